This design comes from an exercise in tuning for small area on the open sky130 flow, not from production work. RTL that was checked went through simulation tests only; none was proved equivalent to the original. The runs stand in the order in which they began. Some may have run side by side, so a run need not build on the results above it, and the first need not be the original design. Some runs may be left out. An edit can pass the tests and still lose a function that they never use. Only the layout flow was run in runs 1, 3 to 5, 8 and 9; the RTL was not checked for function there. Power figures rest on the tool's default switching activity, not on a simulated workload. No driver is modelled on the clock port, so clocking that relies on it looks cheaper here than on a real chip.

**design.v**
```verilog
module ate(clk,reset,pix_data,bin,threshold);
input clk;
input reset;
input [7:0] pix_data;
output reg bin;
output reg [7:0] threshold;
reg [7:0] buffer [64:0]; 
reg [6:0] count;  
reg [7:0] min;
reg [7:0] max;
reg [4:0] block_count;
reg [8:0] tmp;
integer i;
always @(*) begin    
bin= ~|block_count[2:1] ? 1'b0: (buffer[64]>= threshold);
end
always @(posedge reset or posedge clk) begin
if (reset) begin
    max<= 'b0;
	min<= 'hff;
	for(i=0; i<=64; i= i+1)
		buffer[i]<= 'b0;
	count<= 'b0; 
	block_count<= 'b0;
	tmp<= 'b0;
	threshold<= 'b0;
end
else begin
	buffer[0]<= pix_data;
	for(i=1; i<=64; i= i+1)
		buffer[i]<= buffer[i-1];
	if(count[6]) begin
		count<= 1;
		max<= pix_data;
		min<= pix_data;
	end
	else begin
		count<= count+ 1;
		if(pix_data> max)
			max<= pix_data;
		if(pix_data< min)
			min<= pix_data;
	end
	tmp= {1'b0, max}+ {1'b0, min};
	if(count[6]) begin
		if (block_count[2] & block_count[0])  
			block_count <= 5'b0;
		else 
			block_count<= block_count+ 1;
		if ((block_count[1]==0) & ~(block_count[0] ^ block_count[2]))  
			threshold<= 5'b0;
		else
			threshold= tmp[8:1]+ {7'b0, tmp[0]};
	end
end
end
endmodule
```
**run.sh**
```bash
#!/bin/bash
# synth_recipe.tcl (not shown) runs the flow's synth.tcl, then flattens the netlist and writes it again
# the make line also repeats each setting of config.mk as NAME=value (left out here)
make -C /OpenROAD-flow-scripts/flow DESIGN_CONFIG=/design/flow/config.mk WORK_HOME=/design/flow/orfs CLKGATE_MAP_FILE= SYNTH_SCRIPT=/design/flow/synth_recipe.tcl finish
```
**config.mk**
```make
export PLATFORM = sky130hd
export DESIGN_NAME = ate
export DESIGN_NICKNAME = ate
export VERILOG_FILES = /design/flow/design.v
export SDC_FILE = /design/flow/constraint.sdc
export NUM_CORES = 4
export LEC_CHECK = 0
export CAP_MARGIN = 20
export CORE_MARGIN = 2
export CORE_UTILIZATION = 45
export SLEW_MARGIN = 20
```
**constraint.sdc**
```tcl
create_clock -name core_clock -period 4.0 [get_ports {clk}]
set_input_delay 0.8000 -clock core_clock [delete_from_list [all_inputs] [get_ports {clk}]]
set_output_delay 0.8000 -clock core_clock [all_outputs]
set_load 0.01 [all_outputs]
```
==> results of run 1 <==
[critical path, cell delays in order, from the launching register on]
cell and delay, ns:
dfrtp_1 0.42, ha_1 0.30, nand2b_1 0.14, a21o_1 0.18, a21oi_1 0.15, nor2b_1 0.07, o2111ai_1 0.17, a21oi_1 0.10
clkdlybuf4s50_1 0.48
[power by group through the flow]
stage	Clock, mW	Combinational (mW)	Sequential, mW
finish	4.86	1.55	6.09
global route	5.25	1.76	6.12
CTS	5.03	1.56	6.09
detailed placement	0	1.55	6.19
global placement	0	1.52	6.18
floorplan	0	1.24	6.13
[state kept, by name, indices dropped and copies added, names as in the netlist]
register     flops
count            7
min              8
buffer         520
threshold        8
max              8
block_count      3
[per-stage QoR]
stage	util	TNS, ns
6_report	0.530	0
5_1_grt	0.530	0
4_1_cts	0.530	0
3_5_place_dp	0.479	0
3_3_place_gp	0.479	0
2_1_floorplan	-	-2383.72
[cell type report]
class,count,share of cell area
clock buffer,78,0.0868
clock inverter,15,0.00944
inverter,29,0.00620
multi-input combinational,194,0.0862
sequential,554,0.764
tap,455,0.0313
timing repair buffer,27,0.0164
[placed cells by master, fill, tap and decap left out, drive strengths merged, types with 2 or more instances in the layout]
cell type        n
buf              9
nor3            14
clkinvlp         2
nand2           13
o32ai            8
a211oi           6
o21ai            7
clkdlybuf4s50   18
a21oi            7
a211o            8
xor2             7
o22ai            5
clkbuf          78
nand3            3
nand2b           9
and3             2
and2             2
clkinv           9
a21o            10
o21a             4
ha              36
nor2            11
inv             30
a22o            11
nor2b            3
nand4            5
o21bai           2
dfrtp          546
a221oi           2
xnor2            5
dfstp            8
bufinv           3
[cell families (layout without fill, tap and decap cells)]
family,after synthesis,in the layout,share of synthesized area
compound gates,76,76,0.0394
xor+xnor,12,12,0.00675
simple gates,67,67,0.0228
buf+inv,33,149,0.00796
flops,554,554,0.891
mux,2,2,0.00137
fa+ha+maj,37,37,0.0302
[layer usage]
metal  up-vias  part of all wire  track usage
met5         -                 0            0
met4         0             0.024       0.0453
met3        44             0.042       0.0275
met2        93              0.41        0.163
met1      3239              0.52        0.199
li1       2748                 -            -
[final timing paths]
path | from | endpoint | slack [ns] | depth (start not counted)
setup reg to reg | max[0] | threshold[6] | 1.46 | 8
setup / recovery | threshold[0] | bin | 0.62 | 8
hold / removal | buffer[20][1] | buffer[21][1] | 0.34 | 0
hold reg to reg | buffer[20][1] | buffer[21][1] | 0.34 | 0
max in group asynchronous | reset | buffer[19][5] | 2.25 | 3
min in group asynchronous | reset | buffer[30][0] | 0.59 | 2
==> impl_metrics.csv, run 1 <==
group,metric,value,unit
run_status,status,"finished clean",
placement,place_inst,1259,
flow_run,max_cap_viol_count,0,
synthesis,ys_seq_elements,554,
cts,post_cts_resize_count,0,
timing,period_minus_slack,3.38,ns
cts,cts_root_buffer,"clkbuf_16",
timing,finalSetupViolCount,0,
synthesis,synth_edf_count,0,
timing,timing.final.hold_violations,0,
synthesis,synthTopCellsByArea,"dfrtp_1 (88%), ha_1 (2.9%), dfstp_2 (1.4%)",
finish,drive_above_1_share,0.128,
pwr,p_seq_frac,0.487,
finish,num-nets-final,903,
cts,cts_hold_buf,0,
finish,multiInputGateArea,1570,sq um
worst_setup_path,start_kind,"flop",
cts,path_clk_slew,0.06,ns
worst_setup_path,arrival,2.58,ns
detailed_routing,final_antenna_net_count,0,
placement,portBuffers,18,
die,core,34300,sq um
detailed_routing,avgRoutedWirePerCell,15.0,um
finish,fin_area,18200,sq um
finish,stdcell_count,1352,
timing,clock-skew-final,0.0110,ns
detailed_routing,num_vias,6124,
cts,cts_tree,"yes",
timing,fmax,0.296,GHz
synthesis,yosys.cell_count.top_type,"dfrtp_1",
timing,slew_headroom,0.333,
grt,overflow,0,
detailed_routing,first_pass_iters,4,
pwr,power,12.5,mW
finish,n_fill_cell,2668,
detailed_routing,viasPerCell,4.53,
die,die_x,190,um
cts,cts_buffer_depth,3,
grt,grt_pass1_vias,6516,
die,num_rows,68,
placement,gp_congestion,0.713,
pwr,intPower,9.48,mW
die,dieHeight,190,um
worst_setup_path,worstPathMaxFanout,3,
cts,cts.sinks,554,
grt,grt_use_total,0.123,
synthesis,yosysTopAreaCellShare,0.878,
timing,maxSlewViolCount,0,
placement,place_area,16400,sq um
die,io_pins,19,
worst_setup_path,worst_ep_required_time,3.20,ns
synthesis,syn_inst,781,
placement,dp_slack,0.951,ns
pwr,power_frac_clock,0.389,
synthesis,synthArstFlopShare,1.00,
grt,grt_max_degree,167,
pwr,max-vdd-ir-drop,0.388,mV
synthesis,seq_area_frac_synth,0.891,
synthesis,yosys_most_used_dff,"dfrtp_1",
cts,h-tree-depth,2,
finish,antenna_cells,0,
pwr,p_leak,8.56,nW
finish,area_growth,16.7,%
synthesis,yosysUniqueCellTypes,49,
grt,antenna_found_initial,0,
pwr,power.switching,3.02,mW
placement,dp_hpwl,10800,um
finish,regArea,13900,sq um
pwr,cellPowerDensity,688,nW/um^2
synthesis,avgSynthCellArea,19.9,sq um
synthesis,syn-cell-area,15600,sq um
worst_setup_path,critPathCaptureType,"output port",
synthesis,syn-num-nets,828,
detailed_routing,drcViolationCount,0,
synthesis,yosys.area.top_type,"dfrtp_1",
detailed_routing,drt_iter0_markers,435,
timing,rsz0062_at_grt,"no",
synthesis,synthTopCellsByCount,"dfrtp_1 (546), ha_1 (36), inv_1 (29)",
pwr,power_frac_comb,0.124,
worst_setup_path,path_class,"flop to output port",
grt,grt_pass1_wl,35200,um
cts,post-cts-setup-buffer-count,0,
timing,fin_crit_sh,0.844,
timing,tightest_slew,0.992,ns
pwr,swShare,0.242,
cts,cts_made_buffers,50,
detailed_routing,finalWirelength,20300,um
die,initial_utilization,0.454,
cts,worstSkewPairLatency,0.56,ns
synthesis,yosysWarnings,2,
die,die-area,36100,sq um
hold_path,hp-class,"flop to flop",
timing,setup_slack,0.622,ns
timing,hold_ws,0.336,ns
==> run 2: changes to the inputs <==
==> design.v (replaced) <==
module ate(clk,reset,pix_data,bin,threshold);
input clk;
input reset;
input [7:0] pix_data;
output reg bin;
output reg [7:0] threshold;
reg [7:0] buffer [63:0];
reg [5:0] count;         
reg [2:0] block_count;   
reg [7:0] max;
reg [7:0] min;
integer i;
wire       last = &count;
wire [8:0] sum  = {1'b0, max} + {1'b0, min} + 9'd1;
wire       skip = (block_count == 3'd0) | (block_count[2] & (block_count[0] | block_count[1]));
wire [2:0] bc_next = (block_count[2] & ~block_count[1] & block_count[0]) ? 3'd0 : block_count + 3'd1;
wire [7:0] thr_next = last ? (skip ? 8'd0 : sum[8:1]) : threshold;
wire       valid_next = bc_next[1] ^ bc_next[2];
always @(posedge clk) begin
	buffer[0] <= pix_data;
	for (i = 1; i < 64; i = i + 1)
		buffer[i] <= buffer[i-1];
	if (last) begin
		max <= pix_data;
		min <= pix_data;
	end
	else begin
		if (pix_data > max)
			max <= pix_data;
		if (pix_data < min)
			min <= pix_data;
	end
end
always @(posedge reset or posedge clk) begin
	if (reset) begin
		count <= 6'd63;
		block_count <= 3'd7;
		threshold <= 8'd0;
		bin <= 1'b0;
	end
	else begin
		count <= count + 6'd1;
		if (last)
			block_count <= bc_next;
		threshold <= thr_next;
		bin <= (last ? valid_next : (block_count[1] ^ block_count[2])) & (buffer[63] >= thr_next);
	end
end
endmodule
==> run 2 against run 1 <==
  * Still clean
  * Clock power down 11%
  * Combinational power decreased by about 80%
  * Sequential power is 4.9% lower
  * Routed wire length decreased by 28%
  * Synthesized area down 20%
  * Register-to-register slack got worse by 0.32 ns
  * Sequential share of layout area grew 0.50 points
  * Power fell by 17%
  * Count of clock-buffer cells in the layout shrank 7
  * Critical path depth up 3
  * Global-route usage decreased by 1.6 points
  * Critical endpoint is now bin
  * Largest cell class unchanged
  * Highest routed layer unchanged
==> impl_metrics.csv, run 2 <==
group,metric,value,unit
finish,area_growth,17.2,%
synthesis,synthTopCellsByArea,"dfxtp_1 (82%), edfxtp_1 (3.9%), ha_1 (3.4%)",
synthesis,syn_inst,702,
timing,timing.final.hold_violations,0,
synthesis,synthArstFlopShare,0.0330,
timing,slew_headroom,0.408,
synthesis,syn-num-nets,747,
finish,n_fill_cell,2136,
flow_run,max_cap_viol_count,0,
finish,antenna_cells,0,
finish,multiInputGateArea,1140,sq um
grt,overflow,0,
detailed_routing,num_vias,4871,
timing,finalSetupViolCount,0,
synthesis,synth_edf_count,16,
pwr,cellPowerDensity,716,nW/um^2
detailed_routing,drt_iter0_markers,195,
timing,rsz0062_at_grt,"no",
cts,cts.sinks,546,
synthesis,yosys_most_used_dff,"dfxtp_1",
cts,h-tree-depth,2,
die,dieHeight,170,um
grt,grt_pass1_wl,24600,um
cts,post-cts-setup-buffer-count,0,
synthesis,yosys.area.top_type,"dfxtp_1",
detailed_routing,final_antenna_net_count,0,
timing,fmax,0.349,GHz
placement,place_area,13000,sq um
cts,cts_root_buffer,"clkbuf_16",
hold_path,hp-class,"flop to flop",
cts,post_cts_resize_count,0,
synthesis,avgSynthCellArea,17.7,sq um
finish,drive_above_1_share,0.122,
grt,grt_max_degree,20,
worst_setup_path,path_class,"flop to flop",
finish,stdcell_count,1145,
pwr,max-vdd-ir-drop,0.428,mV
timing,period_minus_slack,2.86,ns
placement,dp_hpwl,8500,um
detailed_routing,first_pass_iters,4,
cts,worstSkewPairLatency,0.54,ns
placement,place_inst,1059,
die,initial_utilization,0.460,
finish,num-nets-final,813,
detailed_routing,finalWirelength,14500,um
detailed_routing,drcViolationCount,0,
finish,regArea,11200,sq um
placement,gp_congestion,0.811,
worst_setup_path,worstPathMaxFanout,3,
die,core,27000,sq um
grt,antenna_found_initial,0,
die,die_x,170,um
cts,cts_made_buffers,48,
timing,maxSlewViolCount,0,
finish,layout_commonest_cell,"dfxtp_1",
timing,hold_ws,0.321,ns
worst_setup_path,arrival,3.27,ns
grt,grt_use_total,0.107,
cts,cts_buffer_depth,3,
pwr,intPower,8.37,mW
detailed_routing,viasPerCell,4.25,
run_status,status,"finished clean",
placement,portBuffers,18,
pwr,swShare,0.198,
timing,fin_crit_sh,0.715,
finish,regMostFlops,"buffer",
synthesis,yosysWarnings,2,
synthesis,seq_area_frac_synth,0.900,
timing,setup_slack,1.14,ns
die,io_pins,19,
pwr,power.switching,2.06,mW
synthesis,yosysUniqueCellTypes,51,
worst_setup_path,worst_ep_required_time,4.41,ns
cts,cts_hold_buf,0,
finish,fin_util,0.539,
synthesis,syn-cell-area,12400,sq um
synthesis,yosys.cell_count.top_type,"dfxtp_1",
finish,mostFrequentLayoutCells,"dfxtp_1 (512), clkbuf_16 (48), ha_1 (34)",
die,num_rows,60,
timing,tns,0,ns
pwr,p_leak,6.13,nW
pwr,power_frac_comb,0.030,
finish,largest_reg_flops,512,
pwr,power,10.4,mW
worst_setup_path,critPathCaptureType,"flop",
finish,fin_area,14600,sq um
synthesis,synthTopCellsByCount,"dfxtp_1 (512), ha_1 (34), inv_1 (23)",
timing,clock-skew-final,0.0125,ns
worst_setup_path,start_kind,"flop",
die,die-area,29000,sq um
pwr,p_seq_frac,0.555,
pwr,power_frac_clock,0.415,
grt,grt_pass1_vias,5023,
cts,path_clk_slew,0.06,ns
timing,tightest_slew,0.888,ns
placement,dp_slack,0.802,ns
synthesis,yosysTopAreaCellShare,0.825,
synthesis,ys_seq_elements,546,
cts,cts_tree,"yes",
detailed_routing,avgRoutedWirePerCell,12.7,um
run 2: cell types whose count changed after synthesis, sizes merged, moves of 6 or more:
cell	previous run	this run
dfrtp	546	9
nor3	14	2
inv	29	23
a211o	8	1
a22o	11	2
dfxtp	0	512
nand2b	9	1
edfxtp	0	16
o32ai	8	0
a21o	10	4
run 2: routing by layer:
metal	part of all wire	wire, um	GRT usage	vias up
met5	0	0	0	-
met4	0.028	401	0.0509	0
met3	0.061	890	0.0330	37
met2	0.41	5930	0.148	106
met1	0.50	7320	0.153	2311
li1	-	-	-	2417
run 2: path summary, 6_finish.rpt:
| path | from | endpoint | slack [ns] | cells after the start |
|---|---|---|---|---|
| min reg2reg | buffer[60][2] | buffer[61][2] | 0.32 | 0 |
| min | buffer[60][2] | buffer[61][2] | 0.32 | 0 |
| max reg2reg | min[0] | bin | 1.14 | 11 |
| max | min[0] | bin | 1.14 | 11 |
| min in group asynchronous | reset | threshold[4] | 0.72 | 2 |
| max in group asynchronous | reset | threshold[7] | 2.83 | 2 |
run 2: critical path, stage by stage (launching register included):
cell and delay [ns]:
edfxtp_1 0.39, nor2_1 0.24, fa_1 0.29, nor2b_4 0.06
o31a_1 0.27, o22a_2 0.24, xnor2_2 0.16, o31a_1 0.26
ha_1 0.30, a21o_1 0.18, a211oi_1 0.21, a211oi_1 0.11
run 2: cell families after synthesis:
kind of cell	share of synthesized area
xor gates and xnor gates	0.0106
DFF	0.900
and+or+nand+nor	0.0159
buffers and inverters	0.00795
adders and majority gates	0.0358
muxes	0.00161
AOI/OAI and AO/OA	0.0277
run 2: area by class of cell:
| type | instances | share of cell area |
|---|---|---|
| clock buffers | 71 | 0.0974 |
| clock inverters | 15 | 0.00825 |
| inverters | 23 | 0.00593 |
| multi-input cells | 131 | 0.0782 |
| flip-flops and latches | 546 | 0.769 |
| well taps | 341 | 0.0293 |
| repair buffers | 18 | 0.0124 |
run 2: power by group through the flow:
stage | logic, mW | registers [mW] | clock network, mW
global placement | 0.285 | 5.90 | 0
floorplan | 0.212 | 5.88 | 0
finish | 0.310 | 5.79 | 4.33
global route | 0.340 | 5.81 | 4.72
CTS | 0.310 | 5.80 | 4.47
detailed placement | 0.306 | 5.91 | 0
==> run 3: changes to the inputs <==
==> design.v (replaced) <==
module ate(clk,reset,pix_data,bin,threshold);
input clk;
input reset;
input [7:0] pix_data;
output reg bin;
output reg [7:0] threshold;
reg [7:0] buffer [63:0];
reg [5:0] count;    
reg [2:0] col;      
reg [7:0] max;
reg [7:0] min;
integer i;
function ge8;
	input [7:0] a;
	input [7:0] b;
	integer k;
	reg r;
	begin
		r = 1'b1;
		for (k = 0; k < 8; k = k + 1)
			r = (a[k] & ~b[k]) | ((a[k] | ~b[k]) & r);
		ge8 = r;
	end
endfunction
wire       low0     = ~|count[4:0];
wire       last     = low0 & ~count[5];
wire [2:0] col_next = last ? {col[1:0], ~col[2]} : col;
wire       act_next = ~col_next[0] | col_next[2];    
wire [8:0] sum      = {1'b0, max} + {1'b0, min} + 9'd1;
wire [7:0] thr_next = last ? (act_next ? sum[8:1] : 8'd0) : threshold;
always @(posedge clk) begin
	buffer[0] <= pix_data;
	for (i = 1; i < 64; i = i + 1)
		buffer[i] <= buffer[i-1];
	if (last | ~ge8(max, pix_data))
		max <= pix_data;
	if (last | ~ge8(pix_data, min))
		min <= pix_data;
end
always @(posedge reset or posedge clk) begin
	if (reset) begin
		count <= 6'd0;
		col <= 3'd0;
		threshold <= 8'd0;
		bin <= 1'b0;
	end
	else begin
		count <= {count[4:0], count[5] ^ count[4] ^ low0};
		col <= col_next;
		threshold <= thr_next;
		bin <= act_next & ge8(buffer[63], thr_next);
	end
end
endmodule
==> flow/run.sh (new file) <==
#!/bin/bash
export CTS_ARGS="-sink_clustering_enable -repair_clock_nets -dont_use_dummy_load -buf_list sky130_fd_sc_hd__clkbuf_16 -sink_clustering_size 32 -sink_clustering_max_diameter 80"
export BUFFER_PORTS_ARGS="-buffer_cell sky130_fd_sc_hd__buf_1"
bash standard.sh > standard.log 2>&1
==> standard.sh (new file) <==
#!/bin/bash
# synth_recipe.tcl (not shown) runs the flow's synth.tcl, then flattens the netlist and writes it again
# the make line also repeats each setting of config.mk as NAME=value (left out here)
make -C /OpenROAD-flow-scripts/flow DESIGN_CONFIG=/design/flow/config.mk WORK_HOME=/design/flow/orfs CLKGATE_MAP_FILE= SYNTH_SCRIPT=/design/flow/synth_recipe.tcl "${@:-finish}"
--- a/config.mk
+++ b/config.mk
@@ -8,4 +8,4 @@
 export CAP_MARGIN = 20
 export CORE_MARGIN = 2
-export CORE_UTILIZATION = 45
+export CORE_UTILIZATION = 65
 export SLEW_MARGIN = 20
removed: run.sh
==> run 3 against run 2 <==
  * Sequential share of layout area increased by 10 points
  * Still clean
  * First-iteration DRC count decreased by 30%
  * Combinational power decreased by 55%
  * Synthesized area shrank 3.5%
  * Highest routed layer unchanged
==> impl_metrics.csv, run 3 <==
group,metric,value,unit
worst_setup_path,path_class,"flop to flop",
timing,period_minus_slack,3.41,ns
timing,fmax,0.293,GHz
die,io_pins,19,
timing,clock-skew-final,0.0616,ns
worst_setup_path,worstPathMaxFanout,8,
timing,maxSlewViolCount,0,
worst_setup_path,crit_chain,"nand2b_1, maj3_2, maj3_2, maj3_2, maj3_2, maj3_2, maj3_2, maj3_2, nand2_1",
worst_setup_path,cpPeakStageDelay,0.43,ns
die,num_rows,49,
synthesis,syn_inst,668,
pwr,p_leak,5.35,nW
cts,path_clk_slew,0.11,ns
cts,worstSkewPairLatency,0.52,ns
grt,grt_use_total,0.131,
cts,cts_buffer_depth,3,
detailed_routing,finalWirelength,12400,um
detailed_routing,first_pass_iters,4,
cts,h-tree-depth,1,
finish,largest_reg_flops,512,
die,dieHeight,140,um
worst_setup_path,crit_buf_inv,0,
finish,area_growth,7.27,%
die,core,18000,sq um
synthesis,seq_area_frac_synth,0.932,
worst_setup_path,cp_common_cell,"maj3_2",
synthesis,yosysUniqueCellTypes,41,
timing,setup_slack,0.592,ns
pwr,max-vdd-ir-drop,0.532,mV
worst_setup_path,worst_ep_required_time,4.19,ns
synthesis,yosysWarnings,2,
finish,drive_above_1_share,0.0454,
timing,rsz0062_at_grt,"no",
run_status,status,"finished clean",
detailed_routing,avgRoutedWirePerCell,13.3,um
timing,slew_headroom,0.516,
hold_path,hp-class,"flop to flop",
detailed_routing,num_vias,4305,
timing,finalSetupViolCount,0,
timing,timing.final.hold_violations,0,
placement,dp_slack,0.0734,ns
placement,portBuffers,18,
grt,grt_max_degree,33,
timing,tightest_slew,0.721,ns
die,initial_utilization,0.665,
finish,regMostFlops,"buffer",
grt,antenna_found_initial,0,
cts,post-cts-setup-buffer-count,0,
worst_setup_path,cp_slowest_cell,"edfxtp_1",
finish,antenna_cells,0,
timing,tns,0,ns
finish,stdcell_count,934,
grt,overflow,0,
timing,fin_crit_sh,0.852,
detailed_routing,drcViolationCount,0,
synthesis,ys_seq_elements,546,
synthesis,synth_edf_count,16,
synthesis,yosys.area.top_type,"dfxtp_1",
cts,cts_tree,"yes",
placement,place_inst,913,
worst_setup_path,arrival,3.60,ns
timing,hold_ws,0.259,ns
synthesis,yosysTopAreaCellShare,0.855,
cts,cts_root_buffer,"clkbuf_16",
grt,grt_pass1_wl,21000,um
die,die-area,19500,sq um
synthesis,avgSynthCellArea,17.9,sq um
cts,post_cts_resize_count,0,
placement,dp_hpwl,7150,um
detailed_routing,final_antenna_net_count,0,
die,die_x,140,um
cts,cts.sinks,546,
pwr,cellPowerDensity,641,nW/um^2
worst_setup_path,path_delay_family,"adder cells",
synthesis,yosys.cell_count.top_type,"dfxtp_1",
placement,gp_congestion,0.808,
detailed_routing,drt_iter0_markers,136,
worst_setup_path,start_kind,"flop",
synthesis,yosys_most_used_dff,"dfxtp_1",
synthesis,synthArstFlopShare,0.0330,
synthesis,synthTopCellsByArea,"dfxtp_1 (85%), edfxtp_1 (4.0%), dfrtp_1 (3.8%)",
detailed_routing,viasPerCell,4.61,
flow_run,max_cap_viol_count,0,
grt,grt_pass1_vias,4272,
worst_setup_path,ff2ff_setup_slack,0.59,ns
finish,mostFrequentLayoutCells,"dfxtp_1 (512), clkbuf_16 (21), inv_1 (19)",
synthesis,syn-cell-area,12000,sq um
finish,num-nets-final,725,
cts,cts_hold_buf,0,
cts,cts_made_buffers,21,
synthesis,synthTopCellsByCount,"dfxtp_1 (512), inv_1 (19), dfrtp_1 (18)",
worst_setup_path,critPathCaptureType,"flop",
finish,layout_commonest_cell,"dfxtp_1",
pwr,power,8.25,mW
synthesis,syn-num-nets,686,
==> run 3: changes by cell type in the layout (fill, tap and decap cells not counted), moves of 10 or more <==
| cell | change |
|---|---|
| clkinv_2 | -10 |
| buf_1 | +18 |
| clkbuf_16 | -27 |
| clkdlybuf4s50_1 | -18 |
| clkbuf_8 | -13 |
| clkbuf_1 | -10 |
| maj3_2 | +10 |
| ha_1 | -27 |
==> run 3: cell families (layout without fill, tap and decap cells) <==
logic type,after synthesis,in the layout,synth area share
flip-flops,546,546,0.932
AND/OR/NAND/NOR,39,39,0.0154
AO/OA/AOI/OAI,35,35,0.0199
adder cells (fa/ha/maj),21,21,0.0209
buffers and inverters,21,58,0.00657
XOR/XNOR,4,4,0.00292
multiplexers,2,2,0.00177
==> run 3: path summary, 6_finish.rpt <==
kind / from / endpoint / cells past startpoint
max: max[0] / max[7] / 9
min: buffer[2][3] / buffer[3][3] / 0
max reg2reg: max[0] / max[7] / 9
min reg2reg: buffer[2][3] / buffer[3][3] / 0
max in group asynchronous: reset / threshold[4] / 2
min in group asynchronous: reset / count[1] / 2
==> run 3: layer usage <==
metal | share of wire | track usage
met2 | 0.40 | 0.188
met4 | 0.028 | 0.0437
met5 | 0 | 0
met3 | 0.030 | 0.0265
met1 | 0.54 | 0.202
==> run 3: cell type report <==
| class | count | area [sq um] |
|---|---|---|
| Tap cell | 229 | 287 |
| Fill cell | 1169 | 5160 |
| Sequential cell | 546 | 11200 |
| Multi-Input combinational cell | 101 | 731 |
| Timing Repair Buffer | 18 | 67.6 |
| Inverter | 19 | 71.3 |
| Clock buffer | 21 | 526 |
==> run 3: per-stage QoR <==
stage	util	instance area (sq um)
floorplan	-	12000
global placement	0.684	12300
detailed placement	0.684	12300
CTS	0.714	12900
global route	0.714	12900
finish	0.714	12900
==> run 3: power by group <==
| group | total (mW) | leakage, nW | switching [mW] | internal [mW] |
|---|---|---|---|---|
| combinational | 0.141 | 0.416 | 0.0818 | 0.0592 |
| sequential | 5.76 | 4.67 | 0.0598 | 5.70 |
| clock | 2.35 | 0.259 | 1.40 | 0.950 |
==> run 4: changes to the inputs <==
==> flow/run.sh (replaced) <==
#!/bin/bash
export CTS_ARGS="-sink_clustering_enable -repair_clock_nets -dont_use_dummy_load -buf_list sky130_fd_sc_hd__clkbuf_8 -sink_clustering_size 20 -sink_clustering_max_diameter 60"
export BUFFER_PORTS_ARGS="-buffer_cell sky130_fd_sc_hd__buf_1"
bash standard.sh > standard.log 2>&1
--- a/config.mk
+++ b/config.mk
@@ -8,4 +8,4 @@
 export CAP_MARGIN = 20
 export CORE_MARGIN = 2
-export CORE_UTILIZATION = 65
+export CORE_UTILIZATION = 45
 export SLEW_MARGIN = 20
==> run 4 against run 3 <==
  * Worst hold slack improved by 0.013 ns
  * Synthesized area did not move
  * Clock skew rose by 0.00060 ns
  * Global-route usage fell by 3.5 points
  * Critical path type unchanged
  * Critical endpoint is now max[2]
  * Largest cell class unchanged
  * Largest power group unchanged
==> impl_metrics.csv, run 4 <==
group,metric,value,unit
run_status,status,"finished clean",
placement,dp_hpwl,7250,um
grt,grt_use_total,0.0964,
worst_setup_path,start_kind,"flop",
cts,cts.sinks,546,
synthesis,yosys_most_used_dff,"dfxtp_1",
finish,area_growth,8.01,%
cts,cts_hold_buf,0,
cts,cts_made_buffers,35,
die,initial_utilization,0.459,
timing,fmax,0.294,GHz
cts,path_clk_slew,0.10,ns
placement,portBuffers,18,
finish,fin_util,0.496,
detailed_routing,finalWirelength,12700,um
pwr,cellPowerDensity,627,nW/um^2
worst_setup_path,rr_endpoint,"max[2]",
synthesis,synthTopCellsByCount,"dfxtp_1 (512), inv_1 (19), dfrtp_1 (18)",
timing,setup_slack,0.601,ns
timing,clock-skew-final,0.0622,ns
cts,cts_buffer_depth,3,
hold_path,hold_start,"buffer[55][2]",
detailed_routing,drcViolationCount,0,
worst_setup_path,worstPathMaxFanout,8,
grt,antenna_found_initial,0,
detailed_routing,num_vias,4417,
hold_path,hp-class,"flop to flop",
synthesis,synth_edf_count,16,
cts,worstSkewPairLatency,0.54,ns
cts,cts_root_buffer,"clkbuf_8",
timing,tightest_slew,0.746,ns
worst_setup_path,cpPeakStageDelay,0.42,ns
placement,gp_congestion,0.762,
finish,num-nets-final,739,
cts,post-cts-setup-buffer-count,0,
synthesis,yosysWarnings,2,
placement,dp_slack,0.0573,ns
cts,h-tree-depth,2,
synthesis,syn-num-nets,686,
detailed_routing,final_antenna_net_count,0,
detailed_routing,first_pass_iters,17,
timing,maxSlewViolCount,0,
grt,grt_pass1_wl,22200,um
worst_setup_path,path_class,"flop to flop",
detailed_routing,met2_length,4800,um
synthesis,syn_inst,668,
cts,cts_tree,"yes",
worst_setup_path,path_delay_family,"adder cells",
finish,regMostFlops,"buffer",
worst_setup_path,crit_buf_inv,0,
die,io_pins,19,
timing,hold_ws,0.272,ns
worst_setup_path,worst_ep_required_time,4.16,ns
synthesis,yosys.area.top_type,"dfxtp_1",
worst_setup_path,r2r-start,"max[0]",
finish,mostFrequentLayoutCells,"dfxtp_1 (512), clkbuf_8 (35), inv_1 (19)",
synthesis,syn-cell-area,12000,sq um
worst_setup_path,cp_slowest_cell,"edfxtp_1",
worst_setup_path,r2r_cells,9,
worst_setup_path,critPathLaunch,"max[0]",
synthesis,synthTopCellsByArea,"dfxtp_1 (85%), edfxtp_1 (4.0%), dfrtp_1 (3.8%)",
detailed_routing,highest_layer,"met4",
detailed_routing,drt_iter0_markers,177,
finish,layout_commonest_cell,"dfxtp_1",
worst_setup_path,crit_chain,"nand2b_1, maj3_2, maj3_2, maj3_2, maj3_2, maj3_2, maj3_2, maj3_2, nand2_1",
die,die_x,167,um
worst_setup_path,ff2ff_setup_slack,0.60,ns
worst_setup_path,arrival,3.56,ns
pwr,p_leak,5.34,nW
grt,overflow,0,
cts,post_cts_resize_count,0,
finish,antenna_cells,0,
timing,timing.final.hold_violations,0,
timing,fin_crit_sh,0.850,
timing,rsz0062_at_grt,"no",
synthesis,yosys.cell_count.top_type,"dfxtp_1",
die,core,26100,sq um
synthesis,synthArstFlopShare,0.0330,
hold_path,hold_path_end,"buffer[56][2]",
synthesis,yosysTopAreaCellShare,0.855,
grt,grt_pass1_vias,4619,
timing,finalSetupViolCount,0,
detailed_routing,drt-met1-wl,6730,um
synthesis,ys_seq_elements,546,
timing,period_minus_slack,3.40,ns
finish,drive_above_1_share,0.0640,
synthesis,seq_area_frac_synth,0.932,
hold_path,min_path_cells,0,
worst_setup_path,critPathCaptureType,"flop",
timing,slew_headroom,0.499,
worst_setup_path,cp_common_cell,"maj3_2",
synthesis,avgSynthCellArea,17.9,sq um
detailed_routing,wl_met3,756,um
timing,tns,0,ns
synthesis,yosysUniqueCellTypes,41,
grt,grt_max_degree,21,
die,dieHeight,167,um
detailed_routing,viasPerCell,4.19,
die,num_rows,59,
detailed_routing,avgRoutedWirePerCell,12.0,um
flow_run,max_cap_viol_count,0,
die,die-area,28000,sq um
pwr,max-vdd-ir-drop,0.353,mV
finish,largest_reg_flops,512,
==> run 4: cells by family after synthesis <==
group | count (synthesis) | synth area share
and+or+nand+nor | 39 | 0.0154
AOI/OAI and AO/OA | 35 | 0.0199
adders and majority gates | 21 | 0.0209
muxes | 2 | 0.00177
xor gates and xnor gates | 4 | 0.00292
DFF | 546 | 0.932
buffers and inverters | 21 | 0.00657
==> run 4: final cells by class <==
type	count	area, sq um
multi-input combinational	101	731
fill	2211	13200
timing repair buffer	18	67.6
clock buffer	35	482
inverter	19	71.3
sequential	546	11200
tap	335	419
==> run 4: worst max-delay path by stage <==
stage          endpoint  slack [ns]  cells after the start
4_1_cts          max[2]        0.57                      9
3_5_place_dp     max[4]        0.06                     10
3_3_place_gp     max[0]        0.17                     10
6_report         max[2]        0.60                      9
2_1_floorplan    max[0]        0.50                      9
5_1_grt          min[2]        0.47                      9
==> run 4: routing by layer <==
metal / GRT usage / vias to the layer above
met5: 0 / -
met4: 0.0412 / 0
met3: 0.0272 / 31
met2: 0.130 / 76
met1: 0.145 / 2104
li1: - / 2206
==> run 4: through the flow <==
stage	power [mW]	instance area, sq um	cells
final	8.12	13000	1054
after global placement	6.01	12500	1019
after global routing	8.49	13000	1054
after CTS	8.25	13000	1054
after floorplan	5.96	12000	668
after detailed placement	6.03	12500	1019
==> run 4: power by group <==
part / internal [mW] / switching (mW) / leakage (nW) / total (mW)
logic: 0.0590 / 0.0820 / 0.416 / 0.141
registers: 5.70 / 0.0587 / 4.67 / 5.76
clock network: 0.794 / 1.42 / 0.252 / 2.22
total: 6.55 / 1.56 / 5.34 / 8.12
==> run 4: worst reg2reg max path: stages, from the launching register on <==
cell and delay [ns]:
edfxtp_1 0.42, nand2b_1 0.18, maj3_2 0.31, maj3_2 0.32, maj3_2 0.31, maj3_2 0.31, maj3_2 0.31, maj3_2 0.32
maj3_2 0.31, nand2_1 0.27
==> run 5: changes to the inputs <==
==> flow/run.sh (replaced) <==
#!/bin/bash
export CTS_ARGS="-sink_clustering_enable -repair_clock_nets -dont_use_dummy_load -buf_list sky130_fd_sc_hd__clkbuf_4 -sink_clustering_size 12 -sink_clustering_max_diameter 50"
export BUFFER_PORTS_ARGS="-buffer_cell sky130_fd_sc_hd__buf_1"
bash standard.sh > standard.log 2>&1
==> run 5 against run 4 <==
  * Synthesized area is the same
  * Critical path type unchanged
  * Still clean
  * Highest routed layer unchanged
  * Register-to-register slack barely moved
  * First-iteration DRC count up 17%
==> impl_metrics.csv, run 5 <==
group,metric,value,unit
worst_setup_path,path_class,"flop to flop",
cts,cts_made_buffers,52,
die,io_pins,19,
detailed_routing,avgRoutedWirePerCell,12.0,um
synthesis,syn-num-nets,686,
synthesis,synth_simple_gate_area_share,0.0154,
worst_setup_path,cp_common_cell,"maj3_2",
worst_setup_path,crit_chain,"nand2b_1, maj3_2, maj3_2, maj3_2, maj3_2, maj3_2, maj3_2, maj3_2, nand2_1",
synthesis,yosysTopAreaCellShare,0.855,
grt,overflow,0,
die,core,26100,sq um
synthesis,yosys-mux-area-fraction,0.00177,
detailed_routing,drt_iter0_markers,207,
synthesis,synth_top_family_by_area,"adder cells",
detailed_routing,finalWirelength,12900,um
grt,grt_max_degree,19,
cts,cts_hold_buf,0,
synthesis,yosysUniqueCellTypes,41,
synthesis,synth_adder_area_share,0.0209,
finish,regMostFlops,"buffer",
timing,maxSlewViolCount,0,
synthesis,synthArstFlopShare,0.0330,
pwr,p_leak,5.33,nW
finish,drive_above_1_share,0.0856,
detailed_routing,first_pass_iters,18,
cts,cts.sinks,546,
timing,fmax,0.294,GHz
flow_run,max_cap_viol_count,0,
synthesis,yosysWarnings,2,
run_status,status,"finished clean",
placement,gp_congestion,0.762,
finish,area_growth,7.27,%
placement,dp_slack,0.0573,ns
synthesis,avgSynthCellArea,17.9,sq um
cts,path_clk_slew,0.12,ns
synthesis,seq_area_frac_synth,0.932,
grt,grt_use_total,0.0992,
cts,post_cts_resize_count,0,
finish,layout_commonest_cell,"dfxtp_1",
finish,fin_util,0.492,
cts,cts_buffer_depth,3,
timing,clock-skew-final,0.0678,ns
synthesis,synth_xor_area_frac,0.00292,
worst_setup_path,start_kind,"flop",
die,num_rows,59,
timing,rsz0062_at_grt,"no",
detailed_routing,drcViolationCount,0,
grt,grt_pass1_wl,22800,um
die,initial_utilization,0.459,
timing,tns,0,ns
worst_setup_path,arrival,3.71,ns
detailed_routing,viasPerCell,4.23,
cts,worstSkewPairLatency,0.63,ns
synthesis,synth_edf_count,16,
cts,cts_root_buffer,"clkbuf_4",
synthesis,yosys.cell_count.top_type,"dfxtp_1",
timing,fin_crit_sh,0.850,
pwr,cellPowerDensity,617,nW/um^2
die,dieHeight,167,um
synthesis,yosys_most_used_dff,"dfxtp_1",
cts,h-tree-depth,2,
cts,cts_tree,"yes",
timing,finalSetupViolCount,0,
placement,portBuffers,18,
synthesis,ys_seq_elements,546,
timing,tightest_slew,0.761,ns
synthesis,synth-compound-area-share,0.0199,
synthesis,syn-cell-area,12000,sq um
timing,slew_headroom,0.490,
synthesis,synthTopCellsByCount,"dfxtp_1 (512), inv_1 (19), dfrtp_1 (18)",
grt,grt_pass1_vias,4740,
synthesis,syn_inst,668,
hold_path,hp-class,"primary input to asynchronous set/reset pin",
detailed_routing,final_antenna_net_count,0,
worst_setup_path,cpPeakStageDelay,0.43,ns
synthesis,synthTopCellsByArea,"dfxtp_1 (85%), edfxtp_1 (4.0%), dfrtp_1 (3.8%)",
worst_setup_path,critPathCaptureType,"flop",
timing,period_minus_slack,3.40,ns
detailed_routing,num_vias,4536,
pwr,max-vdd-ir-drop,0.380,mV
finish,largest_reg_flops,512,
finish,num-nets-final,756,
synthesis,yosys.area.top_type,"dfxtp_1",
worst_setup_path,worst_ep_required_time,4.31,ns
placement,dp_hpwl,7250,um
grt,antenna_found_initial,1,
die,die-area,28000,sq um
die,die_x,167,um
finish,mostFrequentLayoutCells,"dfxtp_1 (512), clkbuf_4 (52), inv_1 (19)",
timing,setup_slack,0.601,ns
worst_setup_path,worstPathMaxFanout,8,
timing,timing.final.hold_violations,0,
cts,post-cts-setup-buffer-count,0,
timing,hold_ws,0.187,ns
worst_setup_path,cp_slowest_cell,"edfxtp_1",
## run 5: changes by cell type in the layout (fill, tap and decap cells not counted)
cell,delta
diode_2,+1
clkbuf_8,-35
clkbuf_4,+52
## run 5: metrics by stage
stage | area (sq um) | power, mW | std cells
after CTS | 12900 | 8.06 | 1071
after global routing | 12900 | 8.33 | 1072
after floorplan | 12000 | 5.96 | 668
final | 12900 | 7.94 | 1072
after detailed placement | 12500 | 6.03 | 1019
after global placement | 12500 | 6.01 | 1019
## run 5: worst max-delay path: cells and delay by family (launching register included)
| family | cells | cell delay (ns) |
|---|---|---|
| adder cells (fa/ha/maj) | 7 | 2.20 |
| flip-flops | 1 | 0.43 |
| AND/OR/NAND/NOR | 2 | 0.45 |
## run 5: cell type report
type | instances | area (sq um)
well taps | 335 | 419
fillers | 2222 | 13300
repair buffers | 18 | 67.6
diodes | 1 | 2.50
flip-flops and latches | 546 | 11200
inverters | 19 | 71.3
clock buffers | 52 | 390
multi-input cells | 101 | 731
## run 5: metal layers
layer  track usage  part of all wire  up-vias
met3        0.0310             0.061       35
li1              -                 -     2265
met4        0.0510             0.030        0
met2         0.131              0.38       90
met1         0.145              0.53     2146
met5             0                 0        -
## run 5: power by group
group	switching [mW]	leakage, nW	internal [mW]
Clock	1.44	0.239	0.601
Combinational	0.0826	0.416	0.0590
Sequential	0.0585	4.67	5.70
Total	1.58	5.33	6.36
## run 5: cells by family after synthesis
logic type | Yosys count
flip-flops | 546
AND/OR/NAND/NOR | 39
AO/OA/AOI/OAI | 35
buffers and inverters | 21
adder cells (fa/ha/maj) | 21
XOR/XNOR | 4
multiplexers | 2
## run 5: worst paths after layout
| kind | start | endpoint | slack [ns] | depth (start not counted) |
|---|---|---|---|---|
| worst min-delay path | reset | count[4] | 0.19 | 2 |
| max in group asynchronous | reset | threshold[3] | 3.36 | 2 |
| worst max-delay path | max[0] | max[3] | 0.60 | 9 |
| worst min register to register | buffer[10][2] | buffer[11][2] | 0.25 | 0 |
| min in group core_clock | buffer[10][2] | buffer[11][2] | 0.25 | 0 |
| worst max register to register | max[0] | max[3] | 0.60 | 9 |
==> run 6: changes to the inputs <==
--- a/design.v
+++ b/design.v
@@ -27,5 +27,16 @@
 wire [2:0] col_next = last ? {col[1:0], ~col[2]} : col;
 wire       act_next = ~col_next[0] | col_next[2];    
-wire [8:0] sum      = {1'b0, max} + {1'b0, min} + 9'd1;
+reg  [8:0] sum;      
+reg        cy;
+integer j;
+always @(*) begin
+	cy = max[0] | min[0];
+	sum[0] = 1'b0;
+	for (j = 1; j < 8; j = j + 1) begin
+		sum[j] = max[j] ^ min[j] ^ cy;
+		cy = (max[j] & min[j]) | (max[j] & cy) | (min[j] & cy);
+	end
+	sum[8] = cy;
+end
 wire [7:0] thr_next = last ? (act_next ? sum[8:1] : 8'd0) : threshold;
 always @(posedge clk) begin
--- a/config.mk
+++ b/config.mk
@@ -9,3 +9,4 @@
 export CORE_MARGIN = 2
 export CORE_UTILIZATION = 45
+export SETUP_SLACK_MARGIN = 0.15
 export SLEW_MARGIN = 20
==> run 6 against run 5 <==
  * Still clean on timing, DRC and antenna
  * Synthesized cell count is 1.9% lower
  * First-iteration DRC count is 14% higher
  * Worst hold slack hardly changed
  * Power is 0.37% lower
  * Sequential share of layout area is 0.44 points higher
  * Critical path depth is 5 higher
  * Non-clock buffer count is 1 higher
  * Clock power hardly changed
  * Via count is 3.4% lower
  * Setup slack worse by 0.46 ns
  * Maximum frequency is 12% lower
  * Largest cell class unchanged
  * Largest power group unchanged
==> impl_metrics.csv, run 6 <==
group,metric,value,unit
synthesis,yosys.cell_count.top_type,"dfxtp_1",
placement,dp_hpwl,7240,um
worst_setup_path,critPathCaptureType,"flop",
die,die_x,167,um
cts,cts.sinks,546,
placement,gp_congestion,0.726,
finish,area_growth,7.57,%
worst_setup_path,worstPathMaxFanout,3,
timing,setup_slack,0.136,ns
timing,maxSlewViolCount,0,
die,num_rows,59,
finish,n_fill_cell,2149,
worst_setup_path,path_class,"flop to flop",
grt,antenna_found_initial,1,
worst_setup_path,r2r-start,"max[1]",
cts,cts_tree,"yes",
pwr,max-vdd-ir-drop,0.286,mV
synthesis,yosysUniqueCellTypes,30,
synthesis,yosys_most_used_dff,"dfxtp_1",
synthesis,yosys.area.top_type,"dfxtp_1",
timing,tightest_slew,0.663,ns
die,core,26000,sq um
cts,cts_made_buffers,51,
finish,fin_util,0.492,
detailed_routing,num_vias,4380,
synthesis,syn-cell-area,11900,sq um
die,die-area,27800,sq um
worst_setup_path,cpPeakStageDelay,0.40,ns
worst_setup_path,arrival,4.45,ns
pwr,swShare,0.197,
detailed_routing,viasPerCell,4.13,
cts,post-cts-setup-buffer-count,0,
synthesis,syn_inst,655,
cts,worstSkewPairLatency,0.68,ns
cts,cts_buffer_depth,3,
synthesis,synthTopCellsByCount,"dfxtp_1 (512), inv_1 (26), dfrtp_1 (18)",
grt,grt_use_total,0.0958,
timing,fin_crit_sh,0.966,
hold_path,hp-class,"primary input to asynchronous set/reset pin",
cts,path_clk_slew,0.11,ns
worst_setup_path,r2r_cells,14,
flow_run,max_cap_viol_count,0,
timing,rsz0062_at_grt,"yes",
synthesis,avgSynthCellArea,18.2,sq um
timing,fmax,0.259,GHz
worst_setup_path,worst_ep_required_time,4.59,ns
worst_setup_path,critPathLaunch,"max[1]",
die,initial_utilization,0.458,
grt,overflow,0,
detailed_routing,first_pass_iters,4,
synthesis,yosysWarnings,2,
worst_setup_path,start_kind,"flop",
synthesis,synthTopCellsByArea,"dfxtp_1 (86%), edfxtp_1 (4.0%), dfrtp_1 (3.8%)",
worst_setup_path,path_delay_family,"adder cells",
worst_setup_path,crit_path_end,"bin",
pwr,power_frac_clock,0.254,
worst_setup_path,crit_buf_inv,2,
finish,largest_reg_flops,512,
cts,h-tree-depth,2,
worst_setup_path,ff2ff_setup_slack,0.14,ns
die,io_pins,19,
worst_setup_path,crit_chain,"inv_2, fa_2, fa_2, fa_2, fa_2, fa_2, fa_2, inv_1, fa_1, nor3b_1, a21oi_2, o21ai_1, a31o_2, a21oi_2",
pwr,p_leak,5.29,nW
synthesis,syn-num-nets,672,
worst_setup_path,rr_endpoint,"bin",
finish,drive_above_1_share,0.0953,
worst_setup_path,cp_common_cell,"fa_2",
detailed_routing,drcViolationCount,0,
worst_setup_path,cp.depth,14,
detailed_routing,final_antenna_net_count,0,
detailed_routing,avgRoutedWirePerCell,11.8,um
synthesis,ys_seq_elements,546,
pwr,p_seq_frac,0.729,
placement,dp_slack,-0.0360,ns
cts,cts_hold_buf,0,
synthesis,seq_area_frac_synth,0.940,
detailed_routing,finalWirelength,12600,um
grt,grt_pass1_wl,21800,um
pwr,power_frac_comb,0.017,
worst_setup_path,cp_slowest_cell,"fa_1",
die,dieHeight,167,um
synthesis,yosysTopAreaCellShare,0.862,
timing,timing.final.hold_violations,0,
timing,slew_headroom,0.555,
grt,grt_pass1_vias,4600,
placement,portBuffers,18,
finish,mostFrequentLayoutCells,"dfxtp_1 (512), clkbuf_4 (51), inv_1 (24)",
timing,finalSetupViolCount,0,
pwr,power.switching,1.56,mW
synthesis,synth_edf_count,16,
finish,regMostFlops,"buffer",
timing,tns,0,ns
run_status,status,"finished clean",
synthesis,synthArstFlopShare,0.0330,
timing,period_minus_slack,3.86,ns
grt,grt_max_degree,19,
pwr,intPower,6.35,mW
pwr,cellPowerDensity,618,nW/um^2
finish,num-nets-final,743,
pwr,power,7.91,mW
finish,layout_commonest_cell,"dfxtp_1",
detailed_routing,drt_iter0_markers,237,
timing,clock-skew-final,0.0403,ns
cts,cts_root_buffer,"clkbuf_4",
==> run 6: final cells by class <==
cell class,instances,area [sq um],share of cell area
repair buffers,19,75.1,0.00587
clock buffers,51,383,0.0299
flip-flops and latches,546,11200,0.874
inverters,26,97.6,0.00763
multi-input cells,82,637,0.0498
well taps,335,419,0.0328
diodes,2,5.00,0.000391
==> run 6: power groups by stage <==
| stage | clock [mW] | sequential, mW | combinational, mW |
|---|---|---|---|
| after floorplan | 0 | 5.87 | 0.0885 |
| after global placement | 0 | 5.88 | 0.124 |
| after detailed placement | 0 | 5.89 | 0.132 |
| after CTS | 2.13 | 5.77 | 0.136 |
| after global routing | 2.35 | 5.80 | 0.154 |
| final | 2.01 | 5.77 | 0.133 |
==> run 6: per-stage QoR <==
stage / area (sq um) / hold WS [ns] / instances
5_1_grt: 12800 / 0.186 / 1060
3_5_place_dp: 12400 / 0.312 / 1008
2_1_floorplan: 11900 / 0.310 / 655
6_report: 12800 / 0.187 / 1061
3_3_place_gp: 12400 / 0.311 / 1008
4_1_cts: 12800 / 0.123 / 1059
==> run 6: how the worst min path moves through the flow <==
stage,start,endpoint,depth (start not counted)
finish,reset,count[0],2
global route,reset,count[3],2
CTS,reset,count[2],2
detailed placement,buffer[22][3],buffer[23][3],0
global placement,buffer[2][4],buffer[3][4],0
floorplan,buffer[9][0],buffer[10][0],0
==> run 6: timing repair <==
action,in CTS,in global routing
setup endpoints to repair,1,2
cloned,0,0
resized for setup,5,1
==> run 6: kinds of logic (layout without fill, tap and decap cells) <==
kind of cell,Yosys count,count (layout),share of synthesized area
flops,546,546,0.940
compound gates,32,32,0.0175
buf+inv,27,96,0.00852
other cells,0,2,0
fa+ha+maj,16,16,0.0199
simple gates,33,33,0.0136
xor+xnor,1,1,0.000736
==> run 6: per-layer routing <==
layer | global-route usage | routed length (um) | vias to the layer above
li1 | - | - | 2207
met1 | 0.134 | 6520 | 2058
met2 | 0.134 | 5020 | 83
met3 | 0.0288 | 654 | 32
met4 | 0.0528 | 363 | 0
met5 | 0 | 0 | -
==> run 7: changes to the inputs <==
==> flow/run.sh (replaced) <==
#!/bin/bash
export CTS_ARGS="-sink_clustering_enable -repair_clock_nets -dont_use_dummy_load -buf_list sky130_fd_sc_hd__clkbuf_16 -sink_clustering_size 40 -sink_clustering_max_diameter 40"
export BUFFER_PORTS_ARGS="-buffer_cell sky130_fd_sc_hd__buf_1"
bash standard.sh > standard.log 2>&1
--- a/config.mk
+++ b/config.mk
@@ -8,5 +8,5 @@
 export CAP_MARGIN = 20
 export CORE_MARGIN = 2
-export CORE_UTILIZATION = 45
+export CORE_UTILIZATION = 65
 export SETUP_SLACK_MARGIN = 0.15
 export SLEW_MARGIN = 20
==> run 7 against run 6 <==
  * Still clean on timing, DRC and antenna
  * Via count fell by 1.1%
  * Worst hold slack improved by 0.10 ns
  * Die area fell by 30%
  * Clock power rose by 61%
  * Synthesized area did not move
  * Synthesized cell count did not move
==> impl_metrics.csv, run 7 <==
group,metric,value,unit
worst_setup_path,start_kind,"flop",
finish,layout_commonest_cell,"dfxtp_1",
synthesis,yosysUniqueCellTypes,30,
timing,rsz0062_at_grt,"yes",
worst_setup_path,r2r_cells,14,
finish,fin_util,0.737,
synthesis,ys_seq_elements,546,
finish,regArea,11200,sq um
timing,tightest_slew,1.00,ns
finish,mostFrequentLayoutCells,"dfxtp_1 (512), clkbuf_16 (38), inv_1 (25)",
timing,maxSlewViolCount,0,
grt,grt_use_total,0.139,
cts,worstSkewPairLatency,0.52,ns
timing,setup_slack,0.112,ns
placement,place_area,12300,sq um
grt,antenna_found_initial,0,
cts,cts.sinks,546,
hold_path,hold_start,"buffer[57][6]",
synthesis,seq_area_frac_synth,0.940,
grt,overflow,0,
flow_run,max_cap_viol_count,0,
timing,fin_crit_sh,0.972,
pwr,cellPowerDensity,690,nW/um^2
detailed_routing,drcViolationCount,0,
finish,area_growth,11.3,%
cts,cts_root_buffer,"clkbuf_16",
detailed_routing,first_pass_iters,4,
timing,fmax,0.257,GHz
detailed_routing,num_vias,4330,
detailed_routing,drt_iter0_markers,165,
finish,n_fill_cell,1110,
placement,portBuffers,18,
finish,num-nets-final,731,
synthesis,synthTopCellsByArea,"dfxtp_1 (86%), edfxtp_1 (4.0%), dfrtp_1 (3.8%)",
timing,timing.final.hold_violations,0,
synthesis,yosys_most_used_dff,"dfxtp_1",
detailed_routing,viasPerCell,4.60,
synthesis,syn-cell-area,11900,sq um
synthesis,synthTopCellsByCount,"dfxtp_1 (512), inv_1 (26), dfrtp_1 (18)",
pwr,power,9.13,mW
finish,multiInputGateArea,642,sq um
worst_setup_path,critPathLaunch,"min[1]",
hold_path,hp-class,"flop to flop",
placement,gp_congestion,0.738,
finish,regMostFlops,"buffer",
pwr,p_leak,5.53,nW
detailed_routing,finalWirelength,12800,um
synthesis,yosysTopAreaCellShare,0.862,
grt,grt_max_degree,29,
cts,cts_tree,"yes",
die,num_rows,49,
placement,dp_hpwl,7110,um
grt,grt_pass1_vias,4430,
die,initial_utilization,0.662,
worst_setup_path,worst_ep_required_time,4.42,ns
die,dieHeight,139,um
detailed_routing,avgRoutedWirePerCell,13.6,um
hold_path,min_path_cells,0,
synthesis,yosysWarnings,2,
worst_setup_path,r2r-start,"min[1]",
pwr,max-vdd-ir-drop,0.512,mV
detailed_routing,final_antenna_net_count,0,
cts,h-tree-depth,2,
synthesis,synthArstFlopShare,0.0330,
worst_setup_path,path_class,"flop to flop",
worst_setup_path,arrival,4.30,ns
worst_setup_path,worstPathMaxFanout,3,
cts,path_clk_slew,0.07,ns
die,io_pins,19,
timing,period_minus_slack,3.89,ns
synthesis,yosys.area.top_type,"dfxtp_1",
timing,tns,0,ns
die,die-area,19400,sq um
synthesis,avgSynthCellArea,18.2,sq um
die,die_x,139,um
finish,largest_reg_flops,512,
finish,drive_above_1_share,0.0801,
worst_setup_path,critPathCaptureType,"flop",
grt,grt_pass1_wl,21600,um
timing,clock-skew-final,0.0491,ns
synthesis,syn_inst,655,
cts,cts_buffer_depth,3,
synthesis,syn-num-nets,672,
cts,cts_made_buffers,38,
synthesis,yosys.cell_count.top_type,"dfxtp_1",
timing,slew_headroom,0.323,
placement,dp_slack,-0.0849,ns
die,core,18000,sq um
run_status,status,"finished clean",
finish,fin_area,13200,sq um
synthesis,synth_edf_count,16,
finish,antenna_cells,0,
timing,finalSetupViolCount,0,
[run 7: cell counts after synthesis]
Identical to the previous run, type by type.
[run 7: kinds of logic after synthesis]
group                      synth area share
DFF                                   0.940
adders and majority gates            0.0199
xor gates and xnor gates           0.000736
buffers and inverters               0.00852
and+or+nand+nor                      0.0136
AOI/OAI and AO/OA                    0.0175
[run 7: timing repair]
item / 4_1_cts / 5_1_grt
setup buffers: 1 / 0
pin swaps: 0 / 0
setup endpoints to repair: 1 / 1
resized for setup: 3 / 3
hold buffers: 0 / 0
[run 7: through the flow]
step	std cells	hold WS (ns)
2_1_floorplan	655	0.310
3_3_place_gp	902	0.311
3_5_place_dp	902	0.312
4_1_cts	941	0.293
5_1_grt	941	0.292
6_report	941	0.289
[run 7: final timing paths]
check	endpoint	slack (ns)
max	bin	0.11
min	buffer[58][6]	0.29
max reg2reg	bin	0.11
min reg2reg	buffer[58][6]	0.29
max in group asynchronous	threshold[3]	3.20
min in group asynchronous	count[0]	0.35
[run 7: power breakdown]
group | total [mW] | switching (mW) | internal (mW)
registers | 5.77 | 0.0623 | 5.71
logic | 0.131 | 0.0755 | 0.0552
clock network | 3.23 | 1.55 | 1.68
[run 7: final cells by class]
| class | count | area share |
|---|---|---|
| Inverter | 26 | 0.00737 |
| Clock buffer | 38 | 0.0718 |
| Timing Repair Buffer | 20 | 0.00624 |
| Tap cell | 229 | 0.0216 |
| Sequential cell | 546 | 0.844 |
| Multi-Input combinational cell | 82 | 0.0485 |
[run 7: layer usage]
metal | track usage | part of all wire | up-vias
li1 | - | - | 2163
met1 | 0.202 | 0.51 | 2071
met2 | 0.200 | 0.42 | 66
met3 | 0.0382 | 0.040 | 30
met4 | 0.0558 | 0.027 | 0
met5 | 0 | 0 | -
[run 7: critical path, cell delays in order (launching register included)]
cell and delay, ns:
edfxtp_1 0.35, inv_1 0.06, fa_2 0.36, fa_2 0.35
fa_2 0.35, fa_2 0.35, fa_2 0.35, fa_2 0.34
inv_1 0.07, fa_1 0.41, nor3b_2 0.18, a21oi_2 0.19
o21ai_1 0.10, a31o_2 0.26, a21oi_2 0.09
==> run 8: changes to the inputs <==
--- a/design.v
+++ b/design.v
@@ -8,6 +8,8 @@
 reg [5:0] count;    
 reg [2:0] col;      
-reg [7:0] max;
-reg [7:0] min;
+reg [7:0] nmax;        
+reg [7:0] nmin;        
+wire [7:0] max = ~nmax;
+wire [7:0] min = ~nmin;
 integer i;
 function ge8;
@@ -28,14 +30,17 @@
 wire       act_next = ~col_next[0] | col_next[2];    
 reg  [8:0] sum;      
-reg        cy;
+reg        ncy;
+reg  [7:0] nmx, nmn;
 integer j;
 always @(*) begin
-	cy = max[0] | min[0];
+	nmx = nmax;
+	nmn = nmin;
+	ncy = nmx[0] & nmn[0];
 	sum[0] = 1'b0;
 	for (j = 1; j < 8; j = j + 1) begin
-		sum[j] = max[j] ^ min[j] ^ cy;
-		cy = (max[j] & min[j]) | (max[j] & cy) | (min[j] & cy);
+		sum[j] = ~(nmx[j] ^ nmn[j] ^ ncy);
+		ncy = (nmx[j] & nmn[j]) | (nmx[j] & ncy) | (nmn[j] & ncy);
 	end
-	sum[8] = cy;
+	sum[8] = ~ncy;
 end
 wire [7:0] thr_next = last ? (act_next ? sum[8:1] : 8'd0) : threshold;
@@ -45,7 +50,7 @@
 		buffer[i] <= buffer[i-1];
 	if (last | ~ge8(max, pix_data))
-		max <= pix_data;
+		nmax <= ~pix_data;
 	if (last | ~ge8(pix_data, min))
-		min <= pix_data;
+		nmin <= ~pix_data;
 end
 always @(posedge reset or posedge clk) begin
==> flow/run.sh (replaced) <==
#!/bin/bash
export CTS_ARGS="-sink_clustering_enable -repair_clock_nets -dont_use_dummy_load -buf_list sky130_fd_sc_hd__clkbuf_4 -sink_clustering_size 12 -sink_clustering_max_diameter 50"
export BUFFER_PORTS_ARGS="-buffer_cell sky130_fd_sc_hd__buf_1"
bash standard.sh > standard.log 2>&1
--- a/config.mk
+++ b/config.mk
@@ -8,5 +8,5 @@
 export CAP_MARGIN = 20
 export CORE_MARGIN = 2
-export CORE_UTILIZATION = 65
+export CORE_UTILIZATION = 45
 export SETUP_SLACK_MARGIN = 0.15
 export SLEW_MARGIN = 20
==> run 8 against run 7 <==
  * Now fails the layout checks on negative setup slack
  * First-iteration DRC count decreased by 7.3%
  * Via count rose by 4.5%
  * Cell area down 2.5%
  * Critical endpoint unchanged
  * Largest cell class unchanged
  * Clock power decreased by 37%
  * Setup slack got worse by 0.30 ns
  * Routed wire length rose by 1.3%
==> impl_metrics.csv, run 8 <==
group,metric,value,unit
synthesis,synth_xor_area_frac,0.000731,
timing,slew_headroom,0.571,
pwr,p_leak,5.31,nW
worst_setup_path,worstPathMaxFanout,4,
synthesis,synth-compound-area-share,0.0285,
hold_path,hp-class,"primary input to asynchronous set/reset pin",
die,dieHeight,167,um
synthesis,synthArstFlopShare,0.0330,
timing,tightest_slew,0.643,ns
die,io_pins,19,
timing,fmax,0.239,GHz
cts,cts_hold_buf,0,
placement,place_inst,1014,
die,core,26100,sq um
timing,maxSlewViolCount,0,
finish,num-nets-final,751,
timing,fin_crit_sh,1.05,
timing,rsz0062_at_grt,"yes",
synthesis,synth_simple_gate_area_share,0.0166,
finish,layout_commonest_cell,"dfxtp_1",
cts,path_clk_slew,0.11,ns
die,die-area,27900,sq um
cts,worstSkewPairLatency,0.67,ns
grt,grt_max_degree,19,
grt,antenna_found_initial,3,
synthesis,yosys_most_used_dff,"dfxtp_1",
synthesis,synthTopCellsByCount,"dfxtp_1 (512), dfrtp_1 (18), edfxtp_1 (16)",
synthesis,yosys.cell_count.top_type,"dfxtp_1",
cts,cts.sinks,546,
worst_setup_path,cp_common_cell,"fa_2",
worst_setup_path,cp.depth,13,
worst_setup_path,path_class,"flop to flop",
grt,grt_pass1_wl,22400,um
cts,h-tree-depth,2,
synthesis,synth_edf_count,16,
timing,finalSetupViolCount,1,
worst_setup_path,path_delay_family,"adder cells",
worst_setup_path,cp_slowest_cell,"fa_1",
finish,n_fill_cell,2201,
synthesis,yosysUniqueCellTypes,46,
pwr,cellPowerDensity,618,nW/um^2
timing,setup_slack,-0.189,ns
run_status,so.violations,"negative setup slack",
finish,mostFrequentLayoutCells,"dfxtp_1 (512), clkbuf_4 (52), dfrtp_1 (18), buf_1 (18), edfxtp_1 (16)",
synthesis,yosysWarnings,2,
grt,grt_pass1_vias,4684,
detailed_routing,num_vias,4527,
finish,stdcell_count,1068,
worst_setup_path,rr_endpoint,"bin",
cts,cts_made_buffers,52,
worst_setup_path,arrival,4.70,ns
worst_setup_path,r2r_cells,13,
detailed_routing,avgRoutedWirePerCell,12.1,um
detailed_routing,finalWirelength,13000,um
detailed_routing,final_antenna_net_count,0,
placement,gp_congestion,0.765,
worst_setup_path,crit_chain,"and2_4, fa_2, fa_2, fa_2, fa_2, fa_2, fa_2, fa_1, nor4_2, a21oi_2, a221o_1, a211oi_2, a211oi_1",
synthesis,yosys-mux-area-fraction,0.000835,
synthesis,syn-cell-area,12000,sq um
worst_setup_path,r2r-start,"nmin[0]",
detailed_routing,drt_iter0_markers,153,
detailed_routing,drcViolationCount,0,
worst_setup_path,cpPeakStageDelay,0.45,ns
placement,dp_slack,-0.173,ns
synthesis,syn_inst,660,
synthesis,seq_area_frac_synth,0.933,
die,die_x,167,um
worst_setup_path,ff2ff_setup_slack,-0.19,ns
die,num_rows,59,
cts,cts_tree,"yes",
die,initial_utilization,0.458,
detailed_routing,viasPerCell,4.24,
cts,cts_root_buffer,"clkbuf_4",
worst_setup_path,start_kind,"flop",
worst_setup_path,critPathCaptureType,"flop",
finish,area_growth,7.72,%
synthesis,synth_top_family_by_area,"compound AO/OA/AOI/OAI gates",
synthesis,avgSynthCellArea,18.2,sq um
synthesis,yosys.area.top_type,"dfxtp_1",
cts,cts_buffer_depth,3,
grt,overflow,0,
timing,period_minus_slack,4.19,ns
finish,regMostFlops,"buffer",
worst_setup_path,crit_buf_inv,0,
flow_run,max_cap_viol_count,0,
synthesis,ys_seq_elements,546,
grt,grt_use_total,0.0993,
finish,largest_reg_flops,512,
synthesis,yosysTopAreaCellShare,0.855,
run_status,status,"complete, but fails checks",
synthesis,syn-num-nets,677,
synthesis,synth_adder_area_share,0.0135,
placement,dp_hpwl,7430,um
synthesis,synthTopCellsByArea,"dfxtp_1 (86%), edfxtp_1 (4.0%), dfrtp_1 (3.8%)",
timing,timing.final.hold_violations,0,
finish,drive_above_1_share,0.104,
pwr,max-vdd-ir-drop,0.331,mV
timing,clock-skew-final,0.0489,ns
detailed_routing,first_pass_iters,15,
placement,portBuffers,18,
worst_setup_path,worst_ep_required_time,4.51,ns
-- run 8: cell types whose count changed after synthesis, sizes merged, moves of 3 or more --
cell / change
nor3: -3
a21oi: -6
o211ai: +3
nand3: +3
a211oi: +7
inv: -11
and3: +3
maj3: -7
-- run 8: cell families (layout without fill, tap and decap cells) --
group,count (synthesis),after routing
compound gates,45,45
buf+inv,19,91
xor+xnor,1,1
fa+ha+maj,9,9
mux,1,1
simple gates,39,39
other cells,0,1
flops,546,546
-- run 8: layer usage --
metal / vias up / global-route usage / wire [um]
li1: 2254 / - / -
met3: 37 / 0.0364 / 764
met4: 0 / 0.0454 / 386
met5: - / 0 / 0
met2: 91 / 0.138 / 5090
met1: 2145 / 0.139 / 6730
-- run 8: worst max-delay path by stage --
stage / endpoint / startpoint
2_1_floorplan: bin / nmin[0]
3_3_place_gp: bin / nmin[0]
3_5_place_dp: bin / nmax[0]
4_1_cts: bin / nmin[0]
5_1_grt: bin / nmin[0]
6_report: bin / nmin[0]
-- run 8: worst register-to-register path, cell delays in order, from the launching register on --
cell	delay, ns
edfxtp_1	0.40
and2_4	0.17
fa_2	0.34
fa_2	0.35
fa_2	0.35
fa_2	0.35
fa_2	0.35
fa_2	0.34
fa_1	0.45
nor4_2	0.30
a21oi_2	0.09
a221o_1	0.35
a211oi_2	0.14
a211oi_1	0.06
-- run 8: final cells by class --
| cell class | count | area, sq um | area share |
|---|---|---|---|
| Antenna cell | 1 | 2.50 | 0.000194 |
| Clock buffer | 52 | 390 | 0.0302 |
| Inverter | 15 | 56.3 | 0.00436 |
| Multi-Input combinational cell | 95 | 744 | 0.0577 |
| Sequential cell | 546 | 11200 | 0.866 |
| Tap cell | 335 | 419 | 0.0325 |
| Timing Repair Buffer | 24 | 113 | 0.00873 |
-- run 8: power by group --
| part | switching [mW] | leakage, nW | internal [mW] |
|---|---|---|---|
| clock | 1.44 | 0.239 | 0.601 |
| combinational | 0.0809 | 0.400 | 0.0690 |
| sequential | 0.0751 | 4.67 | 5.71 |
| total | 1.60 | 5.31 | 6.38 |
-- run 8: through the flow --
stage	utilization	hold slack (ns)	instance area [sq um]	setup TNS (ns)	total power, mW
after global routing	0.494	0.176	12900	-0.323	8.39
after detailed placement	0.478	0.312	12500	-0.173	6.06
after CTS	0.493	0.133	12900	-0.207	8.11
final	0.494	0.186	12900	-0.189	7.98
after global placement	0.478	0.311	12500	-0.103	6.05
after floorplan	-	0.310	12000	0	5.98
-- run 8: timing repair --
action | in CTS | in global routing
gates resized for setup | 1 | 1
cloned | 0 | 0
setup buffers | 0 | 1
endpoints found under the setup margin | 1 | 1
pin swaps | 0 | 0
==> run 9: changes to the inputs <==
--- a/design.v
+++ b/design.v
@@ -13,4 +13,17 @@
 wire [7:0] min = ~nmin;
 integer i;
+function cy8;
+	input [7:0] x;
+	input [7:0] y;
+	input       cin;
+	integer k;
+	reg c;
+	begin
+		c = cin;
+		for (k = 0; k < 8; k = k + 1)
+			c = (x[k] & y[k]) | (x[k] & c) | (y[k] & c);
+		cy8 = c;
+	end
+endfunction
 function ge8;
 	input [7:0] a;
@@ -49,7 +62,7 @@
 	for (i = 1; i < 64; i = i + 1)
 		buffer[i] <= buffer[i-1];
-	if (last | ~ge8(max, pix_data))
+	if (last | cy8(pix_data, nmax, 1'b0))      
 		nmax <= ~pix_data;
-	if (last | ~ge8(pix_data, min))
+	if (last | ~cy8(pix_data, nmin, 1'b1))     
 		nmin <= ~pix_data;
 end
==> run 9 against run 8 <==
  * The layout still fails its checks (negative setup slack)
  * Flip-flop and latch count unchanged
  * Final cell count unchanged
  * Sequential power about the same
  * Clock skew is essentially flat
  * Utilization about the same
  * Setup slack improved by 0.13 ns
  * Largest cell class unchanged
==> impl_metrics.csv, run 9 <==
group,metric,value,unit
worst_setup_path,rr_endpoint,"bin",
timing,clock-skew-final,0.0488,ns
finish,mostFrequentLayoutCells,"dfxtp_1 (512), clkbuf_4 (51), dfrtp_1 (18), buf_1 (18), inv_1 (17)",
die,num_rows,59,
grt,grt_use_total,0.0945,
synthesis,synthTopCellsByArea,"dfxtp_1 (86%), edfxtp_1 (4.0%), dfrtp_1 (3.8%)",
die,initial_utilization,0.458,
timing,period_minus_slack,4.06,ns
worst_setup_path,crit_path_end,"bin",
detailed_routing,avgRoutedWirePerCell,12.0,um
synthesis,yosys.area.top_type,"dfxtp_1",
synthesis,avgSynthCellArea,18.2,sq um
detailed_routing,viasPerCell,4.17,
placement,dp_hpwl,7350,um
synthesis,yosys_most_used_dff,"dfxtp_1",
worst_setup_path,critPathCaptureType,"flop",
timing,timing.final.hold_violations,0,
finish,regMostFlops,"buffer",
grt,antenna_found_initial,1,
synthesis,syn-num-nets,674,
die,core,26100,sq um
placement,dp_slack,-0.134,ns
synthesis,yosysTopAreaCellShare,0.859,
worst_setup_path,arrival,4.61,ns
finish,fin_area,12900,sq um
finish,largest_reg_flops,512,
timing,tightest_slew,0.671,ns
finish,num-nets-final,750,
timing,finalSetupViolCount,1,
pwr,power,7.96,mW
cts,cts_made_buffers,51,
synthesis,syn-cell-area,11900,sq um
cts,cts_tree,"yes",
cts,h-tree-depth,2,
worst_setup_path,ff2ff_setup_slack,-0.06,ns
hold_path,hp-class,"primary input to asynchronous set/reset pin",
synthesis,yosysWarnings,2,
worst_setup_path,r2r_cells,13,
synthesis,yosysUniqueCellTypes,36,
synthesis,yosys.cell_count.top_type,"dfxtp_1",
synthesis,ys_seq_elements,546,
finish,fin_util,0.494,
grt,overflow,0,
cts,worstSkewPairLatency,0.67,ns
timing,fmax,0.246,GHz
placement,gp_congestion,0.714,
synthesis,seq_area_frac_synth,0.937,
finish,area_growth,7.87,%
timing,hold_ws,0.198,ns
finish,stdcell_count,1068,
placement,place_area,12500,sq um
finish,layout_commonest_cell,"dfxtp_1",
detailed_routing,drcViolationCount,0,
cts,cts.sinks,546,
detailed_routing,first_pass_iters,4,
worst_setup_path,worstPathMaxFanout,4,
grt,grt_max_degree,20,
timing,slew_headroom,0.551,
pwr,cellPowerDensity,619,nW/um^2
die,dieHeight,167,um
worst_setup_path,path_class,"flop to flop",
synthesis,synthTopCellsByCount,"dfxtp_1 (512), dfrtp_1 (18), inv_1 (17)",
detailed_routing,finalWirelength,12800,um
cts,cts_buffer_depth,3,
placement,place_inst,1012,
die,io_pins,19,
worst_setup_path,r2r-start,"nmax[0]",
timing,tns,-0.0576,ns
synthesis,syn_inst,657,
finish,drive_above_1_share,0.0999,
placement,portBuffers,18,
pwr,max-vdd-ir-drop,0.379,mV
timing,setup_slack,-0.0576,ns
flow_run,max_cap_viol_count,0,
grt,grt_pass1_wl,21500,um
cts,cts_root_buffer,"clkbuf_4",
worst_setup_path,start_kind,"flop",
die,die-area,27800,sq um
cts,path_clk_slew,0.12,ns
grt,grt_pass1_vias,4583,
pwr,p_leak,5.32,nW
timing,maxSlewViolCount,0,
run_status,status,"complete, but fails checks",
worst_setup_path,worst_ep_required_time,4.55,ns
timing,rsz0062_at_grt,"yes",
detailed_routing,drt_iter0_markers,208,
detailed_routing,final_antenna_net_count,0,
synthesis,synth_edf_count,16,
detailed_routing,num_vias,4455,
worst_setup_path,critPathLaunch,"nmax[0]",
synthesis,synthArstFlopShare,0.0330,
finish,n_fill_cell,2177,
die,die_x,167,um
timing,fin_crit_sh,1.01,
run_status,so.violations,"negative setup slack",
## run 9: worst min-delay path by stage
stage,start,end,cells past startpoint
2_1_floorplan,buffer[9][0],buffer[10][0],0
3_3_place_gp,buffer[9][3],buffer[10][3],0
3_5_place_dp,buffer[20][1],buffer[21][1],0
4_1_cts,reset,threshold[0],2
5_1_grt,reset,threshold[1],2
6_report,reset,threshold[4],2
## run 9: layout make-up
cell class / instances / area [sq um] / area share
flip-flops and latches: 546 / 11200 / 0.868
multi-input cells: 93 / 709 / 0.0551
well taps: 335 / 419 / 0.0326
clock buffers: 51 / 383 / 0.0297
repair buffers: 24 / 113 / 0.00875
inverters: 17 / 63.8 / 0.00496
diodes: 2 / 5.00 / 0.000389
## run 9: cell families after synthesis
family,share of synthesized area
AO/OA/AOI/OAI,0.0221
buffers and inverters,0.00566
adder cells (fa/ha/maj),0.0134
multiplexers,0.00723
flip-flops,0.937
XOR/XNOR,0.000734
AND/OR/NAND/NOR,0.0139
## run 9: routing by layer
layer  up-vias  track usage  routed length (um)
met5         -            0                   0
met4         0       0.0487                 361
met3        35       0.0304                 710
met2       105        0.128                5060
met1      2084        0.135                6660
li1       2231            -                   -
## run 9: power breakdown
part	total (mW)	internal, mW	switching [mW]
Clock	2.01	0.591	1.42
Sequential	5.79	5.72	0.0785
Combinational	0.154	0.0672	0.0869
## run 9: what timing repair did
action / in CTS / in global routing
resized for setup: 1 / 2
pin swaps: 1 / 3
buffers inserted: 1 / 2
endpoints found under the setup margin: 1 / 1
hold buffers: 0 / 0
## run 9: worst max-delay path, cell delays in order (launching register included)
cell	delay, ns
edfxtp_1	0.42
and2_4	0.16
fa_2	0.33
fa_2	0.35
fa_2	0.36
fa_2	0.35
fa_2	0.35
fa_2	0.34
fa_1	0.44
nor2_2	0.10
mux2i_2	0.10
a222oi_1	0.40
o31a_1	0.22
a21oi_2	0.05
==> run 10: changes to the inputs <==
==> design.v (replaced) <==
module ate(clk,reset,pix_data,bin,threshold);
input clk;
input reset;
input [7:0] pix_data;
output reg bin;
output reg [7:0] threshold;
reg [7:0] buffer [63:0];
reg [5:0] count;    
reg [2:0] col;      
reg [7:0] max;
reg [7:0] min;
integer i;
function ge8;
	input [7:0] a;
	input [7:0] b;
	integer k;
	reg r;
	begin
		r = 1'b1;
		for (k = 0; k < 8; k = k + 1)
			r = (a[k] & ~b[k]) | ((a[k] | ~b[k]) & r);
		ge8 = r;
	end
endfunction
wire       low0     = ~|count[4:0];
wire       last     = low0 & ~count[5];
wire [2:0] col_next = last ? {col[1:0], ~col[2]} : col;
wire       act_next = ~col_next[0] | col_next[2];    
reg  [8:0] sum;      
reg        cy;
integer j;
always @(*) begin
	cy = max[0] | min[0];
	sum[0] = 1'b0;
	for (j = 1; j < 8; j = j + 1) begin
		sum[j] = max[j] ^ min[j] ^ cy;
		cy = (max[j] & min[j]) | (max[j] & cy) | (min[j] & cy);
	end
	sum[8] = cy;
end
wire [7:0] thr_next = last ? (act_next ? sum[8:1] : 8'd0) : threshold;
always @(posedge clk) begin
	buffer[0] <= pix_data;
	for (i = 1; i < 64; i = i + 1)
		buffer[i] <= buffer[i-1];
	if (last | ~ge8(max, pix_data))
		max <= pix_data;
	if (last | ~ge8(pix_data, min))
		min <= pix_data;
end
always @(posedge reset or posedge clk) begin
	if (reset) begin
		count <= 6'd0;
		col <= 3'd0;
		threshold <= 8'd0;
		bin <= 1'b0;
	end
	else begin
		count <= {count[4:0], count[5] ^ count[4] ^ low0};
		col <= col_next;
		threshold <= thr_next;
		bin <= act_next & ge8(buffer[63], thr_next);
	end
end
endmodule
--- a/config.mk
+++ b/config.mk
@@ -9,4 +9,5 @@
 export CORE_MARGIN = 2
 export CORE_UTILIZATION = 45
+export PLACE_DENSITY = 0.85
 export SETUP_SLACK_MARGIN = 0.15
 export SLEW_MARGIN = 20
==> run 10 against run 9 <==
  * Now clean on timing, DRC and antenna
  * Routed wire length decreased by 0.13%
  * Synthesized cell count decreased by 0.30%
  * Critical path depth rose by 1
  * Combinational power shrank 12%
  * Power is 0.86% lower
  * Worst hold slack better by 0.027 ns
  * Via count shrank 1.9%
  * Maximum frequency grew 5.0%
  * Critical endpoint unchanged
  * Largest cell class unchanged
  * Largest power group unchanged
  * Highest routed layer unchanged
==> impl_metrics.csv, run 10 <==
group,metric,value,unit
die,die-area,27800,sq um
pwr,max-vdd-ir-drop,0.370,mV
finish,num-nets-final,745,
die,io_pins,19,
cts,cts_hold_buf,0,
synthesis,syn-cell-area,11900,sq um
worst_setup_path,ff2ff_setup_slack,0.13,ns
timing,maxSlewViolCount,0,
synthesis,yosys.cell_count.top_type,"dfxtp_1",
cts,cts_made_buffers,51,
cts,cts.sinks,546,
cts,cts_root_buffer,"clkbuf_4",
finish,layout_commonest_cell,"dfxtp_1",
pwr,p_leak,5.30,nW
finish,multiInputGateArea,642,sq um
finish,drive_above_1_share,0.101,
worst_setup_path,worstPathMaxFanout,3,
detailed_routing,drt_iter0_markers,277,
timing,rsz0062_at_grt,"yes",
worst_setup_path,r2r_cells,14,
grt,grt_use_total,0.0965,
synthesis,avgSynthCellArea,18.2,sq um
flow_run,max_cap_viol_count,0,
pwr,power,7.89,mW
finish,area_growth,7.76,%
detailed_routing,avgRoutedWirePerCell,12.0,um
synthesis,synth_edf_count,16,
finish,n_fill_cell,2125,
timing,fin_crit_sh,0.966,
synthesis,yosys.area.top_type,"dfxtp_1",
synthesis,syn-num-nets,672,
detailed_routing,viasPerCell,4.11,
finish,fin_area,12800,sq um
synthesis,yosysWarnings,2,
die,die_x,167,um
synthesis,synthTopCellsByCount,"dfxtp_1 (512), inv_1 (26), dfrtp_1 (18)",
die,dieHeight,167,um
grt,antenna_found_initial,0,
die,num_rows,59,
die,initial_utilization,0.458,
synthesis,yosysUniqueCellTypes,30,
cts,cts_tree,"yes",
finish,regArea,11200,sq um
cts,cts_buffer_depth,3,
detailed_routing,first_pass_iters,4,
run_status,status,"finished clean",
pwr,cellPowerDensity,616,nW/um^2
synthesis,yosysTopAreaCellShare,0.862,
grt,overflow,0,
detailed_routing,finalWirelength,12800,um
cts,worstSkewPairLatency,0.65,ns
finish,fin_util,0.493,
timing,fmax,0.259,GHz
timing,slew_headroom,0.501,
grt,grt_pass1_vias,4556,
cts,h-tree-depth,2,
worst_setup_path,arrival,4.40,ns
synthesis,yosys_most_used_dff,"dfxtp_1",
timing,clock-skew-final,0.0594,ns
timing,period_minus_slack,3.87,ns
synthesis,ys_seq_elements,546,
hold_path,hp-class,"primary input to asynchronous set/reset pin",
detailed_routing,num_vias,4372,
cts,path_clk_slew,0.12,ns
timing,finalSetupViolCount,0,
worst_setup_path,worst_ep_required_time,4.54,ns
synthesis,syn_inst,655,
worst_setup_path,r2r-start,"min[1]",
finish,mostFrequentLayoutCells,"dfxtp_1 (512), clkbuf_4 (51), inv_1 (23)",
detailed_routing,drcViolationCount,0,
finish,regMostFlops,"buffer",
worst_setup_path,critPathCaptureType,"flop",
placement,place_area,12400,sq um
finish,largest_reg_flops,512,
detailed_routing,final_antenna_net_count,0,
synthesis,seq_area_frac_synth,0.940,
worst_setup_path,path_class,"flop to flop",
worst_setup_path,rr_endpoint,"bin",
die,core,26000,sq um
synthesis,synthTopCellsByArea,"dfxtp_1 (86%), edfxtp_1 (4.0%), dfrtp_1 (3.8%)",
placement,portBuffers,18,
synthesis,synthArstFlopShare,0.0330,
worst_setup_path,start_kind,"flop",
timing,timing.final.hold_violations,0,
placement,dp_hpwl,7660,um
timing,tightest_slew,0.743,ns
grt,grt_pass1_wl,21700,um
placement,gp_congestion,0.749,
timing,tns,0,ns
timing,hold_ws,0.225,ns
grt,grt_max_degree,19,
[run 10: changes by cell type in the layout (fill, tap and decap cells not counted), moves of 4 or more]
cell,delta
nor2_1,-8
o21ai_0,-7
inv_1,+6
maj3_2,+5
mux2i_1,-5
nor3_1,+4
[run 10: cell type report]
type,instances,share of cell area
Sequential cell,546,0.872
Multi-Input combinational cell,82,0.0501
Tap cell,335,0.0327
Clock buffer,51,0.0299
Inverter,26,0.00761
Timing Repair Buffer,21,0.00703
Antenna cell,3,0.000586
[run 10: cell families (layout without fill, tap and decap cells)]
group / count (synthesis) / after routing / share of synthesized area
other: 0 / 3 / 0
adders and majority gates: 16 / 16 / 0.0199
and+or+nand+nor: 33 / 33 / 0.0136
buffers and inverters: 27 / 98 / 0.00852
DFF: 546 / 546 / 0.940
AOI/OAI and AO/OA: 32 / 32 / 0.0175
xor gates and xnor gates: 1 / 1 / 0.000736
[run 10: power by group]
group          leakage, nW  switching (mW)  internal, mW  total (mW)
sequential            4.67          0.0623          5.71        5.77
combinational        0.390          0.0796        0.0566       0.136
clock                0.235            1.40         0.591        1.99
[run 10: how the worst max path moves through the flow]
| stage | to | from | slack (ns) | depth (start not counted) |
|---|---|---|---|---|
| finish | bin | min[1] | 0.13 | 14 |
| global placement | bin | max[1] | 0.07 | 14 |
| global route | bin | max[1] | 0.005 | 14 |
| CTS | bin | max[1] | 0.05 | 14 |
| floorplan | bin | max[1] | 0.18 | 14 |
| detailed placement | bin | min[1] | 0.01 | 14 |
[run 10: metrics by stage]
step | std cells | setup WS (ns)
after floorplan | 655 | 0.181
after global placement | 1009 | 0.0735
after detailed placement | 1009 | 0.0101
after CTS | 1061 | 0.0516
after global routing | 1061 | 0.00466
final | 1064 | 0.134
[run 10: worst max-delay path, stage by stage (launching register included)]
cell	delay [ns]
edfxtp_1	0.38
inv_2	0.05
fa_2	0.36
fa_2	0.36
fa_2	0.35
fa_2	0.35
fa_2	0.35
fa_2	0.34
inv_2	0.06
fa_1	0.40
nor3b_2	0.18
a21oi_2	0.18
o31ai_1	0.10
a31o_2	0.25
a21oi_2	0.10
[run 10: routing by layer]
metal	vias to the layer above	share of wire	GRT usage
li1	2208	-	-
met1	2052	0.52	0.138
met2	88	0.41	0.138
met3	24	0.049	0.0299
met4	0	0.017	0.0356
met5	-	0	0
[run 10: timing repair]
action	in CTS	in global routing
gates cloned	0	0
resized for setup	4	4
endpoints found under the setup margin	1	1
pin swaps	1	1
setup buffers	1	0
==> run 11: changes to the inputs <==
==> flow/run.sh (replaced) <==
#!/bin/bash
export CTS_ARGS="-sink_clustering_enable -repair_clock_nets -dont_use_dummy_load -buf_list sky130_fd_sc_hd__clkbuf_4 -sink_clustering_size 13 -sink_clustering_max_diameter 40"
export BUFFER_PORTS_ARGS="-buffer_cell sky130_fd_sc_hd__buf_1"
bash standard.sh > standard.log 2>&1
--- a/config.mk
+++ b/config.mk
@@ -9,5 +9,4 @@
 export CORE_MARGIN = 2
 export CORE_UTILIZATION = 45
-export PLACE_DENSITY = 0.85
 export SETUP_SLACK_MARGIN = 0.15
 export SLEW_MARGIN = 20
==> run 11 against run 10 <==
  * Flip-flop and latch count did not move
  * Largest cell class unchanged
  * Power grew 0.49%
  * Sequential share of layout area barely moved
==> impl_metrics.csv, run 11 <==
group,metric,value,unit
synthesis,syn_inst,655,
pwr,p_leak,5.30,nW
cts,worstSkewPairLatency,0.67,ns
finish,largest_reg_flops,512,
cts,cts_made_buffers,53,
pwr,max-vdd-ir-drop,0.296,mV
finish,drive_above_1_share,0.0963,
placement,dp_slack,-0.0360,ns
detailed_routing,viasPerCell,4.15,
timing,timing.final.hold_violations,0,
finish,mostFrequentLayoutCells,"dfxtp_1 (512), clkbuf_4 (53), inv_1 (26)",
die,num_rows,59,
synthesis,yosys.area.top_type,"dfxtp_1",
worst_setup_path,start_kind,"flop",
grt,overflow,0,
detailed_routing,avgRoutedWirePerCell,11.8,um
timing,tns,0,ns
timing,rsz0062_at_grt,"yes",
die,core,26000,sq um
grt,grt_pass1_vias,4591,
cts,cts.sinks,546,
worst_setup_path,arrival,4.40,ns
placement,dp_hpwl,7240,um
die,initial_utilization,0.458,
detailed_routing,finalWirelength,12600,um
grt,antenna_found_initial,1,
hold_path,hp-class,"primary input to asynchronous set/reset pin",
synthesis,avgSynthCellArea,18.2,sq um
synthesis,synthArstFlopShare,0.0330,
grt,grt_use_total,0.0962,
synthesis,yosysWarnings,2,
run_status,status,"finished clean",
cts,cts_tree,"yes",
synthesis,yosysTopAreaCellShare,0.862,
die,io_pins,19,
synthesis,yosys_most_used_dff,"dfxtp_1",
finish,layout_commonest_cell,"dfxtp_1",
timing,period_minus_slack,3.90,ns
detailed_routing,drt_iter0_markers,254,
synthesis,synthTopCellsByCount,"dfxtp_1 (512), inv_1 (26), dfrtp_1 (18)",
synthesis,syn-num-nets,672,
cts,path_clk_slew,0.12,ns
grt,grt_pass1_wl,21900,um
detailed_routing,first_pass_iters,4,
synthesis,yosys.cell_count.top_type,"dfxtp_1",
finish,stdcell_count,1065,
synthesis,syn-cell-area,11900,sq um
pwr,cellPowerDensity,619,nW/um^2
worst_setup_path,cp_common_cell,"fa_2",
worst_setup_path,path_class,"flop to flop",
detailed_routing,num_vias,4418,
synthesis,synth_edf_count,16,
worst_setup_path,cpPeakStageDelay,0.37,ns
cts,cts_hold_buf,0,
timing,finalSetupViolCount,0,
grt,grt_max_degree,19,
timing,fmax,0.256,GHz
cts,cts_buffer_depth,3,
finish,regMostFlops,"buffer",
timing,maxSlewViolCount,0,
die,dieHeight,167,um
detailed_routing,drcViolationCount,0,
cts,h-tree-depth,2,
die,die_x,167,um
synthesis,ys_seq_elements,546,
finish,area_growth,7.78,%
detailed_routing,final_antenna_net_count,0,
placement,gp_congestion,0.726,
finish,n_fill_cell,2159,
synthesis,yosysUniqueCellTypes,30,
timing,tightest_slew,0.663,ns
worst_setup_path,worst_ep_required_time,4.50,ns
placement,portBuffers,18,
timing,fin_crit_sh,0.975,
worst_setup_path,crit_chain,"nor2_1, fa_2, fa_2, fa_2, fa_2, fa_2, fa_2, inv_1, fa_1, nor3b_1, a21oi_2, buf_4, a222oi_1, a21oi_2",
timing,slew_headroom,0.555,
cts,cts_root_buffer,"clkbuf_4",
finish,num-nets-final,746,
placement,place_inst,1008,
synthesis,synthTopCellsByArea,"dfxtp_1 (86%), edfxtp_1 (4.0%), dfrtp_1 (3.8%)",
worst_setup_path,worstPathMaxFanout,3,
worst_setup_path,critPathCaptureType,"flop",
synthesis,seq_area_frac_synth,0.940,
flow_run,max_cap_viol_count,0,
worst_setup_path,cp_slowest_cell,"edfxtp_1",
die,die-area,27800,sq um
timing,clock-skew-final,0.0659,ns
timing,setup_slack,0.0984,ns
-- run 11: final cells by class --
| cell class | count | area (sq um) | share of cell area |
|---|---|---|---|
| inverter | 26 | 97.6 | 0.00761 |
| timing repair buffer | 20 | 82.6 | 0.00644 |
| tap | 335 | 419 | 0.0327 |
| sequential | 546 | 11200 | 0.872 |
| multi-input combinational | 82 | 637 | 0.0497 |
| antenna | 3 | 7.51 | 0.000585 |
| clock buffer | 53 | 398 | 0.0310 |
-- run 11: power by group --
| group | internal [mW] | switching (mW) |
|---|---|---|
| combinational | 0.0561 | 0.0782 |
| clock | 0.611 | 1.42 |
| sequential | 5.71 | 0.0586 |
-- run 11: worst max-delay path: cells and delay by family (launching register included) --
kind	cells	cell delay, ns
fa+ha+maj	7	2.23
compound gates	3	0.54
flops	1	0.37
simple gates	2	0.35
buf+inv	2	0.23
-- run 11: stage by stage --
step           area [sq um]  power (mW)  utilization  hold WS [ns]
2_1_floorplan         11900        5.95            -         0.310
3_3_place_gp          12400        6.01        0.477         0.311
3_5_place_dp          12400        6.03        0.477         0.312
4_1_cts               12800        8.05        0.493         0.138
5_1_grt               12800        8.33        0.493         0.191
6_report              12800        7.93        0.493         0.180
-- run 11: worst paths after layout --
check / start / end / slack (ns) / depth (start not counted)
max: max[0] / bin / 0.1 / 14
min: reset / count[0] / 0.18 / 2
max reg2reg: max[0] / bin / 0.1 / 14
min reg2reg: buffer[42][7] / buffer[43][7] / 0.25 / 0
max in group asynchronous: reset / bin / 3.36 / 2
min in group core_clock: buffer[42][7] / buffer[43][7] / 0.25 / 0
-- run 11: cells by family (layout without fill, tap and decap cells) --
family / count (synthesis) / count (layout) / synth area share
buffers and inverters: 27 / 99 / 0.00852
adders and majority gates: 16 / 16 / 0.0199
DFF: 546 / 546 / 0.940
xor gates and xnor gates: 1 / 1 / 0.000736
and+or+nand+nor: 33 / 33 / 0.0136
other: 0 / 3 / 0
AOI/OAI and AO/OA: 32 / 32 / 0.0175
-- run 11: layer usage --
metal  vias to the layer above  global-route usage  share of wire
li1                       2208                   -              -
met1                      2067               0.135           0.51
met2                        97               0.133           0.40
met3                        46              0.0280          0.058
met4                         0              0.0536          0.037
met5                         -                   0              0
-- run 11: repair_timing --
action                                  in CTS  in global routing
endpoints found under the setup margin       1                  2
setup buffers                                1                  0
resized for setup                            3                  1
pin swaps                                    0                  0
==> run 12: changes to the inputs <==
--- a/design.v
+++ b/design.v
@@ -8,7 +8,22 @@
 reg [5:0] count;    
 reg [2:0] col;      
-reg [7:0] max;
-reg [7:0] min;
+reg [7:0] nmax;        
+reg [7:0] nmin;        
+wire [7:0] max = ~nmax;
+wire [7:0] min = ~nmin;
 integer i;
+function cy8;
+	input [7:0] x;
+	input [7:0] y;
+	input       cin;
+	integer k;
+	reg c;
+	begin
+		c = cin;
+		for (k = 0; k < 8; k = k + 1)
+			c = (x[k] & y[k]) | (x[k] & c) | (y[k] & c);
+		cy8 = c;
+	end
+endfunction
 function ge8;
 	input [7:0] a;
@@ -28,24 +43,27 @@
 wire       act_next = ~col_next[0] | col_next[2];    
 reg  [8:0] sum;      
-reg        cy;
+reg        ncy;
+reg  [7:0] nmx, nmn;
 integer j;
 always @(*) begin
-	cy = max[0] | min[0];
+	nmx = nmax;
+	nmn = nmin;
+	ncy = nmx[0] & nmn[0];
 	sum[0] = 1'b0;
 	for (j = 1; j < 8; j = j + 1) begin
-		sum[j] = max[j] ^ min[j] ^ cy;
-		cy = (max[j] & min[j]) | (max[j] & cy) | (min[j] & cy);
+		sum[j] = ~(nmx[j] ^ nmn[j] ^ ncy);
+		ncy = (nmx[j] & nmn[j]) | (nmx[j] & ncy) | (nmn[j] & ncy);
 	end
-	sum[8] = cy;
+	sum[8] = ~ncy;
 end
 wire [7:0] thr_next = last ? (act_next ? sum[8:1] : 8'd0) : threshold;
 always @(posedge clk) begin
-	buffer[0] <= pix_data;
+	buffer[0] <= ~pix_data;
 	for (i = 1; i < 64; i = i + 1)
 		buffer[i] <= buffer[i-1];
-	if (last | ~ge8(max, pix_data))
-		max <= pix_data;
-	if (last | ~ge8(pix_data, min))
-		min <= pix_data;
+	if (last | cy8(pix_data, nmax, 1'b0))      
+		nmax <= ~pix_data;
+	if (last | ~cy8(pix_data, nmin, 1'b1))     
+		nmin <= ~pix_data;
 end
 always @(posedge reset or posedge clk) begin
@@ -60,5 +78,5 @@
 		col <= col_next;
 		threshold <= thr_next;
-		bin <= act_next & ge8(buffer[63], thr_next);
+		bin <= act_next & ~cy8(buffer[63], thr_next, 1'b0);    
 	end
 end
==> flow/run.sh (replaced) <==
#!/bin/bash
# The standard layout with three changes:
#  - synthesis is the standard flow's own (same passes, flatten and rename) except that abc
#    maps the logic with flow/area.script; registers are untouched;
#  - CTS builds the clock tree from clkbuf_4 in clusters of at most 12 sinks
#    and inserts no dummy loads;
#  - the port buffers are buf_1.
# Tool logs stay under orfs/logs; make's output goes to synth.log and standard.log.
set -e
here=$PWD
export MY_ABC_SCRIPT=$here/flow/area.script
export CTS_ARGS="-sink_clustering_enable -repair_clock_nets -dont_use_dummy_load -buf_list sky130_fd_sc_hd__clkbuf_4 -sink_clustering_size 12 -sink_clustering_max_diameter 50"
export BUFFER_PORTS_ARGS="-buffer_cell sky130_fd_sc_hd__buf_1"
sed "s#SYNTH_SCRIPT=[^ ]*#SYNTH_SCRIPT=$here/flow/my_synth.tcl#" standard.sh > my_standard.sh
bash my_standard.sh synth > synth.log 2>&1
bash standard.sh > standard.log 2>&1
==> flow/area.script (new file) <==
strash
dch
amap
topo
==> flow/my_synth.tcl (new file) <==
# synth_recipe.tcl with one change: abc maps the logic with flow/area.script
# (an area-oriented script) in place of ORFS's delay-oriented one.
proc synth {args} { yosys synth -nofsm -noshare {*}$args }
proc abc {args} {
  set i [lsearch $args -script]
  if {$i >= 0} { lset args [expr {$i+1}] $::env(MY_ABC_SCRIPT) }
  yosys abc {*}$args
}
source $::env(SCRIPTS_DIR)/synth.tcl
# left out here: clear keep_hierarchy, flatten, clean up, hide names made inside functions, write 1_2_yosys.v
==> run 12 against run 11 <==
  * The layout now fails its checks (negative setup slack)
  * Via count shrank 2.0%
  * Count of clock-buffer cells in the layout shrank 1
  * Maximum frequency shrank 5.5%
  * Critical path depth is the same
  * Global-route usage grew 0.13 points
  * Synthesized cell count shrank 3.4%
  * Sequential power is essentially flat
  * Cell area shrank 0.86%
==> impl_metrics.csv, run 12 <==
group,metric,value,unit
finish,regArea,11200,sq um
cts,cts_tree,"yes",
synthesis,syn-cell-area,11800,sq um
worst_setup_path,crit_chain,"and2_4, fa_2, fa_2, fa_2, fa_2, fa_2, fa_2, fa_1, o31ai_2, o22ai_1, a31oi_1, a21o_1, a222oi_1, nor2b_1",
detailed_routing,num_vias,4331,
grt,grt_pass1_wl,21900,um
grt,overflow,0,
synthesis,synthTopCellsByCount,"dfxtp_1 (512), nand2_1 (24), dfrtp_1 (18)",
synthesis,yosys_most_used_dff,"dfxtp_1",
synthesis,synth_edf_count,16,
finish,layout_commonest_cell,"dfxtp_1",
cts,path_clk_slew,0.12,ns
worst_setup_path,cp_slowest_cell,"fa_1",
timing,rsz0062_at_grt,"yes",
detailed_routing,viasPerCell,4.14,
pwr,cellPowerDensity,623,nW/um^2
cts,h-tree-depth,2,
hold_path,hp-class,"primary input to asynchronous set/reset pin",
detailed_routing,final_antenna_net_count,0,
synthesis,yosysTopAreaCellShare,0.872,
grt,grt_max_degree,19,
detailed_routing,drt-met1-wl,6620,um
timing,tightest_slew,0.590,ns
worst_setup_path,critPathCaptureType,"flop",
placement,dp_hpwl,7010,um
run_status,so.violations,"negative setup slack",
cts,cts_buffer_depth,3,
finish,area_growth,8.14,%
cts,cts_root_buffer,"clkbuf_4",
finish,regMostFlops,"buffer",
timing,period_minus_slack,4.13,ns
detailed_routing,drt_iter0_markers,217,
die,die_x,166,um
placement,gp_congestion,0.728,
die,die-area,27400,sq um
detailed_routing,first_pass_iters,4,
timing,timing.final.hold_violations,0,
cts,cts_hold_buf,0,
synthesis,synthTopCellsByArea,"dfxtp_1 (87%), edfxtp_1 (4.1%), dfrtp_1 (3.8%)",
timing,finalSetupViolCount,1,
finish,num-nets-final,729,
grt,antenna_found_initial,3,
cts,cts_made_buffers,52,
die,dieHeight,166,um
timing,maxSlewViolCount,0,
detailed_routing,met2_length,4880,um
synthesis,yosys.cell_count.top_type,"dfxtp_1",
detailed_routing,finalWirelength,12800,um
finish,mostFrequentLayoutCells,"dfxtp_1 (512), clkbuf_4 (52), nand2_1 (24)",
synthesis,avgSynthCellArea,18.6,sq um
worst_setup_path,path_delay_family,"adder cells",
finish,fin_util,0.492,
pwr,max-vdd-ir-drop,0.244,mV
timing,fin_crit_sh,1.03,
worst_setup_path,worstPathMaxFanout,2,
flow_run,max_cap_viol_count,0,
synthesis,yosysUniqueCellTypes,21,
worst_setup_path,worst_ep_required_time,4.58,ns
synthesis,seq_area_frac_synth,0.951,
timing,slew_headroom,0.604,
detailed_routing,drcViolationCount,0,
die,io_pins,19,
grt,grt_pass1_vias,4489,
detailed_routing,avgRoutedWirePerCell,12.2,um
cts,worstSkewPairLatency,0.70,ns
worst_setup_path,path_class,"flop to flop",
worst_setup_path,cp_common_cell,"fa_2",
worst_setup_path,start_kind,"flop",
worst_setup_path,crit_buf_inv,0,
synthesis,yosys.area.top_type,"dfxtp_1",
placement,portBuffers,18,
die,core,25800,sq um
synthesis,yosysWarnings,2,
timing,fmax,0.242,GHz
finish,n_fill_cell,2141,
timing,setup_slack,-0.129,ns
finish,drive_above_1_share,0.0944,
finish,largest_reg_flops,512,
placement,dp_slack,-0.0735,ns
finish,multiInputGateArea,552,sq um
die,initial_utilization,0.455,
cts,cts.sinks,546,
worst_setup_path,arrival,4.71,ns
detailed_routing,highest_layer,"met5",
detailed_routing,wl_met3,824,um
synthesis,synthArstFlopShare,0.0330,
run_status,status,"complete, but fails checks",
pwr,p_leak,5.14,nW
timing,clock-skew-final,0.0761,ns
die,num_rows,59,
timing,tns,-0.129,ns
synthesis,syn_inst,633,
worst_setup_path,cpPeakStageDelay,0.50,ns
grt,grt_use_total,0.0975,
synthesis,syn-num-nets,650,
synthesis,ys_seq_elements,546,
-- run 12: worst register-to-register path, cell delays in order (launching register included) --
cell and delay [ns]:
edfxtp_1 0.40, and2_4 0.17, fa_2 0.34, fa_2 0.35, fa_2 0.35, fa_2 0.35
fa_2 0.35, fa_2 0.34, fa_1 0.50, o31ai_2 0.07, o22ai_1 0.12, a31oi_1 0.06
a21o_1 0.18, a222oi_1 0.28, nor2b_1 0.16
-- run 12: metrics by stage --
step	power, mW	instances	hold slack (ns)	instance area, sq um
6_report	7.92	1047	0.104	12700
3_3_place_gp	5.99	992	0.310	12300
3_5_place_dp	6.00	992	0.312	12300
5_1_grt	8.28	1046	0.0929	12700
4_1_cts	8.04	1045	0.0508	12700
2_1_floorplan	5.94	633	0.310	11800
-- run 12: worst paths after layout --
kind	start	to	slack (ns)	cells past startpoint
min in group core_clock	buffer[39][0]	buffer[40][0]	0.28	0
min	reset	count[0]	0.10	2
max reg2reg	nmin[0]	bin	-0.13	14
max in group asynchronous	reset	col[1]	3.57	2
max	nmin[0]	bin	-0.13	14
min reg2reg	buffer[39][0]	buffer[40][0]	0.28	0
-- run 12: area by class of cell --
| class | count | area share |
|---|---|---|
| Inverter | 12 | 0.00354 |
| Multi-Input combinational cell | 75 | 0.0434 |
| Antenna cell | 2 | 0.000394 |
| Clock buffer | 52 | 0.0307 |
| Timing Repair Buffer | 25 | 0.00945 |
| Sequential cell | 546 | 0.880 |
| Tap cell | 335 | 0.0330 |
-- run 12: repair_timing --
action | in CTS | in global routing
resized for setup | 1 | 0
pin swaps | 1 | 0
setup buffers | 1 | 0
endpoints found under the setup margin | 1 | 1
-- run 12: report_power, final --
part	internal (mW)	total (mW)	switching [mW]	leakage, nW
sequential	5.71	5.77	0.0687	4.67
combinational	0.0451	0.0997	0.0546	0.235
clock	0.601	2.04	1.44	0.239
-- run 12: cell families (layout without fill, tap and decap cells) --
logic type / count (synthesis) / count (layout) / synth area share
XOR/XNOR: 1 / 1 / 0.000745
flip-flops: 546 / 546 / 0.951
AO/OA/AOI/OAI: 31 / 31 / 0.0194
buffers and inverters: 12 / 89 / 0.00383
AND/OR/NAND/NOR: 36 / 36 / 0.0130
adder cells (fa/ha/maj): 7 / 7 / 0.0119
other: 0 / 2 / 0
-- run 12: routing by layer --
layer  GRT usage  up-vias
met2       0.130       83
met1       0.138     2032
li1            -     2168
met3      0.0363       46
met5           0        -
met4      0.0510        2
==> run 13: changes to the inputs <==
==> flow/area.script (replaced) <==
strash
&get -n
&st
&dch
&nf -a
&put
topo
==> run 13 against run 12 <==
  * The run now finishes clean
  * Clock skew fell by 0.014 ns
  * Routed wire length rose by 0.41%
  * Register-to-register slack improved by 0.18 ns
  * Count of clock-buffer cells in the layout fell by 1
  * Worst hold slack improved by 0.0017 ns
  * Cell area fell by 0.21%
  * Maximum frequency rose by 4.6%
  * Largest power group unchanged
  * Sequential share of layout area rose by 0.18 points
==> impl_metrics.csv, run 13 <==
group,metric,value,unit
synthesis,synthTopCellsByCount,"dfxtp_1 (512), dfrtp_1 (18), edfxtp_1 (16)",
cts,post-cts-setup-buffer-count,0,
die,dieHeight,166,um
run_status,status,"finished clean",
worst_setup_path,cp_slowest_cell,"fa_1",
grt,grt_pass1_wl,22300,um
cts,cts_tree,"yes",
synthesis,avgSynthCellArea,18.7,sq um
die,num_rows,59,
timing,finalSetupViolCount,0,
synthesis,yosysUniqueCellTypes,31,
timing,maxSlewViolCount,0,
timing,clock-skew-final,0.0618,ns
detailed_routing,final_antenna_net_count,0,
synthesis,syn-num-nets,647,
placement,place_area,12300,sq um
die,die-area,27500,sq um
finish,largest_reg_flops,512,
cts,cts_made_buffers,51,
cts,cts_root_buffer,"clkbuf_4",
detailed_routing,num_vias,4353,
detailed_routing,first_pass_iters,4,
detailed_routing,finalWirelength,12800,um
synthesis,synth_adder_area_share,0.0119,
worst_setup_path,arrival,4.54,ns
finish,fin_util,0.490,
worst_setup_path,worst_ep_required_time,4.59,ns
worst_setup_path,critPathCaptureType,"flop",
finish,num-nets-final,719,
synthesis,seq_area_frac_synth,0.950,
detailed_routing,viasPerCell,4.19,
worst_setup_path,crit_buf_inv,0,
die,core,25900,sq um
die,io_pins,19,
synthesis,yosys.area.top_type,"dfxtp_1",
synthesis,synth_edf_count,16,
pwr,max-vdd-ir-drop,0.257,mV
detailed_routing,drt_iter0_markers,200,
synthesis,synth_simple_gate_area_share,0.00967,
finish,mostFrequentLayoutCells,"dfxtp_1 (512), clkbuf_4 (51), dfrtp_1 (18), buf_1 (18), edfxtp_1 (16)",
finish,drive_above_1_share,0.0871,
synthesis,yosys.cell_count.top_type,"dfxtp_1",
synthesis,synth_xor_area_frac,0.000744,
synthesis,syn_inst,630,
hold_path,hp-class,"primary input to asynchronous set/reset pin",
synthesis,synthTopCellsByArea,"dfxtp_1 (87%), edfxtp_1 (4.1%), dfrtp_1 (3.8%)",
synthesis,synthArstFlopShare,0.0330,
cts,cts_buffer_depth,3,
grt,antenna_found_initial,5,
finish,layout_commonest_cell,"dfxtp_1",
grt,grt_pass1_vias,4504,
worst_setup_path,crit_chain,"and2_4, fa_2, fa_2, fa_2, fa_2, fa_2, fa_2, fa_1, o31ai_2, o22ai_1, a21oi_1, a221o_1, a21oi_2",
worst_setup_path,cpPeakStageDelay,0.51,ns
finish,area_growth,7.74,%
pwr,p_leak,5.14,nW
synthesis,yosys-mux-area-fraction,0.000956,
synthesis,yosysWarnings,2,
placement,gp_congestion,0.767,
finish,regArea,11200,sq um
synthesis,ys_seq_elements,546,
worst_setup_path,start_kind,"flop",
timing,slew_headroom,0.398,
synthesis,yosys_most_used_dff,"dfxtp_1",
worst_setup_path,path_delay_family,"adder cells",
cts,worstSkewPairLatency,0.70,ns
worst_setup_path,worstPathMaxFanout,2,
timing,fmax,0.253,GHz
synthesis,syn-cell-area,11800,sq um
finish,multiInputGateArea,583,sq um
grt,grt_max_degree,21,
synthesis,synth-compound-area-share,0.0240,
finish,n_fill_cell,2124,
synthesis,yosysTopAreaCellShare,0.870,
cts,h-tree-depth,2,
pwr,cellPowerDensity,622,nW/um^2
die,die_x,166,um
timing,rsz0062_at_grt,"yes",
worst_setup_path,path_class,"flop to flop",
timing,timing.final.hold_violations,0,
finish,regMostFlops,"buffer",
grt,grt_use_total,0.0987,
placement,portBuffers,18,
finish,fin_area,12700,sq um
timing,tightest_slew,0.901,ns
flow_run,max_cap_viol_count,0,
cts,cts_hold_buf,0,
timing,period_minus_slack,3.95,ns
die,initial_utilization,0.454,
detailed_routing,avgRoutedWirePerCell,12.4,um
cts,path_clk_slew,0.11,ns
detailed_routing,drcViolationCount,0,
grt,overflow,0,
timing,fin_crit_sh,0.987,
cts,cts.sinks,546,
synthesis,synth_top_family_by_area,"compound AO/OA/AOI/OAI gates",
worst_setup_path,cp_common_cell,"fa_2",
placement,dp_hpwl,7160,um
-- run 13: final timing paths --
kind | start | end | slack [ns] | cells after the start
setup / recovery | nmax[0] | bin | 0.05 | 13
hold / removal | reset | col[0] | 0.11 | 2
setup reg to reg | nmax[0] | bin | 0.05 | 13
hold reg to reg | buffer[23][3] | buffer[24][3] | 0.29 | 0
max in group asynchronous | reset | count[5] | 3.58 | 2
min in group core_clock | buffer[23][3] | buffer[24][3] | 0.29 | 0
-- run 13: worst register-to-register path: stages, from the launching register on --
cell and delay, ns:
edfxtp_1 0.41, and2_4 0.18, fa_2 0.33, fa_2 0.35, fa_2 0.35, fa_2 0.35, fa_2 0.35, fa_2 0.34
fa_1 0.51, o31ai_2 0.07, o22ai_1 0.20, a21oi_1 0.06, a221o_1 0.28, a21oi_2 0.13
-- run 13: what timing repair did --
item	4_1_cts	5_1_grt
setup endpoints to repair	1	1
gates resized for setup	5	0
pin swaps	1	2
-- run 13: kinds of logic (layout without fill, tap and decap cells) --
logic type,count (synthesis),after routing
other,0,3
AO/OA/AOI/OAI,40,40
adder cells (fa/ha/maj),7,7
XOR/XNOR,1,1
buffers and inverters,10,80
flip-flops,546,546
AND/OR/NAND/NOR,25,25
multiplexers,1,1
-- run 13: where the power goes --
| part | leakage (nW) | internal (mW) | switching [mW] | total (mW) |
|---|---|---|---|---|
| clock network | 0.235 | 0.590 | 1.43 | 2.02 |
| logic | 0.237 | 0.0398 | 0.0517 | 0.0915 |
| registers | 4.67 | 5.71 | 0.0718 | 5.78 |
| total | 5.14 | 6.34 | 1.55 | 7.89 |
-- run 13: per-stage QoR --
stage	TNS (ns)	hold WS, ns	total power, mW	setup slack (ns)	instances
3_5_place_dp	-0.0503	0.312	5.99	-0.0503	984
6_report	0	0.106	7.89	0.0520	1038
4_1_cts	0	0.0367	8.02	0.0622	1035
5_1_grt	-0.0621	0.0705	8.27	-0.0621	1037
2_1_floorplan	0	0.310	5.93	0.153	630
3_3_place_gp	0	0.312	5.98	0.0251	984
-- run 13: routing by layer --
layer,up-vias,wire length (um),global-route usage
li1,2156,-,-
met1,2050,6600,0.140
met2,97,4880,0.131
met3,44,909,0.0422
met4,6,398,0.0454
met5,-,45,0
-- run 13: area by class of cell --
cell class / instances / area share
flip-flops and latches: 546 / 0.881
well taps: 335 / 0.0330
multi-input cells: 74 / 0.0460
repair buffers: 19 / 0.00592
clock buffers: 51 / 0.0302
inverters: 10 / 0.00296
diodes: 3 / 0.000592
==> run 14: changes to the inputs <==
==> flow/area.script (replaced) <==
strash
&get -n
&st
&dch -f
&nf -a -R 1000
&put
topo
==> run 14 against run 13 <==
  * Largest cell class unchanged
  * Largest power group unchanged
  * Sequential share of layout area is 0.061 points lower
  * Utilization is 0.17 points higher
  * Worst hold slack worse by 0.016 ns
  * Critical path depth is 1 lower
  * First-iteration DRC count is 16% higher
  * Clock power hardly changed
  * Cell area hardly changed
  * Still clean
  * Clock skew is 0.0049 ns higher
  * Synthesized area is 0.35% lower
==> impl_metrics.csv, run 14 <==
group,metric,value,unit
timing,finalSetupViolCount,0,
grt,grt_pass1_wl,21900,um
die,die_x,165,um
synthesis,avgSynthCellArea,18.8,sq um
cts,cts.sinks,546,
synthesis,synthTopCellsByCount,"dfxtp_1 (512), dfrtp_1 (18), edfxtp_1 (16)",
worst_setup_path,cpPeakStageDelay,0.44,ns
worst_setup_path,critPathCaptureType,"flop",
synthesis,yosys_most_used_dff,"dfxtp_1",
detailed_routing,drcViolationCount,0,
detailed_routing,drt_iter0_markers,231,
timing,fmax,0.259,GHz
synthesis,syn-num-nets,642,
worst_setup_path,r2r_cells,12,
placement,dp_hpwl,7080,um
detailed_routing,final_antenna_net_count,0,
synthesis,synthArstFlopShare,0.0330,
synthesis,syn_inst,625,
worst_setup_path,worst_ep_required_time,4.56,ns
synthesis,ys_seq_elements,546,
synthesis,synth_edf_count,16,
synthesis,yosysTopAreaCellShare,0.874,
die,core,25800,sq um
synthesis,syn-cell-area,11700,sq um
timing,tightest_slew,0.807,ns
finish,regMostFlops,"buffer",
timing,rsz0062_at_grt,"yes",
cts,worstSkewPairLatency,0.68,ns
timing,period_minus_slack,3.87,ns
placement,dp_slack,-0.0630,ns
finish,num-nets-final,716,
timing,slew_headroom,0.460,
detailed_routing,viasPerCell,4.21,
pwr,p_leak,5.11,nW
worst_setup_path,ff2ff_setup_slack,0.13,ns
timing,fin_crit_sh,0.967,
grt,antenna_found_initial,4,
cts,cts_tree,"yes",
die,num_rows,59,
hold_path,hp-class,"primary input to asynchronous set/reset pin",
synthesis,yosysUniqueCellTypes,22,
grt,overflow,0,
worst_setup_path,cp_slowest_cell,"fa_2",
run_status,status,"finished clean",
synthesis,seq_area_frac_synth,0.953,
finish,drive_above_1_share,0.0961,
finish,layout_commonest_cell,"dfxtp_1",
placement,gp_congestion,0.761,
worst_setup_path,crit_chain,"and2_1, fa_2, fa_2, fa_2, fa_2, fa_2, fa_2, fa_2, o31ai_4, o221ai_2, a21oi_1, nor2_1",
finish,mostFrequentLayoutCells,"dfxtp_1 (512), clkbuf_4 (51), dfrtp_1 (18), buf_1 (18), edfxtp_1 (16)",
finish,stdcell_count,1034,
synthesis,yosys.area.top_type,"dfxtp_1",
pwr,cellPowerDensity,623,nW/um^2
die,dieHeight,165,um
flow_run,max_cap_viol_count,0,
finish,area_growth,8.19,%
timing,setup_slack,0.132,ns
finish,largest_reg_flops,512,
die,die-area,27400,sq um
synthesis,yosysWarnings,2,
detailed_routing,first_pass_iters,4,
finish,n_fill_cell,2127,
detailed_routing,num_vias,4349,
cts,path_clk_slew,0.13,ns
worst_setup_path,cp_common_cell,"fa_2",
die,io_pins,19,
cts,cts_buffer_depth,3,
detailed_routing,finalWirelength,13000,um
finish,multiInputGateArea,583,sq um
worst_setup_path,r2r-start,"nmax[0]",
cts,cts_made_buffers,51,
timing,timing.final.hold_violations,0,
finish,regArea,11200,sq um
cts,cts_root_buffer,"clkbuf_4",
worst_setup_path,worstPathMaxFanout,3,
detailed_routing,avgRoutedWirePerCell,12.6,um
pwr,power,7.90,mW
grt,grt_pass1_vias,4571,
synthesis,yosys.cell_count.top_type,"dfxtp_1",
worst_setup_path,arrival,4.42,ns
finish,fin_area,12700,sq um
cts,h-tree-depth,2,
worst_setup_path,rr_endpoint,"bin",
timing,tns,0,ns
timing,clock-skew-final,0.0667,ns
synthesis,synthTopCellsByArea,"dfxtp_1 (87%), edfxtp_1 (4.1%), dfrtp_1 (3.8%)",
worst_setup_path,start_kind,"flop",
placement,portBuffers,18,
placement,place_inst,978,
pwr,max-vdd-ir-drop,0.277,mV
placement,place_area,12200,sq um
timing,maxSlewViolCount,0,
cts,cts_hold_buf,0,
grt,grt_use_total,0.102,
die,initial_utilization,0.454,
worst_setup_path,path_class,"flop to flop",
grt,grt_max_degree,23,
run 14: cell count changes in the layout (fill, tap and decap cells not counted), moves of 2 or more:
| cell | delta |
|---|---|
| o31ai_4 | +2 |
| buf_4 | +2 |
| or2_0 | -2 |
| a21oi_1 | -2 |
| o21ai_0 | +3 |
| nor2_1 | +2 |
run 14: cell families (layout without fill, tap and decap cells):
| logic type | count (synthesis) | in the layout | share of synthesized area |
|---|---|---|---|
| xor+xnor | 1 | 1 | 0.000747 |
| mux | 2 | 2 | 0.00192 |
| flops | 546 | 546 | 0.953 |
| buf+inv | 9 | 81 | 0.00288 |
| other cells | 0 | 2 | 0 |
| simple gates | 24 | 24 | 0.00842 |
| compound gates | 36 | 36 | 0.0212 |
| fa+ha+maj | 7 | 7 | 0.0119 |
run 14: metrics by stage:
stage               hold WS [ns]   util
floorplan                  0.310      -
global route              0.0525  0.491
CTS                       0.0299  0.489
finish                    0.0903  0.491
detailed placement         0.312  0.473
global placement           0.311  0.473
run 14: how the worst max path moves through the flow:
stage / start / to / slack [ns] / cells past startpoint
floorplan: nmax[0] / bin / 0.18 / 12
global placement: nmax[0] / bin / 0.03 / 12
detailed placement: nmax[0] / bin / -0.06 / 13
CTS: nmax[0] / bin / 0.07 / 12
global route: nmax[0] / bin / 0.03 / 12
finish: nmax[0] / bin / 0.13 / 12
run 14: cell type report:
| cell class | instances | share of cell area |
|---|---|---|
| clock buffer | 51 | 0.0302 |
| timing repair buffer | 21 | 0.00710 |
| antenna | 2 | 0.000394 |
| tap | 335 | 0.0330 |
| multi-input combinational | 70 | 0.0459 |
| sequential | 546 | 0.881 |
| inverter | 9 | 0.00266 |
run 14: what timing repair did:
action / CTS / global route
setup endpoints to repair: 1 / 1
endpoints found under the hold margin: 0 / 0
resized for setup: 5 / 7
pin swaps: 3 / 2
buffers inserted: 1 / 2
run 14: critical path: cells and delay by family, from the launching register on:
family,cells,cell delay (ns)
adders and majority gates,7,2.55
DFF,1,0.39
and+or+nand+nor,2,0.24
AOI/OAI and AO/OA,3,0.57
run 14: per-layer routing:
layer,wire length (um),vias up,part of all wire,GRT usage
met5,28,-,0.0022,0
met4,446,4,0.034,0.0521
met3,886,47,0.068,0.0400
met2,5080,97,0.39,0.140
met1,6560,2065,0.50,0.139
li1,-,2136,-,-
run 14: power by group:
| part | switching [mW] | leakage [nW] | internal, mW |
|---|---|---|---|
| Clock | 1.43 | 0.235 | 0.590 |
| Combinational | 0.0599 | 0.208 | 0.0450 |
| Sequential | 0.0722 | 4.67 | 5.71 |
| Total | 1.56 | 5.11 | 6.34 |
==> run 15: changes to the inputs <==
==> flow/area.script (replaced) <==
strash
&get -n
&st
&syn2
&dch
&nf -a
&put
topo
==> run 15 against run 14 <==
  * Non-clock buffer count is 2 lower
  * Critical path depth is the same
  * Critical endpoint unchanged
  * Routed wire length down 5.0%
  * First-iteration DRC count decreased by 16%
  * Count of clock-buffer cells in the layout did not move
  * Flip-flop and latch count unchanged
==> impl_metrics.csv, run 15 <==
group,metric,value,unit
synthesis,yosysUniqueCellTypes,24,
cts,cts.sinks,546,
cts,cts_root_buffer,"clkbuf_4",
worst_setup_path,critPathCaptureType,"flop",
cts,cts_buffer_depth,3,
synthesis,seq_area_frac_synth,0.953,
finish,stdcell_count,1031,
placement,portBuffers,18,
cts,cts_made_buffers,51,
timing,hold_ws,0.0924,ns
synthesis,yosys.area.top_type,"dfxtp_1",
cts,h-tree-depth,2,
timing,slew_headroom,0.470,
detailed_routing,finalWirelength,12300,um
synthesis,synth_edf_count,16,
grt,antenna_found_initial,1,
worst_setup_path,path_class,"flop to flop",
synthesis,syn-num-nets,642,
synthesis,synthArstFlopShare,0.0330,
grt,grt_use_total,0.0977,
timing,period_minus_slack,3.79,ns
synthesis,ys_seq_elements,546,
finish,regMostFlops,"buffer",
die,die_x,165,um
cts,worstSkewPairLatency,0.67,ns
synthesis,syn_inst,625,
die,initial_utilization,0.454,
synthesis,yosys_most_used_dff,"dfxtp_1",
synthesis,synthTopCellsByArea,"dfxtp_1 (87%), edfxtp_1 (4.1%), dfrtp_1 (3.8%)",
synthesis,syn-cell-area,11700,sq um
finish,num-nets-final,714,
grt,grt_max_degree,19,
timing,fmax,0.264,GHz
finish,n_fill_cell,2150,
die,io_pins,19,
die,num_rows,59,
finish,largest_reg_flops,512,
finish,area_growth,7.71,%
grt,overflow,0,
synthesis,yosysWarnings,2,
detailed_routing,drcViolationCount,0,
synthesis,yosysTopAreaCellShare,0.874,
grt,grt_pass1_vias,4367,
placement,dp_slack,-0.0393,ns
detailed_routing,first_pass_iters,4,
synthesis,yosys.cell_count.top_type,"dfxtp_1",
synthesis,synthTopCellsByCount,"dfxtp_1 (512), dfrtp_1 (18), edfxtp_1 (16)",
detailed_routing,num_vias,4266,
timing,maxSlewViolCount,0,
pwr,p_leak,5.10,nW
finish,layout_commonest_cell,"dfxtp_1",
detailed_routing,avgRoutedWirePerCell,12.0,um
detailed_routing,drt_iter0_markers,195,
die,dieHeight,165,um
timing,timing.final.hold_violations,0,
timing,clock-skew-final,0.0436,ns
finish,drive_above_1_share,0.0863,
placement,gp_congestion,0.769,
worst_setup_path,worst_ep_required_time,4.55,ns
finish,mostFrequentLayoutCells,"dfxtp_1 (512), clkbuf_4 (51), dfrtp_1 (18), buf_1 (18), edfxtp_1 (16)",
worst_setup_path,start_kind,"flop",
worst_setup_path,worstPathMaxFanout,3,
hold_path,hp-class,"primary input to asynchronous set/reset pin",
placement,dp_hpwl,6820,um
grt,grt_pass1_wl,21100,um
placement,place_inst,978,
run_status,status,"finished clean",
pwr,max-vdd-ir-drop,0.321,mV
timing,fin_crit_sh,0.948,
timing,finalSetupViolCount,0,
worst_setup_path,arrival,4.34,ns
die,core,25800,sq um
cts,cts_tree,"yes",
flow_run,max_cap_viol_count,0,
synthesis,avgSynthCellArea,18.8,sq um
die,die-area,27400,sq um
detailed_routing,final_antenna_net_count,0,
timing,setup_slack,0.209,ns
timing,rsz0062_at_grt,"yes",
detailed_routing,viasPerCell,4.14,
cts,path_clk_slew,0.12,ns
pwr,cellPowerDensity,623,nW/um^2
timing,tightest_slew,0.792,ns
[run 15: final cells by class]
type | count | area [sq um] | area share
diodes | 1 | 2.50 | 0.000198
multi-input cells | 69 | 537 | 0.0425
flip-flops and latches | 546 | 11200 | 0.885
clock buffers | 51 | 383 | 0.0303
repair buffers | 19 | 75.1 | 0.00594
well taps | 335 | 419 | 0.0332
inverters | 10 | 37.5 | 0.00297
[run 15: cells by family after synthesis]
group           Yosys count  synth area share
fa+ha+maj                 7            0.0119
buf+inv                  10           0.00320
flops                   546             0.953
xor+xnor                  1          0.000747
simple gates             20           0.00725
compound gates           41            0.0237
[run 15: path summary, 6_finish.rpt]
path / from / end / slack, ns / cells past startpoint
worst max-delay path: nmax[0] / bin / 0.21 / 12
worst min-delay path: reset / threshold[0] / 0.09 / 2
worst max register to register: nmax[0] / bin / 0.21 / 12
worst min register to register: buffer[25][3] / buffer[26][3] / 0.30 / 0
max in group asynchronous: reset / count[3] / 3.57 / 2
min in group core_clock: buffer[25][3] / buffer[26][3] / 0.30 / 0
[run 15: what timing repair did]
action,in CTS,in global routing
hold buffers,0,0
gates resized for setup,5,5
buffers inserted,1,0
endpoints found under the setup margin,1,1
pin swaps,1,3
[run 15: critical path: stages, from the launching register on]
cell and delay, ns:
edfxtp_1 0.40, and2_1 0.18, fa_2 0.35, fa_2 0.35, fa_2 0.35, fa_2 0.35
fa_2 0.34, fa_2 0.35, fa_1 0.46, o21ai_2 0.22, o22ai_2 0.10, o21ai_1 0.14
a22oi_1 0.09
[run 15: per-layer routing]
layer | global-route usage | part of all wire | up-vias
met5 | 0 | 0 | -
met4 | 0.0505 | 0.035 | 0
met3 | 0.0297 | 0.048 | 41
met2 | 0.132 | 0.39 | 71
met1 | 0.141 | 0.52 | 2032
li1 | - | - | 2122
[run 15: power breakdown]
| group | switching [mW] | total, mW | leakage, nW | internal [mW] |
|---|---|---|---|---|
| clock | 1.41 | 2.00 | 0.235 | 0.590 |
| combinational | 0.0543 | 0.0957 | 0.194 | 0.0415 |
| sequential | 0.0679 | 5.77 | 4.67 | 5.71 |
| total | 1.54 | 7.87 | 5.10 | 6.34 |
[run 15: through the flow]
stage | utilization | area, sq um | TNS [ns] | power, mW
global placement | 0.473 | 12200 | 0 | 5.98
detailed placement | 0.473 | 12200 | -0.0393 | 5.99
global route | 0.489 | 12600 | 0 | 8.25
finish | 0.489 | 12600 | 0 | 7.87
floorplan | - | 11700 | 0 | 5.93
CTS | 0.489 | 12600 | 0 | 8.01
==> run 16: changes to the inputs <==
--- a/flow/run.sh
+++ b/flow/run.sh
@@ -10,5 +10,5 @@
 here=$PWD
 export MY_ABC_SCRIPT=$here/flow/area.script
-export CTS_ARGS="-sink_clustering_enable -repair_clock_nets -dont_use_dummy_load -buf_list sky130_fd_sc_hd__clkbuf_4 -sink_clustering_size 12 -sink_clustering_max_diameter 50"
+export CTS_ARGS="-sink_clustering_enable -repair_clock_nets -dont_use_dummy_load -buf_list sky130_fd_sc_hd__clkbuf_8 -sink_clustering_size 22 -sink_clustering_max_diameter 60"
 export BUFFER_PORTS_ARGS="-buffer_cell sky130_fd_sc_hd__buf_1"
 sed "s#SYNTH_SCRIPT=[^ ]*#SYNTH_SCRIPT=$here/flow/my_synth.tcl#" standard.sh > my_standard.sh
==> run 16 against run 15 <==
  * Still clean
  * Non-clock buffer count is the same
  * Largest power group unchanged
  * Maximum frequency shrank 0.39%
  * Largest cell class unchanged
  * Sequential power is essentially flat
==> impl_metrics.csv, run 16 <==
group,metric,value,unit
placement,dp_hpwl,6820,um
run_status,status,"finished clean",
timing,finalSetupViolCount,0,
pwr,p_leak,5.08,nW
detailed_routing,finalWirelength,12000,um
cts,cts_buffer_depth,3,
worst_setup_path,start_kind,"flop",
finish,fin_area,12700,sq um
timing,maxSlewViolCount,0,
synthesis,avgSynthCellArea,18.8,sq um
detailed_routing,highest_layer,"met4",
timing,hold_ws,0.181,ns
synthesis,yosys_most_used_dff,"dfxtp_1",
pwr,p_seq_frac,0.731,
synthesis,syn_inst,625,
detailed_routing,met2_length,4770,um
placement,place_area,12200,sq um
synthesis,synth-compound-area-share,0.0237,
worst_setup_path,path_class,"flop to flop",
synthesis,ys_seq_elements,546,
timing,setup_slack,0.195,ns
cts,cts.sinks,546,
synthesis,yosys.cell_count.top_type,"dfxtp_1",
finish,largest_reg_flops,512,
pwr,power_frac_clock,0.257,
die,die-area,27400,sq um
synthesis,syn-cell-area,11700,sq um
synthesis,yosysWarnings,2,
placement,gp_congestion,0.769,
die,initial_utilization,0.454,
grt,grt_max_degree,23,
detailed_routing,final_antenna_net_count,0,
finish,mostFrequentLayoutCells,"dfxtp_1 (512), clkbuf_8 (29), dfrtp_1 (18), buf_1 (18), edfxtp_1 (16)",
die,core,25800,sq um
detailed_routing,avgRoutedWirePerCell,11.9,um
detailed_routing,first_pass_iters,4,
synthesis,synth_xor_area_frac,0.000747,
finish,layout_commonest_cell,"dfxtp_1",
synthesis,synth_simple_gate_area_share,0.00725,
detailed_routing,viasPerCell,4.10,
synthesis,synth_edf_count,16,
finish,antenna_cells,0,
worst_setup_path,critPathCaptureType,"flop",
grt,overflow,0,
synthesis,yosys-mux-area-fraction,0,
timing,clock-skew-final,0.0676,ns
detailed_routing,drt_iter0_markers,224,
timing,period_minus_slack,3.81,ns
timing,timing.final.hold_violations,0,
placement,portBuffers,18,
pwr,max-vdd-ir-drop,0.311,mV
timing,fmax,0.263,GHz
pwr,intPower,6.41,mW
cts,path_clk_slew,0.12,ns
flow_run,max_cap_viol_count,0,
die,dieHeight,165,um
detailed_routing,num_vias,4134,
die,num_rows,59,
finish,drive_above_1_share,0.0579,
synthesis,seq_area_frac_synth,0.953,
placement,dp_slack,-0.0393,ns
timing,tightest_slew,0.792,ns
cts,h-tree-depth,1,
synthesis,yosysUniqueCellTypes,24,
synthesis,syn-num-nets,642,
timing,slew_headroom,0.470,
placement,place_inst,978,
cts,cts_tree,"yes",
pwr,cellPowerDensity,625,nW/um^2
timing,rsz0062_at_grt,"yes",
die,die_x,165,um
pwr,power_frac_comb,0.012,
finish,num-nets-final,692,
finish,stdcell_count,1008,
grt,antenna_found_initial,0,
finish,area_growth,7.85,%
grt,grt_pass1_vias,4124,
synthesis,synthArstFlopShare,0.0330,
synthesis,yosys.area.top_type,"dfxtp_1",
synthesis,synthTopCellsByArea,"dfxtp_1 (87%), edfxtp_1 (4.1%), dfrtp_1 (3.8%)",
synthesis,synth_top_family_by_area,"compound AO/OA/AOI/OAI gates",
cts,worstSkewPairLatency,0.58,ns
synthesis,synth_adder_area_share,0.0119,
cts,cts_hold_buf,0,
worst_setup_path,worstPathMaxFanout,3,
hold_path,hp-class,"primary input to asynchronous set/reset pin",
grt,grt_use_total,0.0926,
worst_setup_path,arrival,4.24,ns
cts,cts_root_buffer,"clkbuf_8",
finish,regMostFlops,"buffer",
detailed_routing,wl_met3,431,um
grt,grt_pass1_wl,20300,um
detailed_routing,drt-met1-wl,6490,um
synthesis,synthTopCellsByCount,"dfxtp_1 (512), dfrtp_1 (18), edfxtp_1 (16)",
synthesis,yosysTopAreaCellShare,0.874,
pwr,power.switching,1.50,mW
pwr,swShare,0.189,
die,io_pins,19,
worst_setup_path,worst_ep_required_time,4.43,ns
timing,fin_crit_sh,0.951,
detailed_routing,drcViolationCount,0,
cts,cts_made_buffers,29,
==> run 16: cell counts after synthesis <==
No cell type changed its count.
==> run 16: layer usage <==
| metal | up-vias | global-route usage |
|---|---|---|
| li1 | 2056 | - |
| met1 | 2007 | 0.141 |
| met2 | 48 | 0.129 |
| met3 | 23 | 0.0217 |
| met4 | 0 | 0.0329 |
| met5 | - | 0 |
==> run 16: worst paths after layout <==
path                       depth (start not counted)    startpoint           end  slack [ns]
max in group asynchronous                          2         reset  threshold[4]        3.49
max reg2reg                                       12       nmax[0]           bin        0.19
min reg2reg                                        0  buffer[3][6]  buffer[4][6]        0.25
min                                                2         reset      count[1]        0.18
max                                               12       nmax[0]           bin        0.19
min in group core_clock                            0  buffer[3][6]  buffer[4][6]        0.25
==> run 16: layout make-up <==
class                   count  area, sq um
clock buffers              29          399
fillers                  2157        13200
inverters                  10         37.5
multi-input cells          69          539
flip-flops and latches    546        11200
well taps                 335          419
repair buffers             19         75.1
==> run 16: per-stage QoR <==
| stage | TNS, ns | power (mW) | utilization |
|---|---|---|---|
| finish | 0 | 7.90 | 0.490 |
| global route | 0 | 8.24 | 0.490 |
| CTS | 0 | 8.00 | 0.489 |
| detailed placement | -0.0393 | 5.99 | 0.473 |
| global placement | 0 | 5.98 | 0.473 |
| floorplan | 0 | 5.93 | - |
==> run 16: power groups by stage <==
stage / logic, mW / registers (mW) / clock network (mW)
6_report: 0.0978 / 5.78 / 2.03
5_1_grt: 0.114 / 5.81 / 2.32
4_1_cts: 0.0968 / 5.78 / 2.12
3_5_place_dp: 0.0902 / 5.90 / 0
3_3_place_gp: 0.0859 / 5.89 / 0
2_1_floorplan: 0.0582 / 5.87 / 0
==> run 16: logic make-up after synthesis <==
| family | Yosys count |
|---|---|
| compound gates | 41 |
| fa+ha+maj | 7 |
| simple gates | 20 |
| buf+inv | 10 |
| flops | 546 |
| xor+xnor | 1 |
==> run 16: repair_timing <==
action / 4_1_cts / 5_1_grt
endpoints found under the setup margin: 1 / 1
pin swaps: 2 / 2
buffers inserted: 1 / 0
gates resized for setup: 6 / 6
==> run 16: critical path, stage by stage, from the launching register on <==
cell	delay, ns
edfxtp_1	0.41
and2_4	0.18
fa_2	0.34
fa_2	0.35
fa_2	0.35
fa_2	0.35
fa_2	0.34
fa_2	0.35
fa_1	0.46
o21ai_2	0.20
o22ai_2	0.10
o21ai_1	0.14
a22oi_1	0.08
==> run 17: changes to the inputs <==
--- a/flow/run.sh
+++ b/flow/run.sh
@@ -10,5 +10,5 @@
 here=$PWD
 export MY_ABC_SCRIPT=$here/flow/area.script
-export CTS_ARGS="-sink_clustering_enable -repair_clock_nets -dont_use_dummy_load -buf_list sky130_fd_sc_hd__clkbuf_8 -sink_clustering_size 22 -sink_clustering_max_diameter 60"
+export CTS_ARGS="-sink_clustering_enable -repair_clock_nets -dont_use_dummy_load -buf_list sky130_fd_sc_hd__clkbuf_4 -sink_clustering_size 12 -sink_clustering_max_diameter 50"
 export BUFFER_PORTS_ARGS="-buffer_cell sky130_fd_sc_hd__buf_1"
 sed "s#SYNTH_SCRIPT=[^ ]*#SYNTH_SCRIPT=$here/flow/my_synth.tcl#" standard.sh > my_standard.sh
--- a/config.mk
+++ b/config.mk
@@ -8,5 +8,5 @@
 export CAP_MARGIN = 20
 export CORE_MARGIN = 2
-export CORE_UTILIZATION = 45
+export CORE_UTILIZATION = 55
 export SETUP_SLACK_MARGIN = 0.15
 export SLEW_MARGIN = 20
==> run 17 against run 16 <==
  * Non-clock buffer count up 1
  * Worst hold slack worse by 0.094 ns
  * Still clean
  * First-iteration DRC count down 13%
==> impl_metrics.csv, run 17 <==
group,metric,value,unit
synthesis,synthTopCellsByCount,"dfxtp_1 (512), dfrtp_1 (18), edfxtp_1 (16)",
cts,cts_root_buffer,"clkbuf_4",
timing,maxSlewViolCount,0,
cts,cts_buffer_depth,3,
die,core,21000,sq um
placement,place_area,12100,sq um
pwr,p_leak,5.09,nW
finish,drive_above_1_share,0.0875,
worst_setup_path,ff2ff_setup_slack,0.23,ns
synthesis,syn-num-nets,642,
grt,antenna_found_initial,1,
finish,area_growth,7.15,%
placement,dp_slack,-0.0886,ns
synthesis,seq_area_frac_synth,0.953,
hold_path,hp-class,"primary input to asynchronous set/reset pin",
placement,place_inst,918,
synthesis,synthTopCellsByArea,"dfxtp_1 (87%), edfxtp_1 (4.1%), dfrtp_1 (3.8%)",
timing,slew_headroom,0.500,
synthesis,synth_edf_count,16,
grt,grt_pass1_wl,20500,um
synthesis,syn-cell-area,11700,sq um
timing,timing.final.hold_violations,0,
synthesis,ys_seq_elements,546,
grt,overflow,0,
pwr,cellPowerDensity,627,nW/um^2
worst_setup_path,r2r_cells,12,
placement,gp_congestion,0.783,
detailed_routing,finalWirelength,12000,um
synthesis,yosysTopAreaCellShare,0.874,
synthesis,yosys.cell_count.top_type,"dfxtp_1",
detailed_routing,first_pass_iters,4,
detailed_routing,avgRoutedWirePerCell,12.3,um
finish,fin_area,12600,sq um
detailed_routing,drt_iter0_markers,195,
die,die-area,22500,sq um
die,initial_utilization,0.560,
cts,worstSkewPairLatency,0.66,ns
synthesis,yosysUniqueCellTypes,24,
grt,grt_max_degree,19,
cts,cts_tree,"yes",
die,dieHeight,150,um
timing,tns,0,ns
timing,setup_slack,0.225,ns
grt,grt_use_total,0.115,
cts,h-tree-depth,2,
finish,layout_commonest_cell,"dfxtp_1",
finish,stdcell_count,973,
timing,fmax,0.265,GHz
synthesis,avgSynthCellArea,18.8,sq um
worst_setup_path,worst_ep_required_time,4.59,ns
worst_setup_path,start_kind,"flop",
worst_setup_path,path_class,"flop to flop",
worst_setup_path,r2r-start,"nmax[0]",
synthesis,yosysWarnings,2,
synthesis,yosys.area.top_type,"dfxtp_1",
detailed_routing,wl_met3,569,um
detailed_routing,final_antenna_net_count,0,
run_status,status,"finished clean",
detailed_routing,viasPerCell,4.40,
detailed_routing,met2_length,4800,um
cts,cts_made_buffers,52,
detailed_routing,highest_layer,"met4",
placement,portBuffers,18,
die,io_pins,19,
synthesis,synthArstFlopShare,0.0330,
finish,num-nets-final,716,
finish,largest_reg_flops,512,
timing,fin_crit_sh,0.944,
worst_setup_path,arrival,4.36,ns
cts,cts_hold_buf,0,
flow_run,max_cap_viol_count,0,
timing,hold_ws,0.0869,ns
cts,cts.sinks,546,
detailed_routing,drt-met1-wl,6250,um
cts,path_clk_slew,0.12,ns
finish,fin_util,0.600,
placement,dp_hpwl,6510,um
worst_setup_path,critPathCaptureType,"flop",
synthesis,yosys_most_used_dff,"dfxtp_1",
pwr,power,7.88,mW
finish,regMostFlops,"buffer",
timing,period_minus_slack,3.77,ns
grt,grt_pass1_vias,4324,
detailed_routing,drcViolationCount,0,
timing,finalSetupViolCount,0,
worst_setup_path,rr_endpoint,"bin",
pwr,max-vdd-ir-drop,0.332,mV
die,die_x,150,um
detailed_routing,num_vias,4279,
timing,clock-skew-final,0.0652,ns
timing,tightest_slew,0.747,ns
die,num_rows,53,
finish,mostFrequentLayoutCells,"dfxtp_1 (512), clkbuf_4 (52), dfrtp_1 (18), buf_1 (18), edfxtp_1 (16)",
timing,rsz0062_at_grt,"yes",
worst_setup_path,worstPathMaxFanout,3,
synthesis,syn_inst,625,
-- run 17: cell counts after synthesis --
No cell type changed its count.
-- run 17: area by class of cell --
| cell class | instances | area, sq um |
|---|---|---|
| tap | 275 | 344 |
| timing repair buffer | 20 | 82.6 |
| antenna | 1 | 2.50 |
| clock buffer | 52 | 390 |
| sequential | 546 | 11200 |
| fill | 1585 | 8390 |
| inverter | 10 | 37.5 |
| multi-input combinational | 69 | 531 |
-- run 17: worst max-delay path by stage --
stage	start	end	slack (ns)	depth (start not counted)
after floorplan	nmax[0]	bin	0.18	12
after global placement	nmax[0]	bin	0.04	12
after detailed placement	nmax[0]	bin	-0.09	12
after CTS	nmax[0]	bin	0.19	12
after global routing	nmax[0]	bin	0.12	12
final	nmax[0]	bin	0.23	12
-- run 17: worst max-delay path, stage by stage, from the launching register on --
cell	delay, ns
edfxtp_1	0.39
and2_1	0.18
fa_2	0.34
fa_2	0.35
fa_2	0.35
fa_2	0.35
fa_2	0.35
fa_2	0.34
fa_1	0.52
o21ai_2	0.08
a22oi_1	0.21
o21ai_1	0.10
a22oi_1	0.15
-- run 17: per-layer routing --
metal  track usage  up-vias
li1              -     2136
met1         0.169     2038
met2         0.153       72
met3        0.0354       33
met4        0.0575        0
met5             0        -
-- run 17: kinds of logic after synthesis --
kind of cell	count (synthesis)	synth area share
AO/OA/AOI/OAI	41	0.0237
XOR/XNOR	1	0.000747
adder cells (fa/ha/maj)	7	0.0119
buffers and inverters	10	0.00320
flip-flops	546	0.953
AND/OR/NAND/NOR	20	0.00725
-- run 17: what timing repair did --
item	4_1_cts	5_1_grt
gates resized for setup	7	1
buffers inserted	1	1
pin swaps	2	3
setup endpoints to repair	1	1
-- run 17: report_power, final --
group	internal (mW)	switching (mW)	total (mW)
clock network	0.601	1.41	2.01
registers	5.71	0.0698	5.78
logic	0.0423	0.0542	0.0965
==> run 18: changes to the inputs <==
--- a/config.mk
+++ b/config.mk
@@ -8,5 +8,4 @@
 export CAP_MARGIN = 20
 export CORE_MARGIN = 2
-export CORE_UTILIZATION = 55
-export SETUP_SLACK_MARGIN = 0.15
+export CORE_UTILIZATION = 45
 export SLEW_MARGIN = 20
==> run 18 against run 17 <==
  * Routed wire length increased by 4.7%
  * Critical endpoint unchanged
  * Cell area rose by 0.58%
  * First-iteration DRC count decreased by 22%
  * Setup slack worse by 0.13 ns
  * Via count rose by 0.42%
  * Largest power group unchanged
  * Clock skew increased by 0.022 ns
  * Synthesized area did not move
  * Sequential share of layout area down 0.51 points
==> impl_metrics.csv, run 18 <==
group,metric,value,unit
detailed_routing,num_vias,4297,
synthesis,ys_seq_elements,546,
detailed_routing,drt_iter0_markers,153,
placement,place_inst,980,
grt,grt_pass1_vias,4580,
die,io_pins,19,
synthesis,synth_top_family_by_area,"compound AO/OA/AOI/OAI gates",
die,num_rows,59,
finish,fin_area,12600,sq um
placement,portBuffers,18,
grt,grt_use_total,0.0993,
finish,largest_reg_flops,512,
grt,grt_pass1_wl,21600,um
detailed_routing,first_pass_iters,4,
cts,cts_made_buffers,51,
synthesis,syn_inst,625,
placement,gp_congestion,0.803,
timing,tns,0,ns
timing,clock-skew-final,0.0873,ns
timing,slew_headroom,0.460,
synthesis,synth_xor_area_frac,0.000747,
synthesis,synth_adder_area_share,0.0119,
synthesis,syn-num-nets,642,
finish,num-nets-final,716,
detailed_routing,avgRoutedWirePerCell,12.1,um
timing,fmax,0.256,GHz
synthesis,seq_area_frac_synth,0.953,
die,core,25800,sq um
cts,path_clk_slew,0.12,ns
cts,cts.sinks,546,
worst_setup_path,worstPathMaxFanout,3,
finish,regMostFlops,"buffer",
synthesis,synthArstFlopShare,0.0330,
finish,n_fill_cell,2167,
synthesis,yosys.area.top_type,"dfxtp_1",
synthesis,synth-compound-area-share,0.0237,
flow_run,max_cap_viol_count,0,
synthesis,avgSynthCellArea,18.8,sq um
run_status,status,"finished clean",
cts,worstSkewPairLatency,0.68,ns
synthesis,synthTopCellsByCount,"dfxtp_1 (512), dfrtp_1 (18), edfxtp_1 (16)",
detailed_routing,finalWirelength,12500,um
worst_setup_path,arrival,4.46,ns
timing,finalSetupViolCount,0,
grt,overflow,0,
synthesis,yosys_most_used_dff,"dfxtp_1",
finish,fin_util,0.489,
timing,timing.final.hold_violations,0,
timing,hold_ws,0.112,ns
timing,fin_crit_sh,0.977,
detailed_routing,drcViolationCount,0,
pwr,power,7.89,mW
worst_setup_path,r2r_cells,12,
timing,period_minus_slack,3.91,ns
synthesis,yosysUniqueCellTypes,24,
finish,drive_above_1_share,0.0861,
synthesis,yosysTopAreaCellShare,0.874,
synthesis,synth_edf_count,16,
finish,area_growth,7.77,%
worst_setup_path,critPathCaptureType,"flop",
die,die-area,27400,sq um
finish,mostFrequentLayoutCells,"dfxtp_1 (512), clkbuf_4 (51), dfrtp_1 (18), buf_1 (18), edfxtp_1 (16)",
cts,cts_buffer_depth,3,
pwr,max-vdd-ir-drop,0.373,mV
hold_path,hp-class,"primary input to asynchronous set/reset pin",
synthesis,synthTopCellsByArea,"dfxtp_1 (87%), edfxtp_1 (4.1%), dfrtp_1 (3.8%)",
die,die_x,165,um
placement,dp_slack,-0.214,ns
worst_setup_path,start_kind,"flop",
finish,stdcell_count,1033,
placement,place_area,12200,sq um
pwr,p_leak,5.09,nW
synthesis,syn-cell-area,11700,sq um
pwr,cellPowerDensity,624,nW/um^2
worst_setup_path,path_class,"flop to flop",
timing,tightest_slew,0.806,ns
synthesis,yosysWarnings,2,
worst_setup_path,worst_ep_required_time,4.55,ns
timing,maxSlewViolCount,0,
die,dieHeight,165,um
cts,h-tree-depth,2,
timing,setup_slack,0.0906,ns
grt,grt_max_degree,19,
grt,antenna_found_initial,1,
cts,cts_tree,"yes",
synthesis,yosys.cell_count.top_type,"dfxtp_1",
synthesis,synth_simple_gate_area_share,0.00725,
finish,layout_commonest_cell,"dfxtp_1",
synthesis,yosys-mux-area-fraction,0,
cts,cts_root_buffer,"clkbuf_4",
placement,dp_hpwl,6970,um
die,initial_utilization,0.454,
cts,cts_hold_buf,0,
detailed_routing,viasPerCell,4.16,
detailed_routing,final_antenna_net_count,0,
==> run 18: cell counts after synthesis <==
No cell type changed its count.
==> run 18: cell type report <==
type	count	area [sq um]	area share
well taps	335	419	0.0332
diodes	1	2.50	0.000198
clock buffers	51	383	0.0303
inverters	10	37.5	0.00297
multi-input cells	69	528	0.0418
repair buffers	21	90.1	0.00713
flip-flops and latches	546	11200	0.884
==> run 18: report_power, final <==
part           total (mW)  switching, mW  internal [mW]
Combinational       0.101         0.0576         0.0437
Clock                2.01           1.42          0.590
Sequential           5.78         0.0688           5.71
Total                7.89           1.55           6.34
==> run 18: cells by family after synthesis <==
family	Yosys count
adder cells (fa/ha/maj)	7
AO/OA/AOI/OAI	41
AND/OR/NAND/NOR	20
flip-flops	546
buffers and inverters	10
XOR/XNOR	1
==> run 18: repair_timing <==
| action | CTS | global route |
|---|---|---|
| gates resized for setup | 5 | 5 |
| setup endpoints to repair | 1 | 1 |
| cloned | 0 | 0 |
| hold endpoints to repair | 0 | 0 |
| buffers inserted | 1 | 0 |
| pin swaps | 1 | 1 |
==> run 18: final timing paths <==
| kind | start | endpoint | slack (ns) |
|---|---|---|---|
| min in group core_clock | buffer[25][3] | buffer[26][3] | 0.26 |
| max in group asynchronous | reset | threshold[1] | 3.57 |
| worst min-delay path | reset | col[1] | 0.11 |
| worst max-delay path | nmax[0] | bin | 0.09 |
| worst max register to register | nmax[0] | bin | 0.09 |
| worst min register to register | buffer[25][3] | buffer[26][3] | 0.26 |
==> run 18: per-layer routing <==
layer / global-route usage / part of all wire / up-vias
met5: 0 / 0 / -
met4: 0.0498 / 0.031 / 0
met3: 0.0320 / 0.053 / 37
met2: 0.140 / 0.40 / 82
met1: 0.138 / 0.51 / 2049
li1: - / - / 2129
==> run 18: worst max-delay path, stage by stage (launching register included) <==
cell and delay (ns):
edfxtp_1 0.42, and2_1 0.20, fa_2 0.35, fa_2 0.35
fa_2 0.35, fa_2 0.35, fa_1 0.39, fa_2 0.35
fa_1 0.51, o21ai_2 0.09, a22oi_1 0.22, o21ai_1 0.10
a22oi_1 0.15

==> what the ideal ports hide <==
In the flow no input, the clock included, has a driving cell. The finished layouts below were timed again as built, in two steps. Step 1 assumes that a clkbuf_16 drives the clock port and a buf_2 every other input. Step 2 adds t to the input delays and takes it off the output delays; t is the mean of the earliest and latest rising clock arrival at the registers after step 1. Input paths then give back, and output paths get back, about the clock's delay inside the block. a / b / c = no drivers / after step 1 / after step 2; a / b = the first two.
| run | t (ns) | setup WS [ns] | worst setup path at the end | slew at the worst register clock pin (ns) | cell pins on the clock port's net |
|---|---|---|---|---|---|
| run 1 | 0.601 | 0.622 / 0.573 / 0.930 | input to register | 0.07 / 0.07 | 1 |
| run 2 | 0.579 | 1.138 / 1.138 / 0.799 | input to register | 0.06 / 0.06 | 1 |
| run 3 | 0.535 | 0.592 / 0.592 / 0.132 | input to register | 0.11 / 0.11 | 1 |
| run 4 | 0.549 | 0.601 / 0.601 / 0.071 | input to register | 0.11 / 0.11 | 1 |
| run 5 | 0.661 | 0.601 / 0.601 / 0.103 | input to register | 0.12 / 0.12 | 1 |
| run 6 | 0.701 | 0.136 / 0.136 / 0.136 | register to register | 0.12 / 0.12 | 1 |
| run 7 | 0.533 | 0.112 / 0.112 / 0.112 | register to register | 0.09 / 0.09 | 1 |
| run 8 | 0.688 | -0.189 / -0.189 / -0.189 | register to register | 0.12 / 0.12 | 1 |
| run 9 | 0.688 | -0.058 / -0.058 / -0.058 | register to register | 0.12 / 0.12 | 1 |
| run 10 | 0.657 | 0.134 / 0.134 / 0.134 | register to register | 0.12 / 0.12 | 1 |
| run 11 | 0.681 | 0.098 / 0.098 / 0.098 | register to register | 0.13 / 0.13 | 1 |
| run 12 | 0.697 | -0.129 / -0.129 / -0.129 | register to register | 0.12 / 0.12 | 1 |
| run 13 | 0.702 | 0.052 / 0.052 / 0.052 | register to register | 0.12 / 0.12 | 1 |
| run 14 | 0.686 | 0.132 / 0.132 / 0.132 | register to register | 0.13 / 0.13 | 1 |
| run 15 | 0.684 | 0.209 / 0.209 / 0.209 | register to register | 0.12 / 0.12 | 1 |
| run 16 | 0.581 | 0.195 / 0.195 / 0.195 | register to register | 0.12 / 0.12 | 1 |
| run 17 | 0.665 | 0.225 / 0.225 / 0.225 | register to register | 0.12 / 0.12 | 1 |
| run 18 | 0.683 | 0.091 / 0.091 / 0.091 | register to register | 0.12 / 0.12 | 1 |
For run 4, which loses most, drivers alone change the setup slack by 0.000 ns; drivers and shift together by -0.530 ns.
